What follows belongs to an exercise in optimizing a design on an open flow for small area; a production flow would make more cautious choices. Only simulation tests tie the RTL to the original design; equivalence was not proved. Order is by start time. A run may have started before the one above it ended, and the first run may already hold edits. Some runs may be left out. An edit can pass the tests and still lose a function that they never use. Power is estimated from default activity; no workload was simulated.

<file path="flow/config.mk">
export PLATFORM = sky130hd
export DESIGN_NAME = con_5x5
export DESIGN_NICKNAME = con_5x5
export VERILOG_FILES = /design/flow/design.v
export SDC_FILE = /design/flow/constraint.sdc
export NUM_CORES = 4
export LEC_CHECK = 0
export CAP_MARGIN = 20
export CORE_MARGIN = 2
export CORE_UTILIZATION = 40
export SLEW_MARGIN = 20
</file>
<file path="flow/constraint.sdc">
create_clock -name core_clock -period 14.0 [get_ports {clk}]
set_input_delay 2.8000 -clock core_clock [delete_from_list [all_inputs] [get_ports {clk}]]
set_output_delay 2.8000 -clock core_clock [all_outputs]
set_load 0.01 [all_outputs]
</file>
<file path="flow/design.v">
`timescale 1ns/1ns
module con_5x5(
	input rst_n,			 
	input clk,				 
	input ena,				 
	input [15:0] data,		 
	output reg valid,		 
	output reg finish,		 
	output reg [15:0] result	 
	);
	parameter pics_matrix = 4'd7;
	reg [15:0] data_core[1:3][1:3];
	reg [15:0] data_pics[1:3][1:3];
	reg [15:0] data_pics_next[1:3][1:3];
	reg [15:0] core_now,pics_now;
	reg [3:0] core_num;
	reg [7:0] pics_num;
	reg [1:0] pics_num_add;
	wire [15:0] result_temp;
	con_unit cu_juan(
		.core_11(data_core[1][1]),
		.core_12(data_core[1][2]),
		.core_13(data_core[1][3]),
		.core_21(data_core[2][1]),
		.core_22(data_core[2][2]),
		.core_23(data_core[2][3]),
		.core_31(data_core[3][1]),
		.core_32(data_core[3][2]),
		.core_33(data_core[3][3]),
		.in_Data_11(data_pics[1][1]),
		.in_Data_12(data_pics[1][2]),
		.in_Data_13(data_pics[1][3]),
		.in_Data_21(data_pics[2][1]),
		.in_Data_22(data_pics[2][2]),
		.in_Data_23(data_pics[2][3]),
		.in_Data_31(data_pics[3][1]),
		.in_Data_32(data_pics[3][2]),
		.in_Data_33(data_pics[3][3]),
		.R(result_temp)		 
		);
	always @(posedge clk or negedge rst_n) begin
		if (!rst_n) begin
			core_num <= 4'h0;
			pics_num <= 8'h0;
			pics_num_add <= 2'b00;
			finish <= 1'b0;
		end
		else if(ena) begin
			if (core_num < 4'h9) begin
				core_now <= data;
				core_num <= core_num + 1'b1;
			end
			else if(core_num == 4'h9) begin
				pics_now <= data;
				pics_num <= pics_num + 1'b1;
				if(pics_num > 8'h8) begin
					if(pics_num_add == 2'd3) pics_num_add <= 2'd1;
					else pics_num_add <= pics_num_add + 1'b1;
				end
				else begin
					pics_num_add <= pics_num_add;
				end
			end
		end	
		else if(pics_num > 8'h50 && pics_num < 8'h55) begin
			pics_num <= pics_num + 1'b1;
			case(pics_num_add)
				2'd3: pics_num_add <= 2'd1;
				2'd2: pics_num_add <= 2'd3;
				2'd1: pics_num_add <= 2'd2;
				default: pics_num_add <= 2'd0;
			endcase
			if(pics_num == 8'h54) 
				finish <= 1'b1;
			else 
				finish <= 1'b0;
		end
		else begin
			pics_num <= 8'h0;
			pics_num_add <= 2'd0;
			core_num <= 4'h9;
			finish <= 1'b0;
		end
	end
	always@(posedge clk) begin
		case (core_num)
			4'h1:data_core[1][1] <= core_now;
			4'h2:data_core[1][2] <= core_now;
			4'h3:data_core[1][3] <= core_now;
			4'h4:data_core[2][1] <= core_now;
			4'h5:data_core[2][2] <= core_now;
			4'h6:data_core[2][3] <= core_now;
			4'h7:data_core[3][1] <= core_now;
			4'h8:data_core[3][2] <= core_now;
			4'h9:data_core[3][3] <= core_now;
		endcase
	end
	always@(posedge clk or negedge rst_n) begin
		if (!rst_n)  begin
			valid <= 1'b0;
			result <= 16'h0;
		end
		else 
			case(pics_num_add) 
				2'd1:begin
					data_pics[1][1] <= data_pics_next[1][1];
					data_pics[1][2] <= data_pics_next[1][2];
					data_pics[1][3] <= data_pics_next[1][3];
					data_pics[2][1] <= data_pics_next[2][1];
					data_pics[2][2] <= data_pics_next[2][2];
					data_pics[2][3] <= data_pics_next[2][3];
					data_pics[3][1] <= data_pics_next[3][1];
					data_pics[3][2] <= data_pics_next[3][2];
					data_pics[3][3] <= data_pics_next[3][3];
					valid <= 1'b0;
					result <= result;
				end
				2'd3:begin
					valid <= 1'b1;
					result <=  result_temp;
				end
				default:begin
					valid <= 1'b0;
					result <= result;
				end
			endcase
	end
	always@(posedge clk) begin
		if(pics_num < 8'd10)
			case (pics_num)
				8'h1: data_pics_next[1][1] <= pics_now;
				8'h2: data_pics_next[2][1] <= pics_now;
				8'h3: data_pics_next[3][1] <= pics_now;
				8'h4: data_pics_next[1][2] <= pics_now;
				8'h5: data_pics_next[2][2] <= pics_now;
				8'h6: data_pics_next[3][2] <= pics_now;
				8'h7: data_pics_next[1][3] <= pics_now;
				8'h8: data_pics_next[2][3] <= pics_now;
				8'h9: data_pics_next[3][3] <= pics_now;
			endcase
		else if((pics_num > 8'd9 && pics_num < (3 * pics_matrix + 1'b1)) 
			|| (pics_num > 8'd39 && pics_num < 8'd52) 
			|| (pics_num > 8'd69 && pics_num < 8'd82)) begin
			data_pics_next[1][1] <= data_pics[1][2];
			data_pics_next[2][1] <= data_pics[2][2];
			data_pics_next[3][1] <= data_pics[3][2];
			data_pics_next[1][2] <= data_pics[1][3];
			data_pics_next[2][2] <= data_pics[2][3];
			data_pics_next[3][2] <= data_pics[3][3];
			case(pics_num_add)
				2'd1: data_pics_next[1][3] <= pics_now;
				2'd2: data_pics_next[2][3] <= pics_now;
				2'd3: data_pics_next[3][3] <= pics_now;
			endcase
		end
		else if((pics_num > 8'd21 && pics_num < 8'd25) 
			|| (pics_num > 8'd51 && pics_num < 8'd55) 
			|| (pics_num > 8'd36 && pics_num < 8'd40) 
			|| (pics_num > 8'd66 && pics_num < 8'd70)) begin
			data_pics_next[1][1] <= data_pics[2][1];
			data_pics_next[1][2] <= data_pics[2][2];
			data_pics_next[1][3] <= data_pics[2][3];
			data_pics_next[2][1] <= data_pics[3][1];
			data_pics_next[2][2] <= data_pics[3][2];
			data_pics_next[2][3] <= data_pics[3][3];
			case(pics_num_add)
				2'd1: data_pics_next[3][1] <= pics_now;
				2'd2: data_pics_next[3][2] <= pics_now;
				2'd3: data_pics_next[3][3] <= pics_now;
			endcase
		end
		else if((pics_num > 8'd24 && pics_num < 8'd37) 
			|| (pics_num > 8'd54 && pics_num < 8'd67)) begin
			data_pics_next[1][3] <= data_pics[1][2];
			data_pics_next[2][3] <= data_pics[2][2];
			data_pics_next[3][3] <= data_pics[3][2];
			data_pics_next[1][2] <= data_pics[1][1];
			data_pics_next[2][2] <= data_pics[2][1];
			data_pics_next[3][2] <= data_pics[3][1];
			case(pics_num_add)
				2'd1: data_pics_next[1][1] <= pics_now;
				2'd2: data_pics_next[2][1] <= pics_now;
				2'd3: data_pics_next[3][1] <= pics_now;
			endcase
		end
		else begin
		end
	end
endmodule
module con_unit(
	input [15:0]core_11,core_12,core_13,
				core_21,core_22,core_23,
				core_31,core_32,core_33,
				in_Data_11,in_Data_12,in_Data_13,
				in_Data_21,in_Data_22,in_Data_23,
				in_Data_31,in_Data_32,in_Data_33,
	output [15:0] R
	);
	wire [15:0] P[1:3][1:3];
	wire [15:0] R_temp[1:3];
	multiplier16x16 mul_11(core_11,in_Data_11,P[1][1]);
	multiplier16x16 mul_12(core_12,in_Data_12,P[1][2]);
	multiplier16x16 mul_13(core_13,in_Data_13,P[1][3]);
	multiplier16x16 mul_21(core_21,in_Data_21,P[2][1]);
	multiplier16x16 mul_22(core_22,in_Data_22,P[2][2]);
	multiplier16x16 mul_23(core_23,in_Data_23,P[2][3]);
	multiplier16x16 mul_31(core_31,in_Data_31,P[3][1]);
	multiplier16x16 mul_32(core_32,in_Data_32,P[3][2]);
	multiplier16x16 mul_33(core_33,in_Data_33,P[3][3]);
	assign R_temp[1] = P[1][1] + P[1][2] + P[1][3];
	assign R_temp[2] = P[2][1] + P[2][2] + P[2][3];
	assign R_temp[3] = P[3][1] + P[3][2] + P[3][3];
	assign R = R_temp[1] + R_temp[2] + R_temp[3];
endmodule
module multiplier16x16(A,B,P_16);
	input signed [15:0]A,B; 	 
	output signed [15:0] P_16;
	wire signed [18:0] PP_1;
	wire signed [17:0] PP_2,PP_3,PP_4,PP_5,PP_6,PP_7,PP_8;
	wire signed [14:0] PP_9;
	wire signed [31:0] P_32; 	 
	wire signed [15:0] PP[1:9];
	wire signed [18:0] A_temp; 	 
	assign A_temp = {A[15],A[15],A,1'b0};
	booth_2_unit b2u_1(A_temp[2:0],B,PP[1]);
	booth_2_unit b2u_2(A_temp[4:2],B,PP[2]);
	booth_2_unit b2u_3(A_temp[6:4],B,PP[3]);
	booth_2_unit b2u_4(A_temp[8:6],B,PP[4]);
	booth_2_unit b2u_5(A_temp[10:8],B,PP[5]);
	booth_2_unit b2u_6(A_temp[12:10],B,PP[6]);
	booth_2_unit b2u_7(A_temp[14:12],B,PP[7]);
	booth_2_unit b2u_8(A_temp[16:14],B,PP[8]);
	booth_2_unit b2u_9(A_temp[18:16],B,PP[9]);
	assign PP_1 = {!PP[1][15],PP[1][15],PP[1][15],PP[1]};
	assign PP_2 = {1'b1,!PP[2][15],PP[2]};
	assign PP_3 = {1'b1,!PP[3][15],PP[3]};
	assign PP_4 = {1'b1,!PP[4][15],PP[4]};
	assign PP_5 = {1'b1,!PP[5][15],PP[5]};
	assign PP_6 = {1'b1,!PP[6][15],PP[6]};
	assign PP_7 = {1'b1,!PP[7][15],PP[7]};
	assign PP_8 = {1'b1,!PP[8][15],PP[8]};
	assign PP_9 = {PP[9][14:0]};
	wire signed [21:0]Carry11,Sum11;
	wire signed [21:0]Carry12,Sum12;
	wire signed [19:0]Carry13,Sum13;
	compressor_3to2_20 c3to2_20_11({3'b0,PP_1[18:2]},{2'b0,PP_2},{PP_3,2'b0},Sum11[21:2],Carry11[21:2]); 	 
	assign Sum11[1:0] = {PP_1[1:0]};
	assign Carry11[1:0] = 2'b0;
	compressor_3to2_20 c3to2_20_12({4'b0,PP_4[17:2]},{2'b0,PP_5},{PP_6,2'b0},Sum12[21:2],Carry12[21:2]);
	assign Sum12[1:0] = {PP_4[1:0]};
	assign Carry12[1:0] = 2'b0;
	compressor_3to2_20 c3to2_20_13({2'b0,PP_7},{PP_8,2'b0},{1'b0,PP_9,4'b0},Sum13,Carry13);
	wire signed [27:0]Carry21,Sum21;
	wire signed [25:0]Carry22,Sum22;
	compressor_3to2_20 c3to2_20_21({5'b0,Carry11[21:7]},{6'b0,Sum11[21:8]},Sum12[21:2],Sum21[27:8],Carry21[27:8]);
	compressor_3to2 c3to2_21(Carry11[6],Sum11[7],Sum12[1],Sum21[7],Carry21[7]);
	compressor_3to2 c3to2_22(Carry11[5],Sum11[6],Sum12[0],Sum21[6],Carry21[6]);
	compressor_3to2 c3to2_24(Carry11[4],Sum11[5],1'b0,Sum21[5],Carry21[5]);
	compressor_3to2 c3to2_25(Carry11[3],Sum11[4],1'b0,Sum21[4],Carry21[4]);
	compressor_3to2 c3to2_26(Carry11[2],Sum11[3],1'b0,Sum21[3],Carry21[3]);
	compressor_3to2 c3to2_27(Carry11[1],Sum11[2],1'b0,Sum21[2],Carry21[2]);
	compressor_3to2 c3to2_28(Carry11[0],Sum11[1],1'b0,Sum21[1],Carry21[1]);
	assign Sum21[0] = Sum11[0];
	assign Carry21[0] = 1'b0;
	compressor_3to2_20 c3to2_20_22({4'b0,Carry12[21:6]},{1'b0,Sum13[19:1]},Carry13,Sum22[25:6],Carry22[25:6]);
	compressor_3to2 c3to2_23(Carry12[5],Sum13[0],1'b0,Sum22[5],Carry22[5]);
	assign Sum22[4:0] = Carry12[4:0];
	assign Carry22[4:0] = {5'b0};
	wire [31:0] sum_temp1,sum_temp2;
	assign sum_temp1 = {3'b0,Carry21,1'b0} + {4'b0,Sum21};
	assign sum_temp2 = {Carry22[23:0],8'b0} + {Sum22[24:0],7'b0};
	assign P_32 = sum_temp1 + sum_temp2;
	bin32to16 bin32to16_my(P_32,P_16);
endmodule
module bin32to16(A,B);
	input signed [31:0]A;
	output signed [15:0]B;
	assign B = {A[31],A[26:12]};
endmodule
module booth_2_unit(A,B,PP);
	input [2:0] A;
	input signed [15:0] B;
	output reg signed [15:0] PP;
	wire signed [15:0] B_not;
	wire signed [15:0] B_shift;
	wire signed [15:0] B_shift_not;
	assign B_not = ~B;
	assign B_shift = {B[14:0],1'b0};  
	assign B_shift_not = ~B_shift;
	always@(*) begin
		case(A)
			3'b000: PP = 16'h0;					 
			3'b001: PP = B;						 
			3'b010:	PP = B; 					 
			3'b011: PP = B_shift;				 
			3'b100: PP = B_shift_not + 1'b1;	 
			3'b101: PP = B_not + 1'b1;			 
			3'b110: PP = B_not + 1'b1; 			 
			3'b111: PP = 16'h0;					 
		endcase
	end
endmodule
module compressor_3to2_4(A_1,A_2,A_3,Sum,Carry);
	input [3:0]A_1,A_2,A_3;
	output [3:0]Sum,Carry;
	compressor_3to2 c3to2_0(A_1[0],A_2[0],A_3[0],Sum[0],Carry[0]);
	compressor_3to2 c3to2_1(A_1[1],A_2[1],A_3[1],Sum[1],Carry[1]);
	compressor_3to2 c3to2_2(A_1[2],A_2[2],A_3[2],Sum[2],Carry[2]);
	compressor_3to2 c3to2_3(A_1[3],A_2[3],A_3[3],Sum[3],Carry[3]);
endmodule
module compressor_3to2_20(A_1,A_2,A_3,Sum,Carry);
	input [19:0]A_1,A_2,A_3;
	output [19:0]Sum,Carry;
	compressor_3to2_4 c3to2_4_0(A_1[3:0],A_2[3:0],A_3[3:0],Sum[3:0],Carry[3:0]);
	compressor_3to2_4 c3to2_4_1(A_1[7:4],A_2[7:4],A_3[7:4],Sum[7:4],Carry[7:4]);
	compressor_3to2_4 c3to2_4_2(A_1[11:8],A_2[11:8],A_3[11:8],Sum[11:8],Carry[11:8]);
	compressor_3to2_4 c3to2_4_3(A_1[15:12],A_2[15:12],A_3[15:12],Sum[15:12],Carry[15:12]);
	compressor_3to2_4 c3to2_4_4(A_1[19:16],A_2[19:16],A_3[19:16],Sum[19:16],Carry[19:16]);
endmodule
module compressor_3to2(a,b,cin,sum,cout);
	input a,b,cin;
	output sum,cout;
	assign sum = a + b + cin;
	assign cout = (a&b) + (a&cin) + (b&cin); 
endmodule
</file>
<file path="flow/run.sh">
#!/bin/bash
# synth_recipe.tcl (not shown) runs the flow's synth.tcl, then flattens the netlist and writes it again
# the make line also repeats each setting of config.mk as NAME=value (left out here)
make -C /OpenROAD-flow-scripts/flow DESIGN_CONFIG=/design/flow/config.mk WORK_HOME=/design/flow/orfs CLKGATE_MAP_FILE= SYNTH_SCRIPT=/design/flow/synth_recipe.tcl finish
</file>
==> results.sh, run 1 <==
export IMPL_drive_gt1_frac=0.0688
export IMPL_final_cell_mix="a21oi_1, o21ai_0, inv_1, nor2_1, nand2_1"
export IMPL_combinationalPowerShare=0.872
export IMPL_syn_to_final_growth_pct=5.77
export IMPL_yosys_top_cells_area="fa_1, edfxtp_1, ha_1"
export IMPL_setup_tns_ps=0
export IMPL_p_seq_frac=0.065
export IMPL_synth_cell_type_count=99
export IMPL_layout_min_cycle_time_ps=13410
export IMPL_slowest_delay_ps=580
export IMPL_final_util=0.425
export IMPL_die_width_um=511
export IMPL_p_leak_nw=44.0
export IMPL_grt_max_degree=75
export IMPL_cap_violations=0
export IMPL_power_switching_mw=15.2
export IMPL_rsz0062_at_grt="no"
export IMPL_rows=186
export IMPL_yosysWarnings=10
export IMPL_start_util=0.401
export IMPL_reg2reg_depth=49
export IMPL_cellInternalPower_mw=12.4
export IMPL_cp_endpoint="result[15]"
export IMPL_avgSynthCellArea_um2=7.49
export IMPL_grt_ovfl_total=0
export IMPL_skew_ps=41.2
export IMPL_setup_viol=0
export IMPL_gp_congestion=1.02
export IMPL_swShare=0.551
export IMPL_worst_pin_slew_ps=1220
export IMPL_io_buffers=36
export IMPL_endpoint_kind="flop"
export IMPL_first_pass_iters=9
export IMPL_max_freq_ghz=0.0746
export IMPL_tritoncts="built"
export IMPL_grt_pass1_wl_um=706000
export IMPL_final_nets=14600
export IMPL_yosysTopAreaCellShare=0.165
export IMPL_ys_seq_elements=496
export IMPL_cts_hold_buf=0
export IMPL_die_area_um2=261000
export IMPL_synth_area_um2=103000
export IMPL_worstHoldPathType="flop to flop"
export IMPL_num_vias=110000
export IMPL_synth_cells=13700
export IMPL_async_reset_ff_frac=0.0645
export IMPL_period_share=0.958
export IMPL_cts_clk_slew_worst_paths_ps=70
export IMPL_max_slew_margin=0.178
export IMPL_htree_levels=2
export IMPL_drc=0
export IMPL_clockBufferDepth=3
export IMPL_yosys_area_top_type="fa_1"
export IMPL_worstSetupStartpointType="flop"
export IMPL_ff2ff_setup_slack_ps=590
export IMPL_coreArea_um2=256000
export IMPL_wl_per_cell_um=29.5
export IMPL_status="finished clean"
export IMPL_clk_latency_ps=720
export IMPL_final_antenna_net_count=0
export IMPL_powerDensity_nw_per_um2=253
export IMPL_path_class="flop to flop"
export IMPL_wirelength_um=488000
export IMPL_final_common_cell="a21oi_1"
export IMPL_synth_edf_count=464
export IMPL_final_hold_violation_count=0
export IMPL_grt_total_usage=0.358
export IMPL_ioPinCount=37
export IMPL_antenna_found_initial=29
export IMPL_cp_required_ps=14580
export IMPL_ys_seq_area_frac=0.143
export IMPL_synth_ff_type="edfxtp_1"
export IMPL_setup_worst_path_start="data_pics[0][3]"
export IMPL_die_height_um=511
export IMPL_slowest_stage="fa_1"
export IMPL_drtIter0Drc=19000
export IMPL_hpwl_um=363000
export IMPL_cts_root_buffer="clkbuf_16"
export IMPL_r2r_start="data_pics[0][3]"
export IMPL_grt_pass1_vias=99200
export IMPL_viasPerCell=6.63
export IMPL_irDropWorstVdd_uv=2640
export IMPL_cts_sinks=496
export IMPL_fillerInstances=26300
export IMPL_r2r_end="result[15]"
export IMPL_maxSlewViolCount=0
export IMPL_crit_arrival_ps=13990
export IMPL_cts_made_buffers=60
export IMPL_critPathMaxFanout=17
export IMPL_p_clk_frac=0.063
export IMPL_synth_nets=15300
[area by class of cell]
cell class	count	area (µm²)	area share
Inverter	1256	4710	0.0433
Clock buffer	66	1570	0.0144
Tap cell	3384	4230	0.0389
Clock inverter	46	522	0.00479
Timing Repair Buffer	588	4530	0.0416
Sequential cell	496	14700	0.135
Antenna cell	60	150	0.00138
Multi-Input combinational cell	10600	78500	0.720
[metal layers]
| layer | up-vias | track usage | part of all wire |
|---|---|---|---|
| li1 | 47400 | - | - |
| met1 | 52000 | 0.480 | 0.38 |
| met2 | 8403 | 0.525 | 0.42 |
| met3 | 1709 | 0.0763 | 0.13 |
| met4 | 16 | 0.216 | 0.076 |
| met5 | - | 0 | 0.00025 |
[cells by family (layout without fill, tap and decap cells)]
logic type               count (synthesis)  in the layout  share of synthesized area
AO/OA/AOI/OAI                         5121           5121                      0.305
other                                    0             60                          0
AND/OR/NAND/NOR                       3271           3271                      0.145
buffers and inverters                 2633           1956                     0.0965
XOR/XNOR                               412            412                     0.0355
multiplexers                           110            110                     0.0112
adder cells (fa/ha/maj)               1698           1698                      0.264
flip-flops                             496            496                      0.143
[cells in the mapped netlist (269+ instances only)]
master	count
a211oi_1	269
xnor2_1	286
inv_1	1238
clkbuf_1	1230
fa_1	848
edfxtp_1	464
o22ai_1	612
nor2_1	1216
ha_1	696
nand2_1	934
a21oi_1	1548
o21ai_0	1336
[critical path: cells and delay by family (launching register included)]
kind | cells | cell delay (ps)
adders and majority gates | 9 | 4420
and+or+nand+nor | 11 | 2870
xor gates and xnor gates | 11 | 2110
AOI/OAI and AO/OA | 9 | 2060
buffers and inverters | 8 | 1110
DFF | 1 | 430
muxes | 1 | 270
[worst min-delay path by stage]
stage | start | end | cells after the start
after CTS | data_pics_next[3][6] | data_pics[3][6] | 0
after global placement | data_pics_next[7][12] | data_pics[7][12] | 0
final | data_pics_next[5][14] | data_pics[5][14] | 0
after floorplan | data_pics_next[0][0] | data_pics[0][0] | 0
after detailed placement | data_pics_next[0][9] | data_pics[0][9] | 0
after global routing | data_pics_next[5][14] | data_pics[5][14] | 0
[state kept, by name, summed over array words and instances, names as in the netlist, 4 cells and up]
register        count
data_core         144
data_pics         144
data_pics_next    144
core_now           16
pics_now           16
result             16
pics_num            8
core_num            4
[stage by stage]
stage / hold WS [ps] / cells / instance area, µm² / worst slack, ps / total power [mW]
finish: 404 / 16500 / 109000 / 586 / 27.6
global route: 414 / 16500 / 109000 / 2.00 / 30.5
CTS: 403 / 16400 / 109000 / 676 / 27.2
detailed placement: 405 / 16300 / 107000 / 780 / 25.3
global placement: 401 / 16300 / 107000 / 785 / 25.5
floorplan: 400 / 13700 / 103000 / 1720 / 20.6
[power by group through the flow]
stage	clock network, mW	logic [mW]	registers, mW
finish	1.73	24.0	1.80
global route	1.79	26.9	1.81
detailed placement	0	23.4	1.83
CTS	1.74	23.7	1.80
global placement	0	23.6	1.83
floorplan	0	18.8	1.77
[timing repair]
action | 4_1_cts | 5_1_grt
resized for setup | 0 | 1
endpoints found under the setup margin | 0 | 1
buffers inserted | 0 | 0
==> run 2: changes to the inputs <==
==> flow/design.v (replaced) <==
`timescale 1ns/1ns
module con_5x5(
	input rst_n,
	input clk,
	input ena,
	input [15:0] data,
	output reg valid,
	output reg finish,
	output [15:0] result
	);
	reg [3:0] core_num;
	reg [7:0] pics_num;
	reg [1:0] pics_num_add;
	always @(posedge clk or negedge rst_n) begin
		if (!rst_n) begin
			core_num <= 4'h0;
			pics_num <= 8'h0;
			pics_num_add <= 2'b00;
			finish <= 1'b0;
		end
		else if (ena) begin
			if (core_num < 4'h9)
				core_num <= core_num + 1'b1;
			else if (core_num == 4'h9) begin
				pics_num <= pics_num + 1'b1;
				if (pics_num > 8'h8)
					pics_num_add <= (pics_num_add == 2'd3) ? 2'd1 : pics_num_add + 1'b1;
			end
		end
		else if (pics_num > 8'h50 && pics_num < 8'h55) begin
			pics_num <= pics_num + 1'b1;
			case (pics_num_add)
				2'd3: pics_num_add <= 2'd1;
				2'd2: pics_num_add <= 2'd3;
				2'd1: pics_num_add <= 2'd2;
				default: pics_num_add <= 2'd0;
			endcase
			finish <= (pics_num == 8'h54);
		end
		else begin
			pics_num <= 8'h0;
			pics_num_add <= 2'd0;
			core_num <= 4'h9;
			finish <= 1'b0;
		end
	end
	always @(posedge clk or negedge rst_n) begin
		if (!rst_n) valid <= 1'b0;
		else valid <= (pics_num_add == 2'd3);
	end
	reg [15:0] K [0:8];
	wire kload = ena && (core_num < 4'h9);
	integer q;
	always @(posedge clk) begin
		for (q = 0; q < 8; q = q + 1)
			if (kload && core_num == q) K[q] <= data;
		if (kload) K[8] <= data;
	end
	reg [15:0] b0, b1, b2;
	always @(posedge clk) begin
		b0 <= data;
		b1 <= b0;
		b2 <= b1;
	end
	reg mv;
	reg [1:0] mt;  
	reg [4:0] gg;
	always @(*) begin
		mv = 1'b0;
		mt = 2'd0;
		gg = 5'd0;
		if (pics_num == 8'd3 || pics_num == 8'd6 || pics_num == 8'd9)
			mv = 1'b1;
		else if (pics_num >= 8'd12 && pics_num <= 8'd81 && (pics_num % 3) == 0) begin
			mv = 1'b1;
			gg = (pics_num - 8'd12) / 3;
			case (gg % 10)
				5'd4, 5'd9: mt = 2'd2;
				5'd5, 5'd6, 5'd7, 5'd8: mt = 2'd1;
				default: mt = 2'd0;
			endcase
		end
	end
	reg [15:0] W [0:2][0:2];
	wire [15:0] nw [0:2];
	assign nw[0] = b2;
	assign nw[1] = b1;
	assign nw[2] = b0;
	integer i, j;
	always @(posedge clk) begin
		if (mv) begin
			for (i = 0; i < 3; i = i + 1)
				for (j = 0; j < 3; j = j + 1)
					case (mt)
						2'd0: W[i][j] <= (j == 2) ? nw[i] : W[i][j+1];
						2'd1: W[i][j] <= (j == 0) ? nw[i] : W[i][j-1];
						default: W[i][j] <= (i == 2) ? nw[j] : W[i+1][j];
					endcase
		end
	end
	reg [15:0] ka [0:2];
	reg [15:0] pa [0:2];
	always @(*) begin
		for (i = 0; i < 3; i = i + 1) begin
			case (pics_num_add)
				2'd2: begin ka[i] = K[3*i+1]; pa[i] = W[i][1]; end
				2'd3: begin ka[i] = K[3*i+2]; pa[i] = W[i][2]; end
				default: begin ka[i] = K[3*i]; pa[i] = W[i][0]; end
			endcase
		end
	end
	wire [15:0] t0, t1, t2;
	bmul m0(.a(ka[0]), .b(pa[0]), .t(t0));
	bmul m1(.a(ka[1]), .b(pa[1]), .t(t1));
	bmul m2(.a(ka[2]), .b(pa[2]), .t(t2));
	reg [15:0] acc;
	wire keep = pics_num_add[1];
	always @(posedge clk)
		acc <= (keep ? acc : 16'h0) + t0 + t1 + t2;
	assign result = acc;
endmodule
module bmul(input [15:0] a, input [15:0] b, output [15:0] t);
  wire b8000 = b[15] & ~(|b[14:0]);
  wire b4000 = b[14] & ~(|b[13:0]);
  wire neg0 = a[1];
  wire one0 = a[0] ^ 1'b0;
  wire two0 = (a[1] & ~a[0] & ~1'b0) | (~a[1] & a[0] & 1'b0);
  wire w_n1 = neg0 ^ (one0 & b[0]);
  wire w_n2 = neg0 ^ ((one0 & b[1]) | (two0 & b[0]));
  wire w_n3 = neg0 ^ ((one0 & b[2]) | (two0 & b[1]));
  wire w_n4 = neg0 ^ ((one0 & b[3]) | (two0 & b[2]));
  wire w_n5 = neg0 ^ ((one0 & b[4]) | (two0 & b[3]));
  wire w_n6 = neg0 ^ ((one0 & b[5]) | (two0 & b[4]));
  wire w_n7 = neg0 ^ ((one0 & b[6]) | (two0 & b[5]));
  wire w_n8 = neg0 ^ ((one0 & b[7]) | (two0 & b[6]));
  wire w_n9 = neg0 ^ ((one0 & b[8]) | (two0 & b[7]));
  wire w_n10 = neg0 ^ ((one0 & b[9]) | (two0 & b[8]));
  wire w_n11 = neg0 ^ ((one0 & b[10]) | (two0 & b[9]));
  wire w_n12 = neg0 ^ ((one0 & b[11]) | (two0 & b[10]));
  wire w_n13 = neg0 ^ ((one0 & b[12]) | (two0 & b[11]));
  wire w_n14 = neg0 ^ ((one0 & b[13]) | (two0 & b[12]));
  wire w_n15 = neg0 ^ ((one0 & b[14]) | (two0 & b[13]));
  wire w_n16 = ~(neg0 ^ ((one0 & b[15]) | (two0 & b[14])));
  wire w_n17 = ~(neg0 & ((one0 & b8000) | (two0 & b4000)));
  wire neg1 = a[3];
  wire one1 = a[2] ^ a[1];
  wire two1 = (a[3] & ~a[2] & ~a[1]) | (~a[3] & a[2] & a[1]);
  wire w_n18 = neg1 ^ (one1 & b[0]);
  wire w_n19 = neg1 ^ ((one1 & b[1]) | (two1 & b[0]));
  wire w_n20 = neg1 ^ ((one1 & b[2]) | (two1 & b[1]));
  wire w_n21 = neg1 ^ ((one1 & b[3]) | (two1 & b[2]));
  wire w_n22 = neg1 ^ ((one1 & b[4]) | (two1 & b[3]));
  wire w_n23 = neg1 ^ ((one1 & b[5]) | (two1 & b[4]));
  wire w_n24 = neg1 ^ ((one1 & b[6]) | (two1 & b[5]));
  wire w_n25 = neg1 ^ ((one1 & b[7]) | (two1 & b[6]));
  wire w_n26 = neg1 ^ ((one1 & b[8]) | (two1 & b[7]));
  wire w_n27 = neg1 ^ ((one1 & b[9]) | (two1 & b[8]));
  wire w_n28 = neg1 ^ ((one1 & b[10]) | (two1 & b[9]));
  wire w_n29 = neg1 ^ ((one1 & b[11]) | (two1 & b[10]));
  wire w_n30 = neg1 ^ ((one1 & b[12]) | (two1 & b[11]));
  wire w_n31 = neg1 ^ ((one1 & b[13]) | (two1 & b[12]));
  wire w_n32 = neg1 ^ ((one1 & b[14]) | (two1 & b[13]));
  wire w_n33 = ~(neg1 ^ ((one1 & b[15]) | (two1 & b[14])));
  wire w_n34 = ~(neg1 & ((one1 & b8000) | (two1 & b4000)));
  wire neg2 = a[5];
  wire one2 = a[4] ^ a[3];
  wire two2 = (a[5] & ~a[4] & ~a[3]) | (~a[5] & a[4] & a[3]);
  wire w_n35 = neg2 ^ (one2 & b[0]);
  wire w_n36 = neg2 ^ ((one2 & b[1]) | (two2 & b[0]));
  wire w_n37 = neg2 ^ ((one2 & b[2]) | (two2 & b[1]));
  wire w_n38 = neg2 ^ ((one2 & b[3]) | (two2 & b[2]));
  wire w_n39 = neg2 ^ ((one2 & b[4]) | (two2 & b[3]));
  wire w_n40 = neg2 ^ ((one2 & b[5]) | (two2 & b[4]));
  wire w_n41 = neg2 ^ ((one2 & b[6]) | (two2 & b[5]));
  wire w_n42 = neg2 ^ ((one2 & b[7]) | (two2 & b[6]));
  wire w_n43 = neg2 ^ ((one2 & b[8]) | (two2 & b[7]));
  wire w_n44 = neg2 ^ ((one2 & b[9]) | (two2 & b[8]));
  wire w_n45 = neg2 ^ ((one2 & b[10]) | (two2 & b[9]));
  wire w_n46 = neg2 ^ ((one2 & b[11]) | (two2 & b[10]));
  wire w_n47 = neg2 ^ ((one2 & b[12]) | (two2 & b[11]));
  wire w_n48 = neg2 ^ ((one2 & b[13]) | (two2 & b[12]));
  wire w_n49 = neg2 ^ ((one2 & b[14]) | (two2 & b[13]));
  wire w_n50 = ~(neg2 ^ ((one2 & b[15]) | (two2 & b[14])));
  wire w_n51 = ~(neg2 & ((one2 & b8000) | (two2 & b4000)));
  wire neg3 = a[7];
  wire one3 = a[6] ^ a[5];
  wire two3 = (a[7] & ~a[6] & ~a[5]) | (~a[7] & a[6] & a[5]);
  wire w_n52 = neg3 ^ (one3 & b[0]);
  wire w_n53 = neg3 ^ ((one3 & b[1]) | (two3 & b[0]));
  wire w_n54 = neg3 ^ ((one3 & b[2]) | (two3 & b[1]));
  wire w_n55 = neg3 ^ ((one3 & b[3]) | (two3 & b[2]));
  wire w_n56 = neg3 ^ ((one3 & b[4]) | (two3 & b[3]));
  wire w_n57 = neg3 ^ ((one3 & b[5]) | (two3 & b[4]));
  wire w_n58 = neg3 ^ ((one3 & b[6]) | (two3 & b[5]));
  wire w_n59 = neg3 ^ ((one3 & b[7]) | (two3 & b[6]));
  wire w_n60 = neg3 ^ ((one3 & b[8]) | (two3 & b[7]));
  wire w_n61 = neg3 ^ ((one3 & b[9]) | (two3 & b[8]));
  wire w_n62 = neg3 ^ ((one3 & b[10]) | (two3 & b[9]));
  wire w_n63 = neg3 ^ ((one3 & b[11]) | (two3 & b[10]));
  wire w_n64 = neg3 ^ ((one3 & b[12]) | (two3 & b[11]));
  wire w_n65 = neg3 ^ ((one3 & b[13]) | (two3 & b[12]));
  wire w_n66 = neg3 ^ ((one3 & b[14]) | (two3 & b[13]));
  wire w_n67 = ~(neg3 ^ ((one3 & b[15]) | (two3 & b[14])));
  wire w_n68 = ~(neg3 & ((one3 & b8000) | (two3 & b4000)));
  wire neg4 = a[9];
  wire one4 = a[8] ^ a[7];
  wire two4 = (a[9] & ~a[8] & ~a[7]) | (~a[9] & a[8] & a[7]);
  wire w_n69 = neg4 ^ (one4 & b[0]);
  wire w_n70 = neg4 ^ ((one4 & b[1]) | (two4 & b[0]));
  wire w_n71 = neg4 ^ ((one4 & b[2]) | (two4 & b[1]));
  wire w_n72 = neg4 ^ ((one4 & b[3]) | (two4 & b[2]));
  wire w_n73 = neg4 ^ ((one4 & b[4]) | (two4 & b[3]));
  wire w_n74 = neg4 ^ ((one4 & b[5]) | (two4 & b[4]));
  wire w_n75 = neg4 ^ ((one4 & b[6]) | (two4 & b[5]));
  wire w_n76 = neg4 ^ ((one4 & b[7]) | (two4 & b[6]));
  wire w_n77 = neg4 ^ ((one4 & b[8]) | (two4 & b[7]));
  wire w_n78 = neg4 ^ ((one4 & b[9]) | (two4 & b[8]));
  wire w_n79 = neg4 ^ ((one4 & b[10]) | (two4 & b[9]));
  wire w_n80 = neg4 ^ ((one4 & b[11]) | (two4 & b[10]));
  wire w_n81 = neg4 ^ ((one4 & b[12]) | (two4 & b[11]));
  wire w_n82 = neg4 ^ ((one4 & b[13]) | (two4 & b[12]));
  wire w_n83 = neg4 ^ ((one4 & b[14]) | (two4 & b[13]));
  wire w_n84 = ~(neg4 ^ ((one4 & b[15]) | (two4 & b[14])));
  wire w_n85 = ~(neg4 & ((one4 & b8000) | (two4 & b4000)));
  wire neg5 = a[11];
  wire one5 = a[10] ^ a[9];
  wire two5 = (a[11] & ~a[10] & ~a[9]) | (~a[11] & a[10] & a[9]);
  wire w_n86 = neg5 ^ (one5 & b[0]);
  wire w_n87 = neg5 ^ ((one5 & b[1]) | (two5 & b[0]));
  wire w_n88 = neg5 ^ ((one5 & b[2]) | (two5 & b[1]));
  wire w_n89 = neg5 ^ ((one5 & b[3]) | (two5 & b[2]));
  wire w_n90 = neg5 ^ ((one5 & b[4]) | (two5 & b[3]));
  wire w_n91 = neg5 ^ ((one5 & b[5]) | (two5 & b[4]));
  wire w_n92 = neg5 ^ ((one5 & b[6]) | (two5 & b[5]));
  wire w_n93 = neg5 ^ ((one5 & b[7]) | (two5 & b[6]));
  wire w_n94 = neg5 ^ ((one5 & b[8]) | (two5 & b[7]));
  wire w_n95 = neg5 ^ ((one5 & b[9]) | (two5 & b[8]));
  wire w_n96 = neg5 ^ ((one5 & b[10]) | (two5 & b[9]));
  wire w_n97 = neg5 ^ ((one5 & b[11]) | (two5 & b[10]));
  wire w_n98 = neg5 ^ ((one5 & b[12]) | (two5 & b[11]));
  wire w_n99 = neg5 ^ ((one5 & b[13]) | (two5 & b[12]));
  wire w_n100 = neg5 ^ ((one5 & b[14]) | (two5 & b[13]));
  wire w_n101 = ~(neg5 ^ ((one5 & b[15]) | (two5 & b[14])));
  wire w_n102 = ~(neg5 & ((one5 & b8000) | (two5 & b4000)));
  wire neg6 = a[13];
  wire one6 = a[12] ^ a[11];
  wire two6 = (a[13] & ~a[12] & ~a[11]) | (~a[13] & a[12] & a[11]);
  wire w_n103 = neg6 ^ (one6 & b[0]);
  wire w_n104 = neg6 ^ ((one6 & b[1]) | (two6 & b[0]));
  wire w_n105 = neg6 ^ ((one6 & b[2]) | (two6 & b[1]));
  wire w_n106 = neg6 ^ ((one6 & b[3]) | (two6 & b[2]));
  wire w_n107 = neg6 ^ ((one6 & b[4]) | (two6 & b[3]));
  wire w_n108 = neg6 ^ ((one6 & b[5]) | (two6 & b[4]));
  wire w_n109 = neg6 ^ ((one6 & b[6]) | (two6 & b[5]));
  wire w_n110 = neg6 ^ ((one6 & b[7]) | (two6 & b[6]));
  wire w_n111 = neg6 ^ ((one6 & b[8]) | (two6 & b[7]));
  wire w_n112 = neg6 ^ ((one6 & b[9]) | (two6 & b[8]));
  wire w_n113 = neg6 ^ ((one6 & b[10]) | (two6 & b[9]));
  wire w_n114 = neg6 ^ ((one6 & b[11]) | (two6 & b[10]));
  wire w_n115 = neg6 ^ ((one6 & b[12]) | (two6 & b[11]));
  wire w_n116 = neg6 ^ ((one6 & b[13]) | (two6 & b[12]));
  wire w_n117 = neg6 ^ ((one6 & b[14]) | (two6 & b[13]));
  wire w_n118 = ~(neg6 ^ ((one6 & b[15]) | (two6 & b[14])));
  wire w_n119 = ~(neg6 & ((one6 & b8000) | (two6 & b4000)));
  wire neg7 = a[15];
  wire one7 = a[14] ^ a[13];
  wire two7 = (a[15] & ~a[14] & ~a[13]) | (~a[15] & a[14] & a[13]);
  wire w_n120 = neg7 ^ (one7 & b[0]);
  wire w_n121 = neg7 ^ ((one7 & b[1]) | (two7 & b[0]));
  wire w_n122 = neg7 ^ ((one7 & b[2]) | (two7 & b[1]));
  wire w_n123 = neg7 ^ ((one7 & b[3]) | (two7 & b[2]));
  wire w_n124 = neg7 ^ ((one7 & b[4]) | (two7 & b[3]));
  wire w_n125 = neg7 ^ ((one7 & b[5]) | (two7 & b[4]));
  wire w_n126 = neg7 ^ ((one7 & b[6]) | (two7 & b[5]));
  wire w_n127 = neg7 ^ ((one7 & b[7]) | (two7 & b[6]));
  wire w_n128 = neg7 ^ ((one7 & b[8]) | (two7 & b[7]));
  wire w_n129 = neg7 ^ ((one7 & b[9]) | (two7 & b[8]));
  wire w_n130 = neg7 ^ ((one7 & b[10]) | (two7 & b[9]));
  wire w_n131 = neg7 ^ ((one7 & b[11]) | (two7 & b[10]));
  wire w_n132 = neg7 ^ ((one7 & b[12]) | (two7 & b[11]));
  wire w_n133 = neg7 ^ ((one7 & b[13]) | (two7 & b[12]));
  wire w_n134 = neg7 ^ ((one7 & b[14]) | (two7 & b[13]));
  wire w_n135 = ~(neg7 ^ ((one7 & b[15]) | (two7 & b[14])));
  wire w_n136 = ~(neg7 & ((one7 & b8000) | (two7 & b4000)));
  wire w_n137 = w_n11 ^ w_n26;
  wire w_n138 = w_n11 & w_n26;
  wire w_n139 = w_n12 ^ w_n27;
  wire w_n140 = w_n12 & w_n27;
  wire w_n141 = w_n13 ^ w_n28 ^ w_n43;
  wire w_n142 = (w_n13 & w_n28) | (w_n13 & w_n43) | (w_n28 & w_n43);
  wire w_n143 = w_n58 ^ w_n73;
  wire w_n144 = w_n58 & w_n73;
  wire w_n145 = w_n14 ^ w_n29 ^ w_n44;
  wire w_n146 = (w_n14 & w_n29) | (w_n14 & w_n44) | (w_n29 & w_n44);
  wire w_n147 = w_n59 ^ w_n74;
  wire w_n148 = w_n59 & w_n74;
  wire w_n149 = w_n15 ^ w_n30 ^ w_n45;
  wire w_n150 = (w_n15 & w_n30) | (w_n15 & w_n45) | (w_n30 & w_n45);
  wire w_n151 = w_n60 ^ w_n75 ^ w_n90;
  wire w_n152 = (w_n60 & w_n75) | (w_n60 & w_n90) | (w_n75 & w_n90);
  wire w_n153 = w_n105 ^ w_n120;
  wire w_n154 = w_n105 & w_n120;
  wire w_n155 = w_n16 ^ w_n31 ^ w_n46;
  wire w_n156 = (w_n16 & w_n31) | (w_n16 & w_n46) | (w_n31 & w_n46);
  wire w_n157 = w_n61 ^ w_n76 ^ w_n91;
  wire w_n158 = (w_n61 & w_n76) | (w_n61 & w_n91) | (w_n76 & w_n91);
  wire w_n159 = w_n106 ^ w_n121 ^ 1'b1;
  wire w_n160 = (w_n106 & w_n121) | (w_n106 & 1'b1) | (w_n121 & 1'b1);
  wire w_n161 = w_n17 ^ w_n32 ^ w_n47;
  wire w_n162 = (w_n17 & w_n32) | (w_n17 & w_n47) | (w_n32 & w_n47);
  wire w_n163 = w_n62 ^ w_n77 ^ w_n92;
  wire w_n164 = (w_n62 & w_n77) | (w_n62 & w_n92) | (w_n77 & w_n92);
  wire w_n165 = w_n107 ^ w_n122;
  wire w_n166 = w_n107 & w_n122;
  wire w_n167 = w_n33 ^ w_n48 ^ w_n63;
  wire w_n168 = (w_n33 & w_n48) | (w_n33 & w_n63) | (w_n48 & w_n63);
  wire w_n169 = w_n78 ^ w_n93 ^ w_n108;
  wire w_n170 = (w_n78 & w_n93) | (w_n78 & w_n108) | (w_n93 & w_n108);
  wire w_n171 = w_n34 ^ w_n49 ^ w_n64;
  wire w_n172 = (w_n34 & w_n49) | (w_n34 & w_n64) | (w_n49 & w_n64);
  wire w_n173 = w_n79 ^ w_n94;
  wire w_n174 = w_n79 & w_n94;
  wire w_n175 = w_n50 ^ w_n65 ^ w_n80;
  wire w_n176 = (w_n50 & w_n65) | (w_n50 & w_n80) | (w_n65 & w_n80);
  wire w_n177 = w_n51 ^ w_n66;
  wire w_n178 = w_n51 & w_n66;
  wire w_n179 = w_n7 ^ w_n22;
  wire w_n180 = w_n7 & w_n22;
  wire w_n181 = w_n8 ^ w_n23;
  wire w_n182 = w_n8 & w_n23;
  wire w_n183 = w_n9 ^ w_n24 ^ w_n39;
  wire w_n184 = (w_n9 & w_n24) | (w_n9 & w_n39) | (w_n24 & w_n39);
  wire w_n185 = w_n54 ^ w_n69;
  wire w_n186 = w_n54 & w_n69;
  wire w_n187 = w_n10 ^ w_n25 ^ w_n40;
  wire w_n188 = (w_n10 & w_n25) | (w_n10 & w_n40) | (w_n25 & w_n40);
  wire w_n189 = w_n55 ^ w_n70;
  wire w_n190 = w_n55 & w_n70;
  wire w_n191 = w_n137 ^ w_n41 ^ w_n56;
  wire w_n192 = (w_n137 & w_n41) | (w_n137 & w_n56) | (w_n41 & w_n56);
  wire w_n193 = w_n71 ^ w_n86 ^ neg5;
  wire w_n194 = (w_n71 & w_n86) | (w_n71 & neg5) | (w_n86 & neg5);
  wire w_n195 = w_n138 ^ w_n139 ^ w_n42;
  wire w_n196 = (w_n138 & w_n139) | (w_n138 & w_n42) | (w_n139 & w_n42);
  wire w_n197 = w_n57 ^ w_n72 ^ w_n87;
  wire w_n198 = (w_n57 & w_n72) | (w_n57 & w_n87) | (w_n72 & w_n87);
  wire w_n199 = w_n140 ^ w_n141 ^ w_n143;
  wire w_n200 = (w_n140 & w_n141) | (w_n140 & w_n143) | (w_n141 & w_n143);
  wire w_n201 = w_n88 ^ w_n103 ^ neg6;
  wire w_n202 = (w_n88 & w_n103) | (w_n88 & neg6) | (w_n103 & neg6);
  wire w_n203 = w_n142 ^ w_n144 ^ w_n145;
  wire w_n204 = (w_n142 & w_n144) | (w_n142 & w_n145) | (w_n144 & w_n145);
  wire w_n205 = w_n147 ^ w_n89 ^ w_n104;
  wire w_n206 = (w_n147 & w_n89) | (w_n147 & w_n104) | (w_n89 & w_n104);
  wire w_n207 = w_n146 ^ w_n148 ^ w_n149;
  wire w_n208 = (w_n146 & w_n148) | (w_n146 & w_n149) | (w_n148 & w_n149);
  wire w_n209 = w_n151 ^ w_n153 ^ neg7;
  wire w_n210 = (w_n151 & w_n153) | (w_n151 & neg7) | (w_n153 & neg7);
  wire w_n211 = w_n150 ^ w_n152 ^ w_n154;
  wire w_n212 = (w_n150 & w_n152) | (w_n150 & w_n154) | (w_n152 & w_n154);
  wire w_n213 = w_n155 ^ w_n157 ^ w_n159;
  wire w_n214 = (w_n155 & w_n157) | (w_n155 & w_n159) | (w_n157 & w_n159);
  wire w_n215 = w_n156 ^ w_n158 ^ w_n160;
  wire w_n216 = (w_n156 & w_n158) | (w_n156 & w_n160) | (w_n158 & w_n160);
  wire w_n217 = w_n161 ^ w_n163 ^ w_n165;
  wire w_n218 = (w_n161 & w_n163) | (w_n161 & w_n165) | (w_n163 & w_n165);
  wire w_n219 = w_n162 ^ w_n164 ^ w_n166;
  wire w_n220 = (w_n162 & w_n164) | (w_n162 & w_n166) | (w_n164 & w_n166);
  wire w_n221 = w_n167 ^ w_n169 ^ w_n123;
  wire w_n222 = (w_n167 & w_n169) | (w_n167 & w_n123) | (w_n169 & w_n123);
  wire w_n223 = w_n168 ^ w_n170 ^ w_n171;
  wire w_n224 = (w_n168 & w_n170) | (w_n168 & w_n171) | (w_n170 & w_n171);
  wire w_n225 = w_n173 ^ w_n109 ^ w_n124;
  wire w_n226 = (w_n173 & w_n109) | (w_n173 & w_n124) | (w_n109 & w_n124);
  wire w_n227 = w_n172 ^ w_n174 ^ w_n175;
  wire w_n228 = (w_n172 & w_n174) | (w_n172 & w_n175) | (w_n174 & w_n175);
  wire w_n229 = w_n95 ^ w_n110 ^ w_n125;
  wire w_n230 = (w_n95 & w_n110) | (w_n95 & w_n125) | (w_n110 & w_n125);
  wire w_n231 = w_n176 ^ w_n177 ^ w_n81;
  wire w_n232 = (w_n176 & w_n177) | (w_n176 & w_n81) | (w_n177 & w_n81);
  wire w_n233 = w_n96 ^ w_n111 ^ w_n126;
  wire w_n234 = (w_n96 & w_n111) | (w_n96 & w_n126) | (w_n111 & w_n126);
  wire w_n235 = w_n178 ^ w_n67 ^ w_n82;
  wire w_n236 = (w_n178 & w_n67) | (w_n178 & w_n82) | (w_n67 & w_n82);
  wire w_n237 = w_n97 ^ w_n112 ^ w_n127;
  wire w_n238 = (w_n97 & w_n112) | (w_n97 & w_n127) | (w_n112 & w_n127);
  wire w_n239 = w_n68 ^ w_n83 ^ w_n98;
  wire w_n240 = (w_n68 & w_n83) | (w_n68 & w_n98) | (w_n83 & w_n98);
  wire w_n241 = w_n113 ^ w_n128;
  wire w_n242 = w_n113 & w_n128;
  wire w_n243 = w_n84 ^ w_n99 ^ w_n114;
  wire w_n244 = (w_n84 & w_n99) | (w_n84 & w_n114) | (w_n99 & w_n114);
  wire w_n245 = w_n85 ^ w_n100;
  wire w_n246 = w_n85 & w_n100;
  wire w_n247 = w_n5 ^ w_n20;
  wire w_n248 = w_n5 & w_n20;
  wire w_n249 = w_n6 ^ w_n21;
  wire w_n250 = w_n6 & w_n21;
  wire w_n251 = w_n179 ^ w_n37 ^ w_n52;
  wire w_n252 = (w_n179 & w_n37) | (w_n179 & w_n52) | (w_n37 & w_n52);
  wire w_n253 = w_n180 ^ w_n181 ^ w_n38;
  wire w_n254 = (w_n180 & w_n181) | (w_n180 & w_n38) | (w_n181 & w_n38);
  wire w_n255 = w_n182 ^ w_n183 ^ w_n185;
  wire w_n256 = (w_n182 & w_n183) | (w_n182 & w_n185) | (w_n183 & w_n185);
  wire w_n257 = w_n184 ^ w_n186 ^ w_n187;
  wire w_n258 = (w_n184 & w_n186) | (w_n184 & w_n187) | (w_n186 & w_n187);
  wire w_n259 = w_n188 ^ w_n190 ^ w_n191;
  wire w_n260 = (w_n188 & w_n190) | (w_n188 & w_n191) | (w_n190 & w_n191);
  wire w_n261 = w_n192 ^ w_n194 ^ w_n195;
  wire w_n262 = (w_n192 & w_n194) | (w_n192 & w_n195) | (w_n194 & w_n195);
  wire w_n263 = w_n196 ^ w_n198 ^ w_n199;
  wire w_n264 = (w_n196 & w_n198) | (w_n196 & w_n199) | (w_n198 & w_n199);
  wire w_n265 = w_n200 ^ w_n202 ^ w_n203;
  wire w_n266 = (w_n200 & w_n202) | (w_n200 & w_n203) | (w_n202 & w_n203);
  wire w_n267 = w_n204 ^ w_n206 ^ w_n207;
  wire w_n268 = (w_n204 & w_n206) | (w_n204 & w_n207) | (w_n206 & w_n207);
  wire w_n269 = w_n208 ^ w_n210 ^ w_n211;
  wire w_n270 = (w_n208 & w_n210) | (w_n208 & w_n211) | (w_n210 & w_n211);
  wire w_n271 = w_n212 ^ w_n214 ^ w_n215;
  wire w_n272 = (w_n212 & w_n214) | (w_n212 & w_n215) | (w_n214 & w_n215);
  wire w_n273 = w_n216 ^ w_n218 ^ w_n219;
  wire w_n274 = (w_n216 & w_n218) | (w_n216 & w_n219) | (w_n218 & w_n219);
  wire w_n275 = w_n220 ^ w_n222 ^ w_n223;
  wire w_n276 = (w_n220 & w_n222) | (w_n220 & w_n223) | (w_n222 & w_n223);
  wire w_n277 = w_n224 ^ w_n226 ^ w_n227;
  wire w_n278 = (w_n224 & w_n226) | (w_n224 & w_n227) | (w_n226 & w_n227);
  wire w_n279 = w_n228 ^ w_n230 ^ w_n231;
  wire w_n280 = (w_n228 & w_n230) | (w_n228 & w_n231) | (w_n230 & w_n231);
  wire w_n281 = w_n232 ^ w_n234 ^ w_n235;
  wire w_n282 = (w_n232 & w_n234) | (w_n232 & w_n235) | (w_n234 & w_n235);
  wire w_n283 = w_n236 ^ w_n238 ^ w_n239;
  wire w_n284 = (w_n236 & w_n238) | (w_n236 & w_n239) | (w_n238 & w_n239);
  wire w_n285 = w_n240 ^ w_n242 ^ w_n243;
  wire w_n286 = (w_n240 & w_n242) | (w_n240 & w_n243) | (w_n242 & w_n243);
  wire w_n287 = w_n244 ^ w_n245 ^ w_n115;
  wire w_n288 = (w_n244 & w_n245) | (w_n244 & w_n115) | (w_n245 & w_n115);
  wire w_n289 = w_n246 ^ w_n101 ^ w_n116;
  wire w_n290 = (w_n246 & w_n101) | (w_n246 & w_n116) | (w_n101 & w_n116);
  wire w_n291 = w_n102 ^ w_n117;
  wire w_n292 = w_n102 & w_n117;
  wire w_n293 = w_n3 ^ w_n18;
  wire w_n294 = w_n3 & w_n18;
  wire w_n295 = w_n4 ^ w_n19;
  wire w_n296 = w_n4 & w_n19;
  wire w_n297 = w_n247 ^ w_n35 ^ neg2;
  wire w_n298 = (w_n247 & w_n35) | (w_n247 & neg2) | (w_n35 & neg2);
  wire w_n299 = w_n248 ^ w_n249 ^ w_n36;
  wire w_n300 = (w_n248 & w_n249) | (w_n248 & w_n36) | (w_n249 & w_n36);
  wire w_n301 = w_n250 ^ w_n251 ^ neg3;
  wire w_n302 = (w_n250 & w_n251) | (w_n250 & neg3) | (w_n251 & neg3);
  wire w_n303 = w_n252 ^ w_n253 ^ w_n53;
  wire w_n304 = (w_n252 & w_n253) | (w_n252 & w_n53) | (w_n253 & w_n53);
  wire w_n305 = w_n254 ^ w_n255 ^ neg4;
  wire w_n306 = (w_n254 & w_n255) | (w_n254 & neg4) | (w_n255 & neg4);
  wire w_n307 = w_n256 ^ w_n257 ^ w_n189;
  wire w_n308 = (w_n256 & w_n257) | (w_n256 & w_n189) | (w_n257 & w_n189);
  wire w_n309 = w_n258 ^ w_n259 ^ w_n193;
  wire w_n310 = (w_n258 & w_n259) | (w_n258 & w_n193) | (w_n259 & w_n193);
  wire w_n311 = w_n260 ^ w_n261 ^ w_n197;
  wire w_n312 = (w_n260 & w_n261) | (w_n260 & w_n197) | (w_n261 & w_n197);
  wire w_n313 = w_n262 ^ w_n263 ^ w_n201;
  wire w_n314 = (w_n262 & w_n263) | (w_n262 & w_n201) | (w_n263 & w_n201);
  wire w_n315 = w_n264 ^ w_n265 ^ w_n205;
  wire w_n316 = (w_n264 & w_n265) | (w_n264 & w_n205) | (w_n265 & w_n205);
  wire w_n317 = w_n266 ^ w_n267 ^ w_n209;
  wire w_n318 = (w_n266 & w_n267) | (w_n266 & w_n209) | (w_n267 & w_n209);
  wire w_n319 = w_n268 ^ w_n269 ^ w_n213;
  wire w_n320 = (w_n268 & w_n269) | (w_n268 & w_n213) | (w_n269 & w_n213);
  wire w_n321 = w_n270 ^ w_n271 ^ w_n217;
  wire w_n322 = (w_n270 & w_n271) | (w_n270 & w_n217) | (w_n271 & w_n217);
  wire w_n323 = w_n272 ^ w_n273 ^ w_n221;
  wire w_n324 = (w_n272 & w_n273) | (w_n272 & w_n221) | (w_n273 & w_n221);
  wire w_n325 = w_n274 ^ w_n275 ^ w_n225;
  wire w_n326 = (w_n274 & w_n275) | (w_n274 & w_n225) | (w_n275 & w_n225);
  wire w_n327 = w_n276 ^ w_n277 ^ w_n229;
  wire w_n328 = (w_n276 & w_n277) | (w_n276 & w_n229) | (w_n277 & w_n229);
  wire w_n329 = w_n278 ^ w_n279 ^ w_n233;
  wire w_n330 = (w_n278 & w_n279) | (w_n278 & w_n233) | (w_n279 & w_n233);
  wire w_n331 = w_n280 ^ w_n281 ^ w_n237;
  wire w_n332 = (w_n280 & w_n281) | (w_n280 & w_n237) | (w_n281 & w_n237);
  wire w_n333 = w_n282 ^ w_n283 ^ w_n241;
  wire w_n334 = (w_n282 & w_n283) | (w_n282 & w_n241) | (w_n283 & w_n241);
  wire w_n335 = w_n284 ^ w_n285 ^ w_n129;
  wire w_n336 = (w_n284 & w_n285) | (w_n284 & w_n129) | (w_n285 & w_n129);
  wire w_n337 = w_n286 ^ w_n287 ^ w_n130;
  wire w_n338 = (w_n286 & w_n287) | (w_n286 & w_n130) | (w_n287 & w_n130);
  wire w_n339 = w_n288 ^ w_n289 ^ w_n131;
  wire w_n340 = (w_n288 & w_n289) | (w_n288 & w_n131) | (w_n289 & w_n131);
  wire w_n341 = w_n290 ^ w_n291 ^ w_n132;
  wire w_n342 = (w_n290 & w_n291) | (w_n290 & w_n132) | (w_n291 & w_n132);
  wire w_n343 = w_n292 ^ w_n118 ^ w_n133;
  wire w_n344 = (w_n292 & w_n118) | (w_n292 & w_n133) | (w_n118 & w_n133);
  wire w_n345 = w_n119 ^ w_n134;
  wire w_n346 = w_n119 & w_n134;
  wire w_n347 = w_n1 & neg0;
  wire w_n348 = w_n2 & w_n347;
  wire w_n349 = (w_n293 & neg1) | (w_n293 & w_n348) | (neg1 & w_n348);
  wire w_n350 = (w_n294 & w_n295) | (w_n294 & w_n349) | (w_n295 & w_n349);
  wire w_n351 = (w_n296 & w_n297) | (w_n296 & w_n350) | (w_n297 & w_n350);
  wire w_n352 = (w_n298 & w_n299) | (w_n298 & w_n351) | (w_n299 & w_n351);
  wire w_n353 = (w_n300 & w_n301) | (w_n300 & w_n352) | (w_n301 & w_n352);
  wire w_n354 = (w_n302 & w_n303) | (w_n302 & w_n353) | (w_n303 & w_n353);
  wire w_n355 = (w_n304 & w_n305) | (w_n304 & w_n354) | (w_n305 & w_n354);
  wire w_n356 = (w_n306 & w_n307) | (w_n306 & w_n355) | (w_n307 & w_n355);
  wire w_n357 = (w_n308 & w_n309) | (w_n308 & w_n356) | (w_n309 & w_n356);
  wire w_n358 = (w_n310 & w_n311) | (w_n310 & w_n357) | (w_n311 & w_n357);
  wire w_n359 = w_n312 ^ w_n313 ^ w_n358;
  wire w_n360 = (w_n312 & w_n313) | (w_n312 & w_n358) | (w_n313 & w_n358);
  wire w_n361 = w_n314 ^ w_n315 ^ w_n360;
  wire w_n362 = (w_n314 & w_n315) | (w_n314 & w_n360) | (w_n315 & w_n360);
  wire w_n363 = w_n316 ^ w_n317 ^ w_n362;
  wire w_n364 = (w_n316 & w_n317) | (w_n316 & w_n362) | (w_n317 & w_n362);
  wire w_n365 = w_n318 ^ w_n319 ^ w_n364;
  wire w_n366 = (w_n318 & w_n319) | (w_n318 & w_n364) | (w_n319 & w_n364);
  wire w_n367 = w_n320 ^ w_n321 ^ w_n366;
  wire w_n368 = (w_n320 & w_n321) | (w_n320 & w_n366) | (w_n321 & w_n366);
  wire w_n369 = w_n322 ^ w_n323 ^ w_n368;
  wire w_n370 = (w_n322 & w_n323) | (w_n322 & w_n368) | (w_n323 & w_n368);
  wire w_n371 = w_n324 ^ w_n325 ^ w_n370;
  wire w_n372 = (w_n324 & w_n325) | (w_n324 & w_n370) | (w_n325 & w_n370);
  wire w_n373 = w_n326 ^ w_n327 ^ w_n372;
  wire w_n374 = (w_n326 & w_n327) | (w_n326 & w_n372) | (w_n327 & w_n372);
  wire w_n375 = w_n328 ^ w_n329 ^ w_n374;
  wire w_n376 = (w_n328 & w_n329) | (w_n328 & w_n374) | (w_n329 & w_n374);
  wire w_n377 = w_n330 ^ w_n331 ^ w_n376;
  wire w_n378 = (w_n330 & w_n331) | (w_n330 & w_n376) | (w_n331 & w_n376);
  wire w_n379 = w_n332 ^ w_n333 ^ w_n378;
  wire w_n380 = (w_n332 & w_n333) | (w_n332 & w_n378) | (w_n333 & w_n378);
  wire w_n381 = w_n334 ^ w_n335 ^ w_n380;
  wire w_n382 = (w_n334 & w_n335) | (w_n334 & w_n380) | (w_n335 & w_n380);
  wire w_n383 = w_n336 ^ w_n337 ^ w_n382;
  wire w_n384 = (w_n336 & w_n337) | (w_n336 & w_n382) | (w_n337 & w_n382);
  wire w_n385 = w_n338 ^ w_n339 ^ w_n384;
  wire w_n386 = (w_n338 & w_n339) | (w_n338 & w_n384) | (w_n339 & w_n384);
  wire w_n387 = w_n340 ^ w_n341 ^ w_n386;
  wire w_n388 = (w_n340 & w_n341) | (w_n340 & w_n386) | (w_n341 & w_n386);
  wire w_n389 = (w_n342 & w_n343) | (w_n342 & w_n388) | (w_n343 & w_n388);
  wire w_n390 = (w_n344 & w_n345) | (w_n344 & w_n389) | (w_n345 & w_n389);
  wire w_n391 = (w_n346 & w_n135) | (w_n346 & w_n390) | (w_n135 & w_n390);
  wire w_n392 = w_n136 ^ w_n391;
  assign t = {w_n392, w_n387, w_n385, w_n383, w_n381, w_n379, w_n377, w_n375, w_n373, w_n371, w_n369, w_n367, w_n365, w_n363, w_n361, w_n359};
endmodule
--- a/flow/config.mk
+++ b/flow/config.mk
@@ -5,6 +5,7 @@
 export SDC_FILE = /design/flow/constraint.sdc
 export NUM_CORES = 4
 export LEC_CHECK = 0
+export ABC_AREA = 1
 export CAP_MARGIN = 20
 export CORE_MARGIN = 2
 export CORE_UTILIZATION = 40
==> run 2 against run 1 <==
Still clean. Sequential cell count decreased by 128. Sequential share of layout area rose by 14 points. Clock skew up 8.8 ps. Routed wire length down 80%.
==> results.sh, run 2 <==
export IMPL_gp_congestion=0.893
export IMPL_slowest_stage="a21oi_2"
export IMPL_slowest_delay_ps=700
export IMPL_place_area_um2=35900
export IMPL_ys_seq_elements=368
export IMPL_worstSetupStartpointType="flop"
export IMPL_grt_use_met3=0.0353
export IMPL_period_share=0.928
export IMPL_yosysMostFrequentCell="nand3_1"
export IMPL_reg_top3="K: 144 flops, W: 144 flops"
export IMPL_timing_hold_ws_ps=368
export IMPL_async_reset_ff_frac=0.0435
export IMPL_grt_busiest_layer="met2"
export IMPL_coreArea_um2=85100
export IMPL_worst_pin_slew_ps=1130
export IMPL_numPlacedInstances=4818
export IMPL_cp_endpoint="acc[15]"
export IMPL_setup_viol=0
export IMPL_tritoncts="built"
export IMPL_synth_common_cells="nand3_1, inv_1, xor2_1"
export IMPL_cp_required_ps=14490
export IMPL_htree_levels=2
export IMPL_hpwl_um=68700
export IMPL_yosysWarnings=9
export IMPL_rsz0062_at_grt="no"
export IMPL_wirelength_um=96700
export IMPL_cts_root_buffer="clkbuf_16"
export IMPL_clockBufferDepth=3
export IMPL_cts_hold_buf=0
export IMPL_start_util=0.404
export IMPL_synth_cells=3781
export IMPL_first_pass_iters=6
export IMPL_drc=0
export IMPL_endpoint_kind="flop"
export IMPL_final_antenna_net_count=0
export IMPL_cap_violations=0
export IMPL_rows=107
export IMPL_stdcell_count=4897
export IMPL_grt_pass1_wl_um=153000
export IMPL_reg2reg_depth=44
export IMPL_syn_to_final_growth_pct=8.85
export IMPL_ys_seq_area_frac=0.301
export IMPL_grt_pass1_vias=26800
export IMPL_wl_per_cell_um=19.8
export IMPL_yosys_area_top_type="edfxtp_1"
export IMPL_setup_tns_ps=0
export IMPL_viasPerCell=5.57
export IMPL_cts_clk_slew_worst_paths_ps=60
export IMPL_r2r_end="acc[15]"
export IMPL_setup_worst_path_start="pics_num_add[0]"
export IMPL_layout_min_cycle_time_ps=12990
export IMPL_cts_sinks=368
export IMPL_maxSlewViolCount=0
export IMPL_use_met2=0.342
export IMPL_final_cell_area_um2=37400
export IMPL_max_slew_margin=0.246
export IMPL_antenna_found_initial=3
export IMPL_status="finished clean"
export IMPL_final_nets=4159
export IMPL_synth_edf_count=288
export IMPL_io_buffers=36
export IMPL_yosys_top_cells_area="edfxtp_1, fa_1, xor2_1"
export IMPL_ff2ff_setup_slack_ps=1010
export IMPL_grt_ovfl_total=0
export IMPL_synth_cell_type_count=57
export IMPL_skew_ps=49.9
export IMPL_worstHoldPathType="flop to flop"
export IMPL_grt_max_degree=257
export IMPL_avgSynthCellArea_um2=9.09
export IMPL_final_cell_mix="nand3_1, inv_1, xor2_1, o22ai_1, nand2_1"
export IMPL_ioPinCount=37
export IMPL_synth_ff_type="edfxtp_1"
export IMPL_yosysTopAreaCellShare=0.252
export IMPL_grt_total_usage=0.217
export IMPL_path_depth=44
export IMPL_crit_arrival_ps=13490
export IMPL_critPathMaxFanout=40
export IMPL_cts_made_buffers=41
export IMPL_path_delay_family="adder cells"
export IMPL_die_area_um2=88300
export IMPL_num_vias=27300
export IMPL_clk_latency_ps=600
export IMPL_cp_buffers_inverters=11
export IMPL_final_hold_violation_count=0
export IMPL_drive_gt1_frac=0.0723
export IMPL_final_common_cell="nand3_1"
export IMPL_synth_nets=4223
export IMPL_drtIter0Drc=2506
export IMPL_r2r_start="pics_num_add[0]"
export IMPL_use_met1=0.301
export IMPL_die_width_um=297
export IMPL_die_height_um=297
export IMPL_path_common_cell="fa_1"
export IMPL_synth_area_um2=34400
export IMPL_path_class="flop to flop"
export IMPL_cts_setup_buffers=0
export IMPL_max_freq_ghz=0.0770
run 2: changes by cell type after synthesis, moves of 591 or more:
cell / previous run / this run
a21oi_1: 1548 / 132
o21ai_0: 1336 / 108
nor2_1: 1216 / 93
clkbuf_1: 1230 / 148
inv_1: 1238 / 453
nand2_1: 934 / 325
ha_1: 696 / 105
run 2: layout make-up:
class,instances,area (µm²)
fill,8304,47700
tap,1144,1430
clock inverter,28,375
antenna,4,10.0
inverter,487,1830
sequential,368,10300
timing repair buffer,144,1210
multi-input combinational,2675,21100
clock buffer,47,1080
run 2: worst min-delay path by stage:
stage,startpoint,to,slack (ps),cells past startpoint
3_5_place_dp,b0[7],b1[7],360,0
6_report,b0[3],b1[3],370,0
4_1_cts,b0[15],b1[15],360,0
3_3_place_gp,b0[8],b1[8],360,0
5_1_grt,b0[5],b1[5],370,0
2_1_floorplan,b0[0],b1[0],350,0
run 2: worst register-to-register path, delay by kind of cell, from the launching register on:
family                   cells  cell delay (ps)
AO/OA/AOI/OAI                5             1610
XOR/XNOR                     2              340
buffers and inverters       11             1630
adder cells (fa/ha/maj)     22             8540
flip-flops                   1              400
AND/OR/NAND/NOR              4              420
run 2: metrics by stage:
step	setup slack, ps	util
after detailed placement	565	0.422
final	1010	0.439
after global placement	670	0.422
after global routing	339	0.439
after CTS	554	0.439
after floorplan	1210	-
run 2: what timing repair did:
action	in CTS	in global routing
hold endpoints to repair	0	0
gates resized for setup	0	2
setup endpoints to repair	0	1
run 2: per-layer routing:
metal	vias to the layer above	routed length, µm
met1	13400	42400
met4	0	3110
met3	134	6750
li1	12800	-
met2	923	44500
met5	-	0
run 2: cell families after synthesis:
logic type | synth area share
adders and majority gates | 0.225
buffers and inverters | 0.0868
DFF | 0.301
muxes | 0.000328
and+or+nand+nor | 0.156
AOI/OAI and AO/OA | 0.129
xor gates and xnor gates | 0.101
Power of run 2 is not shown: default switching activity piles up to over one toggle a cycle in this logic, so the estimate is an artifact.
==> run 3: changes to the inputs <==
==> flow/design.v (replaced) <==
`timescale 1ns/1ns
module con_5x5(
	input rst_n,
	input clk,
	input ena,
	input [15:0] data,
	output reg valid,
	output reg finish,
	output [15:0] result
	);
	reg [3:0] core_num;
	reg [7:0] pics_num;
	reg [1:0] pics_num_add;
	always @(posedge clk or negedge rst_n) begin
		if (!rst_n) begin
			core_num <= 4'h0;
			pics_num <= 8'h0;
			pics_num_add <= 2'b00;
			finish <= 1'b0;
		end
		else if (ena) begin
			if (core_num < 4'h9)
				core_num <= core_num + 1'b1;
			else if (core_num == 4'h9) begin
				pics_num <= pics_num + 1'b1;
				if (pics_num > 8'h8)
					pics_num_add <= (pics_num_add == 2'd3) ? 2'd1 : pics_num_add + 1'b1;
			end
		end
		else if (pics_num > 8'h50 && pics_num < 8'h55) begin
			pics_num <= pics_num + 1'b1;
			case (pics_num_add)
				2'd3: pics_num_add <= 2'd1;
				2'd2: pics_num_add <= 2'd3;
				2'd1: pics_num_add <= 2'd2;
				default: pics_num_add <= 2'd0;
			endcase
			finish <= (pics_num == 8'h54);
		end
		else begin
			pics_num <= 8'h0;
			pics_num_add <= 2'd0;
			core_num <= 4'h9;
			finish <= 1'b0;
		end
	end
	always @(posedge clk or negedge rst_n) begin
		if (!rst_n) valid <= 1'b0;
		else valid <= (pics_num_add == 2'd3);
	end
	reg [15:0] kr [0:2][0:2];
	reg [1:0] kph;
	wire kload = ena && (core_num < 4'h9);
	integer q;
	always @(posedge clk) begin
		for (q = 0; q < 3; q = q + 1) begin
			kr[q][0] <= kr[q][1];
			kr[q][1] <= kr[q][2];
			kr[q][2] <= (kload && core_num >= 3*q && core_num < 3*q+3) ? data : kr[q][0];
		end
		kph <= (kload && core_num == 4'd8) ? 2'd0 : (kph == 2'd0) ? 2'd1 : (kph == 2'd1) ? 2'd2 : 2'd0;
	end
	reg [15:0] b0, b1, b2;
	always @(posedge clk) begin
		b0 <= data;
		b1 <= b0;
		b2 <= b1;
	end
	wire mv = (pics_num_add == 2'd3) ? (pics_num <= 8'd81)
		: (pics_num == 8'd3 || pics_num == 8'd6 || pics_num == 8'd9);
	wire mdown = (pics_num == 8'd24 || pics_num == 8'd39 || pics_num == 8'd54 || pics_num == 8'd69);
	wire mleft = (pics_num >= 8'd27 && pics_num <= 8'd36) || (pics_num >= 8'd57 && pics_num <= 8'd66);
	reg [15:0] pr [0:2][0:2];
	wire [15:0] nw [0:2];
	assign nw[0] = b2;
	assign nw[1] = b1;
	assign nw[2] = b0;
	integer i;
	always @(posedge clk) begin
		for (i = 0; i < 3; i = i + 1) begin
			if (!mv) begin
				pr[i][0] <= pr[i][1];
				pr[i][1] <= pr[i][2];
				pr[i][2] <= pr[i][0];
			end
			else if (mdown) begin
				if (i == 2) begin
					pr[i][0] <= nw[0];
					pr[i][1] <= nw[1];
					pr[i][2] <= nw[2];
				end
				else begin
					pr[i][0] <= pr[i+1][1];
					pr[i][1] <= pr[i+1][2];
					pr[i][2] <= pr[i+1][0];
				end
			end
			else if (mleft) begin
				pr[i][0] <= nw[i];
			end
			else begin
				pr[i][0] <= pr[i][2];
				pr[i][1] <= pr[i][0];
				pr[i][2] <= nw[i];
			end
		end
	end
	reg [1:0] psel;
	always @(*) begin
		case ({kph, pics_num_add})
			{2'd0, 2'd1}, {2'd1, 2'd2}, {2'd2, 2'd3}: psel = 2'd0;
			{2'd1, 2'd1}, {2'd2, 2'd2}, {2'd0, 2'd3}: psel = 2'd1;
			default: psel = 2'd2;
		endcase
	end
	reg [15:0] ka [0:2];
	reg [15:0] pa [0:2];
	always @(*) begin
		for (i = 0; i < 3; i = i + 1) begin
			ka[i] = kr[i][0];
			case (psel)
				2'd0: pa[i] = pr[i][0];
				2'd1: pa[i] = pr[i][1];
				default: pa[i] = pr[i][2];
			endcase
		end
	end
	wire [15:0] t0, t1, t2;
	bmul m0(.a(ka[0]), .b(pa[0]), .t(t0));
	bmul m1(.a(ka[1]), .b(pa[1]), .t(t1));
	bmul m2(.a(ka[2]), .b(pa[2]), .t(t2));
	reg [15:0] acc;
	wire keep = pics_num_add[1];
	always @(posedge clk)
		acc <= (keep ? acc : 16'h0) + t0 + t1 + t2;
	assign result = acc;
endmodule
module bmul(input [15:0] a, input [15:0] b, output [15:0] t);
  wire b8000 = b[15] & ~(|b[14:0]);
  wire b4000 = b[14] & ~(|b[13:0]);
  wire one0 = a[0] ^ 1'b0;
  wire two0 = (a[1] & ~a[0] & ~1'b0) | (~a[1] & a[0] & 1'b0);
  wire neg0 = a[1] & ~(b8000 | (two0 & b4000));
  wire w_n1 = neg0 ^ (one0 & b[0]);
  wire w_n2 = neg0 ^ ((one0 & b[1]) | (two0 & b[0]));
  wire w_n3 = neg0 ^ ((one0 & b[2]) | (two0 & b[1]));
  wire w_n4 = neg0 ^ ((one0 & b[3]) | (two0 & b[2]));
  wire w_n5 = neg0 ^ ((one0 & b[4]) | (two0 & b[3]));
  wire w_n6 = neg0 ^ ((one0 & b[5]) | (two0 & b[4]));
  wire w_n7 = neg0 ^ ((one0 & b[6]) | (two0 & b[5]));
  wire w_n8 = neg0 ^ ((one0 & b[7]) | (two0 & b[6]));
  wire w_n9 = neg0 ^ ((one0 & b[8]) | (two0 & b[7]));
  wire w_n10 = neg0 ^ ((one0 & b[9]) | (two0 & b[8]));
  wire w_n11 = neg0 ^ ((one0 & b[10]) | (two0 & b[9]));
  wire w_n12 = neg0 ^ ((one0 & b[11]) | (two0 & b[10]));
  wire w_n13 = neg0 ^ ((one0 & b[12]) | (two0 & b[11]));
  wire w_n14 = neg0 ^ ((one0 & b[13]) | (two0 & b[12]));
  wire w_n15 = neg0 ^ ((one0 & b[14]) | (two0 & b[13]));
  wire w_n16 = ~(neg0 ^ ((one0 & b[15]) | (two0 & b[14])));
  wire one1 = a[2] ^ a[1];
  wire two1 = (a[3] & ~a[2] & ~a[1]) | (~a[3] & a[2] & a[1]);
  wire neg1 = a[3] & ~(b8000 | (two1 & b4000));
  wire w_n17 = neg1 ^ (one1 & b[0]);
  wire w_n18 = neg1 ^ ((one1 & b[1]) | (two1 & b[0]));
  wire w_n19 = neg1 ^ ((one1 & b[2]) | (two1 & b[1]));
  wire w_n20 = neg1 ^ ((one1 & b[3]) | (two1 & b[2]));
  wire w_n21 = neg1 ^ ((one1 & b[4]) | (two1 & b[3]));
  wire w_n22 = neg1 ^ ((one1 & b[5]) | (two1 & b[4]));
  wire w_n23 = neg1 ^ ((one1 & b[6]) | (two1 & b[5]));
  wire w_n24 = neg1 ^ ((one1 & b[7]) | (two1 & b[6]));
  wire w_n25 = neg1 ^ ((one1 & b[8]) | (two1 & b[7]));
  wire w_n26 = neg1 ^ ((one1 & b[9]) | (two1 & b[8]));
  wire w_n27 = neg1 ^ ((one1 & b[10]) | (two1 & b[9]));
  wire w_n28 = neg1 ^ ((one1 & b[11]) | (two1 & b[10]));
  wire w_n29 = neg1 ^ ((one1 & b[12]) | (two1 & b[11]));
  wire w_n30 = neg1 ^ ((one1 & b[13]) | (two1 & b[12]));
  wire w_n31 = neg1 ^ ((one1 & b[14]) | (two1 & b[13]));
  wire w_n32 = ~(neg1 ^ ((one1 & b[15]) | (two1 & b[14])));
  wire one2 = a[4] ^ a[3];
  wire two2 = (a[5] & ~a[4] & ~a[3]) | (~a[5] & a[4] & a[3]);
  wire neg2 = a[5] & ~(b8000 | (two2 & b4000));
  wire w_n33 = neg2 ^ (one2 & b[0]);
  wire w_n34 = neg2 ^ ((one2 & b[1]) | (two2 & b[0]));
  wire w_n35 = neg2 ^ ((one2 & b[2]) | (two2 & b[1]));
  wire w_n36 = neg2 ^ ((one2 & b[3]) | (two2 & b[2]));
  wire w_n37 = neg2 ^ ((one2 & b[4]) | (two2 & b[3]));
  wire w_n38 = neg2 ^ ((one2 & b[5]) | (two2 & b[4]));
  wire w_n39 = neg2 ^ ((one2 & b[6]) | (two2 & b[5]));
  wire w_n40 = neg2 ^ ((one2 & b[7]) | (two2 & b[6]));
  wire w_n41 = neg2 ^ ((one2 & b[8]) | (two2 & b[7]));
  wire w_n42 = neg2 ^ ((one2 & b[9]) | (two2 & b[8]));
  wire w_n43 = neg2 ^ ((one2 & b[10]) | (two2 & b[9]));
  wire w_n44 = neg2 ^ ((one2 & b[11]) | (two2 & b[10]));
  wire w_n45 = neg2 ^ ((one2 & b[12]) | (two2 & b[11]));
  wire w_n46 = neg2 ^ ((one2 & b[13]) | (two2 & b[12]));
  wire w_n47 = neg2 ^ ((one2 & b[14]) | (two2 & b[13]));
  wire w_n48 = ~(neg2 ^ ((one2 & b[15]) | (two2 & b[14])));
  wire one3 = a[6] ^ a[5];
  wire two3 = (a[7] & ~a[6] & ~a[5]) | (~a[7] & a[6] & a[5]);
  wire neg3 = a[7] & ~(b8000 | (two3 & b4000));
  wire w_n49 = neg3 ^ (one3 & b[0]);
  wire w_n50 = neg3 ^ ((one3 & b[1]) | (two3 & b[0]));
  wire w_n51 = neg3 ^ ((one3 & b[2]) | (two3 & b[1]));
  wire w_n52 = neg3 ^ ((one3 & b[3]) | (two3 & b[2]));
  wire w_n53 = neg3 ^ ((one3 & b[4]) | (two3 & b[3]));
  wire w_n54 = neg3 ^ ((one3 & b[5]) | (two3 & b[4]));
  wire w_n55 = neg3 ^ ((one3 & b[6]) | (two3 & b[5]));
  wire w_n56 = neg3 ^ ((one3 & b[7]) | (two3 & b[6]));
  wire w_n57 = neg3 ^ ((one3 & b[8]) | (two3 & b[7]));
  wire w_n58 = neg3 ^ ((one3 & b[9]) | (two3 & b[8]));
  wire w_n59 = neg3 ^ ((one3 & b[10]) | (two3 & b[9]));
  wire w_n60 = neg3 ^ ((one3 & b[11]) | (two3 & b[10]));
  wire w_n61 = neg3 ^ ((one3 & b[12]) | (two3 & b[11]));
  wire w_n62 = neg3 ^ ((one3 & b[13]) | (two3 & b[12]));
  wire w_n63 = neg3 ^ ((one3 & b[14]) | (two3 & b[13]));
  wire w_n64 = ~(neg3 ^ ((one3 & b[15]) | (two3 & b[14])));
  wire one4 = a[8] ^ a[7];
  wire two4 = (a[9] & ~a[8] & ~a[7]) | (~a[9] & a[8] & a[7]);
  wire neg4 = a[9] & ~(b8000 | (two4 & b4000));
  wire w_n65 = neg4 ^ (one4 & b[0]);
  wire w_n66 = neg4 ^ ((one4 & b[1]) | (two4 & b[0]));
  wire w_n67 = neg4 ^ ((one4 & b[2]) | (two4 & b[1]));
  wire w_n68 = neg4 ^ ((one4 & b[3]) | (two4 & b[2]));
  wire w_n69 = neg4 ^ ((one4 & b[4]) | (two4 & b[3]));
  wire w_n70 = neg4 ^ ((one4 & b[5]) | (two4 & b[4]));
  wire w_n71 = neg4 ^ ((one4 & b[6]) | (two4 & b[5]));
  wire w_n72 = neg4 ^ ((one4 & b[7]) | (two4 & b[6]));
  wire w_n73 = neg4 ^ ((one4 & b[8]) | (two4 & b[7]));
  wire w_n74 = neg4 ^ ((one4 & b[9]) | (two4 & b[8]));
  wire w_n75 = neg4 ^ ((one4 & b[10]) | (two4 & b[9]));
  wire w_n76 = neg4 ^ ((one4 & b[11]) | (two4 & b[10]));
  wire w_n77 = neg4 ^ ((one4 & b[12]) | (two4 & b[11]));
  wire w_n78 = neg4 ^ ((one4 & b[13]) | (two4 & b[12]));
  wire w_n79 = neg4 ^ ((one4 & b[14]) | (two4 & b[13]));
  wire w_n80 = ~(neg4 ^ ((one4 & b[15]) | (two4 & b[14])));
  wire one5 = a[10] ^ a[9];
  wire two5 = (a[11] & ~a[10] & ~a[9]) | (~a[11] & a[10] & a[9]);
  wire neg5 = a[11] & ~(b8000 | (two5 & b4000));
  wire w_n81 = neg5 ^ (one5 & b[0]);
  wire w_n82 = neg5 ^ ((one5 & b[1]) | (two5 & b[0]));
  wire w_n83 = neg5 ^ ((one5 & b[2]) | (two5 & b[1]));
  wire w_n84 = neg5 ^ ((one5 & b[3]) | (two5 & b[2]));
  wire w_n85 = neg5 ^ ((one5 & b[4]) | (two5 & b[3]));
  wire w_n86 = neg5 ^ ((one5 & b[5]) | (two5 & b[4]));
  wire w_n87 = neg5 ^ ((one5 & b[6]) | (two5 & b[5]));
  wire w_n88 = neg5 ^ ((one5 & b[7]) | (two5 & b[6]));
  wire w_n89 = neg5 ^ ((one5 & b[8]) | (two5 & b[7]));
  wire w_n90 = neg5 ^ ((one5 & b[9]) | (two5 & b[8]));
  wire w_n91 = neg5 ^ ((one5 & b[10]) | (two5 & b[9]));
  wire w_n92 = neg5 ^ ((one5 & b[11]) | (two5 & b[10]));
  wire w_n93 = neg5 ^ ((one5 & b[12]) | (two5 & b[11]));
  wire w_n94 = neg5 ^ ((one5 & b[13]) | (two5 & b[12]));
  wire w_n95 = neg5 ^ ((one5 & b[14]) | (two5 & b[13]));
  wire w_n96 = ~(neg5 ^ ((one5 & b[15]) | (two5 & b[14])));
  wire one6 = a[12] ^ a[11];
  wire two6 = (a[13] & ~a[12] & ~a[11]) | (~a[13] & a[12] & a[11]);
  wire neg6 = a[13] & ~(b8000 | (two6 & b4000));
  wire w_n97 = neg6 ^ (one6 & b[0]);
  wire w_n98 = neg6 ^ ((one6 & b[1]) | (two6 & b[0]));
  wire w_n99 = neg6 ^ ((one6 & b[2]) | (two6 & b[1]));
  wire w_n100 = neg6 ^ ((one6 & b[3]) | (two6 & b[2]));
  wire w_n101 = neg6 ^ ((one6 & b[4]) | (two6 & b[3]));
  wire w_n102 = neg6 ^ ((one6 & b[5]) | (two6 & b[4]));
  wire w_n103 = neg6 ^ ((one6 & b[6]) | (two6 & b[5]));
  wire w_n104 = neg6 ^ ((one6 & b[7]) | (two6 & b[6]));
  wire w_n105 = neg6 ^ ((one6 & b[8]) | (two6 & b[7]));
  wire w_n106 = neg6 ^ ((one6 & b[9]) | (two6 & b[8]));
  wire w_n107 = neg6 ^ ((one6 & b[10]) | (two6 & b[9]));
  wire w_n108 = neg6 ^ ((one6 & b[11]) | (two6 & b[10]));
  wire w_n109 = neg6 ^ ((one6 & b[12]) | (two6 & b[11]));
  wire w_n110 = neg6 ^ ((one6 & b[13]) | (two6 & b[12]));
  wire w_n111 = neg6 ^ ((one6 & b[14]) | (two6 & b[13]));
  wire w_n112 = ~(neg6 ^ ((one6 & b[15]) | (two6 & b[14])));
  wire one7 = a[14] ^ a[13];
  wire two7 = (a[15] & ~a[14] & ~a[13]) | (~a[15] & a[14] & a[13]);
  wire neg7 = a[15] & ~(b8000 | (two7 & b4000));
  wire w_n113 = neg7 ^ (one7 & b[0]);
  wire w_n114 = neg7 ^ ((one7 & b[1]) | (two7 & b[0]));
  wire w_n115 = neg7 ^ ((one7 & b[2]) | (two7 & b[1]));
  wire w_n116 = neg7 ^ ((one7 & b[3]) | (two7 & b[2]));
  wire w_n117 = neg7 ^ ((one7 & b[4]) | (two7 & b[3]));
  wire w_n118 = neg7 ^ ((one7 & b[5]) | (two7 & b[4]));
  wire w_n119 = neg7 ^ ((one7 & b[6]) | (two7 & b[5]));
  wire w_n120 = neg7 ^ ((one7 & b[7]) | (two7 & b[6]));
  wire w_n121 = neg7 ^ ((one7 & b[8]) | (two7 & b[7]));
  wire w_n122 = neg7 ^ ((one7 & b[9]) | (two7 & b[8]));
  wire w_n123 = neg7 ^ ((one7 & b[10]) | (two7 & b[9]));
  wire w_n124 = neg7 ^ ((one7 & b[11]) | (two7 & b[10]));
  wire w_n125 = neg7 ^ ((one7 & b[12]) | (two7 & b[11]));
  wire w_n126 = neg7 ^ ((one7 & b[13]) | (two7 & b[12]));
  wire w_n127 = neg7 ^ ((one7 & b[14]) | (two7 & b[13]));
  wire w_n128 = ~(neg7 ^ ((one7 & b[15]) | (two7 & b[14])));
  wire w_n129 = w_n11 ^ w_n25;
  wire w_n130 = w_n11 & w_n25;
  wire w_n131 = w_n12 ^ w_n26;
  wire w_n132 = w_n12 & w_n26;
  wire w_n133 = w_n13 ^ w_n27 ^ w_n41;
  wire w_n134 = (w_n13 & w_n27) | (w_n13 & w_n41) | (w_n27 & w_n41);
  wire w_n135 = w_n55 ^ w_n69;
  wire w_n136 = w_n55 & w_n69;
  wire w_n137 = w_n14 ^ w_n28 ^ w_n42;
  wire w_n138 = (w_n14 & w_n28) | (w_n14 & w_n42) | (w_n28 & w_n42);
  wire w_n139 = w_n56 ^ w_n70;
  wire w_n140 = w_n56 & w_n70;
  wire w_n141 = w_n15 ^ w_n29 ^ w_n43;
  wire w_n142 = (w_n15 & w_n29) | (w_n15 & w_n43) | (w_n29 & w_n43);
  wire w_n143 = w_n57 ^ w_n71 ^ w_n85;
  wire w_n144 = (w_n57 & w_n71) | (w_n57 & w_n85) | (w_n71 & w_n85);
  wire w_n145 = w_n99 ^ w_n113;
  wire w_n146 = w_n99 & w_n113;
  wire w_n147 = w_n16 ^ w_n30 ^ w_n44;
  wire w_n148 = (w_n16 & w_n30) | (w_n16 & w_n44) | (w_n30 & w_n44);
  wire w_n149 = w_n58 ^ w_n72 ^ w_n86;
  wire w_n150 = (w_n58 & w_n72) | (w_n58 & w_n86) | (w_n72 & w_n86);
  wire w_n151 = w_n100 ^ w_n114 ^ 1'b1;
  wire w_n152 = (w_n100 & w_n114) | (w_n100 & 1'b1) | (w_n114 & 1'b1);
  wire w_n153 = w_n31 ^ w_n45 ^ w_n59;
  wire w_n154 = (w_n31 & w_n45) | (w_n31 & w_n59) | (w_n45 & w_n59);
  wire w_n155 = w_n73 ^ w_n87 ^ w_n101;
  wire w_n156 = (w_n73 & w_n87) | (w_n73 & w_n101) | (w_n87 & w_n101);
  wire w_n157 = w_n115 ^ 1'b1;
  wire w_n158 = w_n115 & 1'b1;
  wire w_n159 = w_n32 ^ w_n46 ^ w_n60;
  wire w_n160 = (w_n32 & w_n46) | (w_n32 & w_n60) | (w_n46 & w_n60);
  wire w_n161 = w_n74 ^ w_n88 ^ w_n102;
  wire w_n162 = (w_n74 & w_n88) | (w_n74 & w_n102) | (w_n88 & w_n102);
  wire w_n163 = w_n47 ^ w_n61 ^ w_n75;
  wire w_n164 = (w_n47 & w_n61) | (w_n47 & w_n75) | (w_n61 & w_n75);
  wire w_n165 = w_n89 ^ w_n103;
  wire w_n166 = w_n89 & w_n103;
  wire w_n167 = w_n48 ^ w_n62 ^ w_n76;
  wire w_n168 = (w_n48 & w_n62) | (w_n48 & w_n76) | (w_n62 & w_n76);
  wire w_n169 = w_n63 ^ w_n77;
  wire w_n170 = w_n63 & w_n77;
  wire w_n171 = w_n7 ^ w_n21;
  wire w_n172 = w_n7 & w_n21;
  wire w_n173 = w_n8 ^ w_n22;
  wire w_n174 = w_n8 & w_n22;
  wire w_n175 = w_n9 ^ w_n23 ^ w_n37;
  wire w_n176 = (w_n9 & w_n23) | (w_n9 & w_n37) | (w_n23 & w_n37);
  wire w_n177 = w_n51 ^ w_n65;
  wire w_n178 = w_n51 & w_n65;
  wire w_n179 = w_n10 ^ w_n24 ^ w_n38;
  wire w_n180 = (w_n10 & w_n24) | (w_n10 & w_n38) | (w_n24 & w_n38);
  wire w_n181 = w_n52 ^ w_n66;
  wire w_n182 = w_n52 & w_n66;
  wire w_n183 = w_n129 ^ w_n39 ^ w_n53;
  wire w_n184 = (w_n129 & w_n39) | (w_n129 & w_n53) | (w_n39 & w_n53);
  wire w_n185 = w_n67 ^ w_n81 ^ neg5;
  wire w_n186 = (w_n67 & w_n81) | (w_n67 & neg5) | (w_n81 & neg5);
  wire w_n187 = w_n130 ^ w_n131 ^ w_n40;
  wire w_n188 = (w_n130 & w_n131) | (w_n130 & w_n40) | (w_n131 & w_n40);
  wire w_n189 = w_n54 ^ w_n68 ^ w_n82;
  wire w_n190 = (w_n54 & w_n68) | (w_n54 & w_n82) | (w_n68 & w_n82);
  wire w_n191 = w_n132 ^ w_n133 ^ w_n135;
  wire w_n192 = (w_n132 & w_n133) | (w_n132 & w_n135) | (w_n133 & w_n135);
  wire w_n193 = w_n83 ^ w_n97 ^ neg6;
  wire w_n194 = (w_n83 & w_n97) | (w_n83 & neg6) | (w_n97 & neg6);
  wire w_n195 = w_n134 ^ w_n136 ^ w_n137;
  wire w_n196 = (w_n134 & w_n136) | (w_n134 & w_n137) | (w_n136 & w_n137);
  wire w_n197 = w_n139 ^ w_n84 ^ w_n98;
  wire w_n198 = (w_n139 & w_n84) | (w_n139 & w_n98) | (w_n84 & w_n98);
  wire w_n199 = w_n138 ^ w_n140 ^ w_n141;
  wire w_n200 = (w_n138 & w_n140) | (w_n138 & w_n141) | (w_n140 & w_n141);
  wire w_n201 = w_n143 ^ w_n145 ^ neg7;
  wire w_n202 = (w_n143 & w_n145) | (w_n143 & neg7) | (w_n145 & neg7);
  wire w_n203 = w_n142 ^ w_n144 ^ w_n146;
  wire w_n204 = (w_n142 & w_n144) | (w_n142 & w_n146) | (w_n144 & w_n146);
  wire w_n205 = w_n147 ^ w_n149 ^ w_n151;
  wire w_n206 = (w_n147 & w_n149) | (w_n147 & w_n151) | (w_n149 & w_n151);
  wire w_n207 = w_n148 ^ w_n150 ^ w_n152;
  wire w_n208 = (w_n148 & w_n150) | (w_n148 & w_n152) | (w_n150 & w_n152);
  wire w_n209 = w_n153 ^ w_n155 ^ w_n157;
  wire w_n210 = (w_n153 & w_n155) | (w_n153 & w_n157) | (w_n155 & w_n157);
  wire w_n211 = w_n154 ^ w_n156 ^ w_n158;
  wire w_n212 = (w_n154 & w_n156) | (w_n154 & w_n158) | (w_n156 & w_n158);
  wire w_n213 = w_n159 ^ w_n161 ^ w_n116;
  wire w_n214 = (w_n159 & w_n161) | (w_n159 & w_n116) | (w_n161 & w_n116);
  wire w_n215 = w_n160 ^ w_n162 ^ w_n163;
  wire w_n216 = (w_n160 & w_n162) | (w_n160 & w_n163) | (w_n162 & w_n163);
  wire w_n217 = w_n165 ^ w_n117 ^ 1'b1;
  wire w_n218 = (w_n165 & w_n117) | (w_n165 & 1'b1) | (w_n117 & 1'b1);
  wire w_n219 = w_n164 ^ w_n166 ^ w_n167;
  wire w_n220 = (w_n164 & w_n166) | (w_n164 & w_n167) | (w_n166 & w_n167);
  wire w_n221 = w_n90 ^ w_n104 ^ w_n118;
  wire w_n222 = (w_n90 & w_n104) | (w_n90 & w_n118) | (w_n104 & w_n118);
  wire w_n223 = w_n168 ^ w_n169 ^ w_n91;
  wire w_n224 = (w_n168 & w_n169) | (w_n168 & w_n91) | (w_n169 & w_n91);
  wire w_n225 = w_n105 ^ w_n119 ^ 1'b1;
  wire w_n226 = (w_n105 & w_n119) | (w_n105 & 1'b1) | (w_n119 & 1'b1);
  wire w_n227 = w_n170 ^ w_n64 ^ w_n78;
  wire w_n228 = (w_n170 & w_n64) | (w_n170 & w_n78) | (w_n64 & w_n78);
  wire w_n229 = w_n92 ^ w_n106 ^ w_n120;
  wire w_n230 = (w_n92 & w_n106) | (w_n92 & w_n120) | (w_n106 & w_n120);
  wire w_n231 = w_n79 ^ w_n93 ^ w_n107;
  wire w_n232 = (w_n79 & w_n93) | (w_n79 & w_n107) | (w_n93 & w_n107);
  wire w_n233 = w_n121 ^ 1'b1;
  wire w_n234 = w_n121 & 1'b1;
  wire w_n235 = w_n80 ^ w_n94 ^ w_n108;
  wire w_n236 = (w_n80 & w_n94) | (w_n80 & w_n108) | (w_n94 & w_n108);
  wire w_n237 = w_n95 ^ w_n109;
  wire w_n238 = w_n95 & w_n109;
  wire w_n239 = w_n5 ^ w_n19;
  wire w_n240 = w_n5 & w_n19;
  wire w_n241 = w_n6 ^ w_n20;
  wire w_n242 = w_n6 & w_n20;
  wire w_n243 = w_n171 ^ w_n35 ^ w_n49;
  wire w_n244 = (w_n171 & w_n35) | (w_n171 & w_n49) | (w_n35 & w_n49);
  wire w_n245 = w_n172 ^ w_n173 ^ w_n36;
  wire w_n246 = (w_n172 & w_n173) | (w_n172 & w_n36) | (w_n173 & w_n36);
  wire w_n247 = w_n174 ^ w_n175 ^ w_n177;
  wire w_n248 = (w_n174 & w_n175) | (w_n174 & w_n177) | (w_n175 & w_n177);
  wire w_n249 = w_n176 ^ w_n178 ^ w_n179;
  wire w_n250 = (w_n176 & w_n178) | (w_n176 & w_n179) | (w_n178 & w_n179);
  wire w_n251 = w_n180 ^ w_n182 ^ w_n183;
  wire w_n252 = (w_n180 & w_n182) | (w_n180 & w_n183) | (w_n182 & w_n183);
  wire w_n253 = w_n184 ^ w_n186 ^ w_n187;
  wire w_n254 = (w_n184 & w_n186) | (w_n184 & w_n187) | (w_n186 & w_n187);
  wire w_n255 = w_n188 ^ w_n190 ^ w_n191;
  wire w_n256 = (w_n188 & w_n190) | (w_n188 & w_n191) | (w_n190 & w_n191);
  wire w_n257 = w_n192 ^ w_n194 ^ w_n195;
  wire w_n258 = (w_n192 & w_n194) | (w_n192 & w_n195) | (w_n194 & w_n195);
  wire w_n259 = w_n196 ^ w_n198 ^ w_n199;
  wire w_n260 = (w_n196 & w_n198) | (w_n196 & w_n199) | (w_n198 & w_n199);
  wire w_n261 = w_n200 ^ w_n202 ^ w_n203;
  wire w_n262 = (w_n200 & w_n202) | (w_n200 & w_n203) | (w_n202 & w_n203);
  wire w_n263 = w_n204 ^ w_n206 ^ w_n207;
  wire w_n264 = (w_n204 & w_n206) | (w_n204 & w_n207) | (w_n206 & w_n207);
  wire w_n265 = w_n208 ^ w_n210 ^ w_n211;
  wire w_n266 = (w_n208 & w_n210) | (w_n208 & w_n211) | (w_n210 & w_n211);
  wire w_n267 = w_n212 ^ w_n214 ^ w_n215;
  wire w_n268 = (w_n212 & w_n214) | (w_n212 & w_n215) | (w_n214 & w_n215);
  wire w_n269 = w_n216 ^ w_n218 ^ w_n219;
  wire w_n270 = (w_n216 & w_n218) | (w_n216 & w_n219) | (w_n218 & w_n219);
  wire w_n271 = w_n220 ^ w_n222 ^ w_n223;
  wire w_n272 = (w_n220 & w_n222) | (w_n220 & w_n223) | (w_n222 & w_n223);
  wire w_n273 = w_n224 ^ w_n226 ^ w_n227;
  wire w_n274 = (w_n224 & w_n226) | (w_n224 & w_n227) | (w_n226 & w_n227);
  wire w_n275 = w_n228 ^ w_n230 ^ w_n231;
  wire w_n276 = (w_n228 & w_n230) | (w_n228 & w_n231) | (w_n230 & w_n231);
  wire w_n277 = w_n232 ^ w_n234 ^ w_n235;
  wire w_n278 = (w_n232 & w_n234) | (w_n232 & w_n235) | (w_n234 & w_n235);
  wire w_n279 = w_n236 ^ w_n237 ^ w_n123;
  wire w_n280 = (w_n236 & w_n237) | (w_n236 & w_n123) | (w_n237 & w_n123);
  wire w_n281 = w_n238 ^ w_n96 ^ w_n110;
  wire w_n282 = (w_n238 & w_n96) | (w_n238 & w_n110) | (w_n96 & w_n110);
  wire w_n283 = w_n111 ^ w_n125;
  wire w_n284 = w_n111 & w_n125;
  wire w_n285 = w_n3 ^ w_n17;
  wire w_n286 = w_n3 & w_n17;
  wire w_n287 = w_n4 ^ w_n18;
  wire w_n288 = w_n4 & w_n18;
  wire w_n289 = w_n239 ^ w_n33 ^ neg2;
  wire w_n290 = (w_n239 & w_n33) | (w_n239 & neg2) | (w_n33 & neg2);
  wire w_n291 = w_n240 ^ w_n241 ^ w_n34;
  wire w_n292 = (w_n240 & w_n241) | (w_n240 & w_n34) | (w_n241 & w_n34);
  wire w_n293 = w_n242 ^ w_n243 ^ neg3;
  wire w_n294 = (w_n242 & w_n243) | (w_n242 & neg3) | (w_n243 & neg3);
  wire w_n295 = w_n244 ^ w_n245 ^ w_n50;
  wire w_n296 = (w_n244 & w_n245) | (w_n244 & w_n50) | (w_n245 & w_n50);
  wire w_n297 = w_n246 ^ w_n247 ^ neg4;
  wire w_n298 = (w_n246 & w_n247) | (w_n246 & neg4) | (w_n247 & neg4);
  wire w_n299 = w_n248 ^ w_n249 ^ w_n181;
  wire w_n300 = (w_n248 & w_n249) | (w_n248 & w_n181) | (w_n249 & w_n181);
  wire w_n301 = w_n250 ^ w_n251 ^ w_n185;
  wire w_n302 = (w_n250 & w_n251) | (w_n250 & w_n185) | (w_n251 & w_n185);
  wire w_n303 = w_n252 ^ w_n253 ^ w_n189;
  wire w_n304 = (w_n252 & w_n253) | (w_n252 & w_n189) | (w_n253 & w_n189);
  wire w_n305 = w_n254 ^ w_n255 ^ w_n193;
  wire w_n306 = (w_n254 & w_n255) | (w_n254 & w_n193) | (w_n255 & w_n193);
  wire w_n307 = w_n256 ^ w_n257 ^ w_n197;
  wire w_n308 = (w_n256 & w_n257) | (w_n256 & w_n197) | (w_n257 & w_n197);
  wire w_n309 = w_n258 ^ w_n259 ^ w_n201;
  wire w_n310 = (w_n258 & w_n259) | (w_n258 & w_n201) | (w_n259 & w_n201);
  wire w_n311 = w_n260 ^ w_n261 ^ w_n205;
  wire w_n312 = (w_n260 & w_n261) | (w_n260 & w_n205) | (w_n261 & w_n205);
  wire w_n313 = w_n262 ^ w_n263 ^ w_n209;
  wire w_n314 = (w_n262 & w_n263) | (w_n262 & w_n209) | (w_n263 & w_n209);
  wire w_n315 = w_n264 ^ w_n265 ^ w_n213;
  wire w_n316 = (w_n264 & w_n265) | (w_n264 & w_n213) | (w_n265 & w_n213);
  wire w_n317 = w_n266 ^ w_n267 ^ w_n217;
  wire w_n318 = (w_n266 & w_n267) | (w_n266 & w_n217) | (w_n267 & w_n217);
  wire w_n319 = w_n268 ^ w_n269 ^ w_n221;
  wire w_n320 = (w_n268 & w_n269) | (w_n268 & w_n221) | (w_n269 & w_n221);
  wire w_n321 = w_n270 ^ w_n271 ^ w_n225;
  wire w_n322 = (w_n270 & w_n271) | (w_n270 & w_n225) | (w_n271 & w_n225);
  wire w_n323 = w_n272 ^ w_n273 ^ w_n229;
  wire w_n324 = (w_n272 & w_n273) | (w_n272 & w_n229) | (w_n273 & w_n229);
  wire w_n325 = w_n274 ^ w_n275 ^ w_n233;
  wire w_n326 = (w_n274 & w_n275) | (w_n274 & w_n233) | (w_n275 & w_n233);
  wire w_n327 = w_n276 ^ w_n277 ^ w_n122;
  wire w_n328 = (w_n276 & w_n277) | (w_n276 & w_n122) | (w_n277 & w_n122);
  wire w_n329 = w_n278 ^ w_n279 ^ 1'b1;
  wire w_n330 = (w_n278 & w_n279) | (w_n278 & 1'b1) | (w_n279 & 1'b1);
  wire w_n331 = w_n280 ^ w_n281 ^ w_n124;
  wire w_n332 = (w_n280 & w_n281) | (w_n280 & w_n124) | (w_n281 & w_n124);
  wire w_n333 = w_n282 ^ w_n283 ^ 1'b1;
  wire w_n334 = (w_n282 & w_n283) | (w_n282 & 1'b1) | (w_n283 & 1'b1);
  wire w_n335 = w_n284 ^ w_n112 ^ w_n126;
  wire w_n336 = (w_n284 & w_n112) | (w_n284 & w_n126) | (w_n112 & w_n126);
  wire w_n337 = w_n127 ^ 1'b1;
  wire w_n338 = w_n127 & 1'b1;
  wire w_n339 = w_n1 & neg0;
  wire w_n340 = w_n2 & w_n339;
  wire w_n341 = (w_n285 & neg1) | (w_n285 & w_n340) | (neg1 & w_n340);
  wire w_n342 = (w_n286 & w_n287) | (w_n286 & w_n341) | (w_n287 & w_n341);
  wire w_n343 = (w_n288 & w_n289) | (w_n288 & w_n342) | (w_n289 & w_n342);
  wire w_n344 = (w_n290 & w_n291) | (w_n290 & w_n343) | (w_n291 & w_n343);
  wire w_n345 = (w_n292 & w_n293) | (w_n292 & w_n344) | (w_n293 & w_n344);
  wire w_n346 = (w_n294 & w_n295) | (w_n294 & w_n345) | (w_n295 & w_n345);
  wire w_n347 = (w_n296 & w_n297) | (w_n296 & w_n346) | (w_n297 & w_n346);
  wire w_n348 = (w_n298 & w_n299) | (w_n298 & w_n347) | (w_n299 & w_n347);
  wire w_n349 = (w_n300 & w_n301) | (w_n300 & w_n348) | (w_n301 & w_n348);
  wire w_n350 = (w_n302 & w_n303) | (w_n302 & w_n349) | (w_n303 & w_n349);
  wire w_n351 = w_n304 ^ w_n305 ^ w_n350;
  wire w_n352 = (w_n304 & w_n305) | (w_n304 & w_n350) | (w_n305 & w_n350);
  wire w_n353 = w_n306 ^ w_n307 ^ w_n352;
  wire w_n354 = (w_n306 & w_n307) | (w_n306 & w_n352) | (w_n307 & w_n352);
  wire w_n355 = w_n308 ^ w_n309 ^ w_n354;
  wire w_n356 = (w_n308 & w_n309) | (w_n308 & w_n354) | (w_n309 & w_n354);
  wire w_n357 = w_n310 ^ w_n311 ^ w_n356;
  wire w_n358 = (w_n310 & w_n311) | (w_n310 & w_n356) | (w_n311 & w_n356);
  wire w_n359 = w_n312 ^ w_n313 ^ w_n358;
  wire w_n360 = (w_n312 & w_n313) | (w_n312 & w_n358) | (w_n313 & w_n358);
  wire w_n361 = w_n314 ^ w_n315 ^ w_n360;
  wire w_n362 = (w_n314 & w_n315) | (w_n314 & w_n360) | (w_n315 & w_n360);
  wire w_n363 = w_n316 ^ w_n317 ^ w_n362;
  wire w_n364 = (w_n316 & w_n317) | (w_n316 & w_n362) | (w_n317 & w_n362);
  wire w_n365 = w_n318 ^ w_n319 ^ w_n364;
  wire w_n366 = (w_n318 & w_n319) | (w_n318 & w_n364) | (w_n319 & w_n364);
  wire w_n367 = w_n320 ^ w_n321 ^ w_n366;
  wire w_n368 = (w_n320 & w_n321) | (w_n320 & w_n366) | (w_n321 & w_n366);
  wire w_n369 = w_n322 ^ w_n323 ^ w_n368;
  wire w_n370 = (w_n322 & w_n323) | (w_n322 & w_n368) | (w_n323 & w_n368);
  wire w_n371 = w_n324 ^ w_n325 ^ w_n370;
  wire w_n372 = (w_n324 & w_n325) | (w_n324 & w_n370) | (w_n325 & w_n370);
  wire w_n373 = w_n326 ^ w_n327 ^ w_n372;
  wire w_n374 = (w_n326 & w_n327) | (w_n326 & w_n372) | (w_n327 & w_n372);
  wire w_n375 = w_n328 ^ w_n329 ^ w_n374;
  wire w_n376 = (w_n328 & w_n329) | (w_n328 & w_n374) | (w_n329 & w_n374);
  wire w_n377 = w_n330 ^ w_n331 ^ w_n376;
  wire w_n378 = (w_n330 & w_n331) | (w_n330 & w_n376) | (w_n331 & w_n376);
  wire w_n379 = w_n332 ^ w_n333 ^ w_n378;
  wire w_n380 = (w_n332 & w_n333) | (w_n332 & w_n378) | (w_n333 & w_n378);
  wire w_n381 = (w_n334 & w_n335) | (w_n334 & w_n380) | (w_n335 & w_n380);
  wire w_n382 = (w_n336 & w_n337) | (w_n336 & w_n381) | (w_n337 & w_n381);
  wire w_n383 = (w_n338 & w_n128) | (w_n338 & w_n382) | (w_n128 & w_n382);
  wire w_n384 = 1'b1 ^ w_n383;
  assign t = {w_n384, w_n379, w_n377, w_n375, w_n373, w_n371, w_n369, w_n367, w_n365, w_n363, w_n361, w_n359, w_n357, w_n355, w_n353, w_n351};
endmodule
==> run 3 against run 2 <==
Maximum frequency down 2.0%. Register-to-register slack worse by 270 ps. Via count decreased by 7.8%. Clock-buffer cell count grew 7. Critical path depth up 3. Critical path type unchanged. Sequential cell count rose by 2.
==> results.sh, run 3 <==
export IMPL_first_pass_iters=9
export IMPL_die_area_um2=79900
export IMPL_path_class="flop to flop"
export IMPL_drive_gt1_frac=0.0647
export IMPL_antenna_cells=0
export IMPL_worst_pin_slew_ps=1040
export IMPL_worstHoldPathType="flop to flop"
export IMPL_hpwl_um=62300
export IMPL_final_nets=4064
export IMPL_wirelength_um=86500
export IMPL_ys_seq_area_frac=0.272
export IMPL_die_width_um=283
export IMPL_synth_area_um2=31100
export IMPL_wl_per_cell_um=18.3
export IMPL_cts_sinks=370
export IMPL_rsz0062_at_grt="no"
export IMPL_setup_tns_ps=0
export IMPL_drc=0
export IMPL_synth_common_cells="inv_1, nand2_1, o22ai_1"
export IMPL_yosys_top_cells_area="fa_1, dfxtp_1, edfxtp_1"
export IMPL_cts_clk_slew_worst_paths_ps=60
export IMPL_antenna_found_initial=4
export IMPL_grt_max_degree=104
export IMPL_path_common_cell="fa_1"
export IMPL_grt_total_usage=0.218
export IMPL_max_slew_margin=0.307
export IMPL_die_height_um=283
export IMPL_crit_arrival_ps=13730
export IMPL_final_cell_area_um2=34000
export IMPL_yosys_area_top_type="fa_1"
export IMPL_cts_root_buffer="clkbuf_16"
export IMPL_maxSlewViolCount=0
export IMPL_yosysMostFrequentCell="inv_1"
export IMPL_final_common_cell="inv_1"
export IMPL_yosysWarnings=9
export IMPL_htree_levels=2
export IMPL_synth_edf_count=96
export IMPL_stdcell_count=4717
export IMPL_ioPinCount=37
export IMPL_grt_ovfl_total=0
export IMPL_endpoint_kind="flop"
export IMPL_cp_required_ps=14470
export IMPL_synth_cell_type_count=53
export IMPL_coreArea_um2=77200
export IMPL_synth_nets=4129
export IMPL_grt_pass1_wl_um=138000
export IMPL_cts_made_buffers=41
export IMPL_max_freq_ghz=0.0754
export IMPL_tritoncts="built"
export IMPL_numPlacedInstances=4616
export IMPL_status="finished clean"
export IMPL_worstSetupStartpointType="flop"
export IMPL_avgSynthCellArea_um2=8.38
export IMPL_cap_violations=0
export IMPL_final_antenna_net_count=0
export IMPL_slowest_stage="fa_1"
export IMPL_reg_top3="kr: 144 flops, pr: 144 flops"
export IMPL_drtIter0Drc=2335
export IMPL_clk_latency_ps=570
export IMPL_yosysTopAreaCellShare=0.197
export IMPL_period_share=0.947
export IMPL_final_hold_violation_count=0
export IMPL_layout_min_cycle_time_ps=13260
export IMPL_start_util=0.402
export IMPL_place_area_um2=32200
export IMPL_synth_cells=3709
export IMPL_ys_seq_elements=370
export IMPL_grt_pass1_vias=24500
export IMPL_final_cell_mix="inv_1, nand2_1, o22ai_1, fa_1, dfxtp_1"
export IMPL_io_buffers=36
export IMPL_slowest_delay_ps=550
export IMPL_skew_ps=20.2
export IMPL_synth_ff_type="dfxtp_1"
export IMPL_gp_congestion=0.887
export IMPL_critPathMaxFanout=27
export IMPL_rows=102
export IMPL_async_reset_ff_frac=0.0432
export IMPL_clockBufferDepth=3
export IMPL_syn_to_final_growth_pct=9.55
export IMPL_viasPerCell=5.33
export IMPL_num_vias=25100
export IMPL_final_util=0.441
export IMPL_setup_viol=0
[run 3: cell count changes after synthesis, sizes merged, moves of 95 or more]
cell	before	now
o21ai	139	234
nand3	627	122
inv	475	578
xor2	384	234
nor2	103	245
edfxtp	288	96
nand2	342	535
xnor2	14	154
dfxtp	64	258
[run 3: final cells by class]
cell class | instances | area [µm²]
clock buffers | 54 | 1190
flip-flops and latches | 370 | 8450
multi-input cells | 2541 | 19700
inverters | 580 | 2180
repair buffers | 110 | 953
clock inverters | 22 | 288
well taps | 1040 | 1300
fillers | 7590 | 43200
[run 3: metal layers]
layer | track usage | share of wire | vias up
li1 | - | - | 12000
met1 | 0.302 | 0.45 | 12200
met2 | 0.350 | 0.46 | 801
met3 | 0.0256 | 0.055 | 127
met4 | 0.0823 | 0.037 | 0
met5 | 0 | 0 | -
[run 3: what timing repair did]
| item | 4_1_cts | 5_1_grt |
|---|---|---|
| hold buffers | 0 | 0 |
| setup buffers | 0 | 23 |
| resized for setup | 0 | 26 |
| endpoints found under the setup margin | 0 | 2 |
[run 3: kinds of logic (layout without fill, tap and decap cells)]
logic type	after synthesis	in the layout	share of synthesized area
adder cells (fa/ha/maj)	403	403	0.236
flip-flops	370	370	0.272
multiplexers	15	15	0.00544
AO/OA/AOI/OAI	805	805	0.151
XOR/XNOR	388	388	0.109
AND/OR/NAND/NOR	929	930	0.126
buffers and inverters	799	766	0.100
[run 3: per-stage QoR]
stage	setup WS (ps)	hold WS (ps)
2_1_floorplan	1070	310
3_3_place_gp	306	310
3_5_place_dp	221	312
4_1_cts	184	309
5_1_grt	15.7	313
6_report	742	310
[run 3: final timing paths]
path                       cells after the start     endpoint             from  slack (ps)
setup / recovery                              47      acc[15]  pics_num_add[0]         740
min in group asynchronous                      1       finish            rst_n        2710
hold reg to reg                                0    kr[6][12]        kr[7][12]         310
setup reg to reg                              47      acc[15]  pics_num_add[0]         740
max in group asynchronous                      1  pics_num[4]            rst_n       10770
hold / removal                                 0    kr[6][12]        kr[7][12]         310
[run 3: critical path, delay by kind of cell, from the launching register on]
family	cells	cell delay, ps
AO/OA/AOI/OAI	4	950
AND/OR/NAND/NOR	9	1160
adder cells (fa/ha/maj)	23	9150
XOR/XNOR	1	120
flip-flops	1	410
buffers and inverters	10	1350
Power of run 3 is left out for the same reason.
==> run 4: changes to the inputs <==
--- a/flow/config.mk
+++ b/flow/config.mk
@@ -9,4 +9,6 @@
 export CAP_MARGIN = 20
 export CORE_MARGIN = 2
 export CORE_UTILIZATION = 40
+export CTS_CLUSTER_DIAMETER = 150
+export CTS_CLUSTER_SIZE = 20
 export SLEW_MARGIN = 20
==> run 4 against run 3 <==
Still clean. Final cell count down 0.78%. Die area is the same. Routed wire length shrank 0.50%. Critical endpoint unchanged.
==> results.sh, run 4 <==
export IMPL_reg2reg_depth=52
export IMPL_drc=0
export IMPL_maxSlewViolCount=0
export IMPL_cp_required_ps=14470
export IMPL_ys_seq_area_frac=0.272
export IMPL_wirelength_um=86100
export IMPL_hpwl_um=62300
export IMPL_yosysMostFrequentCell="inv_1"
export IMPL_avgSynthCellArea_um2=8.38
export IMPL_hold_start="kr[7][15]"
export IMPL_whs_endpoint="kr[6][15]"
export IMPL_worstSetupStartpointType="flop"
export IMPL_worst_pin_slew_ps=1030
export IMPL_period_share=0.946
export IMPL_cap_violations=0
export IMPL_max_freq_ghz=0.0755
export IMPL_yosysWarnings=9
export IMPL_synth_ff_type="dfxtp_1"
export IMPL_layout_min_cycle_time_ps=13250
export IMPL_io_buffers=36
export IMPL_start_util=0.402
export IMPL_final_common_cell="inv_1"
export IMPL_grt_ovfl_total=0
export IMPL_grt_total_usage=0.216
export IMPL_die_area_um2=79900
export IMPL_yosys_top_cells_area="fa_1, dfxtp_1, edfxtp_1"
export IMPL_syn_to_final_growth_pct=7.02
export IMPL_path_common_cell="fa_1"
export IMPL_grt_pass1_wl_um=137000
export IMPL_async_reset_ff_frac=0.0432
export IMPL_antenna_cells=0
export IMPL_synth_nets=4129
export IMPL_coreArea_um2=77200
export IMPL_cts_made_buffers=23
export IMPL_clk_latency_ps=570
export IMPL_synth_cell_type_count=53
export IMPL_slowest_delay_ps=550
export IMPL_antenna_found_initial=4
export IMPL_synth_edf_count=96
export IMPL_synth_cells=3709
export IMPL_slowest_stage="fa_1"
export IMPL_setup_viol=0
export IMPL_grt_max_degree=104
export IMPL_htree_levels=1
export IMPL_ys_seq_elements=370
export IMPL_die_height_um=283
export IMPL_num_vias=25100
export IMPL_final_hold_violation_count=0
export IMPL_rows=102
export IMPL_drtIter0Drc=2386
export IMPL_status="finished clean"
export IMPL_endpoint_kind="flop"
export IMPL_critPathMaxFanout=24
export IMPL_reg_top3="kr: 144 flops, pr: 144 flops"
export IMPL_ff2ff_setup_slack_ps=750
export IMPL_r2r_end="acc[15]"
export IMPL_min_path_cells=0
export IMPL_synth_area_um2=31100
export IMPL_cts_root_buffer="clkbuf_16"
export IMPL_yosysTopAreaCellShare=0.197
export IMPL_timing_hold_ws_ps=313
export IMPL_skew_ps=29.7
export IMPL_setup_tns_ps=0
export IMPL_fillerInstances=7659
export IMPL_final_antenna_net_count=0
export IMPL_clockBufferDepth=3
export IMPL_r2r_start="pics_num_add[1]"
export IMPL_cts_clk_slew_worst_paths_ps=100
export IMPL_cts_sinks=370
export IMPL_first_pass_iters=6
export IMPL_worstHoldPathType="flop to flop"
export IMPL_final_nets=4046
export IMPL_grt_pass1_vias=24200
export IMPL_yosys_area_top_type="fa_1"
export IMPL_final_cell_mix="inv_1, nand2_1, o22ai_1, fa_1, dfxtp_1"
export IMPL_path_class="flop to flop"
export IMPL_max_slew_margin=0.316
export IMPL_wl_per_cell_um=18.4
export IMPL_viasPerCell=5.37
export IMPL_synth_common_cells="inv_1, nand2_1, o22ai_1"
export IMPL_tritoncts="built"
export IMPL_die_width_um=283
export IMPL_ioPinCount=37
export IMPL_final_util=0.431
export IMPL_drive_gt1_frac=0.0533
export IMPL_gp_congestion=0.887
export IMPL_crit_arrival_ps=13720
[run 4: cell count changes in the layout (fill, tap and decap cells not counted), moves of 4 or more]
| cell | delta |
|---|---|
| clkbuf_16 | -21 |
| clkbuf_1 | +7 |
| bufinv_16 | -5 |
| clkinv_2 | -5 |
| clkbuf_8 | -4 |
| inv_6 | -4 |
[run 4: worst max path at each step]
stage                                from       to  cells past startpoint
after floorplan           pics_num_add[1]  acc[15]                     55
after global placement    pics_num_add[1]  acc[15]                     52
after detailed placement  pics_num_add[1]  acc[15]                     52
after CTS                 pics_num_add[1]  acc[15]                     52
after global routing      pics_num_add[0]  acc[15]                     53
final                     pics_num_add[1]  acc[15]                     52
[run 4: routing by layer]
layer	GRT usage	up-vias	routed length, µm
met4	0.0703	0	2900
li1	-	11900	-
met5	0	-	0
met1	0.303	12300	38600
met3	0.0188	108	4760
met2	0.352	790	39900
[run 4: logic make-up after synthesis]
logic type / synth area share
and+or+nand+nor: 0.126
adders and majority gates: 0.236
muxes: 0.00544
AOI/OAI and AO/OA: 0.151
buffers and inverters: 0.100
xor gates and xnor gates: 0.109
DFF: 0.272
[run 4: cell type report]
class / instances / area, µm² / share of cell area
Clock inverter: 3 / 41.3 / 0.00124
Inverter: 580 / 2180 / 0.0656
Tap cell: 1040 / 1300 / 0.0391
Multi-Input combinational cell: 2541 / 19700 / 0.592
Timing Repair Buffer: 110 / 970 / 0.0292
Sequential cell: 370 / 8450 / 0.254
Clock buffer: 36 / 634 / 0.0191
[run 4: repair_timing]
action / in CTS / in global routing
buffers inserted: 0 / 22
gates resized for setup: 0 / 25
hold buffers: 0 / 0
setup endpoints to repair: 0 / 2
[run 4: critical path, delay by kind of cell, from the launching register on]
| family | cells | cell delay [ps] |
|---|---|---|
| adders and majority gates | 22 | 8970 |
| and+or+nand+nor | 15 | 1820 |
| buffers and inverters | 11 | 1110 |
| AOI/OAI and AO/OA | 3 | 560 |
| DFF | 1 | 410 |
| xor gates and xnor gates | 1 | 280 |
[run 4: stage by stage]
| stage | instance area [µm²] | worst slack (ps) | cells |
|---|---|---|---|
| final | 33200 | 752 | 4680 |
| after global routing | 33200 | -14.0 | 4680 |
| after CTS | 32900 | 176 | 4655 |
| after detailed placement | 32200 | 221 | 4616 |
| after global placement | 32200 | 306 | 4616 |
| after floorplan | 31100 | 1070 | 3709 |
Power of run 4 is left out for the same reason.
==> run 5: changes to the inputs <==
--- a/flow/design.v
+++ b/flow/design.v
@@ -106,11 +106,11 @@
 		end
 	end
 	reg [1:0] psel;
-	always @(*) begin
+	always @(posedge clk) begin
 		case ({kph, pics_num_add})
-			{2'd0, 2'd1}, {2'd1, 2'd2}, {2'd2, 2'd3}: psel = 2'd0;
-			{2'd1, 2'd1}, {2'd2, 2'd2}, {2'd0, 2'd3}: psel = 2'd1;
-			default: psel = 2'd2;
+			{2'd2, 2'd0}, {2'd0, 2'd1}, {2'd1, 2'd2}, {2'd2, 2'd3}: psel <= 2'd0;
+			{2'd0, 2'd0}, {2'd1, 2'd1}, {2'd2, 2'd2}, {2'd0, 2'd3}: psel <= 2'd1;
+			default: psel <= 2'd2;
 		endcase
 	end
 	reg [15:0] ka [0:2];
==> run 5 against run 4 <==
Maximum frequency grew 0.84%. Clock skew is 20 ps higher. Global-route usage decreased by 0.24 points. Non-clock buffer count is 35 lower. Synthesized cell count increased by 2.3%. Final cell count is 1.1% higher. Die area rose by 0.79%. Largest cell class unchanged.
==> results.sh, run 5 <==
export IMPL_crit_arrival_ps=13590
export IMPL_reg_top3="kr: 144 flops, pr: 144 flops"
export IMPL_yosys_area_top_type="fa_1"
export IMPL_critPathMaxFanout=23
export IMPL_hpwl_um=64600
export IMPL_yosysMostFrequentCell="inv_1"
export IMPL_final_cell_mix="inv_1, nand2_1, o22ai_1, fa_1, dfxtp_1"
export IMPL_stdcell_count=4730
export IMPL_cts_clk_slew_worst_paths_ps=100
export IMPL_die_area_um2=80500
export IMPL_cts_root_buffer="clkbuf_16"
export IMPL_worstSetupStartpointType="flop"
export IMPL_max_slew_margin=0.283
export IMPL_clockBufferDepth=3
export IMPL_maxSlewViolCount=0
export IMPL_min_path_cells=0
export IMPL_synth_area_um2=31300
export IMPL_wirelength_um=87400
export IMPL_synth_nets=4214
export IMPL_grt_ovfl_total=0
export IMPL_endpoint_kind="flop"
export IMPL_cp_required_ps=14450
export IMPL_final_nets=4095
export IMPL_worstHoldPathType="flop to flop"
export IMPL_htree_levels=1
export IMPL_syn_to_final_growth_pct=5.65
export IMPL_antenna_found_initial=1
export IMPL_clk_latency_ps=570
export IMPL_final_hold_violation_count=0
export IMPL_final_antenna_net_count=0
export IMPL_synth_cells=3794
export IMPL_cap_violations=0
export IMPL_r2r_end="acc[15]"
export IMPL_drtIter0Drc=2511
export IMPL_max_freq_ghz=0.0761
export IMPL_period_share=0.938
export IMPL_synth_ff_type="dfxtp_1"
export IMPL_setup_viol=0
export IMPL_status="finished clean"
export IMPL_start_util=0.404
export IMPL_numPlacedInstances=4689
export IMPL_viasPerCell=5.34
export IMPL_ioPinCount=37
export IMPL_io_buffers=36
export IMPL_reg2reg_depth=49
export IMPL_path_common_cell="fa_1"
export IMPL_gp_congestion=0.882
export IMPL_avgSynthCellArea_um2=8.25
export IMPL_die_height_um=284
export IMPL_slowest_delay_ps=540
export IMPL_cts_made_buffers=22
export IMPL_whs_endpoint="kr[0][3]"
export IMPL_ff2ff_setup_slack_ps=860
export IMPL_worst_pin_slew_ps=1080
export IMPL_drive_gt1_frac=0.0342
export IMPL_final_common_cell="inv_1"
export IMPL_async_reset_ff_frac=0.0430
export IMPL_grt_total_usage=0.214
export IMPL_fillerInstances=7744
export IMPL_yosysTopAreaCellShare=0.196
export IMPL_setup_tns_ps=0
export IMPL_coreArea_um2=77500
export IMPL_hold_start="kr[1][3]"
export IMPL_layout_min_cycle_time_ps=13140
export IMPL_rsz0062_at_grt="no"
export IMPL_grt_pass1_wl_um=138000
export IMPL_grt_max_degree=99
export IMPL_yosysWarnings=9
export IMPL_first_pass_iters=7
export IMPL_path_delay_family="adder cells"
export IMPL_yosys_top_cells_area="fa_1, dfxtp_1, edfxtp_1"
export IMPL_r2r_start="psel[1]"
export IMPL_ys_seq_elements=372
export IMPL_num_vias=25300
export IMPL_synth_common_cells="inv_1, nand2_1, o22ai_1"
export IMPL_rows=102
export IMPL_synth_edf_count=96
export IMPL_ys_seq_area_frac=0.271
export IMPL_slowest_stage="fa_1"
export IMPL_grt_pass1_vias=24100
export IMPL_cp_buffers_inverters=10
export IMPL_cts_sinks=372
export IMPL_path_class="flop to flop"
export IMPL_tritoncts="built"
export IMPL_wl_per_cell_um=18.5
export IMPL_die_width_um=284
export IMPL_skew_ps=50.2
export IMPL_synth_cell_type_count=49
export IMPL_drc=0
## run 5: changes by cell type in the layout (fill, tap and decap cells not counted), moves of 5 or more
| cell | delta |
|---|---|
| o21ai_0 | +5 |
| inv_1 | +40 |
| nand2_2 | -6 |
| o22ai_1 | -43 |
| a31oi_1 | -73 |
| buf_4 | -32 |
| a2bb2oi_1 | +8 |
| nor2_1 | -36 |
| mux2_2 | -13 |
| o211ai_1 | +42 |
| nand3_4 | -6 |
| a21oi_1 | +139 |
| nand2_1 | +27 |
## run 5: worst max-delay path by stage
stage	start	depth (start not counted)	to
3_3_place_gp	psel[1]	48	acc[15]
2_1_floorplan	psel[1]	52	acc[15]
6_report	psel[1]	49	acc[15]
4_1_cts	psel[1]	51	acc[15]
3_5_place_dp	psel[1]	51	acc[15]
5_1_grt	psel[1]	49	acc[15]
## run 5: layer usage
layer | global-route usage | vias up | wire (µm)
met2 | 0.329 | 889 | 39100
met3 | 0.0248 | 97 | 5550
met1 | 0.314 | 12200 | 40300
li1 | - | 12100 | -
met5 | 0 | - | 0
met4 | 0.0616 | 0 | 2500
## run 5: kinds of logic after synthesis
family / Yosys count / synth area share
flip-flops: 372 / 0.271
buffers and inverters: 839 / 0.104
multiplexers: 2 / 0.000719
XOR/XNOR: 383 / 0.107
adder cells (fa/ha/maj): 401 / 0.234
AND/OR/NAND/NOR: 914 / 0.122
AO/OA/AOI/OAI: 883 / 0.161
## run 5: through the flow
stage	hold WS [ps]	setup slack [ps]	instance area, µm²	utilization
4_1_cts	284	430	33000	0.426
3_5_place_dp	312	486	32400	0.418
2_1_floorplan	310	2020	31300	-
3_3_place_gp	310	600	32400	0.418
6_report	287	862	33100	0.427
5_1_grt	318	33.7	33100	0.427
## run 5: worst register-to-register path, delay by kind of cell, from the launching register on
kind / cells / cell delay [ps]
flops: 1 / 430
fa+ha+maj: 22 / 8900
simple gates: 14 / 2010
xor+xnor: 1 / 250
compound gates: 2 / 510
buf+inv: 10 / 890
## run 5: final cells by class
class | instances | area, µm² | share of cell area
diodes | 1 | 2.50 | 0.0000756
clock buffers | 36 | 613 | 0.0185
clock inverters | 2 | 25.0 | 0.000756
inverters | 621 | 2340 | 0.0707
multi-input cells | 2583 | 19600 | 0.593
flip-flops and latches | 372 | 8490 | 0.257
well taps | 1040 | 1300 | 0.0393
repair buffers | 75 | 677 | 0.0205
## run 5: repair_timing
action                     CTS  global route
hold endpoints to repair     0             0
setup buffers                0             1
hold buffers                 0             0
setup endpoints to repair    0             1
gates resized for setup      0             8
Power of run 5 is left out for the same reason.
==> run 6: changes to the inputs <==
--- a/flow/design.v
+++ b/flow/design.v
@@ -71,45 +71,69 @@
 	wire mdown = (pics_num == 8'd24 || pics_num == 8'd39 || pics_num == 8'd54 || pics_num == 8'd69);
 	wire mleft = (pics_num >= 8'd27 && pics_num <= 8'd36) || (pics_num >= 8'd57 && pics_num <= 8'd66);
 	reg [15:0] pr [0:2][0:2];
+	reg [1:0] wo;
 	wire [15:0] nw [0:2];
 	assign nw[0] = b2;
 	assign nw[1] = b1;
 	assign nw[2] = b0;
-	integer i;
+	wire mh = mv && !mdown;                  
+	reg [1:0] wo_n;
+	always @(*) begin
+		wo_n = wo;
+		if (pics_num == 8'd3)    
+			wo_n = 2'd0;
+		else if (mh) begin
+			if (mleft)
+				wo_n = (wo == 2'd0) ? 2'd1 : (wo == 2'd1) ? 2'd2 : 2'd0;
+			else
+				wo_n = (wo == 2'd1) ? 2'd0 : (wo == 2'd2) ? 2'd1 : 2'd2;
+		end
+	end
+	reg [1:0] ins;
+	always @(*) begin
+		if (mleft)    
+			ins = (wo_n == 2'd1) ? 2'd2 : (wo_n == 2'd2) ? 2'd1 : 2'd0;
+		else          
+			ins = (wo_n == 2'd1) ? 2'd1 : (wo_n == 2'd2) ? 2'd0 : 2'd2;
+	end
+	wire dn = mv && mdown;
+	reg [2:0] s_ins;                         
+	reg [2:0] s_b0, s_b1, s_b2;              
+	reg [2:0] s_rot2;                        
+	integer i, s;
+	always @(*) begin
+		for (s = 0; s < 3; s = s + 1) begin
+			s_ins[s] = mh && (ins == s);
+			s_b2[s] = dn && (((s + wo) % 3) == 0);
+			s_b1[s] = dn && (((s + wo) % 3) == 1);
+			s_b0[s] = (dn && (((s + wo) % 3) == 2)) || s_ins[s];
+			s_rot2[s] = !dn && !s_ins[s];
+		end
+	end
 	always @(posedge clk) begin
-		for (i = 0; i < 3; i = i + 1) begin
-			if (!mv) begin
-				pr[i][0] <= pr[i][1];
-				pr[i][1] <= pr[i][2];
-				pr[i][2] <= pr[i][0];
-			end
-			else if (mdown) begin
-				if (i == 2) begin
-					pr[i][0] <= nw[0];
-					pr[i][1] <= nw[1];
-					pr[i][2] <= nw[2];
-				end
-				else begin
-					pr[i][0] <= pr[i+1][1];
-					pr[i][1] <= pr[i+1][2];
-					pr[i][2] <= pr[i+1][0];
-				end
-			end
-			else if (mleft) begin
-				pr[i][0] <= nw[i];
-			end
-			else begin
-				pr[i][0] <= pr[i][2];
-				pr[i][1] <= pr[i][0];
-				pr[i][2] <= nw[i];
-			end
+		wo <= wo_n;
+		for (s = 0; s < 3; s = s + 1) begin
+			for (i = 0; i < 2; i = i + 1)
+				pr[i][s] <= ({16{s_ins[s]}} & nw[i])
+					| ({16{dn}} & pr[i+1][(s + 1) % 3])
+					| ({16{!dn && !s_ins[s]}} & pr[i][(s + 1) % 3]);
+			pr[2][s] <= ({16{s_b0[s]}} & b0) | ({16{s_b1[s]}} & b1)
+				| ({16{s_b2[s]}} & b2) | ({16{s_rot2[s]}} & pr[2][(s + 1) % 3]);
 		end
 	end
 	reg [1:0] psel;
-	always @(posedge clk) begin
+	reg [1:0] pk;
+	always @(*) begin
 		case ({kph, pics_num_add})
-			{2'd2, 2'd0}, {2'd0, 2'd1}, {2'd1, 2'd2}, {2'd2, 2'd3}: psel <= 2'd0;
-			{2'd0, 2'd0}, {2'd1, 2'd1}, {2'd2, 2'd2}, {2'd0, 2'd3}: psel <= 2'd1;
+			{2'd2, 2'd0}, {2'd0, 2'd1}, {2'd1, 2'd2}, {2'd2, 2'd3}: pk = 2'd0;
+			{2'd0, 2'd0}, {2'd1, 2'd1}, {2'd2, 2'd2}, {2'd0, 2'd3}: pk = 2'd1;
+			default: pk = 2'd2;
+		endcase
+	end
+	always @(posedge clk) begin
+		case ({pk, wo_n})
+			{2'd0, 2'd0}, {2'd1, 2'd1}, {2'd2, 2'd2}: psel <= 2'd0;
+			{2'd1, 2'd0}, {2'd2, 2'd1}, {2'd0, 2'd2}: psel <= 2'd1;
 			default: psel <= 2'd2;
 		endcase
 	end
==> run 6 against run 5 <==
Area after synthesis down 2.9%. Design area down 3.5%. Die area fell by 2.9%. Critical path depth rose by 2. Routed wire length fell by 2.2%. Sequential cell count increased by 2.
==> results.sh, run 6 <==
export IMPL_synth_common_cells="nand2_1, inv_1, dfxtp_1"
export IMPL_cts_clk_slew_worst_paths_ps=90
export IMPL_grt_pass1_wl_um=137000
export IMPL_wl_per_cell_um=18.5
export IMPL_hpwl_um=63700
export IMPL_synth_ff_type="dfxtp_1"
export IMPL_final_hold_violation_count=0
export IMPL_clockBufferDepth=3
export IMPL_period_share=0.940
export IMPL_final_antenna_net_count=0
export IMPL_synth_cells=3766
export IMPL_final_common_cell="nand2_1"
export IMPL_setup_viol=0
export IMPL_ioPinCount=37
export IMPL_reg2reg_depth=51
export IMPL_rsz0062_at_grt="no"
export IMPL_tritoncts="built"
export IMPL_status="finished clean"
export IMPL_grt_max_degree=96
export IMPL_viasPerCell=5.36
export IMPL_synth_area_um2=30400
export IMPL_min_path_cells=0
export IMPL_reg_top3="kr: 144 flops, pr: 144 flops"
export IMPL_htree_levels=1
export IMPL_cap_violations=0
export IMPL_drtIter0Drc=2120
export IMPL_rows=101
export IMPL_layout_min_cycle_time_ps=13160
export IMPL_slowest_delay_ps=890
export IMPL_async_reset_ff_frac=0.0428
export IMPL_yosys_top_cells_area="dfxtp_1, fa_1, nand2_1"
export IMPL_cp_required_ps=14450
export IMPL_endpoint_kind="flop"
export IMPL_wirelength_um=85500
export IMPL_hold_start="kr[2][14]"
export IMPL_cts_sinks=374
export IMPL_path_class="flop to flop"
export IMPL_synth_edf_count=0
export IMPL_antenna_found_initial=5
export IMPL_place_area_um2=31300
export IMPL_path_common_cell="fa_1"
export IMPL_first_pass_iters=6
export IMPL_start_util=0.402
export IMPL_ff2ff_setup_slack_ps=840
export IMPL_setup_worst_path_start="psel[1]"
export IMPL_grt_total_usage=0.220
export IMPL_drc=0
export IMPL_cts_root_buffer="clkbuf_16"
export IMPL_gp_congestion=0.907
export IMPL_grt_ovfl_total=0
export IMPL_max_freq_ghz=0.0760
export IMPL_skew_ps=36.1
export IMPL_ys_seq_elements=374
export IMPL_grt_pass1_vias=24200
export IMPL_final_cell_mix="nand2_1, inv_1, dfxtp_1, o22ai_1, fa_1"
export IMPL_worstSetupStartpointType="flop"
export IMPL_yosysMostFrequentCell="nand2_1"
export IMPL_worst_pin_slew_ps=1030
export IMPL_num_vias=24800
export IMPL_die_height_um=280
export IMPL_cts_setup_buffers=0
export IMPL_yosysWarnings=9
export IMPL_max_slew_margin=0.312
export IMPL_setup_tns_ps=0
export IMPL_final_nets=4075
export IMPL_critPathMaxFanout=32
export IMPL_avgSynthCellArea_um2=8.07
export IMPL_cts_made_buffers=23
export IMPL_clk_latency_ps=570
export IMPL_r2r_start="psel[1]"
export IMPL_synth_cell_type_count=51
export IMPL_maxSlewViolCount=0
export IMPL_die_area_um2=78200
export IMPL_drive_gt1_frac=0.0323
export IMPL_coreArea_um2=75600
export IMPL_io_buffers=36
export IMPL_die_width_um=280
export IMPL_synth_nets=4192
export IMPL_syn_to_final_growth_pct=5.03
export IMPL_crit_arrival_ps=13610
export IMPL_worstHoldPathType="flop to flop"
export IMPL_slowest_stage="dfxtp_2"
export IMPL_cts_resized=0
export IMPL_yosys_area_top_type="dfxtp_1"
export IMPL_final_util=0.422
export IMPL_cts_hold_buf=0
export IMPL_ys_seq_area_frac=0.249
export IMPL_yosysTopAreaCellShare=0.236
export IMPL_final_cell_area_um2=31900
==> run 6: cell count changes after synthesis, sizes merged, moves of 39 or more <==
cell and change:
nor2 -84, dfxtp +98, nand3 +89, edfxtp -96, clkbuf -39, nand2 +230, a21oi -172, o21ai -106
a22oi +54
==> run 6: layer usage <==
metal / GRT usage / vias up / routed length (µm)
li1: - / 11800 / -
met1: 0.308 / 12000 / 37900
met2: 0.363 / 867 / 39800
met3: 0.0184 / 126 / 5270
met4: 0.0649 / 2 / 2560
met5: 0 / - / 13
==> run 6: worst paths after layout <==
path	to
min reg2reg	kr[1][14]
min in group asynchronous	pics_num[5]
max in group asynchronous	core_num[2]
max reg2reg	acc[15]
min	kr[1][14]
max	acc[15]
==> run 6: through the flow <==
step / instances / hold slack, ps / worst slack (ps)
final: 4634 / 320 / 839
after global routing: 4633 / 325 / 67.3
after CTS: 4630 / 320 / 743
after detailed placement: 4600 / 312 / 792
after global placement: 4599 / 310 / 889
after floorplan: 3766 / 310 / 2520
==> run 6: layout make-up <==
class	instances	area (µm²)
Clock inverter	4	41.3
Inverter	602	2260
Sequential cell	374	7570
Clock buffer	26	587
Timing Repair inverter	1	5.00
Timing Repair Buffer	55	531
Fill cell	7638	43700
Tap cell	978	1220
Antenna cell	2	5.00
Multi-Input combinational cell	2592	19700
==> run 6: critical path: cells and delay by family (launching register included) <==
family                     cells  cell delay [ps]
adders and majority gates     22             8320
xor gates and xnor gates       2              430
buffers and inverters         10             1030
and+or+nand+nor               15             2080
AOI/OAI and AO/OA              2              240
DFF                            1              890
==> run 6: logic make-up (layout without fill, tap and decap cells) <==
logic type | count (synthesis) | in the layout | share of synthesized area
DFF | 374 | 374 | 0.249
buffers and inverters | 800 | 688 | 0.103
and+or+nand+nor | 1152 | 1152 | 0.160
adders and majority gates | 407 | 407 | 0.243
xor gates and xnor gates | 385 | 385 | 0.111
other | 0 | 2 | 0
AOI/OAI and AO/OA | 648 | 648 | 0.133
Power of run 6 is left out for the same reason.
==> run 7: changes to the inputs <==
--- a/flow/design.v
+++ b/flow/design.v
@@ -11,6 +11,20 @@
 	reg [3:0] core_num;
 	reg [7:0] pics_num;
 	reg [1:0] pics_num_add;
+	wire [7:0] pics_inc;
+	wire [3:0] core_inc;
+	assign pics_inc[0] = ~pics_num[0];
+	assign pics_inc[1] = pics_num[1] ^ pics_num[0];
+	assign pics_inc[2] = pics_num[2] ^ (&pics_num[1:0]);
+	assign pics_inc[3] = pics_num[3] ^ (&pics_num[2:0]);
+	assign pics_inc[4] = pics_num[4] ^ (&pics_num[3:0]);
+	assign pics_inc[5] = pics_num[5] ^ (&pics_num[4:0]);
+	assign pics_inc[6] = pics_num[6] ^ (&pics_num[5:0]);
+	assign pics_inc[7] = pics_num[7] ^ (&pics_num[6:0]);
+	assign core_inc[0] = ~core_num[0];
+	assign core_inc[1] = core_num[1] ^ core_num[0];
+	assign core_inc[2] = core_num[2] ^ (&core_num[1:0]);
+	assign core_inc[3] = core_num[3] ^ (&core_num[2:0]);
 	always @(posedge clk or negedge rst_n) begin
 		if (!rst_n) begin
 			core_num <= 4'h0;
@@ -20,15 +34,15 @@
 		end
 		else if (ena) begin
 			if (core_num < 4'h9)
-				core_num <= core_num + 1'b1;
+				core_num <= core_inc;
 			else if (core_num == 4'h9) begin
-				pics_num <= pics_num + 1'b1;
+				pics_num <= pics_inc;
 				if (pics_num > 8'h8)
 					pics_num_add <= (pics_num_add == 2'd3) ? 2'd1 : pics_num_add + 1'b1;
 			end
 		end
 		else if (pics_num > 8'h50 && pics_num < 8'h55) begin
-			pics_num <= pics_num + 1'b1;
+			pics_num <= pics_inc;
 			case (pics_num_add)
 				2'd3: pics_num_add <= 2'd1;
 				2'd2: pics_num_add <= 2'd3;
@@ -155,8 +169,10 @@
 	bmul m2(.a(ka[2]), .b(pa[2]), .t(t2));
 	reg [15:0] acc;
 	wire keep = pics_num_add[1];
+	wire [15:0] accn;
+	add4 sum4(.a({16{keep}} & acc), .b(t0), .c(t1), .d(t2), .y(accn));
 	always @(posedge clk)
-		acc <= (keep ? acc : 16'h0) + t0 + t1 + t2;
+		acc <= accn;
 	assign result = acc;
 endmodule
 module bmul(input [15:0] a, input [15:0] b, output [15:0] t);
@@ -572,3 +588,97 @@
   wire w_n384 = 1'b1 ^ w_n383;
   assign t = {w_n384, w_n379, w_n377, w_n375, w_n373, w_n371, w_n369, w_n367, w_n365, w_n363, w_n361, w_n359, w_n357, w_n355, w_n353, w_n351};
 endmodule
+module add4(input [15:0] a, input [15:0] b, input [15:0] c, input [15:0] d, output [15:0] y);
+  wire s1_0 = a[0] ^ b[0] ^ c[0];
+  wire c1_0 = (a[0] & b[0]) | (a[0] & c[0]) | (b[0] & c[0]);
+  wire s1_1 = a[1] ^ b[1] ^ c[1];
+  wire c1_1 = (a[1] & b[1]) | (a[1] & c[1]) | (b[1] & c[1]);
+  wire s1_2 = a[2] ^ b[2] ^ c[2];
+  wire c1_2 = (a[2] & b[2]) | (a[2] & c[2]) | (b[2] & c[2]);
+  wire s1_3 = a[3] ^ b[3] ^ c[3];
+  wire c1_3 = (a[3] & b[3]) | (a[3] & c[3]) | (b[3] & c[3]);
+  wire s1_4 = a[4] ^ b[4] ^ c[4];
+  wire c1_4 = (a[4] & b[4]) | (a[4] & c[4]) | (b[4] & c[4]);
+  wire s1_5 = a[5] ^ b[5] ^ c[5];
+  wire c1_5 = (a[5] & b[5]) | (a[5] & c[5]) | (b[5] & c[5]);
+  wire s1_6 = a[6] ^ b[6] ^ c[6];
+  wire c1_6 = (a[6] & b[6]) | (a[6] & c[6]) | (b[6] & c[6]);
+  wire s1_7 = a[7] ^ b[7] ^ c[7];
+  wire c1_7 = (a[7] & b[7]) | (a[7] & c[7]) | (b[7] & c[7]);
+  wire s1_8 = a[8] ^ b[8] ^ c[8];
+  wire c1_8 = (a[8] & b[8]) | (a[8] & c[8]) | (b[8] & c[8]);
+  wire s1_9 = a[9] ^ b[9] ^ c[9];
+  wire c1_9 = (a[9] & b[9]) | (a[9] & c[9]) | (b[9] & c[9]);
+  wire s1_10 = a[10] ^ b[10] ^ c[10];
+  wire c1_10 = (a[10] & b[10]) | (a[10] & c[10]) | (b[10] & c[10]);
+  wire s1_11 = a[11] ^ b[11] ^ c[11];
+  wire c1_11 = (a[11] & b[11]) | (a[11] & c[11]) | (b[11] & c[11]);
+  wire s1_12 = a[12] ^ b[12] ^ c[12];
+  wire c1_12 = (a[12] & b[12]) | (a[12] & c[12]) | (b[12] & c[12]);
+  wire s1_13 = a[13] ^ b[13] ^ c[13];
+  wire c1_13 = (a[13] & b[13]) | (a[13] & c[13]) | (b[13] & c[13]);
+  wire s1_14 = a[14] ^ b[14] ^ c[14];
+  wire c1_14 = (a[14] & b[14]) | (a[14] & c[14]) | (b[14] & c[14]);
+  wire s1_15 = a[15] ^ b[15] ^ c[15];
+  wire s2_0 = s1_0 ^ d[0];
+  wire c2_0 = s1_0 & d[0];
+  wire s2_1 = s1_1 ^ c1_0 ^ d[1];
+  wire c2_1 = (s1_1 & c1_0) | (s1_1 & d[1]) | (c1_0 & d[1]);
+  wire s2_2 = s1_2 ^ c1_1 ^ d[2];
+  wire c2_2 = (s1_2 & c1_1) | (s1_2 & d[2]) | (c1_1 & d[2]);
+  wire s2_3 = s1_3 ^ c1_2 ^ d[3];
+  wire c2_3 = (s1_3 & c1_2) | (s1_3 & d[3]) | (c1_2 & d[3]);
+  wire s2_4 = s1_4 ^ c1_3 ^ d[4];
+  wire c2_4 = (s1_4 & c1_3) | (s1_4 & d[4]) | (c1_3 & d[4]);
+  wire s2_5 = s1_5 ^ c1_4 ^ d[5];
+  wire c2_5 = (s1_5 & c1_4) | (s1_5 & d[5]) | (c1_4 & d[5]);
+  wire s2_6 = s1_6 ^ c1_5 ^ d[6];
+  wire c2_6 = (s1_6 & c1_5) | (s1_6 & d[6]) | (c1_5 & d[6]);
+  wire s2_7 = s1_7 ^ c1_6 ^ d[7];
+  wire c2_7 = (s1_7 & c1_6) | (s1_7 & d[7]) | (c1_6 & d[7]);
+  wire s2_8 = s1_8 ^ c1_7 ^ d[8];
+  wire c2_8 = (s1_8 & c1_7) | (s1_8 & d[8]) | (c1_7 & d[8]);
+  wire s2_9 = s1_9 ^ c1_8 ^ d[9];
+  wire c2_9 = (s1_9 & c1_8) | (s1_9 & d[9]) | (c1_8 & d[9]);
+  wire s2_10 = s1_10 ^ c1_9 ^ d[10];
+  wire c2_10 = (s1_10 & c1_9) | (s1_10 & d[10]) | (c1_9 & d[10]);
+  wire s2_11 = s1_11 ^ c1_10 ^ d[11];
+  wire c2_11 = (s1_11 & c1_10) | (s1_11 & d[11]) | (c1_10 & d[11]);
+  wire s2_12 = s1_12 ^ c1_11 ^ d[12];
+  wire c2_12 = (s1_12 & c1_11) | (s1_12 & d[12]) | (c1_11 & d[12]);
+  wire s2_13 = s1_13 ^ c1_12 ^ d[13];
+  wire c2_13 = (s1_13 & c1_12) | (s1_13 & d[13]) | (c1_12 & d[13]);
+  wire s2_14 = s1_14 ^ c1_13 ^ d[14];
+  wire c2_14 = (s1_14 & c1_13) | (s1_14 & d[14]) | (c1_13 & d[14]);
+  wire s2_15 = s1_15 ^ c1_14 ^ d[15];
+  assign y[0] = s2_0;
+  assign y[1] = s2_1 ^ c2_0;
+  wire r_2 = s2_1 & c2_0;
+  assign y[2] = s2_2 ^ c2_1 ^ r_2;
+  wire r_3 = (s2_2 & c2_1) | (s2_2 & r_2) | (c2_1 & r_2);
+  assign y[3] = s2_3 ^ c2_2 ^ r_3;
+  wire r_4 = (s2_3 & c2_2) | (s2_3 & r_3) | (c2_2 & r_3);
+  assign y[4] = s2_4 ^ c2_3 ^ r_4;
+  wire r_5 = (s2_4 & c2_3) | (s2_4 & r_4) | (c2_3 & r_4);
+  assign y[5] = s2_5 ^ c2_4 ^ r_5;
+  wire r_6 = (s2_5 & c2_4) | (s2_5 & r_5) | (c2_4 & r_5);
+  assign y[6] = s2_6 ^ c2_5 ^ r_6;
+  wire r_7 = (s2_6 & c2_5) | (s2_6 & r_6) | (c2_5 & r_6);
+  assign y[7] = s2_7 ^ c2_6 ^ r_7;
+  wire r_8 = (s2_7 & c2_6) | (s2_7 & r_7) | (c2_6 & r_7);
+  assign y[8] = s2_8 ^ c2_7 ^ r_8;
+  wire r_9 = (s2_8 & c2_7) | (s2_8 & r_8) | (c2_7 & r_8);
+  assign y[9] = s2_9 ^ c2_8 ^ r_9;
+  wire r_10 = (s2_9 & c2_8) | (s2_9 & r_9) | (c2_8 & r_9);
+  assign y[10] = s2_10 ^ c2_9 ^ r_10;
+  wire r_11 = (s2_10 & c2_9) | (s2_10 & r_10) | (c2_9 & r_10);
+  assign y[11] = s2_11 ^ c2_10 ^ r_11;
+  wire r_12 = (s2_11 & c2_10) | (s2_11 & r_11) | (c2_10 & r_11);
+  assign y[12] = s2_12 ^ c2_11 ^ r_12;
+  wire r_13 = (s2_12 & c2_11) | (s2_12 & r_12) | (c2_11 & r_12);
+  assign y[13] = s2_13 ^ c2_12 ^ r_13;
+  wire r_14 = (s2_13 & c2_12) | (s2_13 & r_13) | (c2_12 & r_13);
+  assign y[14] = s2_14 ^ c2_13 ^ r_14;
+  wire r_15 = (s2_14 & c2_13) | (s2_14 & r_14) | (c2_13 & r_14);
+  assign y[15] = s2_15 ^ c2_14 ^ r_15;
+endmodule
==> run 7 against run 6 <==
Still clean. Synthesized cell count up 0.50%. Area after synthesis down 0.52%. Sequential cell count unchanged. Register-to-register slack worse by 60 ps. Routed wire length up 1.6%. Core utilization up 0.69 points. Sequential share of layout area down 0.11 points. Via count down 1.3%. Non-clock buffer count up 39. Critical path type unchanged. Critical endpoint unchanged. Highest routed layer is now met4.
==> results.sh, run 7 <==
export IMPL_status="finished clean"
export IMPL_grt_ovfl_total=0
export IMPL_worstHoldPathType="flop to flop"
export IMPL_drive_gt1_frac=0.0391
export IMPL_gp_congestion=0.889
export IMPL_top_layer_used="met4"
export IMPL_tritoncts="built"
export IMPL_yosys_area_top_type="dfxtp_1"
export IMPL_critPathMaxFanout=22
export IMPL_antenna_found_initial=1
export IMPL_cap_violations=0
export IMPL_grt_pass1_vias=23600
export IMPL_final_cell_mix="nand2_1, inv_1, dfxtp_1, o22ai_1, fa_1"
export IMPL_skew_ps=36.7
export IMPL_slowest_stage="dfxtp_2"
export IMPL_final_nets=4127
export IMPL_wl_met2_um=38600
export IMPL_cts_made_buffers=22
export IMPL_first_pass_iters=6
export IMPL_coreArea_um2=74700
export IMPL_layout_min_cycle_time_ps=13220
export IMPL_worstSetupStartpointType="flop"
export IMPL_num_vias=24500
export IMPL_setup_viol=0
export IMPL_ys_seq_area_frac=0.250
export IMPL_cts_setup_buffers=0
export IMPL_worst_pin_slew_ps=1140
export IMPL_final_hold_violation_count=0
export IMPL_cts_clk_slew_worst_paths_ps=90
export IMPL_reg_top3="kr: 144 flops, pr: 144 flops"
export IMPL_async_reset_ff_frac=0.0428
export IMPL_yosysWarnings=9
export IMPL_final_common_cell="nand2_1"
export IMPL_io_buffers=36
export IMPL_wl_met3_um=5850
export IMPL_path_delay_family="adder cells"
export IMPL_synth_edf_count=0
export IMPL_clk_latency_ps=590
export IMPL_drc=0
export IMPL_drtIter0Drc=2379
export IMPL_yosysMostFrequentCell="nand2_1"
export IMPL_max_slew_margin=0.237
export IMPL_drt_met1_wl_um=40200
export IMPL_max_freq_ghz=0.0756
export IMPL_synth_area_um2=30200
export IMPL_numPlacedInstances=4646
export IMPL_synth_common_cells="nand2_1, inv_1, dfxtp_1"
export IMPL_cts_root_buffer="clkbuf_16"
export IMPL_die_area_um2=77800
export IMPL_yosysTopAreaCellShare=0.237
export IMPL_viasPerCell=5.24
export IMPL_avgSynthCellArea_um2=7.99
export IMPL_start_util=0.405
export IMPL_cp_required_ps=14480
export IMPL_clockBufferDepth=3
export IMPL_synth_cells=3785
export IMPL_setup_tns_ps=0
export IMPL_hpwl_um=64800
export IMPL_ys_seq_elements=374
export IMPL_crit_arrival_ps=13700
export IMPL_wl_per_cell_um=18.6
export IMPL_rsz0062_at_grt="no"
export IMPL_die_width_um=279
export IMPL_rows=100
export IMPL_ioPinCount=37
export IMPL_htree_levels=1
export IMPL_wirelength_um=86900
export IMPL_cts_sinks=374
export IMPL_period_share=0.945
export IMPL_grt_max_degree=97
export IMPL_yosys_top_cells_area="dfxtp_1, fa_1, nand2_1"
export IMPL_syn_to_final_growth_pct=6.05
export IMPL_synth_ff_type="dfxtp_1"
export IMPL_path_class="flop to flop"
export IMPL_maxSlewViolCount=0
export IMPL_path_common_cell="fa_1"
export IMPL_grt_total_usage=0.223
export IMPL_endpoint_kind="flop"
export IMPL_slowest_delay_ps=640
export IMPL_die_height_um=279
export IMPL_stdcell_count=4678
export IMPL_synth_cell_type_count=50
export IMPL_final_antenna_net_count=0
export IMPL_grt_pass1_wl_um=137000
export IMPL_cp_buffers_inverters=9
export IMPL_synth_nets=4211
## run 7: logic make-up (layout without fill, tap and decap cells)
logic type / Yosys count / in the layout / synth area share
buffers and inverters: 824 / 744 / 0.106
and+or+nand+nor: 1242 / 1242 / 0.173
DFF: 374 / 374 / 0.250
other: 0 / 4 / 0
adders and majority gates: 407 / 407 / 0.247
xor gates and xnor gates: 375 / 375 / 0.109
AOI/OAI and AO/OA: 563 / 563 / 0.114
## run 7: cell type report
class                      instances  area, µm²
sequential                       374       7570
clock inverter                     2       60.1
timing repair buffer              94        816
multi-input combinational       2587      19500
tap                              969       1210
fill                            7522      42600
inverter                         622       2330
clock buffer                      26        576
antenna                            4       10.0
## run 7: what timing repair did
item / 4_1_cts / 5_1_grt
hold buffers: 0 / 0
resized for setup: 0 / 1
setup endpoints to repair: 0 / 1
## run 7: through the flow
stage,instance area [µm²],hold WS (ps),utilization,setup slack [ps]
6_report,32100,322,0.429,777
5_1_grt,32100,332,0.429,117
4_1_cts,32000,323,0.429,648
3_5_place_dp,31400,312,0.420,686
3_3_place_gp,31400,310,0.420,531
2_1_floorplan,30200,310,-,1940
## run 7: routing by layer
layer  up-vias  track usage
met3        96       0.0275
met4         0       0.0605
met2       834        0.349
li1      11800            -
met5         -            0
met1     11800        0.323
## run 7: worst register-to-register path, delay by kind of cell, from the launching register on
family | cells | cell delay (ps)
compound gates | 2 | 180
xor+xnor | 2 | 310
simple gates | 12 | 1910
fa+ha+maj | 22 | 9320
flops | 1 | 640
buf+inv | 9 | 750
## run 7: worst paths after layout
path	cells after the start	start	slack, ps	endpoint
setup / recovery	47	psel[1]	780	acc[15]
hold / removal	0	kr[5][15]	320	kr[4][15]
setup reg to reg	47	psel[1]	780	acc[15]
hold reg to reg	0	kr[5][15]	320	kr[4][15]
max in group asynchronous	1	rst_n	10840	core_num[3]
min in group asynchronous	1	rst_n	2660	pics_num[0]
Power of run 7 is left out for the same reason.
==> run 8: changes to the inputs <==
--- a/flow/config.mk
+++ b/flow/config.mk
@@ -9,6 +9,7 @@
 export CAP_MARGIN = 20
 export CORE_MARGIN = 2
 export CORE_UTILIZATION = 40
-export CTS_CLUSTER_DIAMETER = 150
-export CTS_CLUSTER_SIZE = 20
+export CTS_BUF_LIST = sky130_fd_sc_hd__clkbuf_8
+export CTS_CLUSTER_DIAMETER = 100
+export CTS_CLUSTER_SIZE = 14
 export SLEW_MARGIN = 20
==> run 8 against run 7 <==
Clock skew increased by 35 ps. Routed wire length increased by 0.31%. Synthesized cell count unchanged. Register-to-register slack about the same. Die area unchanged. Still clean. Global-route usage increased by 0.054 points. Critical endpoint unchanged. Maximum frequency about the same. Clock-buffer cell count increased by 4. Final cell count increased by 0.17%.
==> results.sh, run 8 <==
export IMPL_path_class="flop to flop"
export IMPL_rows=100
export IMPL_cts_hold_buf=0
export IMPL_cap_violations=0
export IMPL_ys_seq_elements=374
export IMPL_worstHoldPathType="flop to flop"
export IMPL_grt_pass1_wl_um=137000
export IMPL_yosysMostFrequentCell="nand2_1"
export IMPL_num_vias=24600
export IMPL_synth_cell_type_count=50
export IMPL_synth_cells=3785
export IMPL_clockBufferDepth=3
export IMPL_gp_congestion=0.889
export IMPL_period_share=0.944
export IMPL_setup_viol=0
export IMPL_critPathMaxFanout=22
export IMPL_tritoncts="built"
export IMPL_cts_resized=0
export IMPL_grt_total_usage=0.223
export IMPL_synth_area_um2=30200
export IMPL_synth_compound_area_frac=0.114
export IMPL_synth_common_cells="nand2_1, inv_1, dfxtp_1"
export IMPL_synth_xor_area_frac=0.109
export IMPL_syn_to_final_growth_pct=5.44
export IMPL_layout_min_cycle_time_ps=13210
export IMPL_coreArea_um2=74700
export IMPL_slowest_delay_ps=630
export IMPL_avgSynthCellArea_um2=7.99
export IMPL_rsz0062_at_grt="no"
export IMPL_grt_pass1_vias=23600
export IMPL_setup_tns_ps=0
export IMPL_yosysWarnings=9
export IMPL_synth_ff_type="dfxtp_1"
export IMPL_drc=0
export IMPL_final_common_cell="nand2_1"
export IMPL_async_reset_ff_frac=0.0428
export IMPL_final_cell_mix="nand2_1, inv_1, dfxtp_1, o22ai_1, fa_1"
export IMPL_worstSetupStartpointType="flop"
export IMPL_drtIter0Drc=2519
export IMPL_grt_ovfl_total=0
export IMPL_synth_top_family_by_area="adder cells"
export IMPL_wl_per_cell_um=18.6
export IMPL_status="finished clean"
export IMPL_grt_max_degree=97
export IMPL_die_height_um=279
export IMPL_reg2reg_depth=47
export IMPL_fillerInstances=7547
export IMPL_yosys_area_top_type="dfxtp_1"
export IMPL_max_slew_margin=0.238
export IMPL_hpwl_um=64800
export IMPL_synth_simple_gate_area_frac=0.173
export IMPL_muxShareOfSynthArea=0
export IMPL_ioPinCount=37
export IMPL_wirelength_um=87100
export IMPL_cts_sinks=374
export IMPL_synth_edf_count=0
export IMPL_endpoint_kind="flop"
export IMPL_ys_seq_area_frac=0.250
export IMPL_skew_ps=71.9
export IMPL_die_width_um=279
export IMPL_yosysTopAreaCellShare=0.237
export IMPL_maxSlewViolCount=0
export IMPL_synth_nets=4211
export IMPL_cts_root_buffer="clkbuf_8"
export IMPL_min_path_cells=0
export IMPL_cts_clk_slew_worst_paths_ps=90
export IMPL_final_hold_violation_count=0
export IMPL_yosys_top_cells_area="dfxtp_1, fa_1, nand2_1"
export IMPL_first_pass_iters=7
export IMPL_cts_made_buffers=30
export IMPL_cp_required_ps=14540
export IMPL_start_util=0.405
export IMPL_clk_latency_ps=690
export IMPL_die_area_um2=77800
export IMPL_reg_top3="kr: 144 flops, pr: 144 flops"
export IMPL_final_antenna_net_count=0
export IMPL_worst_pin_slew_ps=1140
export IMPL_htree_levels=1
export IMPL_cts_setup_buffers=0
export IMPL_io_buffers=36
export IMPL_final_nets=4135
export IMPL_antenna_found_initial=2
export IMPL_path_common_cell="fa_1"
export IMPL_drive_gt1_frac=0.0409
export IMPL_synthAdderAreaFrac=0.247
export IMPL_crit_arrival_ps=13750
export IMPL_slowest_stage="dfxtp_2"
export IMPL_max_freq_ghz=0.0757
export IMPL_viasPerCell=5.24
[run 8: cell count changes in the layout (fill, tap and decap cells not counted)]
cell	before	now
clkinv_16	1	0
inv_12	0	1
bufinv_16	1	0
clkbuf_8	1	30
diode_2	4	3
clkinv_2	0	1
clkbuf_1	3	0
clkbuf_16	22	0
inv_1	616	621
[run 8: path summary, 6_finish.rpt]
| kind | startpoint | to | slack, ps |
|---|---|---|---|
| max | psel[1] | acc[15] | 790 |
| min | kr[4][3] | kr[3][3] | 320 |
| max reg2reg | psel[1] | acc[15] | 790 |
| min reg2reg | kr[4][3] | kr[3][3] | 320 |
| max in group asynchronous | rst_n | core_num[3] | 10900 |
| min in group asynchronous | rst_n | pics_num[0] | 2550 |
[run 8: critical path, delay by kind of cell, from the launching register on]
kind	cells	cell delay (ps)
xor+xnor	2	320
compound gates	2	180
fa+ha+maj	22	9290
flops	1	630
buf+inv	9	740
simple gates	12	1890
[run 8: final cells by class]
class                           count  area, µm²  share of cell area
Inverter                          622       2330              0.0732
Multi-Input combinational cell   2587      19500               0.611
Sequential cell                   374       7570               0.237
Antenna cell                        3       7.51            0.000236
Clock buffer                       30        413              0.0130
Timing Repair Buffer               94        816              0.0256
Clock inverter                      7       40.0             0.00126
Tap cell                          969       1210              0.0380
[run 8: logic make-up (layout without fill, tap and decap cells)]
| group | count (synthesis) | in the layout |
|---|---|---|
| AND/OR/NAND/NOR | 1242 | 1242 |
| buffers and inverters | 824 | 753 |
| AO/OA/AOI/OAI | 563 | 563 |
| adder cells (fa/ha/maj) | 407 | 407 |
| XOR/XNOR | 375 | 375 |
| flip-flops | 374 | 374 |
| other | 0 | 3 |
[run 8: layer usage]
| layer | track usage | wire, µm |
|---|---|---|
| met1 | 0.323 | 40100 |
| met4 | 0.0612 | 2370 |
| met2 | 0.349 | 38400 |
| met5 | 0 | 0 |
| met3 | 0.0289 | 6200 |
[run 8: per-stage QoR]
stage               setup slack, ps  std cells  hold slack (ps)   util  area, µm²
finish                          787       4686              318  0.427      31900
global route                   84.5       4684              319  0.427      31900
CTS                             626       4683              319  0.427      31900
detailed placement              686       4646              312  0.420      31400
global placement                531       4645              310  0.420      31400
floorplan                      1940       3785              310      -      30200
Power of run 8 is left out for the same reason.
==> run 9: changes to the inputs <==
==> flow/design.v: back to that of run 6 <==
==> run 9 against run 8 <==
Final cell count is 0.70% lower. Sequential share of layout area is essentially flat. Clock-buffer cell count is 4 higher. Worst setup slack gained 72 ps. Via count is 1.6% higher. Core utilization decreased by 0.54 points. Critical endpoint unchanged. Largest cell class unchanged.
==> results.sh, run 9 <==
export IMPL_status="finished clean"
export IMPL_endpoint_kind="flop"
export IMPL_die_height_um=280
export IMPL_die_width_um=280
export IMPL_cts_root_buffer="clkbuf_8"
export IMPL_cp_required_ps=14520
export IMPL_ioPinCount=37
export IMPL_drtIter0Drc=2282
export IMPL_wirelength_um=86000
export IMPL_path_common_cell="fa_1"
export IMPL_maxSlewViolCount=0
export IMPL_ys_seq_area_frac=0.249
export IMPL_synth_area_um2=30400
export IMPL_synth_cells=3766
export IMPL_slowest_stage="dfxtp_2"
export IMPL_max_slew_margin=0.310
export IMPL_syn_to_final_growth_pct=4.78
export IMPL_grt_max_degree=96
export IMPL_rsz0062_at_grt="no"
export IMPL_cts_hold_buf=0
export IMPL_final_nets=4086
export IMPL_yosys_top_cells_area="dfxtp_1, fa_1, nand2_1"
export IMPL_setup_viol=0
export IMPL_max_freq_ghz=0.0761
export IMPL_worstHoldPathType="flop to flop"
export IMPL_grt_total_usage=0.222
export IMPL_start_util=0.402
export IMPL_drc=0
export IMPL_fillerInstances=7648
export IMPL_cap_violations=0
export IMPL_grt_pass1_wl_um=138000
export IMPL_wl_per_cell_um=18.5
export IMPL_grt_pass1_vias=24400
export IMPL_yosysMostFrequentCell="nand2_1"
export IMPL_path_class="flop to flop"
export IMPL_die_area_um2=78200
export IMPL_num_vias=25000
export IMPL_path_delay_family="adder cells"
export IMPL_yosysWarnings=9
export IMPL_antenna_found_initial=7
export IMPL_tritoncts="built"
export IMPL_synth_ff_type="dfxtp_1"
export IMPL_synth_edf_count=0
export IMPL_clockBufferDepth=3
export IMPL_final_cell_mix="nand2_1, inv_1, dfxtp_1, o22ai_1, fa_1"
export IMPL_cts_made_buffers=34
export IMPL_grt_ovfl_total=0
export IMPL_drive_gt1_frac=0.0365
export IMPL_hpwl_um=63700
export IMPL_period_share=0.939
export IMPL_synth_common_cells="nand2_1, inv_1, dfxtp_1"
export IMPL_setup_tns_ps=0
export IMPL_cts_clk_slew_worst_paths_ps=90
export IMPL_layout_min_cycle_time_ps=13140
export IMPL_clk_latency_ps=640
export IMPL_worst_pin_slew_ps=1030
export IMPL_worstSetupStartpointType="flop"
export IMPL_ys_seq_elements=374
export IMPL_final_common_cell="nand2_1"
export IMPL_cts_setup_buffers=0
export IMPL_first_pass_iters=6
export IMPL_skew_ps=73.2
export IMPL_cp_buffers_inverters=10
export IMPL_rows=101
export IMPL_io_buffers=36
export IMPL_synth_cell_type_count=51
export IMPL_crit_arrival_ps=13660
export IMPL_viasPerCell=5.37
export IMPL_cts_sinks=374
export IMPL_async_reset_ff_frac=0.0428
export IMPL_final_antenna_net_count=0
export IMPL_coreArea_um2=75600
export IMPL_timing_hold_ws_ps=295
export IMPL_synth_nets=4192
export IMPL_htree_levels=2
export IMPL_yosysTopAreaCellShare=0.236
export IMPL_final_hold_violation_count=0
export IMPL_critPathMaxFanout=32
export IMPL_avgSynthCellArea_um2=8.07
export IMPL_slowest_delay_ps=880
export IMPL_reg_top3="kr: 144 flops, pr: 144 flops"
export IMPL_gp_congestion=0.907
export IMPL_yosys_area_top_type="dfxtp_1"
## run 9: cell types whose count changed after synthesis, moves of 12 or more
cell,delta
nand4_1,-24
a21oi_1,+14
clkbuf_1,-19
inv_1,-28
xnor2_1,-36
nand2_1,-68
a22oi_1,+24
o211ai_1,+43
xor2_1,+45
ha_1,+12
fa_1,-12
## run 9: repair_timing
action,in CTS,in global routing
endpoints found under the hold margin,0,0
endpoints found under the setup margin,0,1
resized for setup,0,1
## run 9: kinds of logic (layout without fill, tap and decap cells)
kind of cell               after synthesis  count (layout)  share of synthesized area
buffers and inverters                  800             704                      0.103
AOI/OAI and AO/OA                      648             648                      0.133
adders and majority gates              407             407                      0.243
and+or+nand+nor                       1152            1152                      0.160
other                                    0               5                          0
DFF                                    374             374                      0.249
xor gates and xnor gates               385             385                      0.111
## run 9: final cells by class
class                   instances  area, µm²  area share
inverters                     602       2260      0.0711
flip-flops and latches        374       7570       0.238
repair inverters                1       5.00    0.000157
well taps                     978       1220      0.0384
clock inverters                12       78.8     0.00248
diodes                          5       12.5    0.000393
multi-input cells            2592      19700       0.618
clock buffers                  34        468      0.0147
repair buffers                 55        531      0.0167
## run 9: worst register-to-register path, delay by kind of cell (launching register included)
kind | cells | cell delay, ps
AOI/OAI and AO/OA | 2 | 240
xor gates and xnor gates | 2 | 440
adders and majority gates | 22 | 8340
buffers and inverters | 10 | 1040
DFF | 1 | 880
and+or+nand+nor | 15 | 2090
## run 9: final timing paths
check | from | end | slack, ps | depth (start not counted)
max | psel[1] | acc[15] | 860 | 51
min | kr[5][8] | kr[4][8] | 300 | 0
max reg2reg | psel[1] | acc[15] | 860 | 51
min reg2reg | kr[5][8] | kr[4][8] | 300 | 0
max in group asynchronous | rst_n | core_num[2] | 10890 | 1
min in group asynchronous | rst_n | pics_num[5] | 2580 | 1
## run 9: per-stage QoR
stage,util,area [µm²],worst slack [ps],cells
after floorplan,-,30400,2520,3766
final,0.421,31800,859,4653
after global routing,0.421,31800,74.2,4649
after CTS,0.421,31800,735,4646
after global placement,0.413,31200,889,4599
after detailed placement,0.414,31300,792,4600
## run 9: metal layers
layer / up-vias / share of wire / GRT usage
met2: 930 / 0.46 / 0.360
met4: 2 / 0.038 / 0.0828
met3: 159 / 0.063 / 0.0213
li1: 11800 / - / -
met5: - / 0.00014 / 0
met1: 12000 / 0.44 / 0.308
Power of run 9 is left out for the same reason.
==> run 10: changes to the inputs <==
==> flow/flow/run.sh (new file) <==
#!/bin/bash
# Standard layout, except that the port buffers ORFS inserts before global
# placement are the smallest buffer (buf_1) instead of the default choice.
set -e
export BUFFER_PORTS_ARGS="-buffer_cell sky130_fd_sc_hd__buf_1"
printf '\nexport BUFFER_PORTS_ARGS = -buffer_cell sky130_fd_sc_hd__buf_1\n' >> config.mk
bash standard.sh > standard.log 2>&1
==> flow/standard.sh (new file) <==
#!/bin/bash
# synth_recipe.tcl (not shown) runs the flow's synth.tcl, then flattens the netlist and writes it again
# the make line also repeats each setting of config.mk as NAME=value (left out here)
make -C /OpenROAD-flow-scripts/flow DESIGN_CONFIG=/design/flow/config.mk WORK_HOME=/design/flow/orfs CLKGATE_MAP_FILE= SYNTH_SCRIPT=/design/flow/synth_recipe.tcl "${@:-finish}"
--- a/flow/config.mk
+++ b/flow/config.mk
@@ -13,3 +13,5 @@
 export CTS_CLUSTER_DIAMETER = 100
 export CTS_CLUSTER_SIZE = 14
 export SLEW_MARGIN = 20
+
+export BUFFER_PORTS_ARGS = -buffer_cell sky130_fd_sc_hd__buf_1
removed: flow/run.sh
==> run 10 against run 9 <==
Sequential share of layout area rose by 0.26 points. Non-clock buffer count did not move. Synthesized cell count did not move. Highest routed layer unchanged. Sequential cell count stayed put. Area after synthesis did not move. Worst setup slack worse by 48 ps. Design area shrank 1.1%.
==> results.sh, run 10 <==
export IMPL_cts_clk_slew_worst_paths_ps=100
export IMPL_num_vias=24900
export IMPL_grt_max_degree=94
export IMPL_ys_seq_area_frac=0.249
export IMPL_grt_pass1_wl_um=138000
export IMPL_synth_nets=4192
export IMPL_reg_top3="kr: 144 flops, pr: 144 flops"
export IMPL_die_area_um2=78200
export IMPL_yosys_area_top_type="dfxtp_1"
export IMPL_grt_total_usage=0.220
export IMPL_place_area_um2=31000
export IMPL_final_cell_area_um2=31500
export IMPL_worstSetupStartpointType="flop"
export IMPL_start_util=0.402
export IMPL_synth_common_cells="nand2_1, inv_1, dfxtp_1"
export IMPL_cts_resized=0
export IMPL_crit_arrival_ps=13720
export IMPL_drc=0
export IMPL_synth_edf_count=0
export IMPL_die_height_um=280
export IMPL_final_cell_mix="nand2_1, inv_1, dfxtp_1, o22ai_1, fa_1"
export IMPL_cts_root_buffer="clkbuf_8"
export IMPL_final_util=0.417
export IMPL_yosysMostFrequentCell="nand2_1"
export IMPL_setup_viol=0
export IMPL_maxSlewViolCount=0
export IMPL_synth_cells=3766
export IMPL_io_buffers=36
export IMPL_viasPerCell=5.36
export IMPL_yosysTopAreaCellShare=0.236
export IMPL_synth_cell_type_count=51
export IMPL_syn_to_final_growth_pct=3.66
export IMPL_endpoint_kind="flop"
export IMPL_cts_setup_buffers=0
export IMPL_slowest_delay_ps=540
export IMPL_coreArea_um2=75600
export IMPL_worst_pin_slew_ps=1060
export IMPL_setup_tns_ps=0
export IMPL_tritoncts="built"
export IMPL_ys_seq_elements=374
export IMPL_cts_hold_buf=0
export IMPL_cts_made_buffers=31
export IMPL_first_pass_iters=5
export IMPL_layout_min_cycle_time_ps=13190
export IMPL_ioPinCount=37
export IMPL_synth_area_um2=30400
export IMPL_status="finished clean"
export IMPL_grt_pass1_vias=24400
export IMPL_gp_congestion=0.880
export IMPL_path_common_cell="fa_1"
export IMPL_wl_per_cell_um=18.5
export IMPL_max_slew_margin=0.290
export IMPL_worstHoldPathType="flop to flop"
export IMPL_synth_ff_type="dfxtp_1"
export IMPL_max_freq_ghz=0.0758
export IMPL_htree_levels=1
export IMPL_rsz0062_at_grt="no"
export IMPL_drtIter0Drc=2129
export IMPL_rows=101
export IMPL_die_width_um=280
export IMPL_antenna_found_initial=6
export IMPL_yosysWarnings=9
export IMPL_drive_gt1_frac=0.0344
export IMPL_path_class="flop to flop"
export IMPL_final_antenna_net_count=0
export IMPL_yosys_top_cells_area="dfxtp_1, fa_1, nand2_1"
export IMPL_clk_latency_ps=680
export IMPL_final_common_cell="nand2_1"
export IMPL_critPathMaxFanout=24
export IMPL_period_share=0.942
export IMPL_avgSynthCellArea_um2=8.07
export IMPL_final_hold_violation_count=0
export IMPL_clockBufferDepth=3
export IMPL_grt_ovfl_total=0
export IMPL_final_nets=4082
export IMPL_slowest_stage="fa_1"
export IMPL_wirelength_um=85700
export IMPL_hpwl_um=64000
export IMPL_cts_sinks=374
export IMPL_async_reset_ff_frac=0.0428
export IMPL_cp_required_ps=14530
export IMPL_skew_ps=57.9
export IMPL_cap_violations=0
[run 10: final cells by class]
cell class                 count  area [µm²]
sequential                   374        7570
clock inverter                 8        48.8
multi-input combinational   2592       19700
timing repair buffer          55         278
fill                        7749       44100
antenna                        1        2.50
tap                          978        1220
clock buffer                  31         427
inverter                     602        2260
[run 10: worst paths after layout]
check | from | to | slack (ps) | cells past startpoint
max | psel[1] | acc[15] | 810 | 52
min | kr[7][1] | kr[6][1] | 290 | 0
max reg2reg | psel[1] | acc[15] | 810 | 52
min reg2reg | kr[7][1] | kr[6][1] | 290 | 0
max in group asynchronous | rst_n | core_num[1] | 11190 | 1
min in group asynchronous | rst_n | pics_num[5] | 2220 | 1
[run 10: kinds of logic after synthesis]
| group | share of synthesized area |
|---|---|
| buffers and inverters | 0.103 |
| xor gates and xnor gates | 0.111 |
| and+or+nand+nor | 0.160 |
| adders and majority gates | 0.243 |
| AOI/OAI and AO/OA | 0.133 |
| DFF | 0.249 |
[run 10: critical path: cells and delay by family, from the launching register on]
family | cells | cell delay (ps)
buf+inv | 11 | 1320
xor+xnor | 2 | 530
simple gates | 16 | 2410
compound gates | 2 | 270
flops | 1 | 490
fa+ha+maj | 21 | 8010
[run 10: per-layer routing]
| metal | share of wire | GRT usage |
|---|---|---|
| met3 | 0.061 | 0.0209 |
| met4 | 0.034 | 0.0705 |
| met5 | 0.00029 | 0 |
| met1 | 0.44 | 0.305 |
| met2 | 0.46 | 0.364 |
[run 10: through the flow]
stage / hold slack [ps] / setup slack [ps] / instances
floorplan: 310 / 2520 / 3766
global placement: 310 / 997 / 4601
detailed placement: 312 / 915 / 4601
CTS: 306 / 850 / 4640
global route: 330 / 37.7 / 4641
finish: 287 / 811 / 4641
Power of run 10 is left out for the same reason.
==> run 11: changes to the inputs <==
==> flow/flow/run.sh (replaced) <==
#!/bin/bash
# Standard layout, except that the port buffers ORFS inserts before global
# placement are the smallest buffer (buf_1) instead of the default choice,
# and clock tree synthesis adds no dummy loads.
set -e
printf '\nexport BUFFER_PORTS_ARGS = -buffer_cell sky130_fd_sc_hd__buf_1\n' >> config.mk
printf 'export CTS_ARGS = -sink_clustering_enable -repair_clock_nets -sink_clustering_size 14 -sink_clustering_max_diameter 100 -buf_list sky130_fd_sc_hd__clkbuf_8 -dont_use_dummy_load\n' >> config.mk
bash standard.sh > standard.log 2>&1
--- a/flow/config.mk
+++ b/flow/config.mk
@@ -15,3 +15,4 @@
 export SLEW_MARGIN = 20
 
 export BUFFER_PORTS_ARGS = -buffer_cell sky130_fd_sc_hd__buf_1
+export CTS_ARGS = -sink_clustering_enable -repair_clock_nets -sink_clustering_size 14 -sink_clustering_max_diameter 100 -buf_list sky130_fd_sc_hd__clkbuf_8 -dont_use_dummy_load
==> run 11 against run 10 <==
Sequential cell count unchanged. Global-route usage is the same. Critical path depth unchanged. Maximum frequency down 0.35%.
==> results.sh, run 11 <==
export IMPL_avgSynthCellArea_um2=8.07
export IMPL_setup_viol=0
export IMPL_ys_seq_elements=374
export IMPL_wirelength_um=85800
export IMPL_cts_hold_buf=0
export IMPL_max_slew_margin=0.297
export IMPL_antenna_found_initial=6
export IMPL_gp_congestion=0.880
export IMPL_grt_total_usage=0.220
export IMPL_cts_made_buffers=31
export IMPL_drtIter0Drc=2222
export IMPL_clockBufferDepth=3
export IMPL_rows=101
export IMPL_synth_ff_type="dfxtp_1"
export IMPL_reg_top3="kr: 144 flops, pr: 144 flops"
export IMPL_endpoint_kind="flop"
export IMPL_drc=0
export IMPL_slowest_stage="fa_1"
export IMPL_clk_latency_ps=670
export IMPL_htree_levels=1
export IMPL_path_common_cell="fa_1"
export IMPL_first_pass_iters=6
export IMPL_grt_max_degree=94
export IMPL_viasPerCell=5.35
export IMPL_cts_root_buffer="clkbuf_8"
export IMPL_yosysWarnings=9
export IMPL_synth_cell_type_count=51
export IMPL_wl_per_cell_um=18.5
export IMPL_yosysMostFrequentCell="nand2_1"
export IMPL_synth_area_um2=30400
export IMPL_yosysTopAreaCellShare=0.236
export IMPL_final_cell_mix="nand2_1, inv_1, dfxtp_1, o22ai_1, fa_1"
export IMPL_final_hold_violation_count=0
export IMPL_cts_sinks=374
export IMPL_critPathMaxFanout=24
export IMPL_multi_input_area_um2=19700
export IMPL_status="finished clean"
export IMPL_setup_tns_ps=0
export IMPL_die_height_um=280
export IMPL_yosys_top_cells_area="dfxtp_1, fa_1, nand2_1"
export IMPL_yosys_area_top_type="dfxtp_1"
export IMPL_die_area_um2=78200
export IMPL_synth_nets=4192
export IMPL_worst_pin_slew_ps=1050
export IMPL_die_width_um=280
export IMPL_ioPinCount=37
export IMPL_cts_clk_slew_worst_paths_ps=100
export IMPL_synth_edf_count=0
export IMPL_cts_setup_buffers=0
export IMPL_period_share=0.945
export IMPL_coreArea_um2=75600
export IMPL_io_buffers=36
export IMPL_path_class="flop to flop"
export IMPL_slowest_delay_ps=540
export IMPL_final_antenna_net_count=0
export IMPL_path_delay_family="adder cells"
export IMPL_grt_pass1_wl_um=138000
export IMPL_cp_required_ps=14480
export IMPL_tritoncts="built"
export IMPL_worstSetupStartpointType="flop"
export IMPL_worstHoldPathType="flop to flop"
export IMPL_rsz0062_at_grt="no"
export IMPL_grt_pass1_vias=24300
export IMPL_final_nets=4083
export IMPL_max_freq_ghz=0.0756
export IMPL_async_reset_ff_frac=0.0428
export IMPL_layout_min_cycle_time_ps=13240
export IMPL_ys_seq_area_frac=0.249
export IMPL_fillerInstances=7757
export IMPL_cap_violations=0
export IMPL_skew_ps=93.8
export IMPL_start_util=0.402
export IMPL_num_vias=24800
export IMPL_cts_resized=0
export IMPL_syn_to_final_growth_pct=3.52
export IMPL_final_common_cell="nand2_1"
export IMPL_maxSlewViolCount=0
export IMPL_drive_gt1_frac=0.0337
export IMPL_synth_common_cells="nand2_1, inv_1, dfxtp_1"
export IMPL_register_area_um2=7570
export IMPL_grt_ovfl_total=0
export IMPL_cp_buffers_inverters=11
export IMPL_crit_arrival_ps=13720
export IMPL_synth_cells=3766
export IMPL_hpwl_um=64000
-- run 11: cell counts after synthesis --
Identical to the previous run, type by type.
-- run 11: cell type report --
| cell class | count | area share |
|---|---|---|
| tap | 978 | 0.0389 |
| clock buffer | 31 | 0.0136 |
| antenna | 1 | 0.0000795 |
| sequential | 374 | 0.241 |
| multi-input combinational | 2593 | 0.626 |
| inverter | 602 | 0.0718 |
| timing repair buffer | 55 | 0.00883 |
-- run 11: layer usage --
| layer | global-route usage | up-vias | share of wire |
|---|---|---|---|
| li1 | - | 11800 | - |
| met1 | 0.304 | 12000 | 0.44 |
| met2 | 0.364 | 814 | 0.46 |
| met3 | 0.0207 | 101 | 0.059 |
| met4 | 0.0710 | 4 | 0.034 |
| met5 | 0 | - | 0.00029 |
-- run 11: metrics by stage --
stage           util  hold WS, ps  instance area (µm²)  setup WS (ps)  instances
3_5_place_dp   0.410          312                31000            915       4601
3_3_place_gp   0.410          310                31000            997       4601
6_report       0.416          256                31500            765       4634
2_1_floorplan      -          310                30400           2520       3766
4_1_cts        0.416          276                31400            802       4632
5_1_grt        0.416          296                31500           36.2       4634
-- run 11: worst paths after layout --
kind                               start           to  slack [ps]  depth (start not counted)
worst max-delay path             psel[1]      acc[15]         760                         52
worst min-delay path            kr[7][1]     kr[6][1]         260                          0
worst max register to register   psel[1]      acc[15]         760                         52
worst min register to register  kr[7][1]     kr[6][1]         260                          0
max in group asynchronous          rst_n  pics_num[6]       11150                          1
min in group asynchronous          rst_n  pics_num[5]        2220                          1
-- run 11: cells by family (layout without fill, tap and decap cells) --
logic type,after synthesis,after routing,synth area share
AO/OA/AOI/OAI,648,648,0.133
XOR/XNOR,385,385,0.111
adder cells (fa/ha/maj),407,407,0.243
buffers and inverters,800,688,0.103
flip-flops,374,374,0.249
other,0,1,0
AND/OR/NAND/NOR,1152,1153,0.160
-- run 11: worst register-to-register path, delay by kind of cell (launching register included) --
family / cells / cell delay (ps)
fa+ha+maj: 22 / 8340
simple gates: 15 / 2190
buf+inv: 11 / 1360
flops: 1 / 510
xor+xnor: 2 / 440
compound gates: 2 / 240
Power of run 11 is left out for the same reason.

## what the ideal ports hide
The flow's constraints put no driver on any port. The routed layouts listed below were extracted and timed again, unchanged, in two steps. Step 1 assumes that a clkbuf_16 drives the clock port and a buf_2 every other input. Step 2 also shifts input and output timing later by t, the mid clock arrival at the registers, as if the neighbouring blocks saw the same clock. Three values: no drivers, after step 1, after step 2; two values: the first two.
run	t (ns)	setup slack, ns	worst setup path at the end	worst data-port slew with drivers (ns)	pins driven straight from the clock port
run 1	0.782	0.586 / 0.586 / 0.586	register to register	0.24	1
run 2	0.642	1.008 / 1.008 / 1.008	register to register	0.04	1
run 3	0.619	0.742 / 0.742 / 0.742	register to register	0.05	1
run 4	0.607	0.752 / 0.752 / 0.752	register to register	0.05	1
run 5	0.605	0.862 / 0.862 / 0.862	register to register	0.08	1
run 6	0.612	0.839 / 0.839 / 0.839	register to register	0.10	1
run 7	0.627	0.777 / 0.777 / 0.777	register to register	0.05	1
run 8	0.710	0.787 / 0.787 / 0.787	register to register	0.05	1
run 9	0.662	0.859 / 0.859 / 0.859	register to register	0.09	1
run 10	0.703	0.811 / 0.811 / 0.811	register to register	0.10	1
run 11	0.680	0.765 / 0.765 / 0.765	register to register	0.10	1
After both steps every run listed still meets setup and hold.
